Background: an optimization exercise with open tools, aiming at small area, a short achievable clock period and few clock cycles. Do not read the settings as production practice.
RTL that was checked went through simulation tests only; none was proved equivalent to the original.
Runs are listed by start time; runs that overlapped did not see each other's results, and the first one shown may already differ from the original design.
Not every run is shown, and edits may drop behaviour that the tests do not exercise.
The RTL of runs 2 and 3 was laid out without a check of its function.
Power and IR drop assume default switching activity.

==> design/flow/run.sh <==
#!/bin/bash
# synth_recipe.tcl (not shown) runs the flow's synth.tcl, then flattens the netlist and writes it again
# the make line also repeats each setting of config.mk as NAME=value (left out here)
make -C /OpenROAD-flow-scripts/flow DESIGN_CONFIG=/design/flow/config.mk WORK_HOME=/design/flow/orfs CLKGATE_MAP_FILE= SYNTH_SCRIPT=/design/flow/synth_recipe.tcl finish
==> design/flow/config.mk <==
export PLATFORM = sky130hd
export DESIGN_NAME = cpu_top_pipeline
export DESIGN_NICKNAME = cpu_top_pipeline
export VERILOG_FILES = /design/flow/design.v
export SDC_FILE = /design/flow/constraint.sdc
export NUM_CORES = 4
export LEC_CHECK = 0
export CAP_MARGIN = 20
export CORE_MARGIN = 2
export CORE_UTILIZATION = 40
export SLEW_MARGIN = 20
==> design/flow/constraint.sdc <==
create_clock -name core_clock -period 8.0 [get_ports {clk}]
set_input_delay 1.6000 -clock core_clock [delete_from_list [all_inputs] [get_ports {clk}]]
set_output_delay 1.6000 -clock core_clock [all_outputs]
set_load 0.01 [all_outputs]
==> design/flow/design.v <==
module ALU(input logic [31:0] a, input logic [31:0] b, input logic [3:0] ALU_Sel, output logic [31:0] ALU_Out);
    always_comb begin
        unique case(ALU_Sel)
            4'd0: ALU_Out = a + b;  
            4'd1: ALU_Out = a - b;  
            4'd2: ALU_Out = a & b;  
            4'd3: ALU_Out = a | b;  
            4'd4: ALU_Out = a ^ b;  
            4'd5: ALU_Out = ($signed(a) < $signed(b)) ? 32'b1 : 32'b0;  
            4'd6: ALU_Out = (a < b) ? 32'b1 : 32'b0;  
            4'd7: ALU_Out = a << b[4:0];  
            4'd8: ALU_Out = a >> b[4:0];  
            4'd9: ALU_Out = $signed(a) >>> b[4:0];  
            default: ALU_Out = 32'hDEADBEEF;  
        endcase
    end
endmodule
module ALU_Control(input logic [2:0] funct3, input logic [6:0] funct7, input logic [1:0] ALU_Op, output logic [3:0] ALU_Sel);
    always_comb begin    
        unique case(ALU_Op)
            2'b00: ALU_Sel = 4'd0;  
            2'b01: ALU_Sel = 4'd1;  
            2'b10: begin
                unique case(funct3)
                    3'd0: ALU_Sel = (funct7 == 7'b0000000) ? 4'd0: 4'd1;
                    3'd1: ALU_Sel = 4'd7;
                    3'd2: ALU_Sel = 4'd5;
                    3'd3: ALU_Sel = 4'd6;
                    3'd4: ALU_Sel = 4'd4;
                    3'd5: ALU_Sel = (funct7 == 7'b0000000) ? 4'd8: 4'd9;
                    3'd6: ALU_Sel = 4'd3;
                    3'd7: ALU_Sel = 4'd2;
                    default: ALU_Sel = 4'd0;
                endcase
            end
            2'b11: begin
                unique case(funct3)
                    3'd0: ALU_Sel = 4'd0;
                    3'd1: ALU_Sel = 4'd7;
                    3'd2: ALU_Sel = 4'd5;
                    3'd3: ALU_Sel = 4'd6;
                    3'd4: ALU_Sel = 4'd4;
                    3'd5: ALU_Sel = (funct7 == 7'b0000000) ? 4'd8: 4'd9;
                    3'd6: ALU_Sel = 4'd3;
                    3'd7: ALU_Sel = 4'd2;
                    default: ALU_Sel = 4'd0;
                endcase
            end
            default: ALU_Sel = 4'd0;
        endcase
    end
endmodule
module control_unit(input logic [6:0] opcode, output logic RegWrite,output logic ALU_Src,output logic MemRead,output logic MemWrite,
output logic MemToReg,output logic Branch,output logic [1:0]ALU_Op );
always_comb begin
    RegWrite = 1'b0;
    ALU_Src  = 1'b0;
    MemRead  = 1'b0;
    MemWrite = 1'b0;
    MemToReg = 1'b0;
    Branch   = 1'b0;
    ALU_Op   = 2'b00;
    unique case(opcode)
        7'b0110011:begin
            ALU_Src = 0;
            RegWrite = 1;
            MemRead = 0;
            MemWrite = 0;
            MemToReg = 0;
            Branch = 0;
            ALU_Op = 2'b10;
        end
        7'b0010011:begin
            ALU_Src = 1;
            RegWrite = 1;
            MemRead = 0;
            MemWrite = 0;
            MemToReg = 0;
            Branch = 0;
            ALU_Op = 2'b11;
        end
        7'b0000011:begin
            ALU_Src = 1;
            RegWrite = 1;
            MemRead = 1;
            MemWrite = 0;
            MemToReg = 1;
            Branch = 0;
            ALU_Op = 2'b00;
        end
        7'b0100011:begin
            ALU_Src = 1;
            RegWrite = 0;
            MemRead = 0;
            MemWrite = 1;
            MemToReg = 0;
            Branch = 0;
            ALU_Op = 2'b00;
        end
        7'b1100011:begin
            ALU_Src = 0;
            RegWrite = 0;
            MemRead = 0;
            MemWrite = 0;
            MemToReg = 0;
            Branch = 1;
            ALU_Op = 2'b01;
        end
        7'b1101111, 7'b1100111:begin
            ALU_Src = 1;
            RegWrite = 1;
            MemRead = 0;
            MemWrite = 0;
            MemToReg = 0;
            Branch = 0;
            ALU_Op = 2'b00;
        end
        7'b0110111, 7'b0010111:begin
            ALU_Src = 1;
            RegWrite = 1;
            MemRead = 0;
            MemWrite = 0;
            MemToReg = 0;
            Branch = 0;
            ALU_Op = 2'b00;
        end
        default: begin
            RegWrite = 1'b0;
            ALU_Src  = 1'b0;
            MemRead  = 1'b0;
            MemWrite = 1'b0;
            MemToReg = 1'b0;
            Branch   = 1'b0;
            ALU_Op   = 2'b00;
        end    
    endcase
end
endmodule
module regfile(input logic clk, input logic wenable, input logic [4:0] rs1,input logic [4:0] rs2, 
input logic [4:0] rd, input logic [31:0] wdata, output logic [31:0] rd1, output logic [31:0] rd2);
    logic [31:0] regs [31:0];  
    assign rd1 = (rs1 == 0) ? 32'b0: (wenable && (rd == rs1)) ? wdata : regs[rs1];
    assign rd2 = (rs2 == 0) ? 32'b0: (wenable && (rd == rs2)) ? wdata : regs[rs2];
    always_ff @(posedge clk)begin
        if(wenable && (rd != 5'd0)) begin
            regs[rd] <= wdata;
        end
    end
endmodule
module pc_counter(input logic clk, input logic reset, input logic [31:0] pc_next, input logic pc_en, output logic [31:0] pc);
    always_ff @(posedge clk or posedge reset)begin
        if (reset) begin
            pc <= 32'b0;
        end
        else if (pc_en) begin
            pc <= pc_next;
        end
    end
endmodule
module pc_next(input logic [6:0] opcode, input logic [31:0] pc, input logic [31:0] rs1, input logic [31:0] rs2, input logic [31:0] imm_out, 
input logic [2:0] funct3, output logic [31:0] jal_data, output logic [31:0] pc_next, output logic branch_taken);
always_comb begin
    pc_next  = pc + 32'd4;
    jal_data = 32'b0;
    branch_taken = 1'b0;
    unique case(opcode)
        7'b1100011: begin
                    unique case(funct3)
                        3'h0: if (rs1 == rs2) begin
                                    pc_next = pc + imm_out;
                                    branch_taken = 1'b1;
                        end
                        3'h1: if (rs1 != rs2) begin
                                   pc_next = pc + imm_out;
                                   branch_taken = 1'b1;
                        end
                        3'h4:if ($signed(rs1) < $signed(rs2)) begin
                                    pc_next = pc + imm_out;
                                    branch_taken = 1'b1;
                        end
                        3'h5:if ($signed(rs1) >= $signed(rs2)) begin
                                    pc_next = pc + imm_out;
                                    branch_taken = 1'b1;
                        end
                        3'h6:if (rs1 < rs2) begin
                                    pc_next = pc + imm_out;
                                    branch_taken = 1'b1;
                        end
                        3'h7:if (rs1 >= rs2) begin
                                    pc_next = pc + imm_out;
                                    branch_taken = 1'b1;
                        end
                        default: pc_next = pc + 32'd4;
                    endcase
        end
        7'b1101111: begin
            jal_data = pc + 32'd4;
            pc_next = pc + imm_out;
            branch_taken = 1'b1;
        end
        7'b1100111: begin
            jal_data = pc + 32'd4;
            pc_next = (rs1 + imm_out) & ~32'd1;
            branch_taken = 1'b1;
        end
        default: pc_next = pc + 32'd4;
    endcase
end
endmodule
module imm_gen(input logic [31:0] instr, output logic [31:0] imm_out);
always_comb begin
    unique case(instr[6:0])
        7'b0010011, 7'b0000011, 7'b1100111 : imm_out = {{20{instr[31]}},instr[31:20]};
        7'b0100011: imm_out = {{20{instr[31]}},instr[31:25],instr[11:7]};
        7'b1100011: imm_out = {{19{instr[31]}}, instr[31], instr[7], instr[30:25], instr[11:8], 1'b0};
        7'b0110111, 7'b0010111: imm_out = {instr[31:12],12'b0};
        7'b1101111:imm_out = {{11{instr[31]}}, instr[31], instr[19:12], instr[20], instr[30:21], 1'b0};
        default: imm_out = 32'b0;
    endcase
end
endmodule
module hazard_detection(input logic Mem_Read, input logic [4:0] rs1, input logic [4:0] rs2, input logic [4:0] rd, 
output logic pc_en, output logic if_id_en, output logic id_ex_flush);
    always_comb begin
        if (Mem_Read && (rd != 5'd0) && ((rd == rs1) || (rd == rs2)))begin
            pc_en = 1'b0;
            if_id_en = 1'b0;
            id_ex_flush = 1'b1;
        end
        else begin
            pc_en = 1'b1;
            if_id_en = 1'b1;
            id_ex_flush = 1'b0;
        end
    end
endmodule
module forwarding_unit(input logic [4:0] rd_mem,input logic [4:0] rd_wb, input logic [4:0] rs1_ex, input logic [4:0] rs2_ex, input logic RegWrite_mem, input logic RegWrite_wb,
output logic [1:0] forwardA, output logic [1:0] forwardB);
    always_comb begin
        if (RegWrite_mem && (rd_mem != 5'd0) && (rs1_ex != 5'd0) && (rd_mem == rs1_ex))begin
            forwardA = 2'b10;
        end
        else if (RegWrite_wb && (rd_wb != 5'd0) && (rs1_ex != 5'd0) && (rd_wb == rs1_ex))begin
            forwardA = 2'b01;
        end
        else begin
            forwardA = 2'b00;
        end
        if (RegWrite_mem && (rd_mem != 5'd0) && (rs2_ex != 5'd0) && (rd_mem == rs2_ex))begin
            forwardB = 2'b10;
        end
        else if (RegWrite_wb && (rd_wb != 5'd0) && (rs2_ex != 5'd0) && (rd_wb == rs2_ex))begin
            forwardB = 2'b01;
        end
        else begin
            forwardB = 2'b00;
        end
    end
endmodule
module if_id_reg(input logic clk, input logic reset, input logic [31:0] pc_plus_4_in, input logic [31:0] instr_in, input logic flush, input logic stall, input logic if_id_en,
output logic [31:0] pc_plus_4_out, output logic [31:0] instr_out);
    always_ff @(posedge clk or posedge reset) begin
        if (reset)begin
            pc_plus_4_out <= 32'b0;
            instr_out <= 32'b0;
        end
        else if (flush) begin
            pc_plus_4_out <= 32'b0;
            instr_out <= 32'b0;
        end
        else if (!stall && if_id_en) begin 
            pc_plus_4_out <= pc_plus_4_in;
            instr_out <= instr_in;
        end
    end
endmodule
module id_ex_reg (
    input  logic        clk,
    input  logic        reset,
    input  logic        stall,      
    input  logic        flush,      
    input  logic [31:0] rd1_in,
    input  logic [31:0] rd2_in,
    input  logic [31:0] imm_in,
    input  logic [31:0] pc_plus_4_in,
    input  logic [4:0]  rs1_in,
    input  logic [4:0]  rs2_in,
    input  logic [4:0]  rd_in,
    input  logic [2:0]  funct3_in,
    input  logic [6:0]  funct7_in,
    input  logic [6:0]  opcode_in,
    input  logic        RegWrite_in,
    input  logic        MemRead_in,
    input  logic        MemWrite_in,
    input  logic        MemToReg_in,
    input  logic        ALU_Src_in,
    input  logic        Branch_in,
    input  logic [1:0]  ALU_Op_in,
    input  logic [31:0] instr_in,
    output logic [31:0] rd1_out,
    output logic [31:0] rd2_out,
    output logic [31:0] imm_out,
    output logic [31:0] pc_plus_4_out,
    output logic [4:0]  rs1_out,
    output logic [4:0]  rs2_out,
    output logic [4:0]  rd_out,
    output logic [2:0]  funct3_out,
    output logic [6:0]  funct7_out,
    output logic [6:0]  opcode_out,
    output logic        RegWrite_out,
    output logic        MemRead_out,
    output logic        MemWrite_out,
    output logic        MemToReg_out,
    output logic        ALU_Src_out,
    output logic        Branch_out,
    output logic [1:0]  ALU_Op_out,
    output logic [31:0] instr_out
);
    always_ff @(posedge clk or posedge reset) begin
        if (reset) begin
            rd1_out       <= 32'b0;
            rd2_out       <= 32'b0;
            imm_out       <= 32'b0;
            pc_plus_4_out <= 32'b0;
            rs1_out       <= 5'b0;
            rs2_out       <= 5'b0;
            rd_out        <= 5'b0;
            funct3_out    <= 3'b0;
            funct7_out    <= 7'b0;
            opcode_out    <= 7'b0;
            RegWrite_out  <= 1'b0;
            MemRead_out   <= 1'b0;
            MemWrite_out  <= 1'b0;
            MemToReg_out  <= 1'b0;
            ALU_Src_out   <= 1'b0;
            Branch_out    <= 1'b0;
            ALU_Op_out    <= 2'b0;
            instr_out     <= 32'b0;
        end
        else if (flush) begin
            rd1_out       <= 32'b0;
            rd2_out       <= 32'b0;
            imm_out       <= 32'b0;
            pc_plus_4_out <= 32'b0;
            rs1_out       <= 5'b0;
            rs2_out       <= 5'b0;
            rd_out        <= 5'b0;
            funct3_out    <= 3'b0;
            funct7_out    <= 7'b0;
            opcode_out    <= 7'b0;
            RegWrite_out  <= 1'b0;
            MemRead_out   <= 1'b0;
            MemWrite_out  <= 1'b0;
            MemToReg_out  <= 1'b0;
            ALU_Src_out   <= 1'b0;
            Branch_out    <= 1'b0;
            ALU_Op_out    <= 2'b0;
            instr_out     <= 32'b0;
        end
        else if (!stall) begin
            rd1_out       <= rd1_in;
            rd2_out       <= rd2_in;
            imm_out       <= imm_in;
            pc_plus_4_out <= pc_plus_4_in;
            rs1_out       <= rs1_in;
            rs2_out       <= rs2_in;
            rd_out        <= rd_in;
            funct3_out    <= funct3_in;
            funct7_out    <= funct7_in;
            opcode_out    <= opcode_in;
            RegWrite_out  <= RegWrite_in;
            MemRead_out   <= MemRead_in;
            MemWrite_out  <= MemWrite_in;
            MemToReg_out  <= MemToReg_in;
            ALU_Src_out   <= ALU_Src_in;
            Branch_out    <= Branch_in;
            ALU_Op_out    <= ALU_Op_in;
            instr_out     <= instr_in;
        end
    end
endmodule
module ex_mem_reg (
    input  logic        clk,
    input  logic        reset,
    input  logic        stall,
    input  logic        flush,
    input  logic [31:0] ALU_res_in,
    input  logic [31:0] store_data_in,
    input  logic [4:0]  rd_in,
    input  logic        RegWrite_in,
    input  logic        MemRead_in,
    input  logic        MemWrite_in,
    input  logic        MemToReg_in,
    input  logic [6:0]  opcode_in,
    input  logic [31:0] pc_plus_4_in,
    input  logic [31:0] instr_in,
    output logic [31:0] ALU_res_out,
    output logic [31:0] store_data_out,
    output logic [4:0]  rd_out,
    output logic        RegWrite_out,
    output logic        MemRead_out,
    output logic        MemWrite_out,
    output logic        MemToReg_out,
    output logic [6:0]  opcode_out,
    output logic [31:0] pc_plus_4_out,
    output logic [31:0] instr_out
);
    always_ff @(posedge clk or posedge reset) begin
        if (reset) begin
            ALU_res_out    <= 32'b0;
            store_data_out <= 32'b0;
            rd_out         <= 5'b0;
            RegWrite_out   <= 1'b0;
            MemRead_out    <= 1'b0;
            MemWrite_out   <= 1'b0;
            MemToReg_out   <= 1'b0;
            opcode_out     <= 7'b0;
            pc_plus_4_out  <= 32'b0;
            instr_out      <= 32'b0;
        end
        else if (flush) begin
            ALU_res_out    <= 32'b0;
            store_data_out <= 32'b0;
            rd_out         <= 5'b0;
            RegWrite_out   <= 1'b0;
            MemRead_out    <= 1'b0;
            MemWrite_out   <= 1'b0;
            MemToReg_out   <= 1'b0;
            opcode_out     <= 7'b0;
            pc_plus_4_out  <= 32'b0;
            instr_out      <= 32'b0;
        end
        else if (!stall) begin
            ALU_res_out    <= ALU_res_in;
            store_data_out <= store_data_in;
            rd_out         <= rd_in;
            RegWrite_out   <= RegWrite_in;
            MemRead_out    <= MemRead_in;
            MemWrite_out   <= MemWrite_in;
            MemToReg_out   <= MemToReg_in;
            opcode_out     <= opcode_in;
            pc_plus_4_out  <= pc_plus_4_in;
            instr_out      <= instr_in;
        end
    end
endmodule
module mem_wb_reg (
    input  logic        clk,
    input  logic        reset,
    input  logic        stall,
    input  logic        flush,
    input  logic [31:0] read_data_in,
    input  logic [31:0] ALU_res_in,
    input  logic [4:0]  rd_in,
    input  logic        RegWrite_in,
    input  logic        MemToReg_in,
    input  logic [6:0]  opcode_in,
    input  logic [31:0] pc_plus_4_in,
    input  logic [31:0] instr_in,
    output logic [31:0] read_data_out,
    output logic [31:0] ALU_res_out,
    output logic [4:0]  rd_out,
    output logic        RegWrite_out,
    output logic        MemToReg_out,
    output logic [6:0]  opcode_out,
    output logic [31:0] pc_plus_4_out,
    output logic [31:0] instr_out
);
    always_ff @(posedge clk or posedge reset) begin
        if (reset) begin
            read_data_out <= 32'b0;
            ALU_res_out   <= 32'b0;
            rd_out        <= 5'b0;
            RegWrite_out  <= 1'b0;
            MemToReg_out  <= 1'b0;
            opcode_out    <= 7'b0;
            pc_plus_4_out <= 32'b0;
            instr_out     <= 32'b0;
        end
        else if (flush) begin
            read_data_out <= 32'b0;
            ALU_res_out   <= 32'b0;
            rd_out        <= 5'b0;
            RegWrite_out  <= 1'b0;
            MemToReg_out  <= 1'b0;
            opcode_out    <= 7'b0;
            pc_plus_4_out <= 32'b0;
            instr_out     <= 32'b0;
        end
        else if (!stall) begin
            read_data_out <= read_data_in;
            ALU_res_out   <= ALU_res_in;
            rd_out        <= rd_in;
            RegWrite_out  <= RegWrite_in;
            MemToReg_out  <= MemToReg_in;
            opcode_out    <= opcode_in;
            pc_plus_4_out <= pc_plus_4_in;
            instr_out     <= instr_in;
        end
    end
endmodule
module cpu_top_pipeline(input logic clk, input logic reset,
output logic [31:0] pc, input logic [31:0] instr,
output logic [31:0] dmem_addr, output logic [31:0] dmem_wdata, output logic dmem_we, input logic [31:0] dmem_rdata,
output logic [31:0] reg_write_data,output logic [4:0] reg_write_addr,
output logic reg_debug);
logic [31:0] ALU_res;
logic [31:0] alu_out;
logic [31:0] ALU_a;
logic [31:0] pc_fetch_next;
logic [6:0] opcode;
logic [2:0] funct3;
logic [6:0] funct7;
logic [4:0] rs1;
logic [4:0] rs2;
logic [4:0] rd;
logic [31:0] pc_next;
logic [31:0] jal_data_link;
logic RegWrite, ALU_Src, MemRead,MemWrite,MemToReg,Branch;
logic [1:0] ALU_Op;
logic [3:0] ALU_Sel;
logic [31:0] imm_out;
logic [31:0] ALU_b;
logic [31:0] dmem_data;
logic [31:0] rd1;
logic [31:0] rd2;
logic branch_taken;
logic id_ex_flush;
logic [31:0] pc_plus_4_in_if;
logic [31:0] pc_plus_4_out_if;
logic [31:0] instr_in;
logic [31:0] instr_out;
logic [31:0] rd1_ex;
logic [31:0] rd2_ex;
logic [31:0] imm_ex;
logic [31:0] pc_plus_4_ex;
logic [4:0]  rs1_ex;
logic [4:0]  rs2_ex;
logic [4:0]  rd_ex;
logic [2:0]  funct3_ex;
logic [6:0]  funct7_ex;
logic [6:0]  opcode_ex;
logic        RegWrite_ex, ALU_Src_ex, MemRead_ex, MemWrite_ex, MemToReg_ex, Branch_ex;
logic [1:0]  ALU_Op_ex;
logic [31:0] instr_ex;
logic [31:0] ALU_res_mem;
logic [31:0] store_data_mem;
logic [4:0]  rd_mem;
logic        RegWrite_mem, MemRead_mem, MemWrite_mem, MemToReg_mem;
logic [6:0]  opcode_mem;
logic [31:0] pc_plus_4_mem;
logic [31:0] instr_mem;
logic [31:0] read_data_wb;
logic [31:0] ALU_res_wb;
logic [4:0]  rd_wb;
logic        RegWrite_wb, MemToReg_wb;
logic [6:0]  opcode_wb;
logic [31:0] pc_plus_4_wb;
logic [31:0] instr_wb;
logic pc_en;
logic id_ex_flush_hazard;
logic if_id_en;
logic [1:0] forwardA;
logic [1:0] forwardB;
logic [31:0] ALU_in_1;
logic [31:0] ALU_in_2;
pc_counter pc_counter(
    .clk(clk),
    .reset(reset),
    .pc(pc),
    .pc_en(pc_en),
    .pc_next(pc_fetch_next)
);
assign pc_fetch_next = branch_taken ? pc_next : pc + 32'd4;
assign instr_in = instr;
assign pc_plus_4_in_if = pc + 32'd4;
if_id_reg if_id(
    .clk(clk),
    .reset(reset),
    .pc_plus_4_in(pc_plus_4_in_if),
    .instr_in(instr_in),
    .flush(branch_taken),
    .stall(1'b0),
    .if_id_en(if_id_en),
    .pc_plus_4_out(pc_plus_4_out_if),
    .instr_out(instr_out)
);
assign opcode = instr_out[6:0];
assign funct3 = instr_out[14:12];
assign funct7 =  instr_out[31:25];
assign rs1 = instr_out[19:15];
assign rs2 = instr_out[24:20];
assign rd = instr_out[11:7];
control_unit datapath_signals(
    .opcode(opcode),
    .RegWrite(RegWrite), 
    .ALU_Src(ALU_Src), 
    .MemRead(MemRead),
    .MemWrite(MemWrite),
    .MemToReg(MemToReg),
    .Branch(Branch),
    .ALU_Op(ALU_Op)
);
regfile register_file(
    .clk(clk), 
    .wenable(RegWrite_wb),
    .rs1(rs1),.rs2(rs2),
    .rd(rd_wb),
    .wdata(reg_write_data), 
    .rd1(rd1),
    .rd2(rd2)
);
imm_gen immediate_number(
    .instr(instr_out),
    .imm_out(imm_out)
);
hazard_detection hazard_det(
    .Mem_Read(MemRead_ex),
    .rs1(rs1),
    .rs2(rs2),
    .rd(rd_ex),
    .pc_en(pc_en),
    .if_id_en(if_id_en),
    .id_ex_flush(id_ex_flush_hazard)
);
assign id_ex_flush = id_ex_flush_hazard | branch_taken;
id_ex_reg id_ex(
    .clk(clk),
    .reset(reset),
    .stall(1'b0),
    .flush(id_ex_flush),
    .rd1_in(rd1),
    .rd2_in(rd2),
    .imm_in(imm_out),
    .pc_plus_4_in(pc_plus_4_out_if),
    .rs1_in(rs1),
    .rs2_in(rs2),
    .rd_in(rd),
    .funct3_in(funct3),
    .funct7_in(funct7),
    .opcode_in(opcode),
    .RegWrite_in(RegWrite),
    .MemRead_in(MemRead),
    .MemWrite_in(MemWrite),
    .MemToReg_in(MemToReg),
    .ALU_Src_in(ALU_Src),
    .Branch_in(Branch),
    .ALU_Op_in(ALU_Op),
    .instr_in(instr_out),
    .rd1_out(rd1_ex),
    .rd2_out(rd2_ex),
    .imm_out(imm_ex),
    .pc_plus_4_out(pc_plus_4_ex),
    .rs1_out(rs1_ex),
    .rs2_out(rs2_ex),
    .rd_out(rd_ex),
    .funct3_out(funct3_ex),
    .funct7_out(funct7_ex),
    .opcode_out(opcode_ex),
    .RegWrite_out(RegWrite_ex),
    .MemRead_out(MemRead_ex),
    .MemWrite_out(MemWrite_ex),
    .MemToReg_out(MemToReg_ex),
    .ALU_Src_out(ALU_Src_ex),
    .Branch_out(Branch_ex),
    .ALU_Op_out(ALU_Op_ex),
    .instr_out(instr_ex)
);
forwarding_unit forwarding_unit(
    .rd_mem(rd_mem),
    .rd_wb(rd_wb),
    .rs1_ex(rs1_ex),
    .rs2_ex(rs2_ex),
    .RegWrite_mem(RegWrite_mem),
    .RegWrite_wb(RegWrite_wb),
    .forwardA(forwardA),
    .forwardB(forwardB)
);
always_comb begin
    unique case(forwardA)
        2'b10: ALU_in_1 = ALU_res_mem;
        2'b01: ALU_in_1 = reg_write_data;
        default: ALU_in_1 = rd1_ex;
    endcase
end
always_comb begin
    unique case(forwardB)
        2'b10: ALU_in_2 = ALU_res_mem;
        2'b01: ALU_in_2 = reg_write_data;
        default: ALU_in_2 = rd2_ex;
    endcase
end
ALU_Control ALU_signals(
    .funct3(funct3_ex),
    .funct7(funct7_ex),
    .ALU_Op(ALU_Op_ex),
    .ALU_Sel(ALU_Sel)
);
logic [31:0] pc_branch_ex;
assign pc_branch_ex = pc_plus_4_ex - 32'd4;
pc_next nextpc (
    .opcode(opcode_ex),
    .pc(pc_branch_ex),
    .rs1(ALU_in_1),
    .rs2(ALU_in_2),
    .imm_out(imm_ex),
    .funct3(funct3_ex),
    .jal_data(jal_data_link),
    .pc_next(pc_next),
    .branch_taken(branch_taken)
);
assign ALU_b = (ALU_Src_ex) ? imm_ex : ALU_in_2;
assign ALU_a = (opcode_ex == 7'b0110111) ? 32'b0 :
               (opcode_ex == 7'b0010111) ? pc_branch_ex : ALU_in_1;
ALU ALU_result(
    .a(ALU_a), 
    .b(ALU_b),
    .ALU_Sel(ALU_Sel), 
    .ALU_Out(alu_out)
);
assign ALU_res = ((opcode_ex == 7'b1101111) || (opcode_ex == 7'b1100111)) ? pc_plus_4_ex : alu_out;
ex_mem_reg ex_mem(
    .clk(clk),
    .reset(reset),
    .stall(1'b0),
    .flush(1'b0),
    .ALU_res_in(ALU_res),
    .store_data_in(ALU_in_2),
    .rd_in(rd_ex),
    .RegWrite_in(RegWrite_ex),
    .MemRead_in(MemRead_ex),
    .MemWrite_in(MemWrite_ex),
    .MemToReg_in(MemToReg_ex),
    .opcode_in(opcode_ex),
    .pc_plus_4_in(pc_plus_4_ex),
    .instr_in(instr_ex),
    .ALU_res_out(ALU_res_mem),
    .store_data_out(store_data_mem),
    .rd_out(rd_mem),
    .RegWrite_out(RegWrite_mem),
    .MemRead_out(MemRead_mem),
    .MemWrite_out(MemWrite_mem),
    .MemToReg_out(MemToReg_mem),
    .opcode_out(opcode_mem),
    .pc_plus_4_out(pc_plus_4_mem),
    .instr_out(instr_mem)
);
assign dmem_addr = ALU_res_mem;
assign dmem_wdata = store_data_mem;
assign dmem_we = MemWrite_mem;
assign dmem_data = dmem_rdata;
mem_wb_reg mem_wb(
    .clk(clk),
    .reset(reset),
    .stall(1'b0),
    .flush(1'b0),
    .read_data_in(dmem_data),
    .ALU_res_in(ALU_res_mem),
    .rd_in(rd_mem),
    .RegWrite_in(RegWrite_mem),
    .MemToReg_in(MemToReg_mem),
    .opcode_in(opcode_mem),
    .pc_plus_4_in(pc_plus_4_mem),
    .instr_in(instr_mem),
    .read_data_out(read_data_wb),
    .ALU_res_out(ALU_res_wb),
    .rd_out(rd_wb),
    .RegWrite_out(RegWrite_wb),
    .MemToReg_out(MemToReg_wb),
    .opcode_out(opcode_wb),
    .pc_plus_4_out(pc_plus_4_wb),
    .instr_out(instr_wb)
);
logic is_jal, is_jalr;
assign is_jal  = (opcode_wb == 7'b1101111);  
assign is_jalr = (opcode_wb == 7'b1100111);  
assign reg_write_data =
    (is_jal | is_jalr) ? pc_plus_4_wb: (MemToReg_wb ? read_data_wb: ALU_res_wb);
assign reg_write_addr = rd_wb;
assign reg_debug = RegWrite_wb;
endmodule
==> results of run 1 <==
==> flip-flops by register name (all words and copies together), names as in the netlist, 6 cells and up <==
register and flops:
if_id.pc_plus_4_out 32, id_ex.funct7_out 7, mem_wb.opcode_out 6, pc_counter.pc 32, id_ex.opcode_out 7, id_ex.rd2_out 32, id_ex.pc_plus_4_out 32, id_ex.imm_out 32
ex_mem.pc_plus_4_out 32, ex_mem.store_data_out 32, mem_wb.read_data_out 32, mem_wb.ALU_res_out 32, if_id.instr_out 32, ex_mem.opcode_out 6, ex_mem.ALU_res_out 32, register_file.regs 1024
id_ex.rd1_out 32, mem_wb.pc_plus_4_out 32
==> worst min-delay path by stage <==
stage / slack, ns / endpoint / cells after the start / startpoint
CTS: 0.33 / mem_wb.pc_plus_4_out[2]$_DFF_PP0_ / 0 / ex_mem.pc_plus_4_out[2]$_DFF_PP0_
global placement: 0.33 / mem_wb.pc_plus_4_out[6]$_DFF_PP0_ / 0 / ex_mem.pc_plus_4_out[6]$_DFF_PP0_
finish: 0.34 / mem_wb.pc_plus_4_out[2]$_DFF_PP0_ / 0 / ex_mem.pc_plus_4_out[2]$_DFF_PP0_
floorplan: 0.33 / ex_mem.MemWrite_out$_DFF_PP0_ / 0 / id_ex.MemWrite_out$_DFF_PP0_
global route: 0.35 / mem_wb.pc_plus_4_out[2]$_DFF_PP0_ / 0 / ex_mem.pc_plus_4_out[2]$_DFF_PP0_
detailed placement: 0.33 / mem_wb.opcode_out[2]$_DFF_PP0_ / 0 / ex_mem.opcode_out[2]$_DFF_PP0_
==> Yosys cell counts (62+ instances only) <==
cell / number / area, um2
inv_1: 164 / 615.6
dfrtp_1: 481 / 12040
nor3_1: 62 / 310.3
nor2_1: 425 / 1595
clkbuf_1: 287 / 1077
a21oi_1: 342 / 1712
a211oi_1: 202 / 1516
mux4_2: 588 / 13240
and2_1: 72 / 450.4
a21o_1: 64 / 480.5
mux2_2: 78 / 878.3
o21ai_0: 226 / 1131
buf_1: 85 / 319.1
nor2b_1: 66 / 412.9
nand2_1: 390 / 1464
xnor2_1: 111 / 972.2
ha_1: 192 / 2402
nand3_1: 77 / 385.4
edfxtp_1: 1024 / 30750
mux2i_1: 268 / 2683
==> per-layer routing <==
| metal | GRT usage, % | vias to the layer above | wire (um) |
|---|---|---|---|
| met5 | 0 | - | 37 |
| met2 | 48.11 | 3234 | 147400 |
| met1 | 38.67 | 30038 | 119100 |
| met3 | 5.549 | 756 | 27190 |
| li1 | - | 24062 | - |
| met4 | 18.79 | 6 | 22810 |
==> power by group through the flow <==
stage	logic [mW]	clock network (mW)	registers (mW)
detailed placement	6.94	0	11.0
CTS	6.97	8.00	10.9
global placement	6.92	0	11.1
floorplan	4.00	0	10.3
global route	7.48	8.32	10.9
finish	7.09	7.89	10.9
==> logic make-up after synthesis <==
group	after synthesis
AO/OA/AOI/OAI	1333
buffers and inverters	609
other	1
flip-flops	1505
multiplexers	939
adder cells (fa/ha/maj)	196
XOR/XNOR	172
AND/OR/NAND/NOR	1307
==> final cells by class <==
| class | count | area [um2] | share of cell area, % |
|---|---|---|---|
| well taps | 2672 | 3343 | 3.608 |
| clock inverters | 91 | 1061 | 1.145 |
| repair buffers | 408 | 3739 | 4.034 |
| flip-flops and latches | 1505 | 42830 | 46.21 |
| diodes | 10 | 25.02 | 0.02700 |
| clock buffers | 209 | 4508 | 4.865 |
| inverters | 180 | 681.9 | 0.7358 |
| multi-input cells | 3979 | 36490 | 39.37 |
==> stage by stage <==
step / area (um2) / total power [mW] / utilization (%) / std cells / setup slack (ns)
4_1_cts: 92640 / 25.87 / 45.88 / 9044 / 0.9599
3_5_place_dp: 87070 / 17.99 / 43.13 / 8744 / 0.9919
5_1_grt: 92660 / 26.74 / 45.89 / 9049 / 0.4946
3_3_place_gp: 87070 / 17.97 / 43.13 / 8744 / 1.034
2_1_floorplan: 81340 / 14.33 / - / 6093 / -0.1187
6_report: 92670 / 25.93 / 45.90 / 9054 / 0.8369
==> results.cfg, run 1 <==
[power_and_ir_drop]
power_density_nw_per_um2 = 279.8
p_seq_share_pct = 42.2
p_sw_mw = 9.063
p_sw_share_pct = 34.95
power_frac_comb_pct = 27.3
p_int_mw = 16.87
power.share.clock_pct = 30.4
ir_worst_vdd_v = 0.0002522
p_leak_nw = 33.43

[synthesis]
yosysSeqAreaShare_pct = 52.68
synthCells = 6062
synth_compound_area_share_pct = 11.03
yosys-mux-area-fraction_pct = 20.80
ys_ff_latch = 1505
ys_async_sr_fraction_pct = 31.96
ys.flop_type = edfxtp_1
netlist_area_um2 = 81220
yosys.cell_types.count = 118
synth_top_family_by_area = multiplexers
ys_warn_count = 14
synth.avg_cell_area_um2 = 13.40
synth_adder_area_share_pct = 3.056
synth_edf_count = 1024
synthXorXnorAreaFrac_pct = 1.855
synth-simple-area-share_pct = 7.604

[clock_tree]
clk_latency_ns = 0.85
clock_tree.buffer_depth = 3
cts.sinks = 1505
cts_setup_buffers = 0
clkTransAtPathRegs_ns = 0.06
numCtsBuffers = 165
cts_tree = done
cts_root_buffer = clkbuf_16
cts.hold.buffers_added = 0
post_cts_resized = 0
h-tree-depth = 4

[setup_path]
cp.arrival_ns = 7.80
crit_chain = or3_4 -> o31ai_4 -> nor3_2 -> buf_4 -> mux2i_1 -> nor2_1 -> a21oi_1 -> ha_1 -> nand4_1 -> nor2_1 -> and2_1 -> nor2b_1 -> a311oi_1 -> nand3_1 -> mux2i_1 -> and3_1 -> nor3_2 -> buf_4 -> o21ai_4 -> a211oi_1
worstRegToRegCells = 20
slowest_delay_ns = 0.70
critPathTopFamily = compound AO/OA/AOI/OAI gates
worst-path-buf-inv = 2
startpoint_type = flop
path_depth = 20
path_class = reg -> reg
endpoint_kind = flop
required_ns = 8.64
cp-endpoint = id_ex.rd1_out[23]$_DFF_PP0_
r2r-start = mem_wb.rd_out[3]$_DFF_PP0_
cp_slowest_cell = a211oi_1
r2r-end = id_ex.rd1_out[23]$_DFF_PP0_
rrSetupSlack_ns = 0.84
crit_start = mem_wb.rd_out[3]$_DFF_PP0_
critPathMaxFanout = 32

[drt]
drtAntennaViolNets = 0
wl_per_cell_um = 34.96
drt_iter0_markers = 7151
dr.pass1.iters = 6
drcViolationCount = 0
viasPerCell = 6.417
wl_mm = 316.5
vias = 58096

[finish]
layout-drive-gt1-share_pct = 20.09
syn_to_final_growth_pct = 14.10
mostFrequentLayoutCells = 1,024 x edfxtp_1, 588 x mux4_2, 469 x dfrtp_1
final_nets = 6501
fillers = 17904
layout_commonest_cell = edfxtp_1

[global_route]
grt_pass1_wl_mm = 441.5
grt_pass1_vias = 57000
grt_start_max_net_pins = 148
antenna_found_initial = 14
track_usage_pct = 30.36
grt_overflow = 0

[floorplanning]
coreArea_um2 = 201900
fp-row-count = 165
start_util_pct = 40.23
die_y_um = 454.6
die_w_um = 454.6
ios = 201
dieArea_um2 = 206700

[min_path]
hold_class = reg -> reg

[timing]
final_hold_viol_count = 0
rsz0062_at_grt = false
slew_headroom_pct = 13.25
holdWs_ns = 0.3358
worstMarginPinSlew_ns = 1.292
setup_tns_ns = 0
fmax_ghz = 0.1396
final.min_clock_period_ns = 7.163
setup-violations-final = 0
drv_slew = 0
period_share_pct = 89.54
finClkSkew_ns = 0.04204

[placement]
portBuffers = 200
gp_congestion = 1.008
place_hpwl_mm = 216.0

[run_status]
outcome = timing/DRC/antenna clean

[run]
drv_cap = 0
Testbench counts, summed over its fixed seeds: cycles 571,449.
==> inputs of run 2 (changes only) <==
==> design/flow/design.v (replaced) <==
module ALU(input logic [31:0] a, input logic [31:0] b, input logic [3:0] op, output logic [31:0] y);
    always_comb begin
        case (op[2:0])
            3'd0: y = op[3] ? a - b : a + b;
            3'd1: y = a << b[4:0];
            3'd2: y = {31'b0, $signed(a) < $signed(b)};
            3'd3: y = {31'b0, a < b};
            3'd4: y = a ^ b;
            3'd5: y = op[3] ? 32'($signed(a) >>> b[4:0]) : a >> b[4:0];
            3'd6: y = a | b;
            default: y = a & b;
        endcase
    end
endmodule
module regfile(input logic clk, input logic wenable,
input logic [4:0] rs1, input logic [4:0] rs2,
input logic [4:0] rd, input logic [31:0] wdata,
output logic [31:0] rd1, output logic [31:0] rd2);
    logic [31:0] regs [1:31];
    logic [31:0] r1, r2;
    always_comb begin
        r1 = 32'b0;
        r2 = 32'b0;
        for (int i = 1; i < 32; i++) begin
            if (rs1 == i[4:0]) r1 = regs[i];
            if (rs2 == i[4:0]) r2 = regs[i];
        end
    end
    assign rd1 = (wenable && (rd == rs1)) ? wdata : r1;
    assign rd2 = (wenable && (rd == rs2)) ? wdata : r2;
    always_ff @(posedge clk) begin
        for (int i = 1; i < 32; i++)
            if (wenable && (rd == i[4:0])) regs[i] <= wdata;
    end
endmodule
module cpu_top_pipeline(input logic clk, input logic reset,
output logic [31:0] pc, input logic [31:0] instr,
output logic [31:0] dmem_addr, output logic [31:0] dmem_wdata, output logic dmem_we, input logic [31:0] dmem_rdata,
output logic [31:0] reg_write_data,output logic [4:0] reg_write_addr,
output logic reg_debug);
logic [31:0] a_e, b_e, s_e;
logic [4:0]  rd_e;
logic [3:0]  aluop_e;
logic [2:0]  f3_e;
logic        wr_e, st_e, ld_e, sel_s_e, jalr_e, br_e, pred_e;
logic [31:0] sum, alu_y, result, target;
logic        taken, redirect, lt, ltu, eq;
assign sum = a_e + b_e;
ALU alu(.a(a_e), .b(b_e), .op(aluop_e), .y(alu_y));
assign result = sel_s_e ? s_e : (ld_e ? dmem_rdata : alu_y);
assign eq  = (a_e == b_e);
assign lt  = ($signed(a_e) < $signed(b_e));
assign ltu = (a_e < b_e);
always_comb begin
    case (f3_e)
        3'd0: taken = eq;
        3'd1: taken = ~eq;
        3'd4: taken = lt;
        3'd5: taken = ~lt;
        3'd6: taken = ltu;
        default: taken = ~ltu;
    endcase
end
assign redirect = jalr_e | (br_e & (taken ^ pred_e));
assign target   = jalr_e ? {sum[31:1], 1'b0} : s_e;
assign dmem_addr  = sum;
assign dmem_wdata = s_e;
assign dmem_we    = st_e;
logic [6:0]  opc;
logic [4:0]  rs1, rs2, rd;
logic [2:0]  f3;
logic        is_lui, is_auipc, is_jal, is_jalr, is_br, is_ld, is_st, is_op, is_opimm;
logic [31:0] imm_i, imm_s, imm_b, imm_u, imm_j;
logic [31:0] rv1, rv2;
logic [31:0] pc4, pc_jb, pc_u, pc_next;
logic        predict;
assign opc = instr[6:0];
assign rd  = instr[11:7];
assign f3  = instr[14:12];
assign rs1 = instr[19:15];
assign rs2 = instr[24:20];
assign is_lui   = (opc[6:2] == 5'b01101);
assign is_auipc = (opc[6:2] == 5'b00101);
assign is_jal   = (opc[6:2] == 5'b11011);
assign is_jalr  = (opc[6:2] == 5'b11001);
assign is_br    = (opc[6:2] == 5'b11000);
assign is_ld    = (opc[6:2] == 5'b00000);
assign is_st    = (opc[6:2] == 5'b01000);
assign is_opimm = (opc[6:2] == 5'b00100);
assign is_op    = (opc[6:2] == 5'b01100);
assign imm_i = {{20{instr[31]}}, instr[31:20]};
assign imm_s = {{20{instr[31]}}, instr[31:25], instr[11:7]};
assign imm_b = {{19{instr[31]}}, instr[31], instr[7], instr[30:25], instr[11:8], 1'b0};
assign imm_u = {instr[31:12], 12'b0};
assign imm_j = {{11{instr[31]}}, instr[31], instr[19:12], instr[20], instr[30:21], 1'b0};
regfile register_file(
    .clk(clk), .wenable(wr_e),
    .rs1(rs1), .rs2(rs2),
    .rd(rd_e), .wdata(result),
    .rd1(rv1), .rd2(rv2)
);
assign pc4   = pc + 32'd4;
assign pc_jb = pc + (is_jal ? imm_j : imm_b);
assign pc_u  = pc + imm_u;
assign predict = is_jal | (is_br & instr[31]);
assign pc_next = redirect ? target : (predict ? pc_jb : pc4);
always_ff @(posedge clk or posedge reset) begin
    if (reset) pc <= 32'b0;
    else       pc <= pc_next;
end
always_ff @(posedge clk or posedge reset) begin
    if (reset) begin
        wr_e   <= 1'b0;
        st_e   <= 1'b0;
        jalr_e <= 1'b0;
        br_e   <= 1'b0;
    end else begin
        wr_e   <= ~redirect & (rd != 5'd0) & ~is_br & ~is_st;
        st_e   <= ~redirect & is_st;
        jalr_e <= ~redirect & is_jalr;
        br_e   <= ~redirect & is_br;
    end
end
always_ff @(posedge clk) begin
    rd_e    <= rd;
    f3_e    <= f3;
    pred_e  <= instr[31];
    ld_e    <= is_ld;
    sel_s_e <= is_lui | is_auipc | is_jal | is_jalr;
    aluop_e <= {is_op ? instr[30] : (is_opimm & (f3 == 3'd5) & instr[30]),
                (is_op | is_opimm) ? f3 : 3'd0};
    a_e     <= rv1;
    b_e     <= (is_op | is_br) ? rv2 : (is_st ? imm_s : imm_i);
    s_e     <= is_st ? rv2 :
               is_br ? (instr[31] ? pc4 : pc_jb) :
               is_lui ? imm_u :
               is_auipc ? pc_u : pc4;
end
always_ff @(posedge clk or posedge reset) begin
    if (reset) reg_debug <= 1'b0;
    else       reg_debug <= wr_e;
end
always_ff @(posedge clk) begin
    reg_write_addr <= rd_e;
    reg_write_data <= result;
end
endmodule
==> results.cfg, run 2 <==
[run_status]
outcome = timing/DRC/antenna clean

[drt]
vias = 62125
wl_per_cell_um = 39.02
drcViolationCount = 0
wl_mm = 342.4
viasPerCell = 7.080
drt_iter0_markers = 11277
dr.pass1.iters = 7
drtAntennaViolNets = 0

[timing]
setup_tns_ns = 0
finClkSkew_ns = 0.04357
worstMarginPinSlew_ns = 1.249
final.min_clock_period_ns = 7.428
holdWs_ns = 0.5203
slew_headroom_pct = 16.42
period_share_pct = 92.85
drv_slew = 0
final_hold_viol_count = 0
setup-violations-final = 0
fmax_ghz = 0.1346
rsz0062_at_grt = false

[finish]
finalNonFillerCells = 8775
layout-drive-gt1-share_pct = 12.73
regArea_um2 = 33690
final_nets = 6705
largest-register = register_file.regs
largest_register_ffs = 992
mostFrequentLayoutCells = 992 x edfxtp_1, 527 x nor2_1, 505 x a21oi_1
syn_to_final_growth_pct = 16.05
fillers = 15230
multiInputGateArea_um2 = 30380
layout_commonest_cell = edfxtp_1

[synthesis]
yosys-top-cells-area = edfxtp_1 45%, dfxtp_1 4.5%, a21oi_1 3.9%, nor2_1 3.4%, o21ai_0 3.3%
synth_adder_area_share_pct = 2.919
yosys.cell_types.count = 97
ys_ff_latch = 1177
ys_warn_count = 4
synth_top_area_cell = edfxtp_1
yosys-mux-area-fraction_pct = 5.969
synth_top_family_by_area = compound AO/OA/AOI/OAI gates
synth_edf_count = 992
ys.flop_type = edfxtp_1
synthXorXnorAreaFrac_pct = 1.718
netlist_area_um2 = 65750
synth.avg_cell_area_um2 = 10.45
ys_top_cells_by_count = 992 x edfxtp_1, 588 x nor2_1, 507 x a21oi_1, 468 x nand2_1, 436 x o21ai_0
ys_async_sr_fraction_pct = 3.144
synth-simple-area-share_pct = 11.65
synth_compound_area_share_pct = 22.99
synth_top_area_share_pct = 45.30
synthCells = 6292
yosysMostFrequentCell = edfxtp_1
yosysSeqAreaShare_pct = 51.22

[power_and_ir_drop]
power_mw = 22.69
power.share.clock_pct = 27.9
power_frac_comb_pct = 34.3
p_leak_nw = 26.12
p_sw_share_pct = 38.33
p_seq_share_pct = 37.8
ir_worst_vdd_v = 0.0002339
power_density_nw_per_um2 = 297.4
p_sw_mw = 8.696
p_int_mw = 13.99

[global_route]
track_usage_pct = 39.55
antenna_found_initial = 19
grt_overflow = 0
grt_pass1_vias = 57719
grt_pass1_wl_mm = 469.6
grt_start_max_net_pins = 74

[min_path]
hold_class = reg -> reg

[setup_path]
startpoint_type = flop
path_class = reg -> out
critPathMaxFanout = 9
required_ns = 6.40
cp.arrival_ns = 5.83
endpoint_kind = primary output

[clock_tree]
clkTransAtPathRegs_ns = 0.06
clock_tree.buffer_depth = 3
clk_latency_ns = 0.81
post_cts_resized = 0
cts_tree = done
cts.sinks = 1177
cts_setup_buffers = 0
cts_root_buffer = clkbuf_16
h-tree-depth = 4
cts.hold.buffers_added = 0
numCtsBuffers = 131

[floorplanning]
dieArea_um2 = 167600
fp-row-count = 148
ios = 201
die_w_um = 409.4
start_util_pct = 40.35
die_y_um = 409.4
coreArea_um2 = 163000

[run]
drv_cap = 0

[placement]
portBuffers = 198
dp_cells = 8523
gp_congestion = 1.040
place_hpwl_mm = 243.9
run 2: changes by cell type in the layout (fill, tap and decap cells not counted), moves of 124 or more:
cell | previous run | this run
mux4_2 | 588 | 85
dfxtp_1 | 0 | 143
buf_4 | 194 | 318
dfrtp_1 | 469 | 36
o21ai_0 | 225 | 427
o22ai_1 | 36 | 242
mux2i_1 | 268 | 130
nor2_1 | 392 | 527
a22oi_1 | 18 | 262
a21oi_1 | 342 | 505
run 2: layout make-up:
class	instances	area share (%)
clock buffers	159	4.611
multi-input cells	4511	39.81
repair buffers	525	5.962
flip-flops and latches	1177	44.15
inverters	142	0.6985
diodes	9	0.02952
clock inverters	77	1.172
well taps	2175	3.567
run 2: logic make-up after synthesis:
family | count (synthesis)
AO/OA/AOI/OAI | 2278
AND/OR/NAND/NOR | 1675
flip-flops | 1177
buffers and inverters | 604
multiplexers | 278
adder cells (fa/ha/maj) | 151
XOR/XNOR | 129
run 2: per-layer routing:
| metal | track usage (%) | share of wire, % |
|---|---|---|
| met1 | 50.13 | 36 |
| met2 | 58.97 | 43 |
| met3 | 10.97 | 13 |
| met4 | 26.24 | 8.0 |
| met5 | 0.1149 | 0.040 |
run 2: power by group through the flow:
stage,clock (mW),combinational (mW),sequential (mW)
finish,6.34,7.77,8.58
global route,6.56,8.03,8.55
detailed placement,0,7.37,8.66
global placement,0,7.31,8.66
CTS,6.33,7.41,8.53
floorplan,0,3.73,8.34
run 2: path summary, 6_finish.rpt:
check | from | cells after the start | endpoint | slack [ns]
setup / recovery | a_e[1]$_DFF_P_ | 14 | dmem_addr[23] | 0.57
setup reg to reg | a_e[1]$_DFF_P_ | 12 | register_file.regs[31][25]$_DFFE_PP_ | 1.49
max in group asynchronous | reset | 3 | jalr_e$_DFF_PP0_ | 6.29
hold / removal | rd_e[0]$_DFF_P_ | 0 | reg_write_addr[0]$_DFF_P_ | 0.52
hold reg to reg | rd_e[0]$_DFF_P_ | 0 | reg_write_addr[0]$_DFF_P_ | 0.52
min in group asynchronous | reset | 3 | pc[18]$_DFF_PP0_ | 1.27
run 2: critical path: stages, from the launching register on:
cell             delay (ns)
dfxtp_1                0.84
inv_1                  0.21
ha_1                   0.57
a211oi_1               0.15
o21ai_0                0.46
a2111oi_2              0.14
buf_4                  0.18
o21ai_0                0.54
nand2_1                0.11
o22ai_1                0.17
buf_4                  0.17
o21ai_0                0.07
nand2b_1               0.12
xor2_1                 0.61
clkdlybuf4s50_1        0.69
run 2: per-stage QoR:
step | setup slack (ns) | util [%] | area (um2)
floorplan | 1.950 | - | 65750
global placement | 1.165 | 44.00 | 71700
detailed placement | 1.167 | 44.01 | 71720
CTS | 0.7196 | 46.72 | 76130
global route | 0.4192 | 46.81 | 76280
finish | 0.5723 | 46.82 | 76300
==> inputs of run 3 (changes only) <==
--- a/design/flow/design.v
+++ b/design/flow/design.v
@@ -1,12 +1,26 @@
-module ALU(input logic [31:0] a, input logic [31:0] b, input logic [3:0] op, output logic [31:0] y);
+module ALU(input logic [31:0] a, input logic [31:0] b, input logic cin,
+           input logic [3:0] op, output logic [31:0] sum, output logic [31:0] y,
+           output logic eq, output logic lt, output logic ltu);
+    logic [32:0] s33;
+    logic [31:0] sh;
+    assign s33 = {1'b0, a} + {1'b0, b} + {32'b0, cin};
+    assign sum = s33[31:0];
+    assign ltu = ~s33[32];
+    assign lt  = (a[31] != b[31]) ? s33[31] : a[31];
+    assign eq  = &(a ^ b);
     always_comb begin
         case (op[2:0])
-            3'd0: y = op[3] ? a - b : a + b;
-            3'd1: y = a << b[4:0];
-            3'd2: y = {31'b0, $signed(a) < $signed(b)};
-            3'd3: y = {31'b0, a < b};
+            3'd1: sh = a << b[4:0];
+            default: sh = op[3] ? 32'($signed(a) >>> b[4:0]) : a >> b[4:0];
+        endcase
+    end
+    always_comb begin
+        case (op[2:0])
+            3'd0: y = sum;
+            3'd2: y = {31'b0, lt};
+            3'd3: y = {31'b0, ltu};
             3'd4: y = a ^ b;
-            3'd5: y = op[3] ? 32'($signed(a) >>> b[4:0]) : a >> b[4:0];
             3'd6: y = a | b;
-            default: y = a & b;
+            3'd7: y = a & b;
+            default: y = sh;
         endcase
@@ -19,13 +33,9 @@
     logic [31:0] regs [1:31];
-    logic [31:0] r1, r2;
+    logic [31:0] rf [0:31];
     always_comb begin
-        r1 = 32'b0;
-        r2 = 32'b0;
-        for (int i = 1; i < 32; i++) begin
-            if (rs1 == i[4:0]) r1 = regs[i];
-            if (rs2 == i[4:0]) r2 = regs[i];
-        end
+        rf[0] = 32'b0;
+        for (int i = 1; i < 32; i++) rf[i] = regs[i];
     end
-    assign rd1 = (wenable && (rd == rs1)) ? wdata : r1;
-    assign rd2 = (wenable && (rd == rs2)) ? wdata : r2;
+    assign rd1 = (wenable && (rd == rs1)) ? wdata : rf[rs1];
+    assign rd2 = (wenable && (rd == rs2)) ? wdata : rf[rs2];
     always_ff @(posedge clk) begin
@@ -44,11 +54,8 @@
 logic [2:0]  f3_e;
-logic        wr_e, st_e, ld_e, sel_s_e, jalr_e, br_e, pred_e;
+logic        wr_e, st_e, ld_e, sel_s_e, jalr_e, br_e, pred_e, cin_e;
 logic [31:0] sum, alu_y, result, target;
 logic        taken, redirect, lt, ltu, eq;
-assign sum = a_e + b_e;
-ALU alu(.a(a_e), .b(b_e), .op(aluop_e), .y(alu_y));
+ALU alu(.a(a_e), .b(b_e), .cin(cin_e), .op(aluop_e), .sum(sum), .y(alu_y),
+        .eq(eq), .lt(lt), .ltu(ltu));
 assign result = sel_s_e ? s_e : (ld_e ? dmem_rdata : alu_y);
-assign eq  = (a_e == b_e);
-assign lt  = ($signed(a_e) < $signed(b_e));
-assign ltu = (a_e < b_e);
 always_comb begin
@@ -74,3 +81,4 @@
 logic [31:0] rv1, rv2;
-logic [31:0] pc4, pc_jb, pc_u, pc_next;
+logic [31:0] pc4, pc_jb, pc_next;
+logic        sub;
 logic        predict;
@@ -102,5 +110,6 @@
 assign pc4   = pc + 32'd4;
-assign pc_jb = pc + (is_jal ? imm_j : imm_b);
-assign pc_u  = pc + imm_u;
-assign predict = is_jal | (is_br & instr[31]);
+assign pc_jb = pc + (is_jal ? imm_j : (is_br ? imm_b : imm_u));
+assign sub = is_br | (is_op & ((f3 == 3'd0) ? instr[30] : (f3[2:1] == 2'b01))) |
+             (is_opimm & (f3[2:1] == 2'b01));
+assign predict = is_jal | (is_br & (instr[31] | f3[0]));
 assign pc_next = redirect ? target : (predict ? pc_jb : pc4);
@@ -126,3 +135,3 @@
     f3_e    <= f3;
-    pred_e  <= instr[31];
+    pred_e  <= instr[31] | f3[0];
     ld_e    <= is_ld;
@@ -131,8 +140,11 @@
                 (is_op | is_opimm) ? f3 : 3'd0};
+    cin_e   <= sub;
     a_e     <= rv1;
-    b_e     <= (is_op | is_br) ? rv2 : (is_st ? imm_s : imm_i);
+    b_e     <= (is_op | is_br) ? (sub ? ~rv2 : rv2) :
+               (is_opimm & sub) ? ~imm_i :
+               (is_st ? imm_s : imm_i);
     s_e     <= is_st ? rv2 :
-               is_br ? (instr[31] ? pc4 : pc_jb) :
+               is_br ? (predict ? pc4 : pc_jb) :
                is_lui ? imm_u :
-               is_auipc ? pc_u : pc4;
+               is_auipc ? pc_jb : pc4;
 end
--- a/design/flow/config.mk
+++ b/design/flow/config.mk
@@ -9,3 +9,4 @@
 export CORE_MARGIN = 2
-export CORE_UTILIZATION = 40
+export CORE_UTILIZATION = 55
+export SETUP_SLACK_MARGIN = 3.0
 export SLEW_MARGIN = 20
==> results.cfg, run 3 <==
[synthesis]
synth_edf_count = 992
synthCells = 5203
yosys-top-cells-area = edfxtp_1 50%, a22oi_1 8.7%, dfxtp_1 5.0%, nand2_1 2.8%, nor2_1 2.4%
ys_top_cells_by_count = 992 x edfxtp_1, 689 x a22oi_1, 448 x nand2_1, 382 x nor2_1, 307 x clkbuf_1
synth_top_area_share_pct = 50.12
ys_warn_count = 5
yosys.cell_types.count = 93
synth.avg_cell_area_um2 = 11.42
ys.flop_type = edfxtp_1
yosysMostFrequentCell = edfxtp_1
ys_ff_latch = 1178
netlist_area_um2 = 59430
yosysSeqAreaShare_pct = 56.70
ys_async_sr_fraction_pct = 3.141
synth_top_area_cell = edfxtp_1

[setup_path]
rrSetupSlack_ns = 2.88
endpoint_kind = flop
slowest_delay_ns = 0.62
critPathMaxFanout = 24
cp.arrival_ns = 5.76
critPathMostFrequentCell = a21oi_1
critPathTopFamily = compound AO/OA/AOI/OAI gates
worst-path-buf-inv = 3
path_class = in -> reg
startpoint_type = input pin
required_ns = 8.57
crit_chain = clkdlybuf4s50_1 -> buf_4 -> or3b_2 -> nor2_4 -> buf_12 -> a222oi_1 -> nand3_1 -> nor3_1 -> a21oi_1 -> a21oi_1 -> xnor2_1 -> a21oi_1
cp_slowest_cell = nor2_4

[drt]
viasPerCell = 8.182
wl_per_cell_um = 44.29
vias = 57792
drtAntennaViolNets = 0
wl_mm = 312.8
drt_iter0_markers = 14001
drcViolationCount = 0
dr.pass1.iters = 13

[finish]
largest_register_ffs = 992
layout-drive-gt1-share_pct = 19.01
syn_to_final_growth_pct = 20.65
final_nets = 5715
largest-register = register_file.regs
mostFrequentLayoutCells = 992 x edfxtp_1, 689 x a22oi_1, 442 x nand2_1
layout_commonest_cell = edfxtp_1

[placement]
portBuffers = 198
place_hpwl_mm = 187.9
gp_congestion = 1.059

[global_route]
grt_overflow = 0
grt_pass1_wl_mm = 419.1
antenna_found_initial = 17
grt_pass1_vias = 52486
grt_start_max_net_pins = 76
track_usage_pct = 54.80

[timing]
finClkSkew_ns = 0.06057
slew_headroom_pct = 13.52
setup-violations-final = 0
holdWs_ns = 0.4758
final.min_clock_period_ns = 5.194
setup_tns_ns = 0
period_share_pct = 64.93
fmax_ghz = 0.1925
worstMarginPinSlew_ns = 1.289
drv_slew = 0
rsz0062_at_grt = true
final_hold_viol_count = 0

[clock_tree]
clk_latency_ns = 0.78
cts.sinks = 1178
clock_tree.buffer_depth = 3
h-tree-depth = 3
clkTransAtPathRegs_ns = 0.08
cts_tree = done
numCtsBuffers = 118
cts_root_buffer = clkbuf_16

[floorplanning]
dieArea_um2 = 110700
fp-row-count = 120
die_y_um = 332.7
coreArea_um2 = 107100
die_w_um = 332.7
ios = 201
start_util_pct = 55.52

[min_path]
hold_class = reg -> reg

[run_status]
outcome = timing/DRC/antenna clean

[power_and_ir_drop]
ir_worst_vdd_v = 0.0002137
power_density_nw_per_um2 = 288.9
p_leak_nw = 25.12

[run]
drv_cap = 0
==> run 3: cell types whose count changed in the layout (fill, tap and decap cells not counted), moves of 83 or more <==
cell      change
ha_1         -85
o22ai_1     -219
a21oi_1     -302
o221ai_1     -83
o21ai_0     -250
a22oi_1     +427
a22o_1       +85
nor2_1      -255
==> run 3: area by class of cell <==
class	count	area (um2)
Multi-Input combinational cell	3542	26120
Fill cell	8106	35340
Inverter	98	397.9
Antenna cell	5	12.51
Tap cell	1403	1755
Clock buffer	149	3203
Timing Repair inverter	1	6.256
Timing Repair Buffer	611	5480
Clock inverter	76	930.9
Sequential cell	1178	33800
==> run 3: worst register-to-register path: stages, from the launching register on <==
cell,delay (ns)
dfxtp_4,0.44
buf_4,0.31
buf_6,0.54
mux4_2,0.66
nor2_1,0.11
a21oi_1,0.06
a211oi_1,0.51
a211oi_1,0.10
a311oi_1,0.58
a211oi_4,0.08
buf_4,0.28
a21oi_1,0.69
nor2_1,0.19
a211oi_4,0.39
==> run 3: power by group <==
part | total [mW] | switching [mW] | internal [mW]
Combinational | 6.39 | 4.08 | 2.31
Clock | 5.93 | 2.58 | 3.35
Sequential | 8.39 | 0.627 | 7.77
==> run 3: timing repair <==
| action | 4_1_cts | 5_1_grt |
|---|---|---|
| cloned | 3 | 1 |
| endpoints found under the setup margin | 153 | 71 |
| pin swaps | 55 | 55 |
| resized for setup | 276 | 119 |
| hold buffers | 0 | 0 |
| buffers inserted | 109 | 51 |
==> run 3: worst paths after layout <==
kind	start	end	cells after the start
worst max-delay path	instr[23]	b_e[3]$_DFF_P_	12
worst min-delay path	rd_e[1]$_DFF_P_	reg_write_addr[1]$_DFF_P_	0
worst max register to register	b_e[0]$_DFF_P_	b_e[2]$_DFF_P_	13
worst min register to register	rd_e[1]$_DFF_P_	reg_write_addr[1]$_DFF_P_	0
max in group asynchronous	reset	pc[19]$_DFF_PP0_	3
min in group asynchronous	reset	st_e$_DFF_PP0_	3
==> run 3: layer usage <==
layer	track usage [%]	wire [um]	part of all wire, %
met1	65.16	96780	31
met2	75.25	122000	39
met3	26.59	58810	19
met4	43.26	34510	11
met5	2.779	681	0.22
==> run 3: cell families (layout without fill, tap and decap cells) <==
group                      count (synthesis)  in the layout  synth area share [%]
adders and majority gates                 99             99                 2.122
xor gates and xnor gates                 117            117                 1.724
muxes                                    136            137                 3.562
DFF                                     1178           1178                 56.70
and+or+nand+nor                         1373           1373                 10.51
buffers and inverters                    484            935                 3.173
AOI/OAI and AO/OA                       1816           1816                 22.21
other                                      0              5                     0
==> run 3: metrics by stage <==
step           utilization [%]  total power [mW]  instance area [um2]  cells  worst slack [ns]
6_report                 66.98             20.71                71710   7063             2.806
4_1_cts                  66.11             20.04                70770   7006             2.844
2_1_floorplan                -             11.09                59530   5203             2.823
3_5_place_dp             60.40             13.90                64660   6669             1.293
3_3_place_gp             60.39             13.85                64650   6667             1.332
5_1_grt                  66.97             21.05                71700   7058             2.828
==> inputs of run 4 (changes only) <==
--- a/design/flow/design.v
+++ b/design/flow/design.v
@@ -38,4 +38,4 @@
     end
-    assign rd1 = (wenable && (rd == rs1)) ? wdata : rf[rs1];
-    assign rd2 = (wenable && (rd == rs2)) ? wdata : rf[rs2];
+    assign rd1 = rf[rs1];
+    assign rd2 = rf[rs2];
     always_ff @(posedge clk) begin
@@ -55,7 +55,19 @@
 logic        wr_e, st_e, ld_e, sel_s_e, jalr_e, br_e, pred_e, cin_e;
-logic [31:0] sum, alu_y, result, target;
+logic        fa_e, fb_e, fs_e;
+logic [31:0] res_m, s_m;
+logic [4:0]  rd_m;
+logic        wr_m, st_m, ld_m;
+logic [31:0] result_m;
+assign dmem_addr  = res_m;
+assign dmem_wdata = s_m;
+assign dmem_we    = st_m;
+assign result_m = ld_m ? dmem_rdata : res_m;
+logic [31:0] a, b, s, sum, alu_y, res_e, target;
 logic        taken, redirect, lt, ltu, eq;
-ALU alu(.a(a_e), .b(b_e), .cin(cin_e), .op(aluop_e), .sum(sum), .y(alu_y),
+assign a = fa_e ? result_m : a_e;
+assign b = fb_e ? (result_m ^ {32{cin_e}}) : b_e;
+assign s = fs_e ? result_m : s_e;
+ALU alu(.a(a), .b(b), .cin(cin_e), .op(aluop_e), .sum(sum), .y(alu_y),
         .eq(eq), .lt(lt), .ltu(ltu));
-assign result = sel_s_e ? s_e : (ld_e ? dmem_rdata : alu_y);
+assign res_e = sel_s_e ? s_e : alu_y;
 always_comb begin
@@ -72,5 +84,2 @@
 assign target   = jalr_e ? {sum[31:1], 1'b0} : s_e;
-assign dmem_addr  = sum;
-assign dmem_wdata = s_e;
-assign dmem_we    = st_e;
 logic [6:0]  opc;
@@ -80,6 +89,6 @@
 logic [31:0] imm_i, imm_s, imm_b, imm_u, imm_j;
-logic [31:0] rv1, rv2;
+logic [31:0] rf1, rf2, rv1, rv2;
 logic [31:0] pc4, pc_jb, pc_next;
-logic        sub;
-logic        predict;
+logic        sub, predict, use_rs2;
+logic        e1, e2, m1, m2;
 assign opc = instr[6:0];
@@ -104,7 +113,13 @@
 regfile register_file(
-    .clk(clk), .wenable(wr_e),
+    .clk(clk), .wenable(wr_m),
     .rs1(rs1), .rs2(rs2),
-    .rd(rd_e), .wdata(result),
-    .rd1(rv1), .rd2(rv2)
+    .rd(rd_m), .wdata(result_m),
+    .rd1(rf1), .rd2(rf2)
 );
+assign e1 = wr_e & (rd_e == rs1);
+assign e2 = wr_e & (rd_e == rs2);
+assign m1 = wr_m & (rd_m == rs1);
+assign m2 = wr_m & (rd_m == rs2);
+assign rv1 = m1 ? result_m : rf1;
+assign rv2 = m2 ? result_m : rf2;
 assign pc4   = pc + 32'd4;
@@ -113,2 +128,3 @@
              (is_opimm & (f3[2:1] == 2'b01));
+assign use_rs2 = is_op | is_br;
 assign predict = is_jal | (is_br & (instr[31] | f3[0]));
@@ -125,2 +141,4 @@
         br_e   <= 1'b0;
+        wr_m   <= 1'b0;
+        st_m   <= 1'b0;
     end else begin
@@ -130,2 +148,4 @@
         br_e   <= ~redirect & is_br;
+        wr_m   <= wr_e;
+        st_m   <= st_e;
     end
@@ -141,4 +161,7 @@
     cin_e   <= sub;
+    fa_e    <= e1;
+    fb_e    <= e2 & use_rs2;
+    fs_e    <= e2 & is_st;
     a_e     <= rv1;
-    b_e     <= (is_op | is_br) ? (sub ? ~rv2 : rv2) :
+    b_e     <= use_rs2 ? (sub ? ~rv2 : rv2) :
                (is_opimm & sub) ? ~imm_i :
@@ -149,2 +172,6 @@
                is_auipc ? pc_jb : pc4;
+    rd_m    <= rd_e;
+    ld_m    <= ld_e;
+    res_m   <= res_e;
+    s_m     <= s;
 end
@@ -152,7 +179,7 @@
     if (reset) reg_debug <= 1'b0;
-    else       reg_debug <= wr_e;
+    else       reg_debug <= wr_m;
 end
 always_ff @(posedge clk) begin
-    reg_write_addr <= rd_e;
-    reg_write_data <= result;
+    reg_write_addr <= rd_m;
+    reg_write_data <= result_m;
 end
--- a/design/flow/config.mk
+++ b/design/flow/config.mk
@@ -9,4 +9,5 @@
 export CORE_MARGIN = 2
-export CORE_UTILIZATION = 55
-export SETUP_SLACK_MARGIN = 3.0
+export CORE_UTILIZATION = 35
+export PLACE_DENSITY = 0.5
+export SETUP_SLACK_MARGIN = 4.0
 export SLEW_MARGIN = 20
==> results.cfg, run 4 <==
[floorplanning]
die_w_um = 424.9
fp-row-count = 154
ios = 201
die_y_um = 424.9
coreArea_um2 = 176100
start_util_pct = 35.21
dieArea_um2 = 180600

[drt]
drtAntennaViolNets = 0
vias = 58617
drt_iter0_markers = 11260
wl_per_cell_um = 41.45
viasPerCell = 6.866
wl_mm = 353.9
drcViolationCount = 0
dr.pass1.iters = 10

[setup_path]
crit_chain = buf_6 -> mux2i_4 -> buf_12 -> xnor2_4 -> mux2i_4 -> buf_6 -> fa_2 -> fa_2 -> nand2b_4 -> a211oi_4 -> o21ai_2 -> a211oi_2 -> or4_4 -> buf_6 -> o21ai_2 -> o311a_1 -> a211o_4 -> buf_4 -> buf_12 -> or4_1 -> o211ai_1
cp.arrival_ns = 5.54
startpoint_type = input pin
r2r-end = pc[15]$_DFF_PP0_
critPathMostFrequentCell = buf_6
critPathMaxFanout = 6
endpoint_kind = flop
rrSetupSlack_ns = 3.25
cp_slowest_cell = or4_1
critPathTopFamily = compound AO/OA/AOI/OAI gates
required_ns = 8.69
worst-path-buf-inv = 6
slowest_delay_ns = 0.41
path_class = in -> reg
r2r-start = ld_m$_DFF_P_
worstRegToRegCells = 21

[finish]
largest_register_ffs = 992
fillers = 16074
mostFrequentLayoutCells = 992 x edfxtp_1, 699 x a22oi_1, 528 x buf_4
largest-register = register_file.regs
syn_to_final_growth_pct = 30.58
layout-drive-gt1-share_pct = 25.08
layout_commonest_cell = edfxtp_1
finalNonFillerCells = 8537
final_nets = 6236
final_cell_area_um2 = 80980
utilization_pct = 45.98

[timing]
worstMarginPinSlew_ns = 1.214
setup_tns_ns = 0
final.min_clock_period_ns = 4.857
fmax_ghz = 0.2059
final_hold_viol_count = 0
slew_headroom_pct = 18.96
finClkSkew_ns = 0.06789
period_share_pct = 60.72
rsz0062_at_grt = true
setup-violations-final = 0
drv_slew = 0

[synthesis]
synth_top_area_cell = edfxtp_1
netlist_area_um2 = 62020
ys_top_cells_by_count = 992 x edfxtp_1, 702 x a22oi_1, 391 x nor2_1, 376 x nand2_1, 318 x clkbuf_1
yosysSeqAreaShare_pct = 56.77
yosys-top-cells-area = edfxtp_1 48%, a22oi_1 8.5%, dfxtp_1 7.2%, mux2i_1 2.9%, nor2_1 2.4%
synth.avg_cell_area_um2 = 11.41
ys_ff_latch = 1253
ys_warn_count = 5
yosys.cell_types.count = 98
ys.flop_type = edfxtp_1
synth_edf_count = 992
ys_async_sr_fraction_pct = 3.113
synthCells = 5436
yosysMostFrequentCell = edfxtp_1
synth_top_area_share_pct = 48.03

[global_route]
grt_start_max_net_pins = 65
grt_overflow = 0
track_usage_pct = 37.73
antenna_found_initial = 17
grt_pass1_vias = 54949
grt_pass1_wl_mm = 469.0

[clock_tree]
cts.sinks = 1253
h-tree-depth = 4
cts_root_buffer = clkbuf_16
clkTransAtPathRegs_ns = 0.06
clk_latency_ns = 0.82
clock_tree.buffer_depth = 3
cts_tree = done
numCtsBuffers = 139

[placement]
placed_cell_area_um2 = 68930
portBuffers = 198
place_hpwl_mm = 211.5
dp_cells = 7833
gp_congestion = 0.9773

[run]
drv_cap = 0

[power_and_ir_drop]
power_density_nw_per_um2 = 294.6
power_mw = 23.86
ir_worst_vdd_v = 0.0002082
p_leak_nw = 28.60

[min_path]
hold_depth = 0
hold_path.startpoint = ld_e$_DFF_P_
hold_end = ld_m$_DFF_P_
hold_class = reg -> reg

[run_status]
outcome = timing/DRC/antenna clean
run 4: cell count changes in the layout (fill, tap and decap cells not counted), moves of 55 or more:
cell	before	now
buf_6	19	74
nand2_1	442	355
buf_4	370	528
dfxtp_1	112	216
o21ai_0	177	113
mux4_2	59	4
mux2i_1	65	159
run 4: final cells by class:
class / count / area (um2) / area share, %
sequential: 1253 / 35230 / 43.50
multi-input combinational: 3632 / 28960 / 35.76
timing repair buffer: 892 / 8645 / 10.67
clock buffer: 190 / 3782 / 4.671
tap: 2340 / 2928 / 3.615
clock inverter: 65 / 817.0 / 1.009
inverter: 153 / 591.8 / 0.7308
antenna: 12 / 30.03 / 0.03708
run 4: repair_timing:
action | in CTS | in global routing
setup endpoints to repair | 164 | 147
gates resized for setup | 569 | 216
hold buffers | 0 | 0
pin swaps | 222 | 170
cloned | 4 | 3
setup buffers | 339 | 86
run 4: worst max path at each step:
stage / endpoint / slack (ns) / depth (start not counted) / from
after floorplan: pc[10]$_DFF_PP0_ / 2.59 / 19 / dmem_rdata[0]
after global placement: res_m[30]$_DFF_P_ / 1.48 / 14 / dmem_rdata[9]
after detailed placement: res_m[30]$_DFF_P_ / 1.52 / 14 / dmem_rdata[9]
after CTS: pc[31]$_DFF_PP0_ / 3.18 / 16 / dmem_rdata[13]
after global routing: pc[15]$_DFF_PP0_ / 3.07 / 18 / dmem_rdata[26]
final: pc[15]$_DFF_PP0_ / 3.14 / 21 / dmem_rdata[0]
run 4: power breakdown:
group	switching, mW	internal, mW
clock network	2.86	3.72
registers	0.750	8.37
logic	4.95	3.21
total	8.57	15.3
run 4: per-layer routing:
layer  GRT usage [%]  vias up  share of wire, %
met1           44.40    28612                34
li1                -    22762                 -
met2           55.94     5595                42
met4           28.14       24               9.6
met5          0.2381        -             0.058
met3           14.24     1624                14
run 4: logic make-up (layout without fill, tap and decap cells):
group | Yosys count | in the layout | synth area share, %
DFF | 1253 | 1253 | 56.77
xor gates and xnor gates | 184 | 184 | 2.599
adders and majority gates | 99 | 99 | 2.034
other | 0 | 12 | 0
buffers and inverters | 553 | 1300 | 3.527
muxes | 238 | 238 | 4.099
and+or+nand+nor | 1276 | 1278 | 9.438
AOI/OAI and AO/OA | 1833 | 1833 | 21.53
run 4: metrics by stage:
stage                     hold WS (ns)  setup slack [ns]
after global placement          0.3181             1.480
after detailed placement        0.3222             1.525
final                           0.3296             3.143
after CTS                       0.3308             3.181
after floorplan                 0.3096             2.586
after global routing            0.3422             3.074
Testbench counts for the RTL of run 4, summed over its fixed seeds: cycles 451,214.
==> inputs of run 5 (changes only) <==
--- a/design/flow/design.v
+++ b/design/flow/design.v
@@ -177,10 +177,5 @@
 end
-always_ff @(posedge clk or posedge reset) begin
-    if (reset) reg_debug <= 1'b0;
-    else       reg_debug <= wr_m;
-end
-always_ff @(posedge clk) begin
-    reg_write_addr <= rd_m;
-    reg_write_data <= result_m;
-end
+assign reg_debug      = wr_m;
+assign reg_write_addr = rd_m;
+assign reg_write_data = result_m;
 endmodule
--- a/design/flow/config.mk
+++ b/design/flow/config.mk
@@ -10,2 +10,3 @@
 export CORE_UTILIZATION = 35
+export CTS_BUF_LIST = sky130_fd_sc_hd__clkbuf_4 sky130_fd_sc_hd__clkbuf_8
 export PLACE_DENSITY = 0.5
==> results.cfg, run 5 <==
[global_route]
grt_overflow = 0
grt_pass1_vias = 55781
grt_pass1_wl_mm = 476.9
track_usage_pct = 38.74
antenna_found_initial = 22
grt_start_max_net_pins = 66

[timing]
slew_headroom_pct = 19.95
rsz0062_at_grt = true
final.min_clock_period_ns = 4.686
drv_slew = 0
final_hold_viol_count = 0
finClkSkew_ns = 0.1018
setup-violations-final = 0
setup_tns_ns = 0
period_share_pct = 58.58
worstMarginPinSlew_ns = 1.201
fmax_ghz = 0.2134

[placement]
gp_congestion = 0.9794
place_hpwl_mm = 212.5
portBuffers = 198
dp_cells = 7812

[synthesis]
synth_top_area_share_pct = 48.63
ys_async_sr_fraction_pct = 3.128
ys_warn_count = 5
synth.avg_cell_area_um2 = 11.35
yosys.cell_types.count = 98
ys.flop_type = edfxtp_1
yosysMostFrequentCell = edfxtp_1
synth_edf_count = 992
ys_ff_latch = 1215
yosys-top-cells-area = edfxtp_1 49%, a22oi_1 8.6%, dfxtp_1 6.0%, mux2i_1 3.0%, nor2_1 2.4%
yosysSeqAreaShare_pct = 56.23
synthCells = 5398
synth_top_area_cell = edfxtp_1
ys_top_cells_by_count = 992 x edfxtp_1, 702 x a22oi_1, 391 x nor2_1, 376 x nand2_1, 318 x clkbuf_1
netlist_area_um2 = 61250

[setup_path]
required_ns = 8.88
worstRegToRegCells = 20
path_class = in -> reg
r2r-end = pc[3]$_DFF_PP0_
cp.arrival_ns = 5.57
r2r-start = ld_m$_DFF_P_
rrSetupSlack_ns = 3.35
endpoint_kind = flop
startpoint_type = input pin
critPathMaxFanout = 8

[finish]
regArea_um2 = 34460
mostFrequentLayoutCells = 992 x edfxtp_1, 701 x a22oi_1, 536 x buf_4
fillers = 15992
final_nets = 6341
finalNonFillerCells = 8678
largest-register = register_file.regs
layout-drive-gt1-share_pct = 27.59
largest_register_ffs = 992
multiInputGateArea_um2 = 28360
syn_to_final_growth_pct = 32.02
layout_commonest_cell = edfxtp_1

[drt]
viasPerCell = 6.883
wl_per_cell_um = 41.56
drt_iter0_markers = 11988
dr.pass1.iters = 8
drcViolationCount = 0
drtAntennaViolNets = 0
wl_mm = 360.6
vias = 59735

[min_path]
hold_depth = 0
hold_end = ld_m$_DFF_P_
hold_path.startpoint = ld_e$_DFF_P_
hold_class = reg -> reg

[floorplanning]
die_w_um = 422.3
coreArea_um2 = 173800
ios = 201
start_util_pct = 35.24
fp-row-count = 153
dieArea_um2 = 178400
die_y_um = 422.3

[clock_tree]
clkTransAtPathRegs_ns = 0.06
cts_root_buffer = clkbuf_8
cts.sinks = 1215
clock_tree.buffer_depth = 3
clk_latency_ns = 1.04
cts.hold.buffers_added = 0
numCtsBuffers = 202
cts_tree = done
h-tree-depth = 4

[power_and_ir_drop]
power_density_nw_per_um2 = 300.4
p_leak_nw = 28.79
power_mw = 24.29
ir_worst_vdd_v = 0.0001806

[run_status]
outcome = timing/DRC/antenna clean

[run]
drv_cap = 0
## run 5: cell types whose count changed after synthesis, sizes merged
cell | previous run | this run
dfrtp | 39 | 38
dfxtp | 222 | 185
## run 5: logic make-up (layout without fill, tap and decap cells)
| family | after synthesis | in the layout | share of synthesized area, % |
|---|---|---|---|
| XOR/XNOR | 184 | 184 | 2.631 |
| AO/OA/AOI/OAI | 1833 | 1833 | 21.80 |
| AND/OR/NAND/NOR | 1276 | 1279 | 9.556 |
| multiplexers | 238 | 238 | 4.151 |
| flip-flops | 1215 | 1215 | 56.23 |
| adder cells (fa/ha/maj) | 99 | 99 | 2.059 |
| buffers and inverters | 553 | 1492 | 3.571 |
| other | 0 | 13 | 0 |
## run 5: metrics by stage
step	instance area [um2]	util [%]	hold WS (ns)	worst slack [ns]
global placement	68280	39.28	0.3182	1.335
CTS	79080	45.49	0.3243	3.304
global route	80840	46.51	0.3302	3.291
floorplan	61980	-	0.3096	2.586
finish	80870	46.52	0.3228	3.314
detailed placement	68300	39.29	0.3138	1.345
## run 5: metal layers
| metal | up-vias | track usage (%) | routed length [um] |
|---|---|---|---|
| met3 | 1601 | 15.16 | 54330 |
| li1 | 22959 | - | - |
| met1 | 29311 | 46.95 | 124200 |
| met2 | 5850 | 56.25 | 149500 |
| met4 | 14 | 27.17 | 32440 |
| met5 | - | 0 | 97 |
## run 5: worst max-delay path: stages
cell and delay, ns:
buf_6 0.10, mux2i_4 0.27, buf_6 0.16, xnor2_2 0.05, mux2_4 0.31, ha_4 0.27, a211oi_2 0.25, nor2_2 0.08
or3_4 0.40, o21ai_4 0.21, o41ai_4 0.10, buf_4 0.18, a41o_4 0.29, xnor2_2 0.15, a211o_4 0.43, buf_12 0.18
buf_12 0.14, o41a_1 0.29, o21ai_1 0.08
## run 5: area by class of cell
type	instances	area share [%]
timing repair inverter	7	0.04332
multi-input combinational	3633	35.07
clock inverter	94	1.082
timing repair buffer	964	12.44
tap	2325	3.597
inverter	153	0.8587
clock buffer	274	4.253
antenna	13	0.04023
sequential	1215	42.61
## run 5: where the power goes
part | internal, mW | switching (mW) | total, mW
Combinational | 4.14 | 5.42 | 9.56
Clock | 3.13 | 2.83 | 5.96
Sequential | 8.07 | 0.701 | 8.77
Total | 15.3 | 8.95 | 24.3
## run 5: worst max-delay path by stage
stage	slack, ns	end	from	cells past startpoint
4_1_cts	3.30	pc[6]$_DFF_PP0_	ld_m$_DFF_P_	19
3_3_place_gp	1.34	pc[13]$_DFF_PP0_	dmem_rdata[8]	16
3_5_place_dp	1.34	pc[7]$_DFF_PP0_	dmem_rdata[8]	16
2_1_floorplan	2.59	pc[10]$_DFF_PP0_	dmem_rdata[0]	19
5_1_grt	3.29	pc[3]$_DFF_PP0_	ld_m$_DFF_P_	21
6_report	3.31	pc[3]$_DFF_PP0_	dmem_rdata[8]	19
## run 5: what timing repair did
item	4_1_cts	5_1_grt
endpoints found under the hold margin	0	0
gates cloned	38	2
pin swaps	153	94
endpoints found under the setup margin	196	150
buffers inserted	346	99
resized for setup	841	185
Testbench counts for the RTL of run 5, summed over its fixed seeds: cycles 451,214.
==> inputs of run 6 (changes only) <==
--- a/design/flow/design.v
+++ b/design/flow/design.v
@@ -1,10 +1,30 @@
+module ks_add(input logic [31:0] a, input logic [31:0] b, input logic cin,
+              output logic [31:0] s, output logic co);
+    logic [32:0] g0, p0, g1, p1, g2, p2, g3, p3, g4, p4, g5, p5;
+    assign g0 = {a & b, cin};
+    assign p0 = {a ^ b, 1'b0};
+    ks_level #(.D(1))  l1(.gi(g0), .pi(p0), .go(g1), .po(p1));
+    ks_level #(.D(2))  l2(.gi(g1), .pi(p1), .go(g2), .po(p2));
+    ks_level #(.D(4))  l3(.gi(g2), .pi(p2), .go(g3), .po(p3));
+    ks_level #(.D(8))  l4(.gi(g3), .pi(p3), .go(g4), .po(p4));
+    ks_level #(.D(16)) l5(.gi(g4), .pi(p4), .go(g5), .po(p5));
+    assign s  = p0[32:1] ^ g5[31:0];
+    assign co = g5[32] | (p5[32] & cin);
+endmodule
+module ks_level #(parameter int D = 1)
+    (input logic [32:0] gi, input logic [32:0] pi, output logic [32:0] go, output logic [32:0] po);
+    assign go[D-1:0] = gi[D-1:0];
+    assign po[D-1:0] = pi[D-1:0];
+    assign go[32:D]  = gi[32:D] | (pi[32:D] & gi[32-D:0]);
+    assign po[32:D]  = pi[32:D] & pi[32-D:0];
+endmodule
 module ALU(input logic [31:0] a, input logic [31:0] b, input logic cin,
-           input logic [3:0] op, output logic [31:0] sum, output logic [31:0] y,
+           input logic [4:0] shamt, input logic [3:0] op,
+           output logic [31:0] sum, output logic [31:0] y,
            output logic eq, output logic lt, output logic ltu);
-    logic [32:0] s33;
+    logic        co;
     logic [31:0] sh;
-    assign s33 = {1'b0, a} + {1'b0, b} + {32'b0, cin};
-    assign sum = s33[31:0];
-    assign ltu = ~s33[32];
-    assign lt  = (a[31] != b[31]) ? s33[31] : a[31];
+    ks_add add(.a(a), .b(b), .cin(cin), .s(sum), .co(co));
+    assign ltu = ~co;
+    assign lt  = (a[31] != b[31]) ? sum[31] : a[31];
     assign eq  = &(a ^ b);
@@ -12,4 +32,4 @@
         case (op[2:0])
-            3'd1: sh = a << b[4:0];
-            default: sh = op[3] ? 32'($signed(a) >>> b[4:0]) : a >> b[4:0];
+            3'd1: sh = a << shamt;
+            default: sh = op[3] ? 32'($signed(a) >>> shamt) : a >> shamt;
         endcase
@@ -55,3 +75,4 @@
 logic        wr_e, st_e, ld_e, sel_s_e, jalr_e, br_e, pred_e, cin_e;
-logic        fa_e, fb_e, fs_e;
+logic        fal_e, far_e, fbl_e, fbr_e, fsl_e, fsr_e;
+logic [4:0]  shamt_e;
 logic [31:0] res_m, s_m;
@@ -65,7 +86,9 @@
 logic [31:0] a, b, s, sum, alu_y, res_e, target;
+logic [4:0]  shamt;
 logic        taken, redirect, lt, ltu, eq;
-assign a = fa_e ? result_m : a_e;
-assign b = fb_e ? (result_m ^ {32{cin_e}}) : b_e;
-assign s = fs_e ? result_m : s_e;
-ALU alu(.a(a), .b(b), .cin(cin_e), .op(aluop_e), .sum(sum), .y(alu_y),
+assign a = fal_e ? dmem_rdata : (far_e ? res_m : a_e);
+assign b = fbl_e ? (dmem_rdata ^ {32{cin_e}}) : (fbr_e ? (res_m ^ {32{cin_e}}) : b_e);
+assign s = fsl_e ? dmem_rdata : (fsr_e ? res_m : s_e);
+assign shamt = fbl_e ? dmem_rdata[4:0] : (fbr_e ? res_m[4:0] : shamt_e);
+ALU alu(.a(a), .b(b), .cin(cin_e), .shamt(shamt), .op(aluop_e), .sum(sum), .y(alu_y),
         .eq(eq), .lt(lt), .ltu(ltu));
@@ -90,3 +113,3 @@
 logic [31:0] rf1, rf2, rv1, rv2;
-logic [31:0] pc4, pc_jb, pc_next;
+logic [31:0] pc4, pc_jb;
 logic        sub, predict, use_rs2;
@@ -125,3 +148,3 @@
 assign pc4   = pc + 32'd4;
-assign pc_jb = pc + (is_jal ? imm_j : (is_br ? imm_b : imm_u));
+ks_add add_jb(.a(pc), .b(instr[3] ? imm_j : imm_b), .cin(1'b0), .s(pc_jb), .co());
 assign sub = is_br | (is_op & ((f3 == 3'd0) ? instr[30] : (f3[2:1] == 2'b01))) |
@@ -130,7 +153,15 @@
 assign predict = is_jal | (is_br & (instr[31] | f3[0]));
-assign pc_next = redirect ? target : (predict ? pc_jb : pc4);
+logic [31:0] pc_pred, pc_redir;
+logic        redir_q;
+assign pc = redir_q ? pc_redir : pc_pred;
 always_ff @(posedge clk or posedge reset) begin
-    if (reset) pc <= 32'b0;
-    else       pc <= pc_next;
-end
+    if (reset) begin
+        pc_pred <= 32'b0;
+        redir_q <= 1'b0;
+    end else begin
+        pc_pred <= predict ? pc_jb : pc4;
+        redir_q <= redirect;
+    end
+end
+always_ff @(posedge clk) pc_redir <= target;
 always_ff @(posedge clk or posedge reset) begin
@@ -157,3 +188,3 @@
     ld_e    <= is_ld;
-    sel_s_e <= is_lui | is_auipc | is_jal | is_jalr;
+    sel_s_e <= is_lui | is_jal | is_jalr;
     aluop_e <= {is_op ? instr[30] : (is_opimm & (f3 == 3'd5) & instr[30]),
@@ -161,13 +192,16 @@
     cin_e   <= sub;
-    fa_e    <= e1;
-    fb_e    <= e2 & use_rs2;
-    fs_e    <= e2 & is_st;
-    a_e     <= rv1;
+    fal_e   <= e1 & ~is_auipc & ld_e;
+    far_e   <= e1 & ~is_auipc & ~ld_e;
+    fbl_e   <= e2 & use_rs2 & ld_e;
+    fbr_e   <= e2 & use_rs2 & ~ld_e;
+    fsl_e   <= e2 & is_st & ld_e;
+    fsr_e   <= e2 & is_st & ~ld_e;
+    a_e     <= is_auipc ? pc : rv1;
     b_e     <= use_rs2 ? (sub ? ~rv2 : rv2) :
                (is_opimm & sub) ? ~imm_i :
-               (is_st ? imm_s : imm_i);
+               is_st ? imm_s : (is_auipc ? imm_u : imm_i);
+    shamt_e <= is_op ? rv2[4:0] : instr[24:20];
     s_e     <= is_st ? rv2 :
                is_br ? (predict ? pc4 : pc_jb) :
-               is_lui ? imm_u :
-               is_auipc ? pc_jb : pc4;
+               is_lui ? imm_u : pc4;
     rd_m    <= rd_e;
--- a/design/flow/config.mk
+++ b/design/flow/config.mk
@@ -12,3 +12,3 @@
 export PLACE_DENSITY = 0.5
-export SETUP_SLACK_MARGIN = 4.0
+export SETUP_SLACK_MARGIN = 4.2
 export SLEW_MARGIN = 20
==> results.cfg, run 6 <==
[run_status]
outcome = timing/DRC/antenna clean

[clock_tree]
cts_root_buffer = clkbuf_8
cts.hold.buffers_added = 0
h-tree-depth = 4
clk_latency_ns = 1.08
cts.sinks = 1256
clkTransAtPathRegs_ns = 0.07
clock_tree.buffer_depth = 3
cts_tree = done
numCtsBuffers = 213

[power_and_ir_drop]
p_leak_nw = 29.89
power_density_nw_per_um2 = 297.5
ir_worst_vdd_v = 0.0001599

[synthesis]
synth_top_area_share_pct = 46.20
ys_async_sr_fraction_pct = 3.105
synth.avg_cell_area_um2 = 11.33
synth_top_area_cell = edfxtp_1
yosysMostFrequentCell = edfxtp_1
ys.flop_type = edfxtp_1
synth_edf_count = 992
netlist_area_um2 = 64480
yosys-top-cells-area = edfxtp_1 46%, a22oi_1 8.2%, dfxtp_1 7.0%, mux2i_1 3.6%, nand2_1 2.7%
yosys.cell_types.count = 118
ys_warn_count = 5
synthCells = 5690
ys_top_cells_by_count = 992 x edfxtp_1, 708 x a22oi_1, 471 x nand2_1, 282 x nor2_1, 263 x clkbuf_1
ys_ff_latch = 1256
yosysSeqAreaShare_pct = 54.70

[drt]
viasPerCell = 6.956
drcViolationCount = 0
wl_per_cell_um = 43.99
dr.pass1.iters = 13
wl_mm = 395.9
drt_iter0_markers = 12776
vias = 62605
drtAntennaViolNets = 0

[setup_path]
critPathTopFamily = buffers and inverters
path_class = reg -> out
crit_chain = buf_12 -> buf_16 -> buf_6 -> mux2_4 -> buf_6
cp.arrival_ns = 2.53
critPathMaxFanout = 5
startpoint_type = flop
required_ns = 6.40
endpoint_kind = primary output
worst-path-buf-inv = 4
cp_slowest_cell = dfxtp_4
rrSetupSlack_ns = 3.96
slowest_delay_ns = 0.43
critPathMostFrequentCell = buf_6

[finish]
fillers = 16966
regArea_um2 = 35380
multiInputGateArea_um2 = 30590
final_nets = 6502
finalNonFillerCells = 9000
largest-register = register_file.regs
layout_commonest_cell = edfxtp_1
mostFrequentLayoutCells = 992 x edfxtp_1, 700 x a22oi_1, 489 x buf_4
utilization_pct = 45.47
syn_to_final_growth_pct = 29.09
largest_register_ffs = 992
layout-drive-gt1-share_pct = 28.68

[timing]
final.min_clock_period_ns = 4.127
setup_tns_ns = 0
finClkSkew_ns = 0.1088
period_share_pct = 51.59
fmax_ghz = 0.2423
rsz0062_at_grt = true
slew_headroom_pct = 21.55
setup-violations-final = 0
final_hold_viol_count = 0
drv_slew = 0
worstMarginPinSlew_ns = 1.177

[floorplanning]
dieArea_um2 = 187700
die_w_um = 433.2
die_y_um = 433.2
ios = 201
start_util_pct = 35.22
fp-row-count = 157
coreArea_um2 = 183100

[placement]
gp_congestion = 1.010
place_hpwl_mm = 227.2
dp_cells = 8113
portBuffers = 198

[global_route]
grt_overflow = 0
grt_pass1_wl_mm = 517.4
track_usage_pct = 40.77
grt_start_max_net_pins = 72
grt_pass1_vias = 58503
antenna_found_initial = 29

[min_path]
hold_class = reg -> reg

[run]
drv_cap = 0
[run 6: routing by layer]
metal,track usage [%],vias to the layer above,wire (um)
li1,-,23904,-
met1,46.87,30599,133300
met2,57.68,6193,161000
met3,18.08,1887,59010
met4,34.53,22,42470
met5,0.9628,-,192
[run 6: final cells by class]
class / instances / area share [%]
diodes: 15 / 0.04509
clock buffers: 275 / 4.194
clock inverters: 123 / 1.414
inverters: 127 / 0.6223
multi-input cells: 3872 / 36.74
flip-flops and latches: 1256 / 42.51
well taps: 2464 / 3.704
repair buffers: 867 / 10.76
repair inverters: 1 / 0.01052
[run 6: cell families after synthesis]
logic type,share of synthesized area (%)
compound gates,22.27
flops,54.70
fa+ha+maj,1.925
mux,5.585
xor+xnor,2.010
simple gates,9.568
buf+inv,3.945
[run 6: stage by stage]
step / worst slack [ns] / hold slack, ns / total power [mW] / cell area [um2]
6_report: 3.873 / 0.3836 / 24.77 / 83240
3_5_place_dp: 1.618 / 0.3764 / 15.80 / 70230
2_1_floorplan: 3.619 / 0.3312 / 12.24 / 64800
4_1_cts: 3.874 / 0.3829 / 23.80 / 81170
5_1_grt: 3.872 / 0.3829 / 25.19 / 83220
3_3_place_gp: 1.429 / 0.3703 / 15.80 / 70240
[run 6: worst paths after layout]
| path | startpoint | end | cells after the start |
|---|---|---|---|
| min reg2reg | rd_e[0]$_DFF_P_ | rd_m[0]$_DFF_P_ | 0 |
| max | ld_m$_DFF_P_ | reg_write_data[26] | 5 |
| min | rd_e[0]$_DFF_P_ | rd_m[0]$_DFF_P_ | 0 |
| max reg2reg | fbl_e$_DFF_P_ | res_m[16]$_DFF_P_ | 22 |
| min in group asynchronous | reset | pc_pred[26]$_DFF_PP0_ | 3 |
| max in group asynchronous | reset | redir_q$_DFF_PP0_ | 3 |
[run 6: power breakdown]
group / leakage [nW] / switching (mW) / total, mW / internal [mW]
logic: 16.1 / 5.50 / 8.94 / 3.44
registers: 11.4 / 0.917 / 9.31 / 8.39
clock network: 2.44 / 3.07 / 6.52 / 3.46
total: 29.9 / 9.48 / 24.8 / 15.3
[run 6: worst reg2reg max path: stages, from the launching register on]
cell	delay (ns)
dfxtp_4	0.40
buf_12	0.12
nor2b_4	0.06
buf_6	0.14
buf_16	0.15
a22oi_2	0.12
o21ai_1	0.07
a21o_1	0.21
buf_6	0.13
ha_4	0.27
a21oi_4	0.06
buf_6	0.12
buf_6	0.11
a2111oi_4	0.32
buf_4	0.20
buf_4	0.12
nor3_4	0.05
o21a_2	0.26
o21a_1	0.22
o21ai_0	0.24
a21oi_2	0.11
a31oi_4	0.32
o31ai_2	0.11
[run 6: repair_timing]
| action | 4_1_cts | 5_1_grt |
|---|---|---|
| endpoints found under the setup margin | 281 | 208 |
| pin swaps | 111 | 107 |
| buffers inserted | 312 | 121 |
| gates resized for setup | 1164 | 268 |
| gates cloned | 38 | 1 |
Testbench counts for the RTL of run 6, summed over its fixed seeds: cycles 451,214.
==> inputs of run 7 (changes only) <==
--- a/design/flow/config.mk
+++ b/design/flow/config.mk
@@ -14 +14,2 @@
 export SLEW_MARGIN = 20
+export TNS_END_PERCENT = 5
==> results.cfg, run 7 <==
[floorplanning]
fp-row-count = 157
die_w_um = 433.2
ios = 201
coreArea_um2 = 183100
die_y_um = 433.2
dieArea_um2 = 187700
start_util_pct = 35.22

[drt]
dr.pass1.iters = 14
drcViolationCount = 0
viasPerCell = 7.038
drtAntennaViolNets = 0
drt_iter0_markers = 12823
vias = 62381
wl_mm = 390.1
wl_per_cell_um = 44.01

[power_and_ir_drop]
p_leak_nw = 28.70
p_int_mw = 14.47
power_frac_comb_pct = 32.9
p_sw_share_pct = 38.61
power.share.clock_pct = 27.5
p_sw_mw = 9.101
ir_worst_vdd_v = 0.0001890
p_seq_share_pct = 39.6
power_density_nw_per_um2 = 294.1

[setup_path]
worst-path-buf-inv = 3
cp_slowest_cell = or4_1
crit_chain = clkdlybuf4s50_1 -> buf_4 -> or2_4 -> nor2_4 -> buf_6 -> a22o_1 -> a221oi_1 -> nand3_1 -> or4_1 -> a221oi_4 -> nor2_1
endpoint_kind = flop
startpoint_type = input pin
slowest_delay_ns = 0.71
critPathMaxFanout = 20
path_class = in -> reg
required_ns = 8.92
cp.arrival_ns = 5.12
critPathTopFamily = simple AND/OR/NAND/NOR gates

[clock_tree]
cts_tree = done
clkTransAtPathRegs_ns = 0.06
h-tree-depth = 4
cts_root_buffer = clkbuf_8
clock_tree.buffer_depth = 3
clk_latency_ns = 1.11
cts.sinks = 1256
numCtsBuffers = 212

[global_route]
antenna_found_initial = 42
grt_start_max_net_pins = 65
grt_pass1_wl_mm = 510.8
grt_pass1_vias = 58306
track_usage_pct = 40.21
grt_overflow = 0

[finish]
largest-register = register_file.regs
mostFrequentLayoutCells = 992 x edfxtp_1, 707 x a22oi_1, 462 x nand2_1
largest_register_ffs = 992
layout_commonest_cell = edfxtp_1
layout-drive-gt1-share_pct = 23.83
syn_to_final_growth_pct = 24.28
final_nets = 6363

[synthesis]
synth_edf_count = 992
ys_async_sr_fraction_pct = 3.105
ys_warn_count = 5
yosys-top-cells-area = edfxtp_1 46%, a22oi_1 8.2%, dfxtp_1 7.0%, mux2i_1 3.6%, nand2_1 2.7%
synth.avg_cell_area_um2 = 11.33
synth_top_area_cell = edfxtp_1
synth_top_area_share_pct = 46.20
ys_ff_latch = 1256
yosys.cell_types.count = 118
ys_top_cells_by_count = 992 x edfxtp_1, 708 x a22oi_1, 471 x nand2_1, 282 x nor2_1, 263 x clkbuf_1
yosysSeqAreaShare_pct = 54.70
synthCells = 5690
yosysMostFrequentCell = edfxtp_1
ys.flop_type = edfxtp_1
netlist_area_um2 = 64480

[timing]
period_share_pct = 52.40
final.min_clock_period_ns = 4.192
setup-violations-final = 0
rsz0062_at_grt = true
setup_tns_ns = 0
final_hold_viol_count = 0
worstMarginPinSlew_ns = 1.211
slew_headroom_pct = 19.28
finClkSkew_ns = 0.1011
setup_ws_ns = 3.808
fmax_ghz = 0.2386
drv_slew = 0

[placement]
dp_worst_setup_slack_ns = 1.451
portBuffers = 198
gp_congestion = 1.002
place_hpwl_mm = 228.0

[min_path]
hold_class = reg -> reg

[run]
drv_cap = 0

[run_status]
outcome = timing/DRC/antenna clean
-- run 7: final timing paths --
check	start	to	slack, ns	cells past startpoint
max reg2reg	aluop_e[0]$_SDFF_PN0_	res_m[27]$_DFF_P_	3.90	9
max	instr[19]	a_e[18]$_DFF_P_	3.81	11
min reg2reg	st_e$_DFF_PP0_	st_m$_DFF_PP0_	0.35	0
min	st_e$_DFF_PP0_	st_m$_DFF_PP0_	0.35	0
min in group asynchronous	reset	pc_pred[19]$_DFF_PP0_	1.03	3
max in group asynchronous	reset	redir_q$_DFF_PP0_	6.40	3
-- run 7: layout make-up --
| class | instances | area, um2 |
|---|---|---|
| inverters | 127 | 494.2 |
| multi-input cells | 3875 | 29550 |
| flip-flops and latches | 1256 | 35320 |
| well taps | 2464 | 3083 |
| repair buffers | 727 | 6962 |
| fillers | 17250 | 102900 |
| clock inverters | 120 | 1170 |
| diodes | 17 | 42.54 |
| clock buffers | 278 | 3507 |
-- run 7: repair_timing --
| item | 4_1_cts | 5_1_grt |
|---|---|---|
| endpoints found under the setup margin | 283 | 258 |
| hold buffers | 0 | 0 |
| gates cloned | 28 | 3 |
| pin swaps | 77 | 19 |
| endpoints found under the hold margin | 0 | 0 |
| gates resized for setup | 758 | 138 |
| setup buffers | 241 | 46 |
-- run 7: worst reg2reg max path: stages (launching register included) --
cell and delay, ns:
dfxtp_1 0.31, buf_4 0.50, inv_1 0.76, nor2_1 0.35
nand2_1 0.43, nor2_1 0.84, o211ai_1 0.19, a31oi_1 0.23
o21ai_1 0.18, o31ai_2 0.24
-- run 7: power groups by stage --
stage	clock network [mW]	registers (mW)	logic, mW
after floorplan	0	8.82	3.36
after global placement	0	9.21	6.49
after detailed placement	0	9.21	6.49
after CTS	6.46	9.25	7.30
after global routing	6.74	9.30	7.96
final	6.47	9.34	7.75
-- run 7: cells by family after synthesis --
| family | count (synthesis) | share of synthesized area (%) |
|---|---|---|
| adders and majority gates | 98 | 1.925 |
| AOI/OAI and AO/OA | 1953 | 22.27 |
| DFF | 1256 | 54.70 |
| xor gates and xnor gates | 148 | 2.010 |
| buffers and inverters | 578 | 3.945 |
| muxes | 338 | 5.585 |
| and+or+nand+nor | 1319 | 9.568 |
-- run 7: stage by stage --
| step | total power [mW] | utilization [%] | area [um2] | instances | hold slack [ns] |
|---|---|---|---|---|---|
| floorplan | 12.18 | - | 64610 | 5690 | 0.3312 |
| global placement | 15.70 | 38.32 | 70160 | 8129 | 0.3356 |
| detailed placement | 15.70 | 38.33 | 70170 | 8129 | 0.3364 |
| CTS | 23.01 | 43.26 | 79190 | 8796 | 0.3490 |
| global route | 24.00 | 43.75 | 80100 | 8850 | 0.3532 |
| finish | 23.57 | 43.77 | 80130 | 8864 | 0.3486 |
-- run 7: per-layer routing --
metal,up-vias,GRT usage [%],wire (um)
li1,23625,-,-
met5,-,0,358
met2,6428,56.94,157800
met1,30417,47.27,132900
met3,1861,17.74,60260
met4,50,31.64,38820
==> inputs of run 8 (changes only) <==
--- a/design/flow/design.v
+++ b/design/flow/design.v
@@ -30,8 +30,10 @@
     assign eq  = &(a ^ b);
-    always_comb begin
-        case (op[2:0])
-            3'd1: sh = a << shamt;
-            default: sh = op[3] ? 32'($signed(a) >>> shamt) : a >> shamt;
-        endcase
-    end
+    logic        left;
+    logic [31:0] ar, sr;
+    assign left = (op[2:0] == 3'd1);
+    for (genvar i = 0; i < 32; i++) begin : rev
+        assign ar[i] = left ? a[31 - i] : a[i];
+        assign sh[i] = left ? sr[31 - i] : sr[i];
+    end
+    assign sr = 32'($signed({op[3] & a[31], ar}) >>> shamt);
     always_comb begin
==> design/flow/flow/run.sh (new file) <==
#!/bin/bash
set -euo pipefail
export BUFFER_PORTS_ARGS="-buffer_cell sky130_fd_sc_hd__buf_2"
export CTS_ARGS="-sink_clustering_enable -repair_clock_nets -dont_use_dummy_load -buf_list {sky130_fd_sc_hd__clkbuf_4 sky130_fd_sc_hd__clkbuf_8}"
bash standard.sh > standard.log 2>&1
==> design/flow/standard.sh (new file) <==
#!/bin/bash
# synth_recipe.tcl (not shown) runs the flow's synth.tcl, then flattens the netlist and writes it again
# the make line also repeats each setting of config.mk as NAME=value (left out here)
make -C /OpenROAD-flow-scripts/flow DESIGN_CONFIG=/design/flow/config.mk WORK_HOME=/design/flow/orfs CLKGATE_MAP_FILE= SYNTH_SCRIPT=/design/flow/synth_recipe.tcl "${@:-finish}"
--- a/design/flow/config.mk
+++ b/design/flow/config.mk
@@ -10,3 +10,2 @@
 export CORE_UTILIZATION = 35
-export CTS_BUF_LIST = sky130_fd_sc_hd__clkbuf_4 sky130_fd_sc_hd__clkbuf_8
 export PLACE_DENSITY = 0.5
removed: design/flow/run.sh
==> results.cfg, run 8 <==
[run_status]
outcome = timing/DRC/antenna clean

[clock_tree]
cts.sinks = 1256
h-tree-depth = 4
clock_tree.buffer_depth = 3
clk_latency_ns = 1.03
clkTransAtPathRegs_ns = 0.05
cts_tree = done
numCtsBuffers = 210
cts_root_buffer = clkbuf_8

[finish]
largest-register = register_file.regs
mostFrequentLayoutCells = 992 x edfxtp_1, 636 x a22oi_1, 517 x nand2_1
layout_commonest_cell = edfxtp_1
layout-drive-gt1-share_pct = 20.99
fillers = 16947
syn_to_final_growth_pct = 17.11
final_nets = 6040
largest_register_ffs = 992
finalNonFillerCells = 8239

[drt]
drtAntennaViolNets = 0
dr.pass1.iters = 10
viasPerCell = 7.012
wl_mm = 357.5
drt_iter0_markers = 11530
drcViolationCount = 0
wl_per_cell_um = 43.39
vias = 57772

[floorplanning]
fp-row-count = 155
start_util_pct = 35.15
ios = 201
dieArea_um2 = 182400
coreArea_um2 = 178200
die_y_um = 427.1
die_w_um = 427.1

[placement]
portBuffers = 198
dp_cells = 7872
place_hpwl_mm = 217.9
gp_congestion = 1.015

[setup_path]
slowest_delay_ns = 0.78
required_ns = 8.75
path_class = in -> reg
startpoint_type = input pin
endpoint_kind = flop
cp_slowest_cell = nor2_4
worstRegToRegCells = 17
cp.arrival_ns = 5.14
crit_chain = buf_2 -> nand3b_1 -> nor2_4 -> buf_4 -> a22o_1 -> a221oi_1 -> nand3_1 -> nor3_2 -> nor2_1 -> a21oi_1 -> o21ai_0
rrSetupSlack_ns = 3.80
critPathMaxFanout = 13

[synthesis]
yosys-top-cells-area = edfxtp_1 48%, a22oi_1 7.7%, dfxtp_1 7.2%, nand2_1 3.1%, a221oi_1 2.6%
synth_top_area_share_pct = 47.56
synth_edf_count = 992
yosys.cell_types.count = 102
ys.flop_type = edfxtp_1
ys_async_sr_fraction_pct = 3.105
yosysMostFrequentCell = edfxtp_1
synthCells = 5492
ys_ff_latch = 1256
ys_top_cells_by_count = 992 x edfxtp_1, 639 x a22oi_1, 522 x nand2_1, 341 x clkbuf_1, 296 x nor2_1
synth_top_area_cell = edfxtp_1
synth.avg_cell_area_um2 = 11.41
yosysSeqAreaShare_pct = 56.30
netlist_area_um2 = 62640
ys_warn_count = 5

[global_route]
grt_pass1_wl_mm = 472.5
antenna_found_initial = 22
grt_pass1_vias = 54184
grt_overflow = 0
grt_start_max_net_pins = 65
track_usage_pct = 38.03

[timing]
final.min_clock_period_ns = 4.398
period_share_pct = 54.97
worstMarginPinSlew_ns = 1.203
setup-violations-final = 0
slew_headroom_pct = 19.81
finClkSkew_ns = 0.1224
setup_tns_ns = 0
final_hold_viol_count = 0
drv_slew = 0
fmax_ghz = 0.2274
rsz0062_at_grt = true

[min_path]
hold_depth = 0
hold_class = reg -> reg

[run]
drv_cap = 0

[power_and_ir_drop]
p_leak_nw = 25.74
ir_worst_vdd_v = 0.0001532
power_density_nw_per_um2 = 280.1
## run 8: per-layer routing
metal,wire (um),global-route usage (%),vias to the layer above
met5,138,0,-
met4,32360,28.03,18
met3,49750,12.85,1625
met2,151100,56.34,5654
met1,124100,45.90,28198
li1,-,-,22277
## run 8: logic make-up after synthesis
group	synth area share, %
buf+inv	3.444
simple gates	9.096
flops	56.30
fa+ha+maj	1.981
mux	4.708
compound gates	22.25
xor+xnor	2.221
## run 8: worst paths after layout
path	to	from
hold reg to reg	st_m$_DFF_PP0_	st_e$_DFF_PP0_
hold / removal	st_m$_DFF_PP0_	st_e$_DFF_PP0_
setup / recovery	a_e[25]$_DFF_P_	instr[15]
min in group asynchronous	st_m$_DFF_PP0_	reset
setup reg to reg	st_e$_DFF_PP0_	far_e$_DFF_P_
max in group asynchronous	redir_q$_DFF_PP0_	reset
## run 8: final cells by class
type / count / area (um2) / share of cell area [%]
diodes: 10 / 25.02 / 0.03411
clock buffers: 210 / 2890 / 3.940
inverters: 124 / 495.5 / 0.6754
multi-input cells: 3707 / 27180 / 37.06
flip-flops and latches: 1256 / 35300 / 48.12
well taps: 2355 / 2947 / 4.017
repair buffers: 576 / 4507 / 6.144
repair inverters: 1 / 8.758 / 0.01194
## run 8: critical path: cells and delay by family
family	cells	cell delay (ns)
buffers and inverters	2	0.73
AND/OR/NAND/NOR	5	1.85
AO/OA/AOI/OAI	4	0.92
## run 8: what timing repair did
action | CTS | global route
resized for setup | 267 | 70
cloned | 11 | 0
pin swaps | 51 | 23
hold buffers | 0 | 0
buffers inserted | 123 | 13
endpoints found under the setup margin | 247 | 206
## run 8: where the power goes
part | internal (mW) | leakage (nW) | total [mW] | switching (mW)
clock | 2.29 | 1.51 | 4.77 | 2.48
combinational | 2.11 | 12.9 | 6.64 | 4.53
sequential | 8.39 | 11.3 | 9.13 | 0.739
## run 8: stage by stage
stage | power [mW] | cell area (um2) | hold WS, ns | util, % | setup slack [ns]
4_1_cts | 20.15 | 72920 | 0.3596 | 40.91 | 3.884
2_1_floorplan | 12.04 | 62730 | 0.3312 | - | 3.308
3_3_place_gp | 14.99 | 67590 | 0.3566 | 37.93 | 1.897
3_5_place_dp | 14.99 | 67590 | 0.3503 | 37.93 | 1.936
5_1_grt | 21.02 | 73340 | 0.3671 | 41.15 | 3.716
6_report | 20.55 | 73360 | 0.3580 | 41.16 | 3.602
Testbench counts for the RTL of run 8, summed over its fixed seeds: cycles 451,214.
==> inputs of run 9 (changes only) <==
==> design/flow/run.sh (new file) <==
#!/bin/bash
# synth_recipe.tcl (not shown) runs the flow's synth.tcl, then flattens the netlist and writes it again
# the make line also repeats each setting of config.mk as NAME=value (left out here)
make -C /OpenROAD-flow-scripts/flow DESIGN_CONFIG=/design/flow/config.mk WORK_HOME=/design/flow/orfs CLKGATE_MAP_FILE= SYNTH_SCRIPT=/design/flow/synth_recipe.tcl finish
--- a/design/flow/config.mk
+++ b/design/flow/config.mk
@@ -10,4 +10,5 @@
 export CORE_UTILIZATION = 35
+export CTS_BUF_LIST = sky130_fd_sc_hd__clkbuf_4 sky130_fd_sc_hd__clkbuf_8
 export PLACE_DENSITY = 0.5
-export SETUP_SLACK_MARGIN = 4.2
+export SETUP_SLACK_MARGIN = 3.8
 export SLEW_MARGIN = 20
removed: design/flow/flow/run.sh
removed: design/flow/standard.sh
==> results.cfg, run 9 <==
[global_route]
grt_overflow = 0
track_usage_pct = 39.78
grt_pass1_wl_mm = 490.2
grt_start_max_net_pins = 65
antenna_found_initial = 37
grt_pass1_vias = 55107

[drt]
dr.pass1.iters = 11
wl_mm = 374.6
viasPerCell = 7.037
drcViolationCount = 0
drt_iter0_markers = 12542
vias = 59408
wl_per_cell_um = 44.38
drtAntennaViolNets = 0

[floorplanning]
start_util_pct = 35.15
die_y_um = 427.1
die_w_um = 427.1
ios = 201
coreArea_um2 = 178200
dieArea_um2 = 182400
fp-row-count = 155

[timing]
slew_headroom_pct = 20.40
worstMarginPinSlew_ns = 1.194
rsz0062_at_grt = true
setup_tns_ns = 0
setup_ws_ns = 3.430
final.min_clock_period_ns = 4.570
finClkSkew_ns = 0.08636
final_hold_viol_count = 0
period_share_pct = 57.13
setup-violations-final = 0
drv_slew = 0
fmax_ghz = 0.2188

[synthesis]
ys.flop_type = edfxtp_1
yosysMostFrequentCell = edfxtp_1
synth.avg_cell_area_um2 = 11.41
ys_ff_latch = 1256
synth_top_area_share_pct = 47.56
netlist_area_um2 = 62640
synth_top_area_cell = edfxtp_1
yosys.cell_types.count = 102
synthCells = 5492
ys_top_cells_by_count = 992 x edfxtp_1, 639 x a22oi_1, 522 x nand2_1, 341 x clkbuf_1, 296 x nor2_1
ys_warn_count = 5
ys_async_sr_fraction_pct = 3.105
synth_edf_count = 992
yosys-top-cells-area = edfxtp_1 48%, a22oi_1 7.7%, dfxtp_1 7.2%, nand2_1 3.1%, a221oi_1 2.6%
yosysSeqAreaShare_pct = 56.30

[setup_path]
slowest_delay_ns = 0.66
crit_chain = clkdlybuf4s15_2 -> buf_4 -> nand3b_1 -> nor2_4 -> buf_12 -> a22oi_1 -> nand2_1 -> nor4_1 -> a21oi_1 -> a21oi_2 -> xor2_1 -> o21ai_0
cp-endpoint = b_e[16]$_DFF_P_
path_class = in -> reg
endpoint_kind = flop
rrSetupSlack_ns = 3.66
crit_start = instr[23]
worstRegToRegCells = 15
required_ns = 8.92
critPathMaxFanout = 24
r2r-start = res_m[1]$_DFF_P_
startpoint_type = input pin
r2r-end = res_m[26]$_DFF_P_
cp.arrival_ns = 5.49
cp_slowest_cell = nor2_4

[power_and_ir_drop]
ir_worst_vdd_v = 0.0001513
p_leak_nw = 26.85
power_density_nw_per_um2 = 298.0

[clock_tree]
cts_root_buffer = clkbuf_8
numCtsBuffers = 211
clk_latency_ns = 1.04
clkTransAtPathRegs_ns = 0.06
cts.sinks = 1256
cts_tree = done
clock_tree.buffer_depth = 3
h-tree-depth = 4

[finish]
largest-register = register_file.regs
finalNonFillerCells = 8442
layout-drive-gt1-share_pct = 20.23
layout_commonest_cell = edfxtp_1
final_nets = 6061
mostFrequentLayoutCells = 992 x edfxtp_1, 638 x a22oi_1, 518 x nand2_1
largest_register_ffs = 992
syn_to_final_growth_pct = 21.75

[min_path]
hold_class = reg -> reg
hold_path.startpoint = st_e$_DFF_PP0_

[placement]
dp_worst_setup_slack_ns = 1.442
place_hpwl_mm = 223.6
gp_congestion = 1.030
portBuffers = 198
dp_cells = 7871

[run_status]
outcome = timing/DRC/antenna clean

[run]
drv_cap = 0
run 9: cell counts after synthesis:
Identical to the previous run, type by type.
run 9: cell families (layout without fill, tap and decap cells):
logic type               Yosys count  count (layout)  synth area share (%)
adder cells (fa/ha/maj)           98              98                 1.981
AO/OA/AOI/OAI                   1924            1924                 22.25
XOR/XNOR                         158             158                 2.221
other                              0              16                     0
AND/OR/NAND/NOR                 1271            1271                 9.096
buffers and inverters            534            1096                 3.444
multiplexers                     251             268                 4.708
flip-flops                      1256            1256                 56.30
run 9: where the power goes:
part	internal (mW)	total (mW)	leakage (nW)	switching, mW
registers	8.39	9.31	11.3	0.919
clock network	3.27	6.23	2.37	2.96
logic	2.43	7.18	13.2	4.75
total	14.1	22.7	26.9	8.63
run 9: through the flow:
stage	util, %	hold slack [ns]	power (mW)	area, um2
2_1_floorplan	-	0.3312	12.03	62720
3_3_place_gp	38.64	0.3811	15.54	68870
3_5_place_dp	38.64	0.3845	15.56	68870
4_1_cts	42.35	0.3999	22.20	75480
5_1_grt	42.77	0.4034	23.13	76230
6_report	42.79	0.4113	22.72	76270
run 9: area by class of cell:
| class | count | area [um2] |
|---|---|---|
| Fill cell | 16821 | 102000 |
| Sequential cell | 1256 | 35310 |
| Multi-Input combinational cell | 3719 | 27210 |
| Timing Repair Buffer | 585 | 5808 |
| Clock buffer | 300 | 3647 |
| Tap cell | 2355 | 2947 |
| Clock inverter | 87 | 800.8 |
| Inverter | 124 | 498.0 |
| Antenna cell | 16 | 40.04 |
run 9: critical path, delay by kind of cell:
family	cells	cell delay [ns]
compound gates	4	1.26
xor+xnor	1	0.23
buf+inv	3	1.10
simple gates	4	1.25
run 9: how the worst min path moves through the flow:
stage	to	slack (ns)	cells after the start
after floorplan	st_m$_DFF_PP0_	0.33	0
after global placement	st_m$_DFF_PP0_	0.38	0
after detailed placement	st_m$_DFF_PP0_	0.38	0
after CTS	st_m$_DFF_PP0_	0.40	0
after global routing	st_m$_DFF_PP0_	0.40	0
final	st_m$_DFF_PP0_	0.41	0
run 9: per-layer routing:
metal	global-route usage (%)	wire [um]
met1	46.96	127400
met2	58.10	155400
met3	15.77	55140
met4	29.98	36410
met5	0	227
run 9: what timing repair did:
| item | 4_1_cts | 5_1_grt |
|---|---|---|
| gates cloned | 20 | 1 |
| endpoints found under the setup margin | 242 | 187 |
| resized for setup | 349 | 121 |
| hold buffers | 0 | 0 |
| setup buffers | 106 | 41 |
| pin swaps | 36 | 27 |
==> inputs of run 10 (changes only) <==
--- a/design/flow/design.v
+++ b/design/flow/design.v
@@ -21,3 +21,4 @@
 module ALU(input logic [31:0] a, input logic [31:0] b, input logic cin,
-           input logic [4:0] shamt, input logic [3:0] op,
+           input logic [4:0] shamt, input logic sra, input logic [8:0] sel,
+           input logic [31:0] s,
            output logic [31:0] sum, output logic [31:0] y,
@@ -25,3 +26,3 @@
     logic        co;
-    logic [31:0] sh;
+    logic [31:0] sl, sr;
     ks_add add(.a(a), .b(b), .cin(cin), .s(sum), .co(co));
@@ -30,21 +31,13 @@
     assign eq  = &(a ^ b);
-    logic        left;
-    logic [31:0] ar, sr;
-    assign left = (op[2:0] == 3'd1);
-    for (genvar i = 0; i < 32; i++) begin : rev
-        assign ar[i] = left ? a[31 - i] : a[i];
-        assign sh[i] = left ? sr[31 - i] : sr[i];
-    end
-    assign sr = 32'($signed({op[3] & a[31], ar}) >>> shamt);
-    always_comb begin
-        case (op[2:0])
-            3'd0: y = sum;
-            3'd2: y = {31'b0, lt};
-            3'd3: y = {31'b0, ltu};
-            3'd4: y = a ^ b;
-            3'd6: y = a | b;
-            3'd7: y = a & b;
-            default: y = sh;
-        endcase
-    end
+    assign sl = a << shamt;
+    assign sr = 32'($signed({sra & a[31], a}) >>> shamt);
+    assign y = ({32{sel[0]}} & sum) |
+               {31'b0, sel[1] & lt} |
+               {31'b0, sel[2] & ltu} |
+               ({32{sel[3]}} & (a ^ b)) |
+               ({32{sel[4]}} & (a | b)) |
+               ({32{sel[5]}} & (a & b)) |
+               ({32{sel[6]}} & sl) |
+               ({32{sel[7]}} & sr) |
+               ({32{sel[8]}} & s);
 endmodule
@@ -74,5 +67,5 @@
 logic [4:0]  rd_e;
-logic [3:0]  aluop_e;
-logic [2:0]  f3_e;
-logic        wr_e, st_e, ld_e, sel_s_e, jalr_e, br_e, pred_e, cin_e;
+logic [8:0]  sel_e;
+logic        sra_e, beq_e, blt_e, bltu_e, binv_e;
+logic        wr_e, st_e, ld_e, jalr_e, br_e, cin_e;
 logic        fal_e, far_e, fbl_e, fbr_e, fsl_e, fsr_e;
@@ -87,3 +80,3 @@
 assign result_m = ld_m ? dmem_rdata : res_m;
-logic [31:0] a, b, s, sum, alu_y, res_e, target;
+logic [31:0] a, b, s, sum, res_e, target;
 logic [4:0]  shamt;
@@ -94,16 +87,6 @@
 assign shamt = fbl_e ? dmem_rdata[4:0] : (fbr_e ? res_m[4:0] : shamt_e);
-ALU alu(.a(a), .b(b), .cin(cin_e), .shamt(shamt), .op(aluop_e), .sum(sum), .y(alu_y),
-        .eq(eq), .lt(lt), .ltu(ltu));
-assign res_e = sel_s_e ? s_e : alu_y;
-always_comb begin
-    case (f3_e)
-        3'd0: taken = eq;
-        3'd1: taken = ~eq;
-        3'd4: taken = lt;
-        3'd5: taken = ~lt;
-        3'd6: taken = ltu;
-        default: taken = ~ltu;
-    endcase
-end
-assign redirect = jalr_e | (br_e & (taken ^ pred_e));
+ALU alu(.a(a), .b(b), .cin(cin_e), .shamt(shamt), .sra(sra_e), .sel(sel_e), .s(s_e),
+        .sum(sum), .y(res_e), .eq(eq), .lt(lt), .ltu(ltu));
+assign taken = (beq_e & eq) | (blt_e & lt) | (bltu_e & ltu);
+assign redirect = jalr_e | (br_e & (taken ^ binv_e));
 assign target   = jalr_e ? {sum[31:1], 1'b0} : s_e;
@@ -116,3 +99,3 @@
 logic [31:0] pc4, pc_jb;
-logic        sub, predict, use_rs2;
+logic        sub, predict, use_rs2, is_alu;
 logic        e1, e2, m1, m2;
@@ -154,2 +137,3 @@
 assign use_rs2 = is_op | is_br;
+assign is_alu  = is_op | is_opimm;
 assign predict = is_jal | (is_br & (instr[31] | f3[0]));
@@ -187,8 +171,13 @@
     rd_e    <= rd;
-    f3_e    <= f3;
-    pred_e  <= instr[31] | f3[0];
     ld_e    <= is_ld;
-    sel_s_e <= is_lui | is_jal | is_jalr;
-    aluop_e <= {is_op ? instr[30] : (is_opimm & (f3 == 3'd5) & instr[30]),
-                (is_op | is_opimm) ? f3 : 3'd0};
+    beq_e   <= (f3[2:1] == 2'b00);
+    blt_e   <= (f3[2:1] == 2'b10);
+    bltu_e  <= (f3[2:1] == 2'b11);
+    binv_e  <= f3[0] ^ predict;
+    sra_e   <= instr[30];
+    sel_e   <= {is_lui | is_jal | is_jalr,
+                is_alu & (f3 == 3'd5), is_alu & (f3 == 3'd1), is_alu & (f3 == 3'd7),
+                is_alu & (f3 == 3'd6), is_alu & (f3 == 3'd4), is_alu & (f3 == 3'd3),
+                is_alu & (f3 == 3'd2),
+                ~(is_alu | is_lui | is_jal | is_jalr) | (is_alu & (f3 == 3'd0))};
     cin_e   <= sub;
==> design/flow/flow/run.sh (new file) <==
#!/bin/bash
set -euo pipefail
export BUFFER_PORTS_ARGS="-buffer_cell sky130_fd_sc_hd__buf_2"
export CTS_ARGS="-sink_clustering_enable -repair_clock_nets -dont_use_dummy_load -buf_list {sky130_fd_sc_hd__clkbuf_4 sky130_fd_sc_hd__clkbuf_8}"
bash standard.sh > standard.log 2>&1
==> design/flow/standard.sh (new file) <==
#!/bin/bash
# synth_recipe.tcl (not shown) runs the flow's synth.tcl, then flattens the netlist and writes it again
# the make line also repeats each setting of config.mk as NAME=value (left out here)
make -C /OpenROAD-flow-scripts/flow DESIGN_CONFIG=/design/flow/config.mk WORK_HOME=/design/flow/orfs CLKGATE_MAP_FILE= SYNTH_SCRIPT=/design/flow/synth_recipe.tcl "${@:-finish}"
--- a/design/flow/config.mk
+++ b/design/flow/config.mk
@@ -10,6 +10,4 @@
 export CORE_UTILIZATION = 35
-export CTS_BUF_LIST = sky130_fd_sc_hd__clkbuf_4 sky130_fd_sc_hd__clkbuf_8
 export PLACE_DENSITY = 0.5
-export SETUP_SLACK_MARGIN = 3.8
+export SETUP_SLACK_MARGIN = 4.2
 export SLEW_MARGIN = 20
-export TNS_END_PERCENT = 5
removed: design/flow/run.sh
==> results.cfg, run 10 <==
[floorplanning]
ios = 201
fp-row-count = 155
start_util_pct = 35.26
die_y_um = 428.4
die_w_um = 428.4
coreArea_um2 = 178800
dieArea_um2 = 183500

[clock_tree]
clk_latency_ns = 1.02
cts_root_buffer = clkbuf_8
clkTransAtPathRegs_ns = 0.05
cts.hold.buffers_added = 0
cts_tree = done
numCtsBuffers = 216
h-tree-depth = 4
cts.sinks = 1261
clock_tree.buffer_depth = 3

[synthesis]
ys_top_cells_by_count = 992 x edfxtp_1, 663 x a22oi_1, 545 x nand2_1, 332 x clkbuf_1, 330 x nor2_1
ys.flop_type = edfxtp_1
synth_top_area_share_pct = 47.25
ys_ff_latch = 1261
yosysSeqAreaShare_pct = 56.10
yosysMostFrequentCell = edfxtp_1
synth_edf_count = 992
synth_top_area_cell = edfxtp_1
synth.avg_cell_area_um2 = 11.10
yosys.cell_types.count = 86
synthCells = 5679
yosys-top-cells-area = edfxtp_1 47%, a22oi_1 7.9%, dfxtp_1 7.3%, nand2_1 3.2%, a221oi_1 2.6%
ys_async_sr_fraction_pct = 3.093
ys_warn_count = 4
netlist_area_um2 = 63050

[min_path]
hold_path.startpoint = st_e$_DFF_PP0_
hold_class = reg -> reg
hold_depth = 0

[finish]
largest_register_ffs = 992
final_nets = 6567
mostFrequentLayoutCells = 992 x edfxtp_1, 654 x a22oi_1, 593 x buf_4
syn_to_final_growth_pct = 26.90
largest-register = register_file.regs
layout_commonest_cell = edfxtp_1
layout-drive-gt1-share_pct = 27.25

[setup_path]
r2r-start = res_m[29]$_DFF_P_
crit_chain = mux2i_1 -> o21ai_2 -> ha_4 -> a21oi_1 -> a21oi_1 -> a211o_1 -> inv_1 -> o211ai_1 -> and4b_1 -> a2111o_1 -> nor3_2
cp_slowest_cell = o21ai_2
endpoint_kind = flop
path_class = reg -> reg
crit_start = res_m[29]$_DFF_P_
startpoint_type = flop
cp.arrival_ns = 5.22
critPathMaxFanout = 6
required_ns = 8.87
worstRegToRegCells = 11
slowest_delay_ns = 0.83
critPathMostFrequentCell = a21oi_1

[global_route]
grt_pass1_vias = 57175
grt_start_max_net_pins = 80
antenna_found_initial = 25
track_usage_pct = 40.70
grt_overflow = 0
grt_pass1_wl_mm = 509.8

[timing]
setup-violations-final = 0
final.min_clock_period_ns = 4.354
period_share_pct = 54.43
slew_headroom_pct = 19.19
worstMarginPinSlew_ns = 1.212
drv_slew = 0
setup_tns_ns = 0
rsz0062_at_grt = true
final_hold_viol_count = 0
finClkSkew_ns = 0.1352
fmax_ghz = 0.2297

[run]
drv_cap = 0

[drt]
drcViolationCount = 0
wl_per_cell_um = 45.28
viasPerCell = 7.140
drt_iter0_markers = 12524
dr.pass1.iters = 10
wl_mm = 397.3
drtAntennaViolNets = 0
vias = 62643

[power_and_ir_drop]
power_mw = 23.83
power_density_nw_per_um2 = 297.9
p_leak_nw = 28.55
ir_worst_vdd_v = 0.0001507

[placement]
portBuffers = 198
gp_congestion = 1.015
place_hpwl_mm = 232.2

[run_status]
outcome = timing/DRC/antenna clean
[run 10: cell families (layout without fill, tap and decap cells)]
group	count (synthesis)	in the layout	share of synthesized area [%]
xor gates and xnor gates	139	139	1.931
AOI/OAI and AO/OA	2034	2034	22.87
adders and majority gates	98	98	1.969
other	0	18	0
buffers and inverters	551	1263	3.445
and+or+nand+nor	1371	1373	9.865
DFF	1261	1261	56.10
muxes	225	233	3.820
[run 10: repair_timing]
action / in CTS / in global routing
gates cloned: 24 / 26
resized for setup: 533 / 304
setup buffers: 231 / 206
pin swaps: 73 / 79
endpoints found under the setup margin: 245 / 182
[run 10: through the flow]
step | cells | instance area (um2) | utilization (%) | setup slack (ns) | hold WS [ns]
after floorplan | 5679 | 63500 | - | 3.652 | 0.3312
after global placement | 8052 | 68420 | 38.26 | 2.035 | 0.3403
after detailed placement | 8053 | 68440 | 38.28 | 2.021 | 0.3472
after CTS | 8524 | 76330 | 42.69 | 3.859 | 0.3585
after global routing | 8761 | 79980 | 44.73 | 3.580 | 0.3601
final | 8774 | 80010 | 44.74 | 3.646 | 0.3625
[run 10: worst paths after layout]
kind,endpoint,slack (ns)
max in group asynchronous,redir_q$_DFF_PP0_,6.54
min in group asynchronous,pc_pred[0]$_DFF_PP0_,0.80
worst min-delay path,st_m$_DFF_PP0_,0.36
worst min register to register,st_m$_DFF_PP0_,0.36
worst max-delay path,jalr_e$_DFF_PP0_,3.65
worst max register to register,jalr_e$_DFF_PP0_,3.65
[run 10: critical path, delay by kind of cell (launching register included)]
family / cells / cell delay, ns
flip-flops: 1 / 0.73
multiplexers: 1 / 0.23
AO/OA/AOI/OAI: 6 / 2.47
buffers and inverters: 1 / 0.07
AND/OR/NAND/NOR: 2 / 0.42
adder cells (fa/ha/maj): 1 / 0.35
[run 10: where the power goes]
group,total [mW],switching (mW),internal [mW]
logic,9.55,5.85,3.70
registers,9.35,0.930,8.42
clock network,4.94,2.58,2.35
total,23.8,9.37,14.5
[run 10: routing by layer]
layer	up-vias	wire length, um	global-route usage, %
li1	23656	-	-
met5	-	185	0
met3	2025	59850	15.90
met2	6216	161900	58.97
met1	30718	132800	47.59
met4	28	42570	33.44
[run 10: final cells by class]
| type | count | area, um2 |
|---|---|---|
| fill | 16714 | 98800 |
| antenna | 18 | 45.04 |
| multi-input combinational | 3877 | 29130 |
| inverter | 115 | 462.9 |
| clock buffer | 216 | 2973 |
| sequential | 1261 | 35400 |
| timing repair buffer | 932 | 9045 |
| tap | 2355 | 2947 |
Testbench counts for the RTL of run 10, summed over its fixed seeds: cycles 451,214.
==> inputs of run 11 (changes only) <==
--- a/design/flow/config.mk
+++ b/design/flow/config.mk
@@ -9,4 +9,4 @@
 export CORE_MARGIN = 2
-export CORE_UTILIZATION = 35
-export PLACE_DENSITY = 0.5
+export CORE_UTILIZATION = 45
+export PLACE_DENSITY = 0.6
 export SETUP_SLACK_MARGIN = 4.2
==> results.cfg, run 11 <==
[run_status]
outcome = timing/DRC/antenna clean

[timing]
finClkSkew_ns = 0.1216
final.min_clock_period_ns = 4.439
drv_slew = 0
slew_headroom_pct = 18.99
final_hold_viol_count = 0
fmax_ghz = 0.2253
setup-violations-final = 0
worstMarginPinSlew_ns = 1.215
period_share_pct = 55.49
rsz0062_at_grt = true
setup_tns_ns = 0

[setup_path]
critPathMostFrequentCell = buf_4
required_ns = 8.84
crit_chain = mux2_2 -> mux2i_1 -> buf_4 -> inv_1 -> ha_2 -> nand3_4 -> o211ai_1 -> a21oi_2 -> o41ai_4 -> buf_4 -> a2111oi_4 -> o31ai_4 -> o21ai_2 -> and4b_1 -> a2111o_2 -> nor3_2
rrSetupSlack_ns = 3.56
cp.arrival_ns = 5.28
slowest_delay_ns = 0.80
critPathMaxFanout = 7
crit_start = res_m[9]$_DFF_P_
cp_slowest_cell = dfxtp_1
endpoint_kind = flop
worstRegToRegCells = 16
r2r-start = res_m[9]$_DFF_P_
r2r-end = jalr_e$_DFF_PP0_
startpoint_type = flop
path_class = reg -> reg
cp-endpoint = jalr_e$_DFF_PP0_

[floorplanning]
fp-row-count = 137
start_util_pct = 45.24
dieArea_um2 = 143100
die_w_um = 378.3
coreArea_um2 = 139400
ios = 201
die_y_um = 378.3

[clock_tree]
clock_tree.buffer_depth = 3
clkTransAtPathRegs_ns = 0.07
cts.sinks = 1261
numCtsBuffers = 205
cts_root_buffer = clkbuf_8
cts_tree = done
cts.hold.buffers_added = 0
h-tree-depth = 4
clk_latency_ns = 0.99

[drt]
viasPerCell = 7.796
vias = 63635
wl_mm = 374.1
drtAntennaViolNets = 0
drt_iter0_markers = 14730
dr.pass1.iters = 11
wl_per_cell_um = 45.83
drcViolationCount = 0

[power_and_ir_drop]
ir_worst_vdd_v = 0.0002410
power.share.clock_pct = 20.9
p_leak_nw = 27.74
power_density_nw_per_um2 = 292.4
p_int_mw = 13.83
power_frac_comb_pct = 37.9
p_sw_share_pct = 39.34
p_sw_mw = 8.965
p_seq_share_pct = 41.2

[finish]
largest-register = register_file.regs
syn_to_final_growth_pct = 23.62
layout-drive-gt1-share_pct = 25.51
mostFrequentLayoutCells = 992 x edfxtp_1, 655 x a22oi_1, 535 x nand2_1
layout_commonest_cell = edfxtp_1
largest_register_ffs = 992
final_cell_area_um2 = 77940
final_nets = 6426

[global_route]
met3_usage_pct = 28.36
globalRouteMet1Util_pct = 55.31
grt_overflow = 0
antenna_found_initial = 42
grt_start_max_net_pins = 65
grt_pass1_vias = 57991
busiest_layer = met2
grt_pass1_wl_mm = 488.7
track_usage_pct = 50.55
grtUsageMet2_pct = 69.71

[synthesis]
ys_warn_count = 4
yosysMostFrequentCell = edfxtp_1
netlist_area_um2 = 63050
yosys-top-cells-area = edfxtp_1 47%, a22oi_1 7.9%, dfxtp_1 7.3%, nand2_1 3.2%, a221oi_1 2.6%
synthCells = 5679
ys.flop_type = edfxtp_1
yosys.cell_types.count = 86
ys_ff_latch = 1261
ys_async_sr_fraction_pct = 3.093
synth_edf_count = 992
synth.avg_cell_area_um2 = 11.10
synth_top_area_cell = edfxtp_1
synth_top_area_share_pct = 47.25
ys_top_cells_by_count = 992 x edfxtp_1, 663 x a22oi_1, 545 x nand2_1, 332 x clkbuf_1, 330 x nor2_1
yosysSeqAreaShare_pct = 56.10

[placement]
gp_congestion = 1.032
placed_cell_area_um2 = 67320
portBuffers = 198
place_hpwl_mm = 207.3

[run]
drv_cap = 0

[min_path]
hold_class = reg -> reg
## run 11: logic make-up after synthesis
| logic type | count (synthesis) | synth area share, % |
|---|---|---|
| AOI/OAI and AO/OA | 2034 | 22.87 |
| and+or+nand+nor | 1371 | 9.865 |
| DFF | 1261 | 56.10 |
| buffers and inverters | 551 | 3.445 |
| muxes | 225 | 3.820 |
| xor gates and xnor gates | 139 | 1.931 |
| adders and majority gates | 98 | 1.969 |
## run 11: routing by layer
layer | up-vias | part of all wire (%) | wire length, um
li1 | 23440 | - | -
met1 | 30270 | 31 | 116000
met2 | 7308 | 39 | 145400
met3 | 2575 | 18 | 66460
met4 | 42 | 12 | 45250
met5 | - | 0.27 | 1014
## run 11: worst max-delay path: cells and delay by family, from the launching register on
| family | cells | cell delay [ns] |
|---|---|---|
| muxes | 2 | 0.35 |
| and+or+nand+nor | 3 | 0.55 |
| AOI/OAI and AO/OA | 7 | 1.78 |
| buffers and inverters | 3 | 0.43 |
| adders and majority gates | 1 | 0.34 |
| DFF | 1 | 0.80 |
## run 11: worst min path at each step
stage | to | startpoint | depth (start not counted) | slack [ns]
global route | rd_m[2]$_DFF_P_ | rd_e[2]$_DFF_P_ | 0 | 0.40
finish | st_m$_DFF_PP0_ | st_e$_DFF_PP0_ | 0 | 0.39
global placement | rd_m[2]$_DFF_P_ | rd_e[2]$_DFF_P_ | 0 | 0.38
floorplan | st_m$_DFF_PP0_ | st_e$_DFF_PP0_ | 0 | 0.33
CTS | st_m$_DFF_PP0_ | st_e$_DFF_PP0_ | 0 | 0.39
detailed placement | st_m$_DFF_PP0_ | st_e$_DFF_PP0_ | 0 | 0.38
## run 11: power by group through the flow
| stage | clock (mW) | sequential [mW] | combinational (mW) |
|---|---|---|---|
| 2_1_floorplan | 0 | 8.90 | 3.31 |
| 3_3_place_gp | 0 | 9.22 | 5.99 |
| 3_5_place_dp | 0 | 9.22 | 6.02 |
| 4_1_cts | 4.68 | 9.24 | 7.63 |
| 5_1_grt | 4.96 | 9.34 | 8.74 |
| 6_report | 4.76 | 9.40 | 8.63 |
## run 11: timing repair
item                       4_1_cts  5_1_grt
pin swaps                       75       66
buffers inserted               258      108
setup endpoints to repair      250      203
resized for setup              573      227
gates cloned                    42        6
## run 11: cell type report
| cell class | count | area (um2) |
|---|---|---|
| sequential | 1261 | 35410 |
| fill | 11871 | 61420 |
| antenna | 27 | 67.56 |
| timing repair buffer | 791 | 7712 |
| clock buffer | 205 | 2821 |
| tap | 1876 | 2347 |
| multi-input combinational | 3888 | 29130 |
| inverter | 115 | 446.7 |
## run 11: per-stage QoR
stage	util (%)	hold slack [ns]	power [mW]	setup WS, ns	instances
2_1_floorplan	-	0.3312	12.21	3.652	5679
3_3_place_gp	48.31	0.3826	15.21	1.877	7516
3_5_place_dp	48.31	0.3819	15.24	1.916	7517
4_1_cts	54.34	0.3871	21.55	3.712	8022
5_1_grt	55.89	0.4033	23.04	3.482	8144
6_report	55.93	0.3869	22.79	3.561	8163
==> inputs of run 12 (changes only) <==
--- a/design/flow/design.v
+++ b/design/flow/design.v
@@ -202,5 +202,10 @@
 end
-assign reg_debug      = wr_m;
-assign reg_write_addr = rd_m;
-assign reg_write_data = result_m;
-endmodule
+always_ff @(posedge clk or posedge reset) begin
+    if (reset) reg_debug <= 1'b0;
+    else       reg_debug <= wr_m;
+end
+always_ff @(posedge clk) begin
+    reg_write_addr <= rd_m;
+    reg_write_data <= result_m;
+end
+endmodule
--- a/design/flow/config.mk
+++ b/design/flow/config.mk
@@ -9,5 +9,6 @@
 export CORE_MARGIN = 2
-export CORE_UTILIZATION = 45
-export PLACE_DENSITY = 0.6
+export CORE_UTILIZATION = 35
+export PLACE_DENSITY = 0.5
 export SETUP_SLACK_MARGIN = 4.2
 export SLEW_MARGIN = 20
+export TNS_END_PERCENT = 5
==> results.cfg, run 12 <==
[synthesis]
ys.flop_type = edfxtp_1
synth_top_area_cell = edfxtp_1
ys_warn_count = 4
ys_top_cells_by_count = 992 x edfxtp_1, 663 x a22oi_1, 545 x nand2_1, 332 x clkbuf_1, 330 x nor2_1
ys_async_sr_fraction_pct = 3.079
synth.avg_cell_area_um2 = 11.16
yosysSeqAreaShare_pct = 56.63
yosysMostFrequentCell = edfxtp_1
ys_ff_latch = 1299
yosys.cell_types.count = 86
synth_edf_count = 992
yosys-top-cells-area = edfxtp_1 47%, dfxtp_1 8.4%, a22oi_1 7.8%, nand2_1 3.2%, a221oi_1 2.6%
synthCells = 5717
netlist_area_um2 = 63810
synth_top_area_share_pct = 46.68

[clock_tree]
clkTransAtPathRegs_ns = 0.06
cts_root_buffer = clkbuf_8
h-tree-depth = 4
numCtsBuffers = 223
cts_tree = done
cts.sinks = 1299
cts.hold.buffers_added = 0
clk_latency_ns = 1.01
clock_tree.buffer_depth = 3

[drt]
wl_mm = 374.5
drcViolationCount = 0
dr.pass1.iters = 11
viasPerCell = 7.010
drt_iter0_markers = 11297
wl_per_cell_um = 43.93
drtAntennaViolNets = 0
vias = 59756

[finish]
layout-drive-gt1-share_pct = 21.98
final_nets = 6304
largest_register_ffs = 992
fillers = 17081
mostFrequentLayoutCells = 992 x edfxtp_1, 653 x a22oi_1, 532 x nand2_1
syn_to_final_growth_pct = 19.18
layout_commonest_cell = edfxtp_1
largest-register = register_file.regs

[timing]
slew_headroom_pct = 16.29
drv_slew = 0
setup-violations-final = 0
rsz0062_at_grt = true
finClkSkew_ns = 0.1074
worstMarginPinSlew_ns = 1.254
final.min_clock_period_ns = 4.346
period_share_pct = 54.32
setup_tns_ns = 0
fmax_ghz = 0.2301
final_hold_viol_count = 0

[setup_path]
cp.arrival_ns = 5.17
crit_chain = buf_4 -> buf_4 -> or3b_2 -> nor2_4 -> buf_12 -> a22oi_1 -> nand4_1 -> nor2_1 -> a21oi_1 -> a21oi_1 -> xnor2_1 -> o21ai_0
cp_slowest_cell = a21oi_1
worst-path-buf-inv = 3
slowest_delay_ns = 0.68
endpoint_kind = flop
required_ns = 8.82
startpoint_type = input pin
critPathTopFamily = simple AND/OR/NAND/NOR gates
critPathMaxFanout = 24
path_class = in -> reg

[floorplanning]
die_y_um = 431.0
coreArea_um2 = 180900
dieArea_um2 = 185800
start_util_pct = 35.27
fp-row-count = 156
die_w_um = 431.0
ios = 201

[global_route]
grt_pass1_vias = 55672
grt_start_max_net_pins = 66
track_usage_pct = 38.63
antenna_found_initial = 18
grt_pass1_wl_mm = 488.4
grt_overflow = 0

[placement]
gp_congestion = 0.9846
portBuffers = 198
place_hpwl_mm = 228.2

[run_status]
outcome = timing/DRC/antenna clean

[power_and_ir_drop]
ir_worst_vdd_v = 0.0001924
power_mw = 21.67
p_leak_nw = 26.43
power_density_nw_per_um2 = 285.0

[min_path]
hold_class = reg -> reg

[run]
drv_cap = 0
run 12: cell types whose count changed in the layout (fill, tap and decap cells not counted), moves of 10 or more:
cell	change
buf_8	-12
buf_2	+79
bufbuf_16	-11
clkbuf_8	+17
ha_2	-11
inv_2	-17
inv_1	+12
buf_12	-22
buf_6	-77
buf_4	-109
mux2_4	-40
dfxtp_1	+47
diode_2	-10
mux2_2	+29
run 12: final timing paths:
kind / startpoint / endpoint / slack [ns] / cells after the start
worst min register to register: st_e$_DFF_PP0_ / st_m$_DFF_PP0_ / 0.35 / 0
min in group asynchronous: reset / pc_pred[0]$_DFF_PP0_ / 0.78 / 2
worst max register to register: fbl_e$_DFF_P_ / res_m[20]$_DFF_P_ / 3.89 / 18
worst max-delay path: instr[23] / b_e[26]$_DFF_P_ / 3.65 / 12
worst min-delay path: st_e$_DFF_PP0_ / st_m$_DFF_PP0_ / 0.35 / 0
max in group asynchronous: reset / redir_q$_DFF_PP0_ / 6.58 / 2
run 12: logic make-up after synthesis:
kind of cell    Yosys count  synth area share [%]
buf+inv                 551                 3.404
xor+xnor                139                 1.908
simple gates           1371                 9.747
flops                  1299                 56.63
fa+ha+maj                98                 1.945
mux                     225                 3.774
compound gates         2034                 22.60
run 12: per-stage QoR:
step | utilization [%] | worst slack, ns | cells | hold WS [ns] | cell area (um2)
after floorplan | - | 3.651 | 5717 | 0.3290 | 64060
after global placement | 38.05 | 2.053 | 8065 | 0.3362 | 68850
after detailed placement | 38.05 | 2.039 | 8066 | 0.3371 | 68850
after CTS | 40.96 | 3.801 | 8399 | 0.3493 | 74120
after global routing | 42.01 | 3.838 | 8509 | 0.3530 | 76010
final | 42.03 | 3.654 | 8525 | 0.3479 | 76050
run 12: timing repair:
| item | 4_1_cts | 5_1_grt |
|---|---|---|
| cloned | 8 | 4 |
| buffers inserted | 102 | 105 |
| gates resized for setup | 238 | 203 |
| endpoints found under the setup margin | 218 | 204 |
| pin swaps | 42 | 77 |
run 12: power breakdown:
group | internal (mW) | total (mW) | switching [mW]
Sequential | 8.73 | 9.56 | 0.833
Clock | 2.43 | 5.05 | 2.63
Combinational | 2.14 | 7.06 | 4.92
Total | 13.3 | 21.7 | 8.38
run 12: metal layers:
| metal | up-vias | GRT usage (%) | part of all wire (%) |
|---|---|---|---|
| met1 | 29115 | 45.29 | 34 |
| met2 | 5722 | 57.91 | 42 |
| li1 | 23182 | - | - |
| met5 | - | 0.9368 | 0.18 |
| met3 | 1707 | 13.07 | 13 |
| met4 | 30 | 30.30 | 10 |
run 12: area by class of cell:
type	instances	area [um2]	area share, %
antenna	17	42.54	0.05593
clock buffer	223	3069	4.036
inverter	115	457.9	0.6021
multi-input combinational	3870	28130	36.99
sequential	1299	36160	47.55
tap	2370	2965	3.899
timing repair buffer	631	5224	6.868
Testbench counts for the RTL of run 12, summed over its fixed seeds: cycles 451,214.
==> inputs of run 13 (changes only) <==
--- a/design/flow/design.v
+++ b/design/flow/design.v
@@ -202,10 +202,5 @@
 end
-always_ff @(posedge clk or posedge reset) begin
-    if (reset) reg_debug <= 1'b0;
-    else       reg_debug <= wr_m;
-end
-always_ff @(posedge clk) begin
-    reg_write_addr <= rd_m;
-    reg_write_data <= result_m;
-end
-endmodule
+assign reg_debug      = wr_m;
+assign reg_write_addr = rd_m;
+assign reg_write_data = result_m;
+endmodule
==> results.cfg, run 13 <==
[run_status]
outcome = timing/DRC/antenna clean

[synthesis]
yosysSeqAreaShare_pct = 56.10
synthCells = 5679
ys_warn_count = 4
synth_top_area_share_pct = 47.25
yosys.cell_types.count = 86
yosys-top-cells-area = edfxtp_1 47%, a22oi_1 7.9%, dfxtp_1 7.3%, nand2_1 3.2%, a221oi_1 2.6%
ys_top_cells_by_count = 992 x edfxtp_1, 663 x a22oi_1, 545 x nand2_1, 332 x clkbuf_1, 330 x nor2_1
yosysMostFrequentCell = edfxtp_1
ys_async_sr_fraction_pct = 3.093
ys_ff_latch = 1261
synth.avg_cell_area_um2 = 11.10
ys.flop_type = edfxtp_1
synth_edf_count = 992
netlist_area_um2 = 63050
synth_top_area_cell = edfxtp_1

[global_route]
antenna_found_initial = 26
grt_pass1_wl_mm = 485.2
grt_pass1_vias = 55233
track_usage_pct = 38.57
grt_start_max_net_pins = 80
grt_overflow = 0

[setup_path]
startpoint_type = input pin
cp_slowest_cell = nor3_1
slowest_delay_ns = 0.51
worst-path-buf-inv = 3
critPathMostFrequentCell = buf_4
crit_chain = buf_2 -> nand2b_4 -> nor2_4 -> buf_4 -> buf_4 -> a22o_1 -> a221oi_1 -> nand4_1 -> nor3_1 -> nor2_1 -> a211oi_1 -> a21oi_1
critPathMaxFanout = 20
cp.arrival_ns = 5.10
path_class = in -> reg
critPathTopFamily = compound AO/OA/AOI/OAI gates
endpoint_kind = flop
required_ns = 8.72

[power_and_ir_drop]
p_int_mw = 12.92
p_seq_share_pct = 43.9
power_mw = 21.05
power_frac_comb_pct = 32.9
p_sw_mw = 8.137
ir_worst_vdd_v = 0.0001593
power.share.clock_pct = 23.2
p_sw_share_pct = 38.65
power_density_nw_per_um2 = 283.9
p_leak_nw = 25.72

[drt]
dr.pass1.iters = 9
vias = 59426
wl_mm = 368.4
drt_iter0_markers = 11676
drcViolationCount = 0
drtAntennaViolNets = 0
viasPerCell = 7.069
wl_per_cell_um = 43.82

[timing]
worstMarginPinSlew_ns = 1.193
setup-violations-final = 0
drv_slew = 0
fmax_ghz = 0.2282
slew_headroom_pct = 20.49
finClkSkew_ns = 0.1483
final.min_clock_period_ns = 4.381
holdWs_ns = 0.3642
setup_tns_ns = 0
final_hold_viol_count = 0
period_share_pct = 54.77
rsz0062_at_grt = true

[finish]
regArea_um2 = 35400
final_nets = 6197
layout_commonest_cell = edfxtp_1
fillers = 17060
syn_to_final_growth_pct = 17.61
layout-drive-gt1-share_pct = 20.63
largest_register_ffs = 992
mostFrequentLayoutCells = 992 x edfxtp_1, 653 x a22oi_1, 538 x nand2_1
largest-register = register_file.regs
multiInputGateArea_um2 = 27840

[clock_tree]
h-tree-depth = 4
cts_tree = done
clkTransAtPathRegs_ns = 0.06
cts_root_buffer = clkbuf_8
clk_latency_ns = 1.03
numCtsBuffers = 217
clock_tree.buffer_depth = 3
cts.sinks = 1261

[min_path]
hold_class = reg -> reg

[placement]
place_hpwl_mm = 228.8
portBuffers = 198
gp_congestion = 1.021

[floorplanning]
coreArea_um2 = 178800
fp-row-count = 155
die_w_um = 428.4
ios = 201
die_y_um = 428.4
start_util_pct = 35.26
dieArea_um2 = 183500

[run]
drv_cap = 0
[run 13: changes by cell type after synthesis, sizes merged]
cell   change
dfrtp      -1
dfxtp     -37
[run 13: through the flow]
stage | utilization [%] | instance area (um2) | setup slack [ns] | instances
2_1_floorplan | - | 63300 | 3.651 | 5679
3_3_place_gp | 38.04 | 68020 | 2.077 | 8021
3_5_place_dp | 38.04 | 68030 | 2.061 | 8022
4_1_cts | 41.04 | 73390 | 3.867 | 8347
5_1_grt | 41.45 | 74110 | 3.768 | 8392
6_report | 41.47 | 74150 | 3.619 | 8407
[run 13: power groups by stage]
stage,Clock [mW],Combinational (mW),Sequential [mW]
after global routing,5.14,7.15,9.23
final,4.89,6.92,9.25
after CTS,4.89,6.60,9.20
after detailed placement,0,6.14,9.29
after floorplan,0,3.23,8.90
after global placement,0,6.15,9.29
[run 13: routing by layer]
layer	GRT usage, %	share of wire (%)	up-vias
li1	-	-	22934
met1	45.39	34	29042
met2	57.17	42	5700
met3	13.14	13	1730
met4	31.27	10	20
met5	0	0.074	-
[run 13: final timing paths]
check / start / endpoint / slack, ns / cells after the start
max in group asynchronous: reset / redir_q$_DFF_PP0_ / 6.59 / 2
min in group asynchronous: reset / pc_pred[6]$_DFF_PP0_ / 0.81 / 2
worst max-delay path: instr[18] / a_e[17]$_DFF_P_ / 3.62 / 12
worst min register to register: st_e$_DFF_PP0_ / st_m$_DFF_PP0_ / 0.36 / 0
worst min-delay path: st_e$_DFF_PP0_ / st_m$_DFF_PP0_ / 0.36 / 0
worst max register to register: redir_q$_DFF_PP0_ / s_e[23]$_DFF_P_ / 3.90 / 15
[run 13: cell families (layout without fill, tap and decap cells)]
family	count (synthesis)	after routing	synth area share [%]
multiplexers	225	226	3.820
XOR/XNOR	139	139	1.931
AND/OR/NAND/NOR	1371	1371	9.865
flip-flops	1261	1261	56.10
other	0	21	0
buffers and inverters	551	902	3.445
adder cells (fa/ha/maj)	98	98	1.969
AO/OA/AOI/OAI	2034	2034	22.87
[run 13: what timing repair did]
item                       in CTS  in global routing
setup buffers                 102                 37
pin swaps                      50                 34
gates cloned                    6                  1
hold buffers                    0                  0
setup endpoints to repair     257                225
resized for setup             302                 75
[run 13: area by class of cell]
class,count,area share [%]
Multi-Input combinational cell,3868,37.55
Antenna cell,21,0.07087
Timing Repair Buffer,570,6.051
Clock buffer,217,4.028
Inverter,115,0.5889
Tap cell,2355,3.974
Sequential cell,1261,47.74
Testbench counts for the RTL of run 13, summed over its fixed seeds: cycles 451,214.
==> inputs of run 14 (changes only) <==
--- a/design/flow/design.v
+++ b/design/flow/design.v
@@ -202,5 +202,10 @@
 end
-assign reg_debug      = wr_m;
-assign reg_write_addr = rd_m;
-assign reg_write_data = result_m;
-endmodule
+always_ff @(posedge clk or posedge reset) begin
+    if (reset) reg_debug <= 1'b0;
+    else       reg_debug <= wr_m;
+end
+always_ff @(posedge clk) begin
+    reg_write_addr <= rd_m;
+    reg_write_data <= result_m;
+end
+endmodule
--- a/design/flow/config.mk
+++ b/design/flow/config.mk
@@ -11,3 +11,3 @@
 export PLACE_DENSITY = 0.5
-export SETUP_SLACK_MARGIN = 4.2
+export SETUP_SLACK_MARGIN = 4.6
 export SLEW_MARGIN = 20
==> results.cfg, run 14 <==
[floorplanning]
coreArea_um2 = 180900
die_y_um = 431.0
ios = 201
dieArea_um2 = 185800
fp-row-count = 156
die_w_um = 431.0
start_util_pct = 35.27

[min_path]
hold_path.startpoint = st_e$_DFF_PP0_
hold_class = reg -> reg

[drt]
wl_per_cell_um = 43.67
wl_mm = 374.6
dr.pass1.iters = 11
viasPerCell = 7.043
drcViolationCount = 0
drtAntennaViolNets = 0
drt_iter0_markers = 11934
vias = 60409

[timing]
rsz0062_at_grt = true
holdWs_ns = 0.4167
period_share_pct = 54.83
setup_tns_ns = 0
final.min_clock_period_ns = 4.387
setup-violations-final = 0
setup_ws_ns = 3.613
drv_slew = 0
fmax_ghz = 0.2280
finClkSkew_ns = 0.1439
final_hold_viol_count = 0
slew_headroom_pct = 20.75
worstMarginPinSlew_ns = 1.189

[synthesis]
synth_edf_count = 992
netlist_area_um2 = 63810
ys_top_cells_by_count = 992 x edfxtp_1, 663 x a22oi_1, 545 x nand2_1, 332 x clkbuf_1, 330 x nor2_1
ys_async_sr_fraction_pct = 3.079
ys_ff_latch = 1299
yosysSeqAreaShare_pct = 56.63
yosys-top-cells-area = edfxtp_1 47%, dfxtp_1 8.4%, a22oi_1 7.8%, nand2_1 3.2%, a221oi_1 2.6%
yosys.cell_types.count = 86
ys_warn_count = 4
synth_top_area_cell = edfxtp_1
synthCells = 5717
synth_top_area_share_pct = 46.68
synth.avg_cell_area_um2 = 11.16
ys.flop_type = edfxtp_1
yosysMostFrequentCell = edfxtp_1

[global_route]
grt_pass1_vias = 55798
grt_overflow = 0
grt_start_max_net_pins = 80
track_usage_pct = 38.66
antenna_found_initial = 14
grt_pass1_wl_mm = 489.5

[setup_path]
endpoint_kind = flop
required_ns = 8.88
startpoint_type = flop
r2r-start = far_e$_DFF_P_
slowest_delay_ns = 0.84
crit_start = far_e$_DFF_P_
worst-path-buf-inv = 6
cp_slowest_cell = xor2_1
crit_chain = buf_6 -> buf_16 -> buf_6 -> buf_4 -> mux2i_1 -> o21ai_1 -> buf_4 -> ha_4 -> nand4_1 -> buf_4 -> nor2_2 -> o21a_1 -> o21ai_2 -> a21o_4 -> o21ai_0 -> xor2_1 -> nand2_1 -> nand3_1
critPathTopFamily = buffers and inverters
cp.arrival_ns = 5.27
path_class = reg -> reg
rrSetupSlack_ns = 3.61
critPathMostFrequentCell = buf_4
critPathMaxFanout = 9

[placement]
dp_worst_setup_slack_ns = 2.057
gp_congestion = 1.032
place_hpwl_mm = 228.7
portBuffers = 198
placed_cell_area_um2 = 68900

[finish]
largest-register = register_file.regs
layout_commonest_cell = edfxtp_1
largest_register_ffs = 992
final_nets = 6366
mostFrequentLayoutCells = 992 x edfxtp_1, 656 x a22oi_1, 535 x nand2_1
layout-drive-gt1-share_pct = 22.79
final_cell_area_um2 = 76600
syn_to_final_growth_pct = 20.03

[clock_tree]
numCtsBuffers = 223
cts_root_buffer = clkbuf_8
clk_latency_ns = 1.08
cts_tree = done
cts.sinks = 1299
clock_tree.buffer_depth = 3
clkTransAtPathRegs_ns = 0.06
h-tree-depth = 4

[run]
drv_cap = 0

[run_status]
outcome = timing/DRC/antenna clean

[power_and_ir_drop]
power_density_nw_per_um2 = 284.0
ir_worst_vdd_v = 0.0001582
p_leak_nw = 26.80
-- run 14: repair_timing --
action	4_1_cts	5_1_grt
buffers inserted	140	119
endpoints found under the setup margin	239	228
pin swaps	65	69
hold buffers	0	0
cloned	8	5
resized for setup	250	232
-- run 14: final timing paths --
path | endpoint | cells after the start
max | res_m[24]$_DFF_P_ | 18
min | st_m$_DFF_PP0_ | 0
max reg2reg | res_m[24]$_DFF_P_ | 18
min reg2reg | st_m$_DFF_PP0_ | 0
max in group asynchronous | redir_q$_DFF_PP0_ | 3
min in group asynchronous | pc_pred[5]$_DFF_PP0_ | 3
-- run 14: routing by layer --
metal	global-route usage, %	share of wire, %
met1	45.49	34
met4	30.93	10
met3	13.25	14
met2	57.42	42
met5	0	0.069
-- run 14: report_power, final --
| group | internal (mW) | switching [mW] | total, mW |
|---|---|---|---|
| logic | 2.17 | 4.90 | 7.07 |
| registers | 8.73 | 0.902 | 9.63 |
| clock network | 2.42 | 2.63 | 5.06 |
| total | 13.3 | 8.44 | 21.8 |
-- run 14: kinds of logic (layout without fill, tap and decap cells) --
family / Yosys count / after routing / share of synthesized area (%)
adders and majority gates: 98 / 98 / 1.945
other: 0 / 7 / 0
buffers and inverters: 551 / 1034 / 3.404
DFF: 1299 / 1299 / 56.63
AOI/OAI and AO/OA: 2034 / 2034 / 22.60
xor gates and xnor gates: 139 / 139 / 1.908
and+or+nand+nor: 1371 / 1371 / 9.747
muxes: 225 / 225 / 3.774
-- run 14: area by class of cell --
cell class / count / area, um2
clock buffer: 223 / 3069
antenna: 7 / 17.52
multi-input combinational: 3867 / 28130
tap: 2370 / 2965
fill: 17107 / 104300
timing repair buffer: 696 / 5807
sequential: 1299 / 36160
inverter: 115 / 451.7
-- run 14: metrics by stage --
stage	std cells	util [%]	power (mW)
after floorplan	5717	-	12.42
after global placement	8074	38.08	15.72
after detailed placement	8074	38.08	15.72
after CTS	8445	41.16	21.05
after global routing	8571	42.33	22.17
final	8577	42.33	21.76
Testbench counts for the RTL of run 14, summed over its fixed seeds: cycles 451,214.

-- port drivers added, routing unchanged --
The results above use ideal ports. As a check the final layouts listed here were re-extracted and re-timed, cells and wires unchanged.
Step 1, drivers: a clkbuf_16 drives clk and a buf_2 each remaining input, both assumed.
Step 2 adds t to the input delays and takes it off the output delays; t is the mean of the earliest and latest rising clock arrival at the registers after step 1. Input paths then give back, and output paths get back, about the clock's delay inside the block.
Three values: ideal, step 1, step 2; two values: the first two.
run | t, ns | setup slack, ns | worst setup path at the end | slew at the worst register clock pin (ns) | worst data-port slew with drivers (ns)
run 1 | 0.917 | 0.837 / 0.837 / 0.837 | register to register | 0.07 / 0.07 | 0.10
run 2 | 0.869 | 0.572 / 0.490 / 1.024 | input to register | 0.07 / 0.07 | 0.10
run 3 | 0.827 | 2.806 / 2.760 / 2.023 | input to register | 0.08 / 0.08 | 0.07
run 4 | 0.867 | 3.143 / 3.183 / 2.316 | input to register | 0.08 / 0.08 | 0.28
run 5 | 1.060 | 3.314 / 3.352 / 2.298 | input to register | 0.07 / 0.07 | 0.35
run 6 | 1.106 | 3.873 / 3.792 / 2.876 | input to register | 0.08 / 0.08 | 0.09
run 7 | 1.139 | 3.808 / 3.783 / 2.659 | input to register | 0.08 / 0.08 | 0.24
run 8 | 1.064 | 3.602 / 3.674 / 2.610 | input to register | 0.07 / 0.07 | 0.05
run 9 | 1.083 | 3.430 / 3.484 / 2.404 | input to register | 0.08 / 0.08 | 0.07
run 10 | 1.022 | 3.646 / 3.646 / 2.771 | input to register | 0.07 / 0.07 | 0.22
run 11 | 1.018 | 3.561 / 3.561 / 2.602 | input to register | 0.07 / 0.07 | 0.10
run 12 | 1.038 | 3.654 / 3.713 / 2.675 | input to register | 0.07 / 0.07 | 0.11
run 13 | 1.028 | 3.619 / 3.682 / 2.654 | input to register | 0.07 / 0.07 | 0.11
run 14 | 1.064 | 3.613 / 3.613 / 2.725 | input to register | 0.08 / 0.08 | 0.11
After both steps every run listed still meets setup and hold. For run 7, which loses most, drivers alone change the setup slack by -0.025 ns; drivers and shift together by -1.149 ns.
